Context: an optimization exercise on an open-source flow, tuned for small area, a short achievable clock period and few clock cycles per item. The choices shown serve that exercise and are no tape-out recipe.
Where RTL was checked, it was by simulation tests only, not by an equivalence proof against the original.
Runs are listed by start time; runs that overlapped did not see each other's results, and the first one shown may already differ from the original design.
Some runs may be left out. An edit can pass the tests and still lose a function that they never use.
Function not checked in runs 1, 5 to 7, 10, 13, 15, 16 and 25 to 28: the RTL went through the layout flow alone.
Power and IR drop assume default switching activity. The flow treats the clock pin as an ideal source, which a real chip does not have.

===== flow/design.v =====
`timescale 1ns/1ps
module dut(
    clk    ,
    rst_n  ,
    addr   ,
    din    ,
    rw     ,
    enable ,
    dout   ,
    txd    ,
    tx_vld ,
    rxd    ,
    rx_vld   
);
input         clk    ;
input         rst_n  ;
input  [7:0 ] addr   ;
input  [31:0] din    ;
input         rw     ;
input         enable ;
output [31:0] dout   ;
input  [7:0 ] rxd    ;
input         rx_vld ;
output [7:0 ] txd    ;
output        tx_vld ;
wire        clk   ;
wire        rst_n ;
wire [7:0 ] addr   ;
wire [31:0] din    ;
wire        rw     ;
wire        enable ;
reg  [31:0] dout   ;
wire [7:0 ] rxd    ;
wire        rx_vld ;
reg  [7:0 ] txd    ;
reg         tx_vld ;
wire        write ;
wire        read  ;
wire [31:0] config_reg ;
reg         pkt_en;
reg  [31:0] min_pkt_size ;
reg  [31:0] max_pkt_size ;
reg  [7:0 ] mem[0:512];
reg  [9:0 ] mem_wr_ptr;
reg  [9:0 ] mem_rd_ptr;
reg  [9:0 ] need_to_sent_pkt_size;
reg  [9:0 ] sending_pkt_size;
reg  [2:0 ] pkt_recv_status;
reg  [1:0 ] pkt_sent_status;
reg         new_pkt;
reg         one_pkt_sent;
reg  [1:0 ] pkt_no;
assign write = (rw == 1'b0 && enable == 1'b1);
assign read  = (rw == 1'b1 && enable == 1'b1);
assign config_reg = {31'h0, pkt_en};
always @(posedge clk or negedge rst_n) begin
    if(rst_n == 1'b0) begin
        pkt_en <= 1'b0;
    end
    else begin
        if((addr == 8'h0) && (write == 1'b1)) begin
            pkt_en <= din[0];
        end
    end
end
always @(posedge clk or negedge rst_n) begin
    if(rst_n == 1'b0) begin
        min_pkt_size <= 32'd64;
    end
    else begin
        if((addr == 8'h4) && (write == 1'b1)) begin
            if((din[9:0] >= 64) && (din[9:0] < max_pkt_size[9:0]))
                min_pkt_size[9:0] <= din[9:0];
        end
    end
end
always @(posedge clk or negedge rst_n) begin
    if(rst_n == 1'b0) begin
        max_pkt_size <= 32'd512;
    end
    else begin
        if((addr == 8'h8) && (write == 1'b1)) begin
            if((din[9:0] <= 512) && (din[9:0] > min_pkt_size[9:0]))
                max_pkt_size[9:0] <= din[9:0];
        end
    end
end
always @(*) begin
    case(addr)
        8'h0    : dout = config_reg;
        8'h4    : dout = min_pkt_size;
        8'h8    : dout = max_pkt_size;
        default : dout = 32'h0;
    endcase
end
always @(posedge clk or negedge rst_n) begin
    if(rst_n == 1'b0) begin
        pkt_recv_status <= 'h0;
        pkt_recv_status <= 0;
        mem_wr_ptr <= 8'h0;
        new_pkt    <= 1'b0;
    end
    else begin
        case(pkt_recv_status)
            0: begin
                mem_wr_ptr <= 8'h0;
                if((rx_vld == 1'b1) && (pkt_en == 1'b1)) begin
                    mem_wr_ptr <= mem_wr_ptr + 1;
                    mem[mem_wr_ptr] <= rxd;
                    if(rxd != 8'h55) begin
                        pkt_recv_status <= 4;
                    end
                    else begin
                        pkt_recv_status <= 1;
                    end
                end
            end
            1: begin
                if(rx_vld == 1'b1) begin
                    mem_wr_ptr <= mem_wr_ptr + 1;
                    mem[mem_wr_ptr] <= rxd;
                    if(rxd != 8'hd5) begin
                        pkt_recv_status <= 4;
                    end
                    else begin
                        pkt_recv_status <= 2;
                    end
                end
                else begin
                    pkt_recv_status <= 4;
                end
            end
            2: begin
                if(rx_vld == 1'b1) begin
                    if(mem_wr_ptr == max_pkt_size) begin
                        pkt_recv_status <= 4;
                    end
                    else begin
                        mem_wr_ptr <= mem_wr_ptr + 1;
                        pkt_recv_status <= 2;
                        mem[mem_wr_ptr] <= rxd;
                    end
                end
                else begin
                    pkt_recv_status <= 3;
                end
            end
            3: begin
                if(mem_wr_ptr >= min_pkt_size) begin
                    new_pkt <= 1'b1;
                    need_to_sent_pkt_size <= mem_wr_ptr;
                end
                pkt_recv_status <= 4;
            end
            4: begin
                new_pkt <= 1'b0;
                if(rx_vld == 1'b0) begin
                    pkt_recv_status <= 0;
                end
            end
            default : begin
            end
        endcase
    end
end
always @(posedge clk or negedge rst_n) begin
    if(rst_n == 1'b0) begin
        pkt_sent_status <= 0;
        pkt_sent_status <= 'h0;
        mem_rd_ptr <= 'h0;
        sending_pkt_size <= 'h0;
        txd <= 'h0;
        tx_vld <= 1'b0;
        one_pkt_sent <= 1'b0;
    end
    else begin
        case(pkt_sent_status)
            0: begin
                if(pkt_no > 0) begin
                    pkt_sent_status <= 1;
                    sending_pkt_size <= need_to_sent_pkt_size;
                    mem_rd_ptr <= 'h0;
                end
            end
            1: begin
                if(mem_rd_ptr < sending_pkt_size) begin
                    mem_rd_ptr <= mem_rd_ptr + 1;
                    txd <= mem[mem_rd_ptr];
                    tx_vld <= 1'b1;
                end
                else begin
                    pkt_sent_status <= 2;
                    txd <= 'h0;
                    tx_vld <= 1'b0;
                end
            end
            2: begin
                pkt_sent_status <= 3;
                one_pkt_sent <= 1'b1;
            end
            3: begin
                pkt_sent_status <= 0;
                one_pkt_sent <= 1'b0;
            end
            default: begin
            end
        endcase
    end
end
always @(posedge clk or negedge rst_n) begin
    if(rst_n == 1'b0) begin
        pkt_no <= 'h0;
    end
    else begin
        if(new_pkt == 1'b1) begin
            pkt_no <= pkt_no + 1;
        end
        else if(one_pkt_sent == 1'b1) begin
            pkt_no <= pkt_no - 1;
        end
    end
end
endmodule

===== flow/run.sh =====
#!/bin/bash
# synth_recipe.tcl (not shown) runs the flow's synth.tcl, then flattens the netlist and writes it again
# the make line also repeats each setting of config.mk as NAME=value (left out here)
make -C /OpenROAD-flow-scripts/flow DESIGN_CONFIG=/design/flow/config.mk WORK_HOME=/design/flow/orfs CLKGATE_MAP_FILE= SYNTH_SCRIPT=/design/flow/synth_recipe.tcl finish

===== flow/config.mk =====
export PLATFORM = sky130hd
export DESIGN_NAME = dut
export DESIGN_NICKNAME = dut
export VERILOG_FILES = /design/flow/design.v
export SDC_FILE = /design/flow/constraint.sdc
export NUM_CORES = 8
export LEC_CHECK = 0
export CAP_MARGIN = 40
export CORE_MARGIN = 2
export CORE_UTILIZATION = 20
export PLACE_DENSITY = 0.3
export SLEW_MARGIN = 40
export SYNTH_MEMORY_MAX_BITS = 8192

===== flow/constraint.sdc =====
create_clock -name core_clock -period 9.0 [get_ports {clk}]
set_input_delay 1.8000 -clock core_clock [delete_from_list [all_inputs] [get_ports {clk}]]
set_output_delay 1.8000 -clock core_clock [all_outputs]
set_load 0.01 [all_outputs]

==> impl_metrics.csv, run 1 <==
group,metric,value,unit
outcome,status,"complete, no violations",
sta,worst_slew_pin_slew,1.17,ns
sta,worst_clock_skew,0.0594,ns
cts,cts_root_buf,"clkbuf_16",
power,seqPwrFrac,44.1,%
placement,port_buffers,49,
drt,first_pass_iters,10,
cts,cts_setup_buffers,0,
placement,dp_slack,1.99,ns
sta,setup_tns,0,ns
synth,async_flop_share,1.65,%
drt,drt_iter0_markers,39600,
power,p_sw_share,28.7,%
final_layout,most-common-layout-cells,"edfxtp_1, buf_4, a22oi_1",
global_routing,grt_max_degree,129,
global_routing,grt_pass1_wl,2340000,um
sta,finalCritPeriodShare,83.3,%
critical_path,arrival,8.58,ns
drt,vias,156000,
sta,drv_slew,0,
final_layout,area_delta_synth_final,35.7,%
sta,setup_violations,0,
synth,ys_seq_area_share,77.5,%
power,ir_drop,0.207,mV
power,p_comb_share,9.5,%
cts,cts_max_level,6,
cts,path_clk_slew,0.06,ns
power,intPower,34900,uW
die,core_area,0.807,mm2
final_layout,fin_cells,24000,
global_routing,busiest_layer,"met2",
cts,ctsResizeCount,0,
power,p_leak,0.0687,uW
sta,hold_viol,0,
sta,rsz0062_at_grt,"no",
sta,timing.fmax,133,MHz
drt,route.detailed.drc,0,
global_routing,grtUsageMet1,59.0,%
synth,synth-seq-cells,4183,
global_routing,grt_use_total,48.7,%
cts,clockBufferDepth,4,
placement,place.gp.congestion,1.08,
critical_path,criticalPathCategory,"reg -> reg",
final_layout,final_common_cell,"edfxtp_1",
final_layout,num-fill-cells,81900,
drt,viasPerCell,6.50,
drt,drt_wl_total,2060000,um
critical_path,setup.worst_path.start_class,"flop",
drt,detail_route.wl_per_cell,85.7,um
cts,cts_buffers,556,
global_routing,grt_use_met3,22.3,%
synth,synthDistinctLibCells,89,
run,drv_cap,0,
global_routing,grt_util_met2,64.5,%
die,fp.dieH,903,um
final_layout,layout-drive-gt1-share,31.9,%
critical_path,critical_path_required,10.08,ns
placement,dp.cells,22200,
die,die_x,903,um
die,row_count,330,
global_routing,grt.overflow.total,0,
synth,syn_avg_cell_area,16.2,um2
sta,min_period,7.50,ns
power,power.switching,14100,uW
critical_path,end_kind,"flop",
cts,clk-insertion-delay-late,1.20,ns
drt,ant_nets,0,
die,start_util,20.0,%
global_routing,antenna_found_initial,709,
global_routing,grt_pass1_vias,124000,
critical_path,cp_max_fo,18,
synth,syn_area,0.162,mm2
die,num_io_pins,94,
final_layout,fin_nets,12100,
cts,clock-sinks,4183,
die,die_area,0.816,mm2
power,power_density,223,mW/mm2
cts,cts_tree,"built",
sta,final.setup.worst_slack,1.50,ns
sta,maxSlewHeadroom,22.0,%
cts,hold_buffers,0,
synth,synth-edff-count,4114,
min_path,hold_path_class,"reg -> reg",
power,clkPwrFrac,46.4,%
placement,dp.final_hpwl,1540000,um
synth,netlist_instances,10000,
synth,yosysWarnings,2,
synth,synth-main-ff-cell,"edfxtp_1",
==> layer usage <==
metal | vias to the layer above | share of wire (%)
met3 | 4749 | 13
met5 | - | 0.079
met1 | 85900 | 38
met2 | 18400 | 39
li1 | 46900 | -
met4 | 117 | 10
==> power groups by stage <==
stage / sequential [uW] / clock (uW) / combinational [uW]
floorplan: 21900 / 0 / 956
global placement: 22000 / 0 / 4230
detailed placement: 22000 / 0 / 4280
CTS: 21600 / 22600 / 4290
global route: 21600 / 23300 / 4360
finish: 21600 / 22800 / 4640
==> state kept, by name, indices dropped and copies added, names as in the netlist, 2 cells and up <==
register	cells
need_to_sent_pkt_size	10
min_pkt_size	10
mem_rd_ptr	10
mem	4104
sending_pkt_size	10
txd	8
pkt_no	2
pkt_sent_status	2
pkt_recv_status	3
max_pkt_size	10
mem_wr_ptr	10
==> cell type report <==
cell class | count | area (um2) | share of cell area, %
multi-input combinational | 5059 | 40000 | 18.2
tap | 10800 | 13500 | 6.15
inverter | 54 | 203 | 0.0923
antenna | 792 | 1980 | 0.903
sequential | 4183 | 125000 | 57.1
clock inverter | 298 | 2840 | 1.29
timing repair buffer | 2167 | 21000 | 9.55
clock buffer | 693 | 14700 | 6.69
==> cell usage after synthesis, drive strengths merged (9+ instances only) <==
cell type | count | share of area (%)
edfxtp | 4114 | 76
a22oi | 1029 | 4.8
nor2 | 633 | 1.5
nand3 | 397 | 1.2
a32oi | 385 | 2.1
buf | 380 | 1.2
nor3 | 373 | 1.2
clkbuf | 347 | 0.81
nand2 | 249 | 0.58
nand4 | 213 | 0.82
a21oi | 193 | 0.60
o22ai | 182 | 0.70
a22o | 175 | 0.95
nor4 | 158 | 0.62
o21ai | 131 | 0.41
a32o | 96 | 0.59
a222oi | 70 | 0.43
dfrtp | 67 | 1.0
a221oi | 56 | 0.30
inv | 54 | 0.13
a221o | 50 | 0.31
and3 | 50 | 0.19
ha | 50 | 0.39
or4 | 43 | 0.20
a31oi | 38 | 0.15
a2111oi | 34 | 0.18
and4 | 33 | 0.18
mux2 | 33 | 0.23
nor2b | 30 | 0.12
nand2b | 24 | 0.093
a21o | 21 | 0.097
o211ai | 21 | 0.097
o221ai | 17 | 0.092
or3 | 16 | 0.062
a41oi | 15 | 0.081
o2111ai | 15 | 0.081
a211oi | 13 | 0.060
nor3b | 13 | 0.067
or2 | 13 | 0.050
xnor2 | 13 | 0.070
nor4bb | 12 | 0.074
o31ai | 10 | 0.046
and2 | 9 | 0.035
nand4b | 9 | 0.053
==> metrics by stage <==
| stage | hold slack [ns] | total power (uW) | util (%) | cell area (um2) |
|---|---|---|---|---|
| CTS | 0.485 | 48500 | 26.9 | 217000 |
| global placement | 0.475 | 26200 | 23.9 | 193000 |
| finish | 0.482 | 49000 | 27.2 | 220000 |
| global route | 0.492 | 49200 | 27.1 | 218000 |
| floorplan | 0.449 | 22900 | - | 162000 |
| detailed placement | 0.471 | 26300 | 24.7 | 199000 |
==> cells by family (layout without fill, tap and decap cells) <==
family,count (synthesis),after routing,share of synthesized area (%)
fa+ha+maj,50,50,0.387
buf+inv,781,3212,2.14
compound gates,2616,2616,12.4
simple gates,2312,2312,7.22
other cells,1,814,0.00232
mux,41,41,0.279
xor+xnor,18,18,0.0975
flops,4183,4183,77.5
==> critical path, stage by stage, from the launching register on <==
cell and delay, ns:
dfrtp_2 0.66, or3b_4 0.77, buf_12 0.38, nor2_4 0.12, buf_4 0.33, buf_4 0.39
a32oi_1 0.76, nand4_1 0.83, or4_1 0.79, nor4_1 0.31, nand4_1 0.13, or4_1 0.86
buf_4 0.32, o32a_1 0.32
==> path summary, 6_finish.rpt <==
path | start | to | slack [ns] | cells after the start
worst min-delay path | need_to_sent_pkt_size[9] | sending_pkt_size[9] | 0.48 | 1
worst max register to register | mem_rd_ptr[2] | txd[5] | 1.50 | 13
worst min register to register | need_to_sent_pkt_size[9] | sending_pkt_size[9] | 0.48 | 1
worst max-delay path | mem_rd_ptr[2] | txd[5] | 1.50 | 13
max in group asynchronous | rst_n | pkt_recv_status[2] | 7.05 | 3
min in group asynchronous | rst_n | txd[1] | 0.77 | 2
==> run 2: changes to the inputs <==
==> flow/design.v (replaced) <==
`timescale 1ns/1ps
module dut(
    clk    ,
    rst_n  ,
    addr   ,
    din    ,
    rw     ,
    enable ,
    dout   ,
    txd    ,
    tx_vld ,
    rxd    ,
    rx_vld
);
input         clk    ;
input         rst_n  ;
input  [7:0 ] addr   ;
input  [31:0] din    ;
input         rw     ;
input         enable ;
output [31:0] dout   ;
input  [7:0 ] rxd    ;
input         rx_vld ;
output [7:0 ] txd    ;
output        tx_vld ;
reg  [31:0] dout ;
reg  [7:0 ] txd  ;
reg         tx_vld ;
wire write = (rw == 1'b0) && (enable == 1'b1);
reg         pkt_en ;
reg  [9:0 ] min_pkt_size ;
reg  [9:0 ] max_pkt_size ;
always @(posedge clk or negedge rst_n) begin
    if (!rst_n) begin
        pkt_en       <= 1'b0;
        min_pkt_size <= 10'd64;
        max_pkt_size <= 10'd512;
    end
    else if (write) begin
        if (addr == 8'h0)
            pkt_en <= din[0];
        if ((addr == 8'h4) && (din[9:0] >= 10'd64) && (din[9:0] < max_pkt_size))
            min_pkt_size <= din[9:0];
        if ((addr == 8'h8) && (din[9:0] <= 10'd512) && (din[9:0] > min_pkt_size))
            max_pkt_size <= din[9:0];
    end
end
always @(*) begin
    case (addr)
        8'h0    : dout = {31'h0, pkt_en};
        8'h4    : dout = {22'h0, min_pkt_size};
        8'h8    : dout = {22'h0, max_pkt_size};
        default : dout = 32'h0;
    endcase
end
reg  [4095:0] line ;
always @(posedge clk)
    line <= {line[4087:0], rxd};
reg         rx_prev ;    
reg  [9:0 ] cnt ;        
reg         hdr_ok ;
reg  [4:0 ] tap ;        
reg         pend ;
reg  [3:0 ] wait_cnt ;
wire        frame_end = rx_prev & ~rx_vld;
wire        accept    = hdr_ok & (cnt < max_pkt_size) & (cnt >= min_pkt_size - 10'd1);
wire        start     = (frame_end & accept & (cnt[3:0] == 4'hf)) | (pend & (wait_cnt == 4'd1));
wire [9:0 ] cnt_rx    = rx_prev ? cnt + {9'd0, ~cnt[9]} : 10'd0;
always @(posedge clk or negedge rst_n) begin
    if (!rst_n) begin
        rx_prev <= 1'b0;
        pend    <= 1'b0;
        tx_vld  <= 1'b0;
    end
    else begin
        rx_prev <= rx_vld;
        if (frame_end & accept & (cnt[3:0] != 4'hf))
            pend <= 1'b1;
        else if (start)
            pend <= 1'b0;
        if (start)
            tx_vld <= 1'b1;
        else if (tx_vld & (cnt == 10'd0))
            tx_vld <= 1'b0;
    end
end
always @(posedge clk) begin
    if (rx_vld) begin
        cnt <= cnt_rx;
        tap <= cnt_rx[8:4];
        if (!rx_prev)
            hdr_ok <= pkt_en & (rxd == 8'h55);
        else if (cnt == 10'd0)
            hdr_ok <= hdr_ok & (rxd == 8'hd5);
    end
    else if (tx_vld)
        cnt <= cnt - 10'd1;
    if (frame_end)
        wait_cnt <= ~cnt[3:0];
    else
        wait_cnt <= wait_cnt - 4'd1;
end
reg  [7:0 ] tap_data ;
integer     i ;
always @(*) begin
    tap_data = line[63*8 +: 8];
    for (i = 4; i < 32; i = i + 1)
        if (tap == i)
            tap_data = line[(16*i+15)*8 +: 8];
end
always @(posedge clk)
    txd <= tap_data;
endmodule
--- a/flow/config.mk
+++ b/flow/config.mk
@@ -7,7 +7,6 @@
 export LEC_CHECK = 0
 export CAP_MARGIN = 40
 export CORE_MARGIN = 2
-export CORE_UTILIZATION = 20
-export PLACE_DENSITY = 0.3
+export CORE_UTILIZATION = 50
+export PLACE_DENSITY = 0.6
 export SLEW_MARGIN = 40
-export SYNTH_MEMORY_MAX_BITS = 8192
==> impl_metrics.csv, run 2 <==
group,metric,value,unit
synth,synthDistinctLibCells,82,
sta,hold_viol,0,
cts,clockBufferDepth,4,
min_path,min_to,"line[2697]",
sta,worst_slew_pin_slew,0.837,ns
critical_path,setup.worst_path.start_class,"primary input",
drt,drt_iter0_markers,1675,
sta,min_period,5.72,ns
cts,cts_setup_buffers,0,
cts,cts_tree,"built",
drt,drt_wl_total,120000,um
drt,vias,33700,
run,drv_cap,0,
synth,syn_area,0.0889,mm2
min_path,worstHoldStart,"line[2689]",
die,fp.dieH,426,um
power,total_power,34800,uW
cts,clk-insertion-delay-late,0.93,ns
global_routing,antenna_found_initial,8,
final_layout,final_util,59.2,%
critical_path,criticalPathCategory,"in -> out",
sta,drv_slew,0,
cts,clock-sinks,4148,
final_layout,layout-drive-gt1-share,11.7,%
final_layout,final_common_cell,"dfxtp_1",
sta,maxSlewHeadroom,44.0,%
synth,synth-seq-cells,4148,
final_layout,fin_nets,5447,
global_routing,grt_use_total,13.4,%
sta,rsz0062_at_grt,"no",
power,p_sw_share,19.5,%
power,seqPwrFrac,53.5,%
critical_path,arrival,3.92,ns
final_layout,finalInstanceArea,0.104,mm2
power,power.switching,6800,uW
synth,netlist_instances,4977,
die,die_area,0.181,mm2
placement,place.gp.congestion,0.758,
synth,synth_top_cell_area_share,92.5,%
critical_path,end_kind,"output port",
final_layout,largest_register_ff_count,4096,
synth,yosys-mux-area-fraction,0.951,%
die,num_io_pins,94,
sta,timing.fmax,175,MHz
critical_path,critical_path_required,7.20,ns
drt,viasPerCell,4.23,
outcome,status,"complete, no violations",
sta,worst_clock_skew,0.0687,ns
die,start_util,50.4,%
synth,synth_top_family_by_area,"compound AO/OA/AOI/OAI gates",
final_layout,area_delta_synth_final,17.4,%
min_path,hold_path_class,"reg -> reg",
die,core_area,0.176,mm2
global_routing,grt_pass1_vias,33900,
drt,route.detailed.drc,0,
power,clkPwrFrac,44.4,%
synth,synth_common_cells,"dfxtp_1, nor2_1, a21oi_1, nand2_1, o21ai_0",
sta,finalCritPeriodShare,63.6,%
final_layout,most-common-layout-cells,"dfxtp_1, clkbuf_16, clkbuf_8",
cts,hold_buffers,0,
power,ir_drop,0.250,mV
global_routing,grt.overflow.total,0,
placement,placed_area,0.0921,mm2
cts,path_clk_slew,0.06,ns
synth,synth_fa_ha_area_share,0.647,%
placement,port_buffers,49,
cts,cts_buffers,368,
die,die_x,426,um
critical_path,rrSetupSlack,5.40,ns
cts,cts_root_buf,"clkbuf_16",
min_path,hold-path-cell-count,0,
placement,dp.final_hpwl,66400,um
power,power_density,334,mW/mm2
sta,setup_violations,0,
power,intPower,28000,uW
power,p_leak,0.0420,uW
sta,setup_tns,0,ns
critical_path,rr_startpoint,"tap[1]",
synth,syn_avg_cell_area,17.9,um2
synth,yosys.area_share.simple,1.69,%
cts,ctsResizeCount,0,
synth,synth-main-ff-cell,"dfxtp_1",
synth,synthXorXnorAreaFrac,0.197,%
synth,ys_seq_area_share,93.7,%
final_layout,top_register,"line",
synth,synth_top_cell_by_area,"dfxtp_1",
drt,first_pass_iters,4,
drt,detail_route.wl_per_cell,15.1,um
global_routing,grt_pass1_wl,188000,um
synth,synth_area_leaders,"dfxtp_1, ha_1, dfrtp_1, edfxtp_1, mux2_2",
drt,ant_nets,0,
die,row_count,154,
synth,yosysWarnings,1,
synth,yosysMostFrequentCell,"dfxtp_1",
critical_path,reg2reg_to,"txd[5]",
cts,cts_max_level,5,
synth,async_flop_share,0.579,%
synth,synth_compound_area_share,2.15,%
power,p_comb_share,2.1,%
global_routing,grt_max_degree,80,
critical_path,rr_worst_depth,9,
synth,synth-edff-count,16,
critical_path,cp_max_fo,10,
-- run 2: layout make-up --
class / count / area [um2]
inverters: 38 / 143
repair buffers: 67 / 641
clock buffers: 534 / 10900
fillers: 13000 / 72100
diodes: 2 / 5.00
flip-flops and latches: 4148 / 83300
well taps: 2340 / 2930
clock inverters: 115 / 1400
multi-input cells: 725 / 5110
-- run 2: stage by stage --
step | worst slack, ns | instances | hold WS (ns)
2_1_floorplan | 4.38 | 4998 | 0.310
5_1_grt | 3.17 | 7967 | 0.274
3_3_place_gp | 3.24 | 7318 | 0.310
4_1_cts | 3.27 | 7967 | 0.272
6_report | 3.28 | 7969 | 0.283
3_5_place_dp | 3.27 | 7318 | 0.312
-- run 2: how the worst max path moves through the flow --
stage,start,endpoint,slack [ns],depth (start not counted)
2_1_floorplan,addr[5],dout[1],4.38,4
3_3_place_gp,addr[5],dout[9],3.24,6
3_5_place_dp,addr[4],dout[9],3.27,6
4_1_cts,addr[4],dout[8],3.27,6
5_1_grt,addr[4],dout[8],3.17,6
6_report,addr[5],dout[9],3.28,6
-- run 2: power by group through the flow --
stage	Sequential, uW	Combinational (uW)	Clock (uW)
5_1_grt	18600	797	16600
6_report	18600	728	15500
4_1_cts	18600	735	15900
3_3_place_gp	19000	710	0
2_1_floorplan	19000	455	0
3_5_place_dp	19000	730	0
-- run 2: worst max-delay path, stage by stage --
cell and delay [ns]:
clkdlybuf4s50_1 0.40, nor4_1 0.26, nand2_1 0.21, nor3b_4 0.46, a22o_1 0.23, clkdlybuf4s50_1 0.56
-- run 2: routing by layer --
metal	track usage, %	vias to the layer above	part of all wire, %
met5	0	-	0.010
met1	19.2	16100	50
li1	-	16700	-
met4	5.97	2	3.5
met2	19.3	582	42
met3	3.18	338	4.2
-- run 2: logic make-up (layout without fill, tap and decap cells) --
| group | Yosys count | count (layout) |
|---|---|---|
| multiplexers | 73 | 73 |
| AND/OR/NAND/NOR | 284 | 284 |
| buffers and inverters | 125 | 754 |
| adder cells (fa/ha/maj) | 46 | 46 |
| XOR/XNOR | 20 | 20 |
| AO/OA/AOI/OAI | 280 | 280 |
| flip-flops | 4148 | 4148 |
| other | 1 | 24 |
Testbench counts for the RTL of run 2, summed over its fixed seeds: cycles 100,898, frames 156.
==> run 3: changes to the inputs <==
--- a/flow/config.mk
+++ b/flow/config.mk
@@ -7,6 +7,10 @@
 export LEC_CHECK = 0
 export CAP_MARGIN = 40
 export CORE_MARGIN = 2
-export CORE_UTILIZATION = 50
-export PLACE_DENSITY = 0.6
+export CORE_UTILIZATION = 60
+export CTS_BUF_LIST = sky130_fd_sc_hd__clkbuf_8
+export CTS_CLUSTER_DIAMETER = 50
+export CTS_CLUSTER_SIZE = 20
+export PLACE_DENSITY = 0.7
+export SETUP_SLACK_MARGIN = 5
 export SLEW_MARGIN = 40
==> impl_metrics.csv, run 3 <==
group,metric,value,unit
cts,path_clk_slew,0.10,ns
critical_path,rrSetupSlack,5.33,ns
synth,syn_avg_cell_area,17.9,um2
placement,dp_slack,3.31,ns
power,power.switching,5480,uW
drt,drt_wl_total,114000,um
power,total_power,26600,uW
critical_path,cp_max_fo,5,
min_path,hold-path-cell-count,0,
critical_path,rr_worst_depth,8,
cts,cts_tree,"built",
drt,first_pass_iters,5,
global_routing,grt_pass1_vias,32400,
min_path,hold_path_class,"reg -> reg",
power,intPower,21200,uW
cts,clock-sinks,4148,
critical_path,path_cells,"buf_6, nor4_4, nand2_2, nor3_4, buf_4, buf_12, a22o_1, buf_2",
final_layout,final_common_cell,"dfxtp_1",
drt,viasPerCell,4.50,
final_layout,top_register,"line",
sta,worst_clock_skew,0.0400,ns
synth,synth-main-ff-cell,"dfxtp_1",
critical_path,cp_slowest_cell,"nor4_4",
drt,detail_route.wl_per_cell,15.9,um
critical_path,slowest_delay,0.27,ns
global_routing,antenna_found_initial,5,
synth,synth-edff-count,16,
critical_path,end_kind,"output port",
die,row_count,141,
synth,async_flop_share,0.579,%
global_routing,grt.overflow.total,0,
sta,final.setup.worst_slack,4.21,ns
sta,finalCritPeriodShare,53.2,%
synth,synth_area_leaders,"dfxtp_1, ha_1, dfrtp_1, edfxtp_1, mux2_2",
final_layout,largest_register_ff_count,4096,
sta,setup_violations,0,
critical_path,setup.worst_path.start_class,"primary input",
sta,setup_tns,0,ns
sta,worst_slew_pin_slew,0.842,ns
sta,drv_slew,0,
synth,synthDistinctLibCells,82,
final_layout,layout-drive-gt1-share,6.87,%
synth,netlist_instances,4977,
placement,place.gp.congestion,0.787,
synth,synth-seq-cells,4148,
synth,synth_top_cell_area_share,92.5,%
final_layout,most-common-layout-cells,"dfxtp_1, clkbuf_8, nor2_1",
critical_path,critical_path_required,7.20,ns
synth,ys_seq_area_share,93.7,%
run,drv_cap,0,
drt,drt_iter0_markers,1438,
power,clkPwrFrac,27.4,%
global_routing,grt_pass1_wl,178000,um
die,die_x,389,um
sta,holdWs,0.302,ns
outcome,status,"complete, no violations",
cts,clockBufferDepth,3,
drt,ant_nets,0,
power,p_sw_share,20.6,%
critical_path,arrival,2.99,ns
drt,route.detailed.drc,0,
cts,cts_root_buf,"clkbuf_8",
cts,cts_buffers,229,
power,seqPwrFrac,69.9,%
sta,maxSlewHeadroom,43.0,%
synth,synth_common_cells,"dfxtp_1, nor2_1, a21oi_1, nand2_1, o21ai_0",
die,fp.dieH,389,um
die,die_area,0.151,mm2
cts,cts_max_level,4,
power,p_leak,0.0378,uW
die,num_io_pins,94,
sta,min_period,4.79,ns
die,core_area,0.147,mm2
synth,syn_area,0.0889,mm2
sta,rsz0062_at_grt,"yes",
final_layout,area_delta_synth_final,7.01,%
synth,yosysWarnings,1,
cts,hold_buffers,0,
power,p_comb_share,2.7,%
power,ir_drop,0.212,mV
global_routing,grt_max_degree,111,
synth,synth_top_cell_by_area,"dfxtp_1",
sta,hold_viol,0,
die,start_util,60.3,%
synth,yosysMostFrequentCell,"dfxtp_1",
critical_path,criticalPathCategory,"in -> out",
placement,dp.final_hpwl,67500,um
cts,clk-insertion-delay-late,0.97,ns
placement,port_buffers,49,
power,power_density,280,mW/mm2
final_layout,fin_nets,5318,
drt,vias,32400,
sta,timing.fmax,209,MHz
global_routing,grt_use_total,15.2,%
==> run 3: cell counts after synthesis <==
No cell type changed its count.
==> run 3: cell type report <==
| cell class | instances | area (um2) |
|---|---|---|
| clock buffers | 232 | 3190 |
| flip-flops and latches | 4148 | 83300 |
| repair buffers | 77 | 703 |
| multi-input cells | 725 | 5120 |
| diodes | 4 | 10.0 |
| inverters | 38 | 143 |
| well taps | 1930 | 2410 |
| fillers | 9995 | 52300 |
| clock inverters | 32 | 278 |
==> run 3: final timing paths <==
| check | from | end |
|---|---|---|
| min | line[410] | line[418] |
| min in group asynchronous | rst_n | min_pkt_size[7] |
| max reg2reg | tap[1] | txd[0] |
| min reg2reg | line[410] | line[418] |
| max | addr[6] | dout[8] |
| max in group asynchronous | rst_n | min_pkt_size[1] |
==> run 3: routing by layer <==
metal	share of wire, %	wire length, um	global-route usage, %
met3	4.8	5430	3.57
met2	42	47900	22.4
met5	0	0	0
met1	51	57800	22.2
met4	2.7	3090	5.45
==> run 3: repair_timing <==
| item | in CTS | in global routing |
|---|---|---|
| gates resized for setup | 66 | 1 |
| cloned | 1 | 0 |
| setup endpoints to repair | 10 | 10 |
| setup buffers | 6 | 1 |
| hold endpoints to repair | 0 | 0 |
| pin swaps | 7 | 2 |
==> run 3: metrics by stage <==
| step | utilization [%] | area [um2] | std cells |
|---|---|---|---|
| after floorplan | - | 89000 | 4998 |
| after global placement | 62.1 | 91600 | 6909 |
| after detailed placement | 62.1 | 91700 | 6910 |
| after CTS | 64.5 | 95200 | 7181 |
| after global routing | 64.5 | 95200 | 7185 |
| final | 64.5 | 95200 | 7186 |
==> run 3: cell families (layout without fill, tap and decap cells) <==
group	count (synthesis)	count (layout)	share of synthesized area [%]
xor+xnor	20	20	0.197
compound gates	280	280	2.15
fa+ha+maj	46	46	0.647
flops	4148	4148	93.7
simple gates	284	284	1.69
buf+inv	125	379	0.686
other cells	1	26	0.00422
mux	73	73	0.951
==> run 3: power by group through the flow <==
| stage | logic (uW) | clock network [uW] | registers [uW] |
|---|---|---|---|
| after global placement | 697 | 0 | 19000 |
| final | 724 | 7290 | 18600 |
| after CTS | 722 | 7540 | 18600 |
| after detailed placement | 722 | 0 | 19000 |
| after global routing | 790 | 8180 | 18700 |
| after floorplan | 455 | 0 | 19000 |
==> run 3: critical path, delay by kind of cell <==
kind | cells | cell delay [ns]
AO/OA/AOI/OAI | 1 | 0.13
buffers and inverters | 4 | 0.47
AND/OR/NAND/NOR | 3 | 0.58
==> run 4: changes to the inputs <==
--- a/flow/config.mk
+++ b/flow/config.mk
@@ -8,9 +8,9 @@
 export CAP_MARGIN = 40
 export CORE_MARGIN = 2
 export CORE_UTILIZATION = 60
-export CTS_BUF_LIST = sky130_fd_sc_hd__clkbuf_8
+export CTS_BUF_LIST = sky130_fd_sc_hd__clkbuf_16
 export CTS_CLUSTER_DIAMETER = 50
-export CTS_CLUSTER_SIZE = 20
+export CTS_CLUSTER_SIZE = 30
 export PLACE_DENSITY = 0.7
 export SETUP_SLACK_MARGIN = 5
 export SLEW_MARGIN = 40
==> impl_metrics.csv, run 4 <==
group,metric,value,unit
global_routing,antenna_found_initial,4,
cts,clockBufferDepth,3,
critical_path,rr_startpoint,"tap[1]",
die,die_x,389,um
power,p_leak,0.0390,uW
critical_path,rr_worst_depth,8,
critical_path,cp_max_fo,5,
synth,ys_seq_area_share,93.7,%
drt,wl_met3,5470,um
critical_path,crit_family,"simple AND/OR/NAND/NOR gates",
cts,cts_tree,"built",
critical_path,criticalPathCategory,"in -> out",
synth,synth-main-ff-cell,"dfxtp_1",
cts,cts_root_buf,"clkbuf_16",
final_layout,layout-drive-gt1-share,7.56,%
critical_path,reg2reg_to,"txd[0]",
placement,dp.final_hpwl,67500,um
drt,detail_route.wl_per_cell,16.5,um
critical_path,critical_path_required,7.20,ns
min_path,hold-path-cell-count,0,
placement,place.gp.congestion,0.787,
global_routing,grt_max_degree,111,
synth,synth_top_cell_area_share,92.5,%
sta,maxSlewHeadroom,42.2,%
global_routing,grt_pass1_wl,184000,um
cts,cts_buffers,184,
critical_path,crit_buf_inv,4,
final_layout,most-common-layout-cells,"dfxtp_1, clkbuf_16, nor2_1",
min_path,hold_path_class,"reg -> reg",
min_path,worstHoldStart,"line[315]",
drt,drt_wl_total,119000,um
final_layout,fin_nets,5273,
synth,async_flop_share,0.579,%
power,power_density,299,mW/mm2
placement,port_buffers,49,
sta,timing.fmax,209,MHz
synth,syn_avg_cell_area,17.9,um2
critical_path,end_kind,"output port",
critical_path,rrSetupSlack,5.29,ns
sta,worst_slew_pin_slew,0.864,ns
synth,synthDistinctLibCells,82,
sta,worst_clock_skew,0.0289,ns
synth,synth-seq-cells,4148,
global_routing,grt_pass1_vias,32900,
min_path,min_to,"line[323]",
die,fp.dieH,389,um
drt,drt_iter0_markers,1617,
synth,synth_common_cells,"dfxtp_1, nor2_1, a21oi_1, nand2_1, o21ai_0",
sta,setup_violations,0,
power,ir_drop,0.235,mV
cts,cts_max_level,4,
cts,clock-sinks,4148,
drt,ant_nets,0,
drt,vias,32600,
die,start_util,60.3,%
synth,synth_area_leaders,"dfxtp_1, ha_1, dfrtp_1, edfxtp_1, mux2_2",
critical_path,path_cells,"buf_6, nor4_4, nand2_2, nor3_4, buf_4, buf_12, a22o_1, buf_2",
sta,setup_tns,0,ns
final_layout,largest_register_ff_count,4096,
critical_path,path_depth,8,
synth,synth_top_cell_by_area,"dfxtp_1",
synth,syn_area,0.0889,mm2
synth,yosysMostFrequentCell,"dfxtp_1",
sta,rsz0062_at_grt,"yes",
die,core_area,0.147,mm2
drt,highest_layer,"met5",
critical_path,cp_slowest_cell,"nor4_4",
critical_path,slowest_delay,0.27,ns
die,num_io_pins,94,
critical_path,arrival,2.99,ns
drt,viasPerCell,4.50,
drt,route.detailed.drc,0,
final_layout,final_util,66.3,%
synth,netlist_instances,4977,
outcome,status,"complete, no violations",
die,die_area,0.151,mm2
final_layout,final_common_cell,"dfxtp_1",
global_routing,grt_use_total,15.8,%
die,row_count,141,
drt,wl_met2,51700,um
cts,path_clk_slew,0.10,ns
cts,clk-insertion-delay-late,0.83,ns
final_layout,top_register,"line",
drt,wl_met1,58600,um
synth,yosysWarnings,1,
global_routing,grt.overflow.total,0,
sta,finalCritPeriodShare,53.2,%
cts,hold_buffers,0,
drt,first_pass_iters,8,
synth,synth-edff-count,16,
sta,hold_viol,0,
sta,drv_slew,0,
final_layout,area_delta_synth_final,9.97,%
run,drv_cap,0,
sta,min_period,4.79,ns
critical_path,setup.worst_path.start_class,"primary input",
==> run 4: worst max-delay path by stage <==
stage,startpoint,to
floorplan,addr[5],dout[1]
global placement,addr[5],dout[8]
detailed placement,addr[5],dout[7]
CTS,addr[6],dout[9]
global route,addr[6],dout[8]
finish,addr[6],dout[8]
==> run 4: stage by stage <==
| stage | std cells | setup slack, ns | power, uW | instance area, um2 | hold slack, ns |
|---|---|---|---|---|---|
| final | 7234 | 4.21 | 29200 | 97800 | 0.306 |
| after global routing | 7231 | 4.15 | 30200 | 97800 | 0.308 |
| after CTS | 7230 | 4.14 | 29500 | 97800 | 0.291 |
| after detailed placement | 6910 | 3.31 | 19800 | 91700 | 0.312 |
| after global placement | 6909 | 3.30 | 19700 | 91600 | 0.309 |
| after floorplan | 4998 | 4.42 | 19400 | 89000 | 0.310 |
==> run 4: where the power goes <==
part           total [uW]  switching, uW  internal [uW]  leakage (uW)
Sequential          18600            111          18500        0.0337
Clock                9870           5630           4240       0.00299
Combinational         729            466            263       0.00227
Total               29200           6210          23000        0.0390
==> run 4: cell type report <==
cell class / count / area [um2]
flip-flops and latches: 4148 / 83300
fillers: 9634 / 49700
multi-input cells: 725 / 5120
clock buffers: 189 / 4730
well taps: 1930 / 2410
clock inverters: 124 / 1380
repair buffers: 77 / 703
inverters: 38 / 143
diodes: 3 / 7.51
==> run 4: repair_timing <==
action                                  CTS  global route
pin swaps                                 7             2
cloned                                    1             0
gates resized for setup                  66             1
buffers inserted                          6             1
endpoints found under the setup margin   10            10
==> run 4: logic make-up after synthesis <==
logic type	count (synthesis)	share of synthesized area, %
xor+xnor	20	0.197
mux	73	0.951
simple gates	284	1.69
other cells	1	0.00422
fa+ha+maj	46	0.647
flops	4148	93.7
buf+inv	125	0.686
compound gates	280	2.15
==> run 4: layer usage <==
metal  track usage (%)  up-vias
met1              22.6    15500
li1                  -    16200
met4              5.83        2
met5                 0        -
met3              3.40      256
met2              24.1      559
==> run 5: changes to the inputs <==
==> flow/design.v (replaced) <==
`timescale 1ns/1ps
module dut(
    clk    ,
    rst_n  ,
    addr   ,
    din    ,
    rw     ,
    enable ,
    dout   ,
    txd    ,
    tx_vld ,
    rxd    ,
    rx_vld
);
input         clk    ;
input         rst_n  ;
input  [7:0 ] addr   ;
input  [31:0] din    ;
input         rw     ;
input         enable ;
output [31:0] dout   ;
input  [7:0 ] rxd    ;
input         rx_vld ;
output [7:0 ] txd    ;
output        tx_vld ;
reg  [7:0 ] txd  ;
reg         tx_vld ;
function lt10;
    input [9:0] a;
    input [9:0] b;
    integer k;
    reg r;
    begin
        r = 1'b0;
        for (k = 0; k < 10; k = k + 1)
            r = (~a[k] & b[k]) | ((~a[k] | b[k]) & r);
        lt10 = r;
    end
endfunction
reg         pkt_en ;
reg  [8:0 ] min_pkt_size ;    
reg  [9:0 ] max_pkt_size ;
wire        write = ~rw & enable;
wire [9:0 ] d     = din[9:0];
always @(posedge clk or negedge rst_n) begin
    if (!rst_n) begin
        pkt_en       <= 1'b0;
        min_pkt_size <= 9'd64;
        max_pkt_size <= 10'd512;
    end
    else if (write) begin
        if (addr == 8'h0)
            pkt_en <= d[0];
        if ((addr == 8'h4) && (|d[9:6]) && lt10(d, max_pkt_size))
            min_pkt_size <= d[8:0];
        if ((addr == 8'h8) && (~d[9] | ~|d[8:0]) && lt10({1'b0, min_pkt_size}, d))
            max_pkt_size <= d;
    end
end
wire        sel_hi = ~|{addr[7:4], addr[1:0]};
wire        sel0   = sel_hi & ~addr[3] & ~addr[2];
wire        sel4   = sel_hi & ~addr[3] &  addr[2];
wire        sel8   = sel_hi &  addr[3] & ~addr[2];
assign dout = {22'h0, ({10{sel8}} & max_pkt_size) |
                      ({10{sel4}} & {1'b0, min_pkt_size}) |
                      {9'h0, sel0 & pkt_en}};
reg  [4095:0] line ;
always @(posedge clk)
    line <= {line[4087:0], rxd};
reg         rx_prev ;    
reg         second ;     
reg  [9:0 ] cnt ;        
reg         over ;       
reg         hdr_ok ;
reg  [4:0 ] tap ;        
reg         pend ;
reg  [3:0 ] wait_cnt ;
wire        frame_end = rx_prev & ~rx_vld;
wire        accept    = pkt_en & hdr_ok & ~over & ~lt10(max_pkt_size, cnt) &
                        ~lt10(cnt, {1'b0, min_pkt_size});
wire        aligned   = (cnt[3:0] == 4'h0);
wire        start     = (frame_end & accept & aligned) | (pend & (wait_cnt == 4'h0));
always @(posedge clk or negedge rst_n) begin
    if (!rst_n) begin
        rx_prev <= 1'b0;
        pend    <= 1'b0;
        tx_vld  <= 1'b0;
    end
    else begin
        rx_prev <= rx_vld;
        if (frame_end & accept & ~aligned)
            pend <= 1'b1;
        else if (start)
            pend <= 1'b0;
        if (start)
            tx_vld <= 1'b1;
        else if (cnt == 10'd1)
            tx_vld <= 1'b0;
    end
end
always @(posedge clk) begin
    second <= rx_vld & ~rx_prev;
    if (rx_vld) begin
        tap <= cnt[8:4];
        if (!rx_prev) begin
            cnt  <= 10'd1;
            over <= 1'b0;
        end
        else begin
            cnt  <= cnt + 10'd1;
            over <= over | cnt[9];
        end
        if (second)
            hdr_ok <= (line[7:0] == 8'h55) & (rxd == 8'hd5);
    end
    else if (tx_vld)
        cnt <= cnt - 10'd1;
    if (frame_end)
        wait_cnt <= ~cnt[3:0];
    else
        wait_cnt <= wait_cnt - 4'd1;
end
reg  [7:0 ] tap_data ;
integer     i ;
always @(*) begin
    tap_data = 8'h0;
    for (i = 3; i < 32; i = i + 1)
        tap_data = tap_data | (line[(16*i+15)*8 +: 8] & {8{tap == i}});
end
always @(posedge clk)
    txd <= tap_data;
endmodule
--- a/flow/config.mk
+++ b/flow/config.mk
@@ -8,9 +8,9 @@
 export CAP_MARGIN = 40
 export CORE_MARGIN = 2
 export CORE_UTILIZATION = 60
-export CTS_BUF_LIST = sky130_fd_sc_hd__clkbuf_16
+export CTS_BUF_LIST = sky130_fd_sc_hd__clkbuf_8
 export CTS_CLUSTER_DIAMETER = 50
-export CTS_CLUSTER_SIZE = 30
+export CTS_CLUSTER_SIZE = 20
 export PLACE_DENSITY = 0.7
 export SETUP_SLACK_MARGIN = 5
 export SLEW_MARGIN = 40
==> impl_metrics.csv, run 5 <==
group,metric,value,unit
outcome,status,"complete, no violations",
final_layout,layout-drive-gt1-share,7.19,%
die,core_area,0.144,mm2
cts,cts_tree,"built",
synth,synth-main-ff-cell,"dfxtp_1",
sta,final.setup.worst_slack,4.21,ns
sta,min_period,4.79,ns
drt,route.detailed.drc,0,
sta,rsz0062_at_grt,"yes",
critical_path,setup.worst_path.start_class,"primary input",
cts,cts_root_buf,"clkbuf_8",
synth,synth_area_leaders,"dfxtp_1, dfrtp_1, edfxtp_1, a22oi_1, a22o_1",
global_routing,grt_max_degree,38,
synth,ys_seq_area_share,95.7,%
cts,path_clk_slew,0.10,ns
global_routing,grt_pass1_vias,30500,
sta,hold_viol,0,
run,drv_cap,0,
power,power_density,284,mW/mm2
drt,first_pass_iters,7,
synth,syn_avg_cell_area,18.4,um2
final_layout,fin_nets,5070,
cts,clockBufferDepth,3,
sta,setup_tns,0,ns
cts,cts_buffers,232,
cts,clock-sinks,4149,
sta,worst_slew_pin_slew,0.940,ns
die,fp.dieH,385,um
final_layout,final_common_cell,"dfxtp_1",
placement,port_buffers,49,
synth,netlist_instances,4724,
critical_path,slowest_delay,0.31,ns
drt,vias,31000,
final_layout,largest_register_ff_count,4096,
critical_path,criticalPathCategory,"in -> out",
power,p_leak,0.0372,uW
critical_path,end_kind,"output port",
drt,drt_iter0_markers,1403,
synth,syn_area,0.0871,mm2
sta,setup_violations,0,
final_layout,num-fill-cells,9516,
synth,synthDistinctLibCells,74,
global_routing,grt_use_total,15.2,%
synth,synth-seq-cells,4149,
synth,async_flop_share,0.554,%
critical_path,path_cells,"buf_6, nor4_4, nand2_2, nor3b_4, buf_6, a22o_1, buf_6",
final_layout,finalInstanceArea,0.0938,mm2
final_layout,area_delta_synth_final,7.70,%
synth,synth_top_cell_area_share,94.5,%
critical_path,cp_slowest_cell,"nor4_4",
die,num_io_pins,94,
global_routing,grt_pass1_wl,170000,um
synth,synth-edff-count,17,
global_routing,grt.overflow.total,0,
cts,cts_max_level,4,
synth,yosysMostFrequentCell,"dfxtp_1",
placement,dp.final_hpwl,67500,um
critical_path,cpMostUsedCell,"buf_6",
power,total_power,26700,uW
die,start_util,60.5,%
placement,dp_slack,3.31,ns
critical_path,critical_path_required,7.20,ns
final_layout,most-common-layout-cells,"dfxtp_1, clkbuf_8, a22oi_1",
synth,synth_common_cells,"dfxtp_1, nor2_1, a22oi_1",
drt,ant_nets,0,
sta,timing.fmax,209,MHz
drt,detail_route.wl_per_cell,16.0,um
final_layout,top_register,"line",
sta,worst_clock_skew,0.0369,ns
critical_path,cp_max_fo,5,
final_layout,reg_top3,"line x4096, cnt x10, max_pkt_size x10",
cts,clk-insertion-delay-late,0.96,ns
synth,yosysWarnings,1,
sta,finalCritPeriodShare,53.2,%
sta,maxSlewHeadroom,37.1,%
final_layout,final_util,65.2,%
global_routing,antenna_found_initial,16,
min_path,hold_path_class,"reg -> reg",
placement,place.gp.congestion,0.804,
power,ir_drop,0.214,mV
die,die_area,0.148,mm2
synth,synth_top_cell_by_area,"dfxtp_1",
drt,viasPerCell,4.45,
sta,drv_slew,0,
placement,placed_area,0.0900,mm2
critical_path,arrival,2.99,ns
drt,drt_wl_total,112000,um
die,die_x,385,um
die,row_count,139,
## run 5: layer usage
layer	track usage (%)	wire length (um)
met1	22.9	57900
met4	6.03	3520
met5	0	13
met3	3.07	5020
met2	21.7	45100
## run 5: cell type report
| type | instances | area (um2) | area share, % |
|---|---|---|---|
| diodes | 7 | 17.5 | 0.0187 |
| clock buffers | 235 | 3230 | 3.45 |
| clock inverters | 35 | 479 | 0.511 |
| inverters | 29 | 109 | 0.116 |
| multi-input cells | 514 | 3480 | 3.71 |
| flip-flops and latches | 4149 | 83300 | 88.9 |
| well taps | 1903 | 2380 | 2.54 |
| repair buffers | 85 | 718 | 0.766 |
## run 5: per-stage QoR
step | hold WS, ns | std cells
global placement | 0.310 | 6669
floorplan | 0.310 | 4745
finish | 0.307 | 6957
CTS | 0.303 | 6947
detailed placement | 0.312 | 6669
global route | 0.310 | 6952
## run 5: logic make-up after synthesis
family / share of synthesized area, %
AND/OR/NAND/NOR: 1.43
other: 0.00431
buffers and inverters: 0.467
AO/OA/AOI/OAI: 1.74
XOR/XNOR: 0.0604
flip-flops: 95.7
adder cells (fa/ha/maj): 0.155
multiplexers: 0.410
## run 5: critical path: cells and delay by family
kind                   cells  cell delay [ns]
AO/OA/AOI/OAI              1             0.16
buffers and inverters      3             0.36
AND/OR/NAND/NOR            3             0.66
## run 5: worst paths after layout
check / from / end / slack, ns / depth (start not counted)
max in group asynchronous: rst_n / max_pkt_size[1] / 7.84 / 1
setup / recovery: addr[0] / dout[8] / 4.21 / 7
min in group asynchronous: rst_n / max_pkt_size[6] / 0.79 / 1
hold reg to reg: line[1768] / line[1776] / 0.31 / 0
setup reg to reg: tap[0] / txd[0] / 5.65 / 9
hold / removal: line[1768] / line[1776] / 0.31 / 0
## run 5: power by group
group	switching (uW)	internal [uW]	leakage (uW)
Clock	4950	2590	0.00193
Combinational	374	144	0.00156
Sequential	89.3	18500	0.0337
## run 5: what timing repair did
item / in CTS / in global routing
endpoints found under the setup margin: 10 / 10
hold buffers: 0 / 0
pin swaps: 6 / 5
gates resized for setup: 69 / 2
buffers inserted: 7 / 3
cloned: 1 / 0
==> run 6: changes to the inputs <==
--- a/flow/config.mk
+++ b/flow/config.mk
@@ -5,6 +5,7 @@
 export SDC_FILE = /design/flow/constraint.sdc
 export NUM_CORES = 8
 export LEC_CHECK = 0
+export ABC_CLOCK_PERIOD_IN_PS = 500
 export CAP_MARGIN = 40
 export CORE_MARGIN = 2
 export CORE_UTILIZATION = 60
==> impl_metrics.csv, run 6 <==
group,metric,value,unit
sta,min_period,4.79,ns
min_path,hold_path_class,"reg -> reg",
global_routing,grt_pass1_vias,30500,
power,total_power,26700,uW
sta,setup_tns,0,ns
final_layout,num-fill-cells,9516,
run,drv_cap,0,
drt,detail_route.wl_per_cell,16.0,um
placement,dp.cells,6669,
die,die_area,0.148,mm2
critical_path,arrival,2.99,ns
final_layout,layout-drive-gt1-share,7.19,%
final_layout,reg_top3,"line x4096, cnt x10, max_pkt_size x10",
final_layout,fin_nets,5070,
critical_path,slowest_delay,0.31,ns
critical_path,cpMostUsedCell,"buf_6",
final_layout,area_delta_synth_final,7.70,%
power,power_density,284,mW/mm2
critical_path,critical_path_required,7.20,ns
synth,synth-seq-cells,4149,
cts,hold_buffers,0,
synth,synth_top_cell_area_share,94.5,%
outcome,status,"complete, no violations",
sta,setup_violations,0,
sta,drv_slew,0,
power,ir_drop,0.214,mV
synth,yosysMostFrequentCell,"dfxtp_1",
final_layout,multiInputGateArea,0.00348,mm2
synth,synth_common_cells,"dfxtp_1, nor2_1, a22oi_1",
critical_path,criticalPathCategory,"in -> out",
sta,worst_slew_pin_slew,0.940,ns
sta,finalCritPeriodShare,53.2,%
final_layout,most-common-layout-cells,"dfxtp_1, clkbuf_8, a22oi_1",
drt,first_pass_iters,7,
global_routing,antenna_found_initial,16,
cts,path_clk_slew,0.10,ns
final_layout,regArea,0.0833,mm2
final_layout,finalInstanceArea,0.0938,mm2
placement,placed_area,0.0900,mm2
sta,maxSlewHeadroom,37.1,%
sta,final.setup.worst_slack,4.21,ns
critical_path,path_cells,"buf_6, nor4_4, nand2_2, nor3b_4, buf_6, a22o_1, buf_6",
global_routing,grt_use_total,15.2,%
placement,place.gp.congestion,0.804,
synth,ys_seq_area_share,95.7,%
drt,route.detailed.drc,0,
critical_path,cp_max_fo,5,
sta,rsz0062_at_grt,"yes",
synth,syn_avg_cell_area,18.4,um2
die,start_util,60.5,%
critical_path,end_kind,"output port",
final_layout,top_register,"line",
synth,synth_area_leaders,"dfxtp_1, dfrtp_1, edfxtp_1, a22oi_1, a22o_1",
synth,synth-edff-count,17,
placement,dp_slack,3.31,ns
cts,cts_root_buf,"clkbuf_8",
die,fp.dieH,385,um
placement,port_buffers,49,
cts,cts_max_level,4,
cts,clk-insertion-delay-late,0.96,ns
final_layout,final_common_cell,"dfxtp_1",
die,row_count,139,
synth,yosysWarnings,1,
sta,timing.fmax,209,MHz
drt,vias,31000,
cts,clockBufferDepth,3,
drt,drt_iter0_markers,1403,
critical_path,cp_slowest_cell,"nor4_4",
drt,viasPerCell,4.45,
cts,cts_tree,"built",
sta,hold_viol,0,
drt,drt_wl_total,112000,um
cts,cts_buffers,232,
synth,synth_top_cell_by_area,"dfxtp_1",
placement,dp.final_hpwl,67500,um
global_routing,grt.overflow.total,0,
sta,worst_clock_skew,0.0369,ns
synth,syn_area,0.0871,mm2
die,core_area,0.144,mm2
cts,clock-sinks,4149,
synth,netlist_instances,4724,
synth,async_flop_share,0.554,%
die,num_io_pins,94,
final_layout,largest_register_ff_count,4096,
synth,synth-main-ff-cell,"dfxtp_1",
critical_path,setup.worst_path.start_class,"primary input",
power,p_leak,0.0372,uW
global_routing,grt_pass1_wl,170000,um
synth,synthDistinctLibCells,74,
die,die_x,385,um
drt,ant_nets,0,
global_routing,grt_max_degree,38,
final_layout,fin_cells,6957,
run 6: logic make-up (layout without fill, tap and decap cells):
| group | Yosys count | in the layout | synth area share, % |
|---|---|---|---|
| AOI/OAI and AO/OA | 208 | 208 | 1.74 |
| xor gates and xnor gates | 6 | 6 | 0.0604 |
| adders and majority gates | 12 | 12 | 0.155 |
| buffers and inverters | 82 | 384 | 0.467 |
| DFF | 4149 | 4149 | 95.7 |
| muxes | 31 | 31 | 0.410 |
| other | 1 | 29 | 0.00431 |
| and+or+nand+nor | 235 | 235 | 1.43 |
run 6: repair_timing:
action,in CTS,in global routing
gates cloned,1,0
resized for setup,69,2
endpoints found under the setup margin,10,10
buffers inserted,7,3
pin swaps,6,5
run 6: cell type report:
type | instances | share of cell area [%]
multi-input combinational | 514 | 3.71
tap | 1903 | 2.54
timing repair buffer | 85 | 0.766
clock buffer | 235 | 3.45
clock inverter | 35 | 0.511
sequential | 4149 | 88.9
antenna | 7 | 0.0187
inverter | 29 | 0.116
run 6: path summary, 6_finish.rpt:
check,startpoint,endpoint,slack [ns],cells after the start
worst max-delay path,addr[0],dout[8],4.21,7
worst min-delay path,line[1768],line[1776],0.31,0
worst max register to register,tap[0],txd[0],5.65,9
worst min register to register,line[1768],line[1776],0.31,0
max in group asynchronous,rst_n,max_pkt_size[1],7.84,1
min in group asynchronous,rst_n,max_pkt_size[6],0.79,1
run 6: worst max-delay path: cells and delay by family:
family | cells | cell delay (ns)
buf+inv | 3 | 0.36
simple gates | 3 | 0.66
compound gates | 1 | 0.16
run 6: stage by stage:
step                      util, %  hold slack, ns
after detailed placement     62.6           0.312
after global routing         65.2           0.310
after global placement       62.5           0.310
after CTS                    65.2           0.303
final                        65.2           0.307
after floorplan                 -           0.310
run 6: power breakdown:
group / switching [uW] / total [uW] / internal [uW]
clock network: 4950 / 7530 / 2590
logic: 374 / 519 / 144
registers: 89.3 / 18600 / 18500
total: 5410 / 26700 / 21200
run 6: metal layers:
layer | track usage (%) | vias up | share of wire [%]
met1 | 22.9 | 14700 | 52
met2 | 21.7 | 611 | 40
met3 | 3.07 | 254 | 4.5
met4 | 6.03 | 2 | 3.2
li1 | - | 15400 | -
met5 | 0 | - | 0.012
==> run 7: changes to the inputs <==
--- a/flow/design.v
+++ b/flow/design.v
@@ -57,13 +57,15 @@
             max_pkt_size <= d;
     end
 end
-wire        sel_hi = ~|{addr[7:4], addr[1:0]};
-wire        sel0   = sel_hi & ~addr[3] & ~addr[2];
-wire        sel4   = sel_hi & ~addr[3] &  addr[2];
-wire        sel8   = sel_hi &  addr[3] & ~addr[2];
-assign dout = {22'h0, ({10{sel8}} & max_pkt_size) |
-                      ({10{sel4}} & {1'b0, min_pkt_size}) |
-                      {9'h0, sel0 & pkt_en}};
+assign dout[31:10] = 22'h0;
+dout_bit3 u_dout0 (.a(addr), .r0(pkt_en), .r1(min_pkt_size[0]), .r2(max_pkt_size[0]), .y(dout[0]));
+genvar g;
+generate
+    for (g = 1; g < 9; g = g + 1) begin : g_dout
+        dout_bit2 u_dout (.a(addr), .r1(min_pkt_size[g]), .r2(max_pkt_size[g]), .y(dout[g]));
+    end
+endgenerate
+dout_bit1 u_dout9 (.a(addr), .r2(max_pkt_size[9]), .y(dout[9]));
 reg  [4095:0] line ;
 always @(posedge clk)
     line <= {line[4087:0], rxd};
@@ -130,3 +132,21 @@
 always @(posedge clk)
     txd <= tap_data;
 endmodule
+module dout_bit3(a, r0, r1, r2, y);
+input  [7:0] a;
+input        r0, r1, r2;
+output       y;
+assign y = ~|{a[7:4], a[1:0]} & (a[3] ? (~a[2] & r2) : (a[2] ? r1 : r0));
+endmodule
+module dout_bit2(a, r1, r2, y);
+input  [7:0] a;
+input        r1, r2;
+output       y;
+assign y = ~|{a[7:4], a[1:0]} & (a[3] ? (~a[2] & r2) : (a[2] & r1));
+endmodule
+module dout_bit1(a, r2, y);
+input  [7:0] a;
+input        r2;
+output       y;
+assign y = ~|{a[7:4], a[2:0]} & a[3] & r2;
+endmodule
--- a/flow/config.mk
+++ b/flow/config.mk
@@ -5,7 +5,6 @@
 export SDC_FILE = /design/flow/constraint.sdc
 export NUM_CORES = 8
 export LEC_CHECK = 0
-export ABC_CLOCK_PERIOD_IN_PS = 500
 export CAP_MARGIN = 40
 export CORE_MARGIN = 2
 export CORE_UTILIZATION = 60
@@ -15,3 +14,5 @@
 export PLACE_DENSITY = 0.7
 export SETUP_SLACK_MARGIN = 5
 export SLEW_MARGIN = 40
+export SYNTH_HIERARCHICAL = 1
+export SYNTH_MINIMUM_KEEP_SIZE = 0
==> impl_metrics.csv, run 7 <==
group,metric,value,unit
global_routing,grt.overflow.total,0,
global_routing,grt_pass1_wl,170000,um
final_layout,layout-drive-gt1-share,7.53,%
synth,async_flop_share,0.554,%
sta,drv_slew,0,
critical_path,critical_path_required,7.20,ns
critical_path,rrSetupSlack,5.84,ns
synth,synth-main-ff-cell,"dfxtp_1",
synth,synth_area_leaders,"dfxtp_1, dfrtp_1, edfxtp_1, a22oi_1, nor2_1",
drt,ant_nets,0,
final_layout,top_register,"line",
die,row_count,139,
critical_path,cp_max_fo,11,
critical_path,arrival,2.95,ns
synth,yosysMostFrequentCell,"dfxtp_1",
drt,drt_wl_total,111000,um
critical_path,end_kind,"output port",
synth,synth_common_cells,"dfxtp_1, nor2_1, a22oi_1",
critical_path,reg2reg_to,"txd[5]",
cts,hold_buffers,0,
final_layout,final_util,65.3,%
cts,clock-sinks,4149,
cts,cts_tree,"built",
sta,setup_tns,0,ns
synth,synth_top_cell_by_area,"dfxtp_1",
cts,clockBufferDepth,3,
critical_path,rr_worst_depth,7,
min_path,hold_path_class,"reg -> reg",
drt,viasPerCell,4.41,
power,p_leak,0.0372,uW
die,core_area,0.144,mm2
cts,cts_buffers,231,
cts,clk-insertion-delay-late,0.97,ns
power,p_sw_share,20.1,%
final_layout,area_delta_synth_final,7.75,%
die,num_io_pins,94,
sta,maxSlewHeadroom,39.7,%
cts,path_clk_slew,0.11,ns
synth,syn_area,0.0871,mm2
power,intPower,21200,uW
sta,timing.fmax,210,MHz
drt,route.detailed.drc,0,
run,drv_cap,0,
power,power.switching,5350,uW
drt,vias,30700,
global_routing,grt_pass1_vias,30000,
final_layout,num-fill-cells,9516,
placement,place.gp.congestion,0.786,
die,die_x,385,um
die,start_util,60.6,%
min_path,worstHoldStart,"line[1637]",
synth,yosysWarnings,7,
drt,first_pass_iters,5,
critical_path,criticalPathCategory,"in -> out",
final_layout,most-common-layout-cells,"dfxtp_1, clkbuf_8, a22oi_1",
sta,hold_viol,0,
final_layout,reg_top3,"line x4096, cnt x10, max_pkt_size x10",
placement,port_buffers,49,
final_layout,multiInputGateArea,0.00377,mm2
synth,ys_seq_area_share,95.7,%
min_path,min_to,"line[1645]",
global_routing,grt_max_degree,31,
die,die_area,0.148,mm2
synth,synth-seq-cells,4149,
sta,holdWs,0.310,ns
power,clkPwrFrac,28.1,%
drt,detail_route.wl_per_cell,16.0,um
die,fp.dieH,385,um
sta,setup_violations,0,
final_layout,largest_register_ff_count,4096,
global_routing,grt_use_total,15.2,%
cts,cts_max_level,4,
placement,dp.final_hpwl,66500,um
drt,drt_iter0_markers,1369,
final_layout,fin_nets,5061,
global_routing,antenna_found_initial,13,
min_path,hold-path-cell-count,0,
sta,worst_clock_skew,0.0446,ns
cts,cts_root_buf,"clkbuf_8",
power,seqPwrFrac,70.2,%
power,p_comb_share,1.8,%
outcome,status,"complete, no violations",
sta,rsz0062_at_grt,"yes",
synth,synthDistinctLibCells,71,
sta,worst_slew_pin_slew,0.904,ns
power,ir_drop,0.192,mV
synth,synth-edff-count,17,
synth,synth_top_cell_area_share,94.4,%
sta,finalCritPeriodShare,52.8,%
sta,min_period,4.75,ns
final_layout,regArea,0.0833,mm2
synth,syn_avg_cell_area,18.5,um2
critical_path,rr_startpoint,"tap[1]",
power,power_density,283,mW/mm2
synth,netlist_instances,4719,
final_layout,final_common_cell,"dfxtp_1",
critical_path,setup.worst_path.start_class,"primary input",
-- run 7: changes by cell type in the layout (fill, tap and decap cells not counted), moves of 10 or more --
| cell | before | now |
|---|---|---|
| a22o_1 | 25 | 14 |
| nor2_2 | 6 | 17 |
| nand3b_1 | 6 | 20 |
| mux2_2 | 17 | 7 |
| a221oi_1 | 7 | 24 |
| a21oi_1 | 27 | 16 |
| mux2i_1 | 12 | 22 |
-- run 7: worst max-delay path by stage --
stage                        from       to  cells past startpoint
after floorplan           addr[1]  dout[0]                      3
after global placement    addr[5]  dout[0]                      5
after detailed placement  addr[5]  dout[0]                      5
after CTS                 addr[6]  dout[0]                      5
after global routing      addr[6]  dout[0]                      5
final                     addr[6]  dout[0]                      5
-- run 7: metal layers --
layer	share of wire (%)	global-route usage [%]
met5	0	0
met4	2.3	5.00
met3	4.1	3.17
met2	42	22.4
met1	51	22.6
-- run 7: critical path, stage by stage --
cell     delay (ns)
buf_4          0.15
or4_4          0.53
nor4_4         0.15
o311a_1        0.20
buf_2          0.12
-- run 7: stage by stage --
| step | area (um2) | std cells | worst slack [ns] | total power, uW |
|---|---|---|---|---|
| 6_report | 93900 | 6946 | 4.25 | 26500 |
| 5_1_grt | 93900 | 6944 | 4.22 | 27500 |
| 4_1_cts | 93800 | 6938 | 4.25 | 26800 |
| 3_5_place_dp | 90200 | 6671 | 2.99 | 19500 |
| 3_3_place_gp | 90200 | 6671 | 3.02 | 19500 |
| 2_1_floorplan | 87300 | 4740 | 4.51 | 19200 |
-- run 7: what timing repair did --
action,CTS,global route
pin swaps,3,5
endpoints found under the setup margin,10,10
gates resized for setup,97,8
setup buffers,0,1
-- run 7: layout make-up --
cell class | instances | share of cell area [%]
antenna | 7 | 0.0187
multi-input combinational | 514 | 4.02
tap | 1903 | 2.54
clock buffer | 234 | 3.43
timing repair buffer | 73 | 0.672
clock inverter | 33 | 0.414
inverter | 33 | 0.132
sequential | 4149 | 88.8
-- run 7: per-module statistics from Yosys, one instance, submodules excluded --
module     cell area [um2]  cells
dout_bit1             30.0      3
dout_bit2             37.5      4
dut                  86800   4678
dout_bit3             45.0      6
-- run 7: power by group through the flow --
stage               logic (uW)  registers [uW]  clock network [uW]
finish                     466           18600                7450
global route               502           18700                8340
CTS                        468           18600                7690
detailed placement         464           19000                   0
global placement           446           19000                   0
floorplan                  265           19000                   0
-- run 7: cell families (layout without fill, tap and decap cells) --
family          Yosys count  in the layout  synth area share, %
flops                  4149           4149                 95.7
simple gates            248            248                 1.52
compound gates          194            194                 1.77
buf+inv                  77            373                0.427
mux                      33             33                0.412
fa+ha+maj                13             13                0.171
xor+xnor                  4              4               0.0402
other cells               1             29              0.00430
==> run 8: changes to the inputs <==
--- a/flow/design.v
+++ b/flow/design.v
@@ -58,14 +58,29 @@
     end
 end
 assign dout[31:10] = 22'h0;
-dout_bit3 u_dout0 (.a(addr), .r0(pkt_en), .r1(min_pkt_size[0]), .r2(max_pkt_size[0]), .y(dout[0]));
+wire [9:0] dz76, dz54, dz10, dt8, dt4;
 genvar g;
 generate
-    for (g = 1; g < 9; g = g + 1) begin : g_dout
-        dout_bit2 u_dout (.a(addr), .r1(min_pkt_size[g]), .r2(max_pkt_size[g]), .y(dout[g]));
+    for (g = 0; g < 10; g = g + 1) begin : g_dout
+        g_nor2  u_z76 (.a(addr[7]), .b(addr[6]), .y(dz76[g]));
+        g_nor2  u_z54 (.a(addr[5]), .b(addr[4]), .y(dz54[g]));
+        g_nor2  u_z10 (.a(addr[1]), .b(addr[0]), .y(dz10[g]));
+        g_and3b u_t8  (.an(addr[2]), .b(addr[3]), .c(max_pkt_size[g]), .y(dt8[g]));
+        if (g == 0) begin : g_b0
+            wire t4, t0;
+            g_and3b u_t4 (.an(addr[3]), .b(addr[2]), .c(min_pkt_size[0]), .y(t4));
+            g_nor3b u_t0 (.a(addr[3]), .b(addr[2]), .cn(pkt_en), .y(t0));
+            g_o3111a u_y (.a1(dt8[0]), .a2(t4), .a3(t0), .b1(dz76[0]), .c1(dz54[0]), .d1(dz10[0]), .x(dout[0]));
+        end
+        else if (g < 9) begin : g_b
+            g_and3b u_t4 (.an(addr[3]), .b(addr[2]), .c(min_pkt_size[g]), .y(dt4[g]));
+            g_o2111a u_y (.a1(dt8[g]), .a2(dt4[g]), .b1(dz76[g]), .c1(dz54[g]), .d1(dz10[g]), .x(dout[g]));
+        end
+        else begin : g_b9
+            g_and4 u_y (.a(dt8[9]), .b(dz76[9]), .c(dz54[9]), .d(dz10[9]), .x(dout[9]));
+        end
     end
 endgenerate
-dout_bit1 u_dout9 (.a(addr), .r2(max_pkt_size[9]), .y(dout[9]));
 reg  [4095:0] line ;
 always @(posedge clk)
     line <= {line[4087:0], rxd};
@@ -132,21 +147,33 @@
 always @(posedge clk)
     txd <= tap_data;
 endmodule
-module dout_bit3(a, r0, r1, r2, y);
-input  [7:0] a;
-input        r0, r1, r2;
-output       y;
-assign y = ~|{a[7:4], a[1:0]} & (a[3] ? (~a[2] & r2) : (a[2] ? r1 : r0));
+module g_nor2(a, b, y);
+input a, b;
+output y;
+assign y = ~(a | b);
 endmodule
-module dout_bit2(a, r1, r2, y);
-input  [7:0] a;
-input        r1, r2;
-output       y;
-assign y = ~|{a[7:4], a[1:0]} & (a[3] ? (~a[2] & r2) : (a[2] & r1));
+module g_and3b(an, b, c, y);
+input an, b, c;
+output y;
+assign y = ~an & b & c;
 endmodule
-module dout_bit1(a, r2, y);
-input  [7:0] a;
-input        r2;
-output       y;
-assign y = ~|{a[7:4], a[2:0]} & a[3] & r2;
+module g_nor3b(a, b, cn, y);
+input a, b, cn;
+output y;
+assign y = ~(a | b | ~cn);
 endmodule
+module g_o2111a(a1, a2, b1, c1, d1, x);
+input a1, a2, b1, c1, d1;
+output x;
+assign x = (a1 | a2) & b1 & c1 & d1;
+endmodule
+module g_o3111a(a1, a2, a3, b1, c1, d1, x);
+input a1, a2, a3, b1, c1, d1;
+output x;
+assign x = (a1 | a2 | a3) & b1 & c1 & d1;
+endmodule
+module g_and4(a, b, c, d, x);
+input a, b, c, d;
+output x;
+assign x = a & b & c & d;
+endmodule
==> impl_metrics.csv, run 8 <==
group,metric,value,unit
cts,clockBufferDepth,3,
critical_path,cp_slowest_cell,"o2111a_1",
global_routing,grt_pass1_vias,30300,
sta,rsz0062_at_grt,"yes",
power,ir_drop,0.180,mV
sta,timing.fmax,233,MHz
critical_path,path_cells,"buf_12, and3b_1, o2111a_1, buf_2",
final_layout,top_register,"line",
global_routing,grt.overflow.total,0,
final_layout,fin_cells,7011,
sta,setup_tns,0,ns
drt,vias,31100,
sta,holdWs,0.296,ns
placement,placed_area,0.0904,mm2
sta,finalCritPeriodShare,47.6,%
placement,place.gp.congestion,0.779,
final_layout,area_delta_synth_final,7.77,%
die,fp.dieH,386,um
critical_path,slowest_delay,0.24,ns
cts,cts_tree,"built",
synth,netlist_instances,4766,
global_routing,grt_max_degree,29,
synth,synth_area_leaders,"dfxtp_1, dfrtp_1, edfxtp_1, a22oi_1, mux2_2",
die,row_count,140,
synth,yosysMostFrequentCell,"dfxtp_1",
cts,clk-insertion-delay-late,0.97,ns
critical_path,cp_max_fo,6,
global_routing,antenna_found_initial,16,
final_layout,largest_register_ff_count,4096,
final_layout,layout-drive-gt1-share,7.44,%
min_path,hold_path_class,"reg -> reg",
drt,drt_wl_total,114000,um
die,num_io_pins,94,
drt,detail_route.wl_per_cell,16.3,um
global_routing,grt_use_total,15.5,%
final_layout,final_common_cell,"dfxtp_1",
die,die_x,386,um
power,seqPwrFrac,69.7,%
cts,cts_buffers,234,
power,p_comb_share,2.2,%
critical_path,end_kind,"output port",
final_layout,most-common-layout-cells,"dfxtp_1, clkbuf_8, nor2_1",
final_layout,finalInstanceArea,0.0943,mm2
synth,syn_avg_cell_area,18.4,um2
sta,worst_slew_pin_slew,0.876,ns
cts,clock-sinks,4149,
cts,path_clk_slew,0.11,ns
outcome,status,"complete, no violations",
power,p_leak,0.0376,uW
sta,maxSlewHeadroom,41.4,%
power,intPower,21200,uW
synth,synth-main-ff-cell,"dfxtp_1",
synth,synth_top_cell_by_area,"dfxtp_1",
sta,hold_viol,0,
synth,synth_common_cells,"dfxtp_1, nor2_1, a22oi_1",
die,die_area,0.149,mm2
synth,yosysWarnings,7,
placement,dp.cells,6718,
synth,ys_seq_area_share,95.3,%
synth,synth-edff-count,17,
synth,async_flop_share,0.554,%
drt,drt_iter0_markers,1335,
die,core_area,0.145,mm2
critical_path,setup.worst_path.start_class,"primary input",
final_layout,multiInputGateArea,0.00390,mm2
sta,drv_slew,0,
drt,ant_nets,0,
die,start_util,60.2,%
critical_path,critical_path_required,7.20,ns
placement,port_buffers,49,
final_layout,num-fill-cells,9686,
synth,synth_top_cell_area_share,94.0,%
global_routing,grt_pass1_wl,172000,um
sta,min_period,4.28,ns
power,p_sw_share,20.6,%
synth,synthDistinctLibCells,76,
drt,first_pass_iters,5,
final_layout,regArea,0.0833,mm2
final_layout,fin_nets,5104,
critical_path,arrival,2.48,ns
cts,cts_max_level,4,
synth,synth-seq-cells,4149,
drt,viasPerCell,4.44,
final_layout,reg_top3,"line x4096, cnt x10, max_pkt_size x10",
synth,syn_area,0.0875,mm2
power,power.switching,5490,uW
sta,worst_clock_skew,0.0487,ns
cts,hold_buffers,0,
critical_path,criticalPathCategory,"in -> out",
sta,setup_violations,0,
cts,cts_root_buf,"clkbuf_8",
placement,dp.final_hpwl,70500,um
run,drv_cap,0,
drt,route.detailed.drc,0,
power,power_density,283,mW/mm2
power,clkPwrFrac,28.1,%
-- run 8: routing by layer --
metal / GRT usage [%] / vias up / routed length (um)
li1: - / 15600 / -
met1: 23.0 / 14800 / 58800
met2: 22.2 / 543 / 46800
met3: 3.54 / 240 / 5440
met4: 5.66 / 2 / 3310
met5: 0 / - / 13
-- run 8: worst paths after layout --
| check | startpoint | end | slack [ns] | depth (start not counted) |
|---|---|---|---|---|
| setup / recovery | addr[3] | dout[7] | 4.72 | 4 |
| hold / removal | line[3746] | line[3754] | 0.30 | 0 |
| setup reg to reg | tap[4] | txd[4] | 5.79 | 8 |
| hold reg to reg | line[3746] | line[3754] | 0.30 | 0 |
| max in group asynchronous | rst_n | max_pkt_size[9] | 7.47 | 2 |
| min in group asynchronous | rst_n | rx_prev | 1.22 | 2 |
-- run 8: logic make-up (layout without fill, tap and decap cells) --
group / Yosys count / in the layout / share of synthesized area [%]
flops: 4149 / 4149 / 95.3
simple gates: 259 / 259 / 1.61
compound gates: 213 / 213 / 1.89
buf+inv: 83 / 380 / 0.469
mux: 46 / 46 / 0.566
fa+ha+maj: 11 / 11 / 0.144
xor+xnor: 4 / 4 / 0.0401
other cells: 1 / 32 / 0.00429
-- run 8: layout make-up --
type	count	share of cell area [%]
Clock inverter	33	0.411
Multi-Input combinational cell	555	4.14
Inverter	25	0.0995
Timing Repair Buffer	80	0.840
Sequential cell	4149	88.4
Antenna cell	10	0.0265
Clock buffer	242	3.53
Tap cell	1917	2.54
-- run 8: critical path: cells and delay by family --
kind            cells  cell delay (ns)
buf+inv             2             0.25
simple gates        1             0.20
compound gates      1             0.24
-- run 8: power by group through the flow --
stage | registers [uW] | clock network, uW | logic, uW
after global placement | 19000 | 0 | 549
after detailed placement | 19000 | 0 | 567
after global routing | 18600 | 8400 | 609
after floorplan | 19000 | 0 | 315
after CTS | 18600 | 7760 | 575
final | 18600 | 7520 | 579
-- run 8: what timing repair did --
action,4_1_cts,5_1_grt
setup endpoints to repair,10,10
resized for setup,95,6
cloned,5,1
endpoints found under the hold margin,0,0
pin swaps,8,6
setup buffers,2,0
-- run 8: stage by stage --
stage,setup WS (ns),power (uW),util (%)
after floorplan,4.98,19300,-
after global placement,3.35,19600,62.2
after detailed placement,3.40,19600,62.2
after CTS,4.67,27000,64.9
after global routing,4.67,27600,64.9
final,4.72,26700,64.9
-- run 8: Yosys stat by module (local to each module, per instance) --
module    cells  cell area (um2)
dut        4704            87100
g_o3111a      3             18.8
g_nor3b       1             12.5
g_o2111a      1             11.3
g_and3b       1             8.76
g_and4        1             8.76
g_nor2        1             3.75
Testbench counts for the RTL of run 8, summed over its fixed seeds: cycles 100,898, frames 156.
==> run 9: changes to the inputs <==
==> flow/flow/run.sh (new file) <==
#!/bin/bash
# The standard layout, with two changes to how ORFS is driven:
#  - clock tree synthesis without dummy loads, with clkbuf_8 clusters of <= 20 sinks
#  - port buffers start as buf_1 (the resizer sizes them up where timing needs it)
set -euo pipefail
export CTS_ARGS="-sink_clustering_enable -repair_clock_nets -buf_list sky130_fd_sc_hd__clkbuf_8 -sink_clustering_size 20 -sink_clustering_max_diameter 50 -dont_use_dummy_load"
export BUFFER_PORTS_ARGS="-buffer_cell sky130_fd_sc_hd__buf_1"
bash standard.sh > flow_make.log 2>&1
==> flow/standard.sh (new file) <==
#!/bin/bash
# synth_recipe.tcl (not shown) runs the flow's synth.tcl, then flattens the netlist and writes it again
# the make line also repeats each setting of config.mk as NAME=value (left out here)
make -C /OpenROAD-flow-scripts/flow DESIGN_CONFIG=/design/flow/config.mk WORK_HOME=/design/flow/orfs CLKGATE_MAP_FILE= SYNTH_SCRIPT=/design/flow/synth_recipe.tcl "${@:-finish}"
removed: flow/run.sh
==> impl_metrics.csv, run 9 <==
group,metric,value,unit
outcome,status,"complete, no violations",
cts,clk-insertion-delay-late,0.94,ns
critical_path,crit_family,"simple AND/OR/NAND/NOR gates",
min_path,worstHoldStart,"line[202]",
synth,synth_top_cell_by_area,"dfxtp_1",
critical_path,criticalPathCategory,"in -> out",
sta,min_period,4.29,ns
synth,synth_area_leaders,"dfxtp_1, dfrtp_1, edfxtp_1, a22oi_1, mux2_2",
min_path,hold_path_class,"reg -> reg",
synth,ys_seq_area_share,95.3,%
global_routing,grt_max_degree,32,
sta,hold_viol,0,
drt,ant_nets,0,
synth,synth-edff-count,17,
sta,finalCritPeriodShare,47.7,%
die,fp.dieH,386,um
synth,synth_top_cell_area_share,94.0,%
placement,port_buffers,49,
global_routing,grt_pass1_wl,171000,um
global_routing,grt.overflow.total,0,
sta,maxSlewHeadroom,40.0,%
die,row_count,140,
power,clkPwrFrac,27.1,%
power,power_density,281,mW/mm2
final_layout,reg_top3,"line x4096, cnt x10, max_pkt_size x10",
die,core_area,0.145,mm2
run,drv_cap,0,
cts,cts_max_level,4,
synth,yosysWarnings,7,
power,intPower,21000,uW
global_routing,antenna_found_initial,12,
die,num_io_pins,94,
global_routing,grt_pass1_vias,30200,
critical_path,arrival,2.49,ns
sta,drv_slew,0,
critical_path,critical_path_required,7.20,ns
cts,path_clk_slew,0.11,ns
drt,drt_wl_total,114000,um
critical_path,slowest_delay,0.22,ns
sta,final.setup.worst_slack,4.71,ns
placement,place.gp.congestion,0.796,
final_layout,layout-drive-gt1-share,7.03,%
cts,cts_buffers,235,
placement,dp.final_hpwl,70300,um
critical_path,reg2reg_to,"txd[6]",
drt,route.detailed.drc,0,
cts,clock-sinks,4149,
synth,syn_area,0.0875,mm2
final_layout,most-common-layout-cells,"dfxtp_1, clkbuf_8, nor2_1",
power,p_comb_share,2.2,%
sta,setup_tns,0,ns
synth,synthDistinctLibCells,76,
synth,yosysMostFrequentCell,"dfxtp_1",
synth,syn_avg_cell_area,18.4,um2
critical_path,cp_slowest_cell,"nor3_2",
synth,synth_common_cells,"dfxtp_1, nor2_1, a22oi_1",
sta,worst_slew_pin_slew,0.897,ns
final_layout,final_common_cell,"dfxtp_1",
cts,hold_buffers,0,
synth,synth-seq-cells,4149,
final_layout,area_delta_synth_final,7.03,%
power,ir_drop,0.195,mV
power,power.switching,5310,uW
final_layout,largest_register_ff_count,4096,
cts,cts_root_buf,"clkbuf_8",
cts,cts_tree,"built",
cts,clockBufferDepth,3,
power,p_leak,0.0373,uW
synth,synth-main-ff-cell,"dfxtp_1",
global_routing,grt_use_total,15.3,%
critical_path,rrSetupSlack,5.76,ns
drt,vias,31200,
sta,rsz0062_at_grt,"yes",
min_path,hold-path-cell-count,0,
final_layout,fin_nets,5109,
sta,setup_violations,0,
final_layout,num-fill-cells,9750,
die,start_util,60.2,%
drt,viasPerCell,4.47,
final_layout,top_register,"line",
power,seqPwrFrac,70.7,%
sta,worst_clock_skew,0.104,ns
critical_path,crit_buf_inv,2,
synth,async_flop_share,0.554,%
power,p_sw_share,20.2,%
critical_path,setup.worst_path.start_class,"primary input",
die,die_area,0.149,mm2
critical_path,end_kind,"output port",
drt,first_pass_iters,5,
synth,netlist_instances,4766,
critical_path,cp_max_fo,5,
sta,timing.fmax,233,MHz
die,die_x,386,um
critical_path,path_cells,"buf_16, and3b_1, nor3_2, nor2_2, buf_2",
min_path,min_to,"line[210]",
drt,detail_route.wl_per_cell,16.4,um
placement,dp_slack,4.11,ns
drt,drt_iter0_markers,1527,
critical_path,rr_worst_depth,9,
critical_path,rr_startpoint,"tap[4]",
==> run 9: cell counts after synthesis <==
No cell type changed its count.
==> run 9: modules after synthesis, one instance, submodules excluded <==
module,cells inside,copies in the design,flip-flops and latches,cell area (um2)
dut,4704,1,4149,87100
g_o3111a,3,1,0,18.8
g_nor3b,1,1,0,12.5
g_o2111a,1,8,0,11.3
g_and3b,1,19,0,8.76
g_and4,1,1,0,8.76
g_nor2,1,30,0,3.75
==> run 9: through the flow <==
step | utilization, % | cells | power (uW) | area [um2] | hold WS, ns
2_1_floorplan | - | 4787 | 19300 | 87600 | 0.310
3_3_place_gp | 62.0 | 6720 | 19600 | 90100 | 0.310
3_5_place_dp | 62.1 | 6721 | 19600 | 90100 | 0.312
4_1_cts | 64.4 | 6963 | 26600 | 93500 | 0.252
5_1_grt | 64.5 | 6968 | 27200 | 93600 | 0.254
6_report | 64.5 | 6976 | 26300 | 93600 | 0.248
==> run 9: metal layers <==
layer	up-vias	GRT usage, %	routed length [um]
met5	-	0	0
met4	0	5.86	3490
met3	255	3.28	5520
met2	603	21.8	46300
met1	14800	23.0	59200
li1	15500	-	-
==> run 9: logic make-up after synthesis <==
logic type	synth area share (%)
muxes	0.566
and+or+nand+nor	1.61
buffers and inverters	0.469
DFF	95.3
AOI/OAI and AO/OA	1.89
adders and majority gates	0.144
other	0.00429
xor gates and xnor gates	0.0401
==> run 9: what timing repair did <==
| action | CTS | global route |
|---|---|---|
| endpoints found under the setup margin | 10 | 10 |
| buffers inserted | 3 | 0 |
| pin swaps | 10 | 2 |
| resized for setup | 30 | 12 |
| cloned | 4 | 2 |
==> run 9: power groups by stage <==
stage               Sequential (uW)  Clock, uW  Combinational (uW)
floorplan                     19000          0                 315
global route                  18600       8000                 603
CTS                           18600       7370                 570
global placement              19000          0                 542
detailed placement            19000          0                 559
finish                        18600       7140                 580
==> run 9: worst reg2reg max path, delay by kind of cell, from the launching register on <==
family / cells / cell delay [ns]
buffers and inverters: 4 / 1.65
AOI/OAI and AO/OA: 4 / 0.81
DFF: 1 / 0.34
and+or+nand+nor: 1 / 0.36
==> run 9: cell type report <==
cell class                 instances  area, um2  area share, %
inverter                          25       93.8          0.100
sequential                      4149      83300           89.0
multi-input combinational        555       3900           4.17
tap                             1917       2400           2.56
antenna                           11       27.5         0.0294
timing repair buffer              84        624          0.667
clock buffer                     235       3230           3.45
==> run 9: how the worst max path moves through the flow <==
stage | startpoint | to | slack [ns] | depth (start not counted)
final | addr[3] | dout[0] | 4.71 | 5
after global placement | addr[2] | dout[0] | 4.08 | 5
after floorplan | addr[3] | dout[1] | 4.98 | 2
after global routing | addr[3] | dout[0] | 4.64 | 5
after CTS | addr[2] | dout[0] | 4.68 | 5
after detailed placement | addr[2] | dout[0] | 4.11 | 5
==> run 10: changes to the inputs <==
--- a/flow/design.v
+++ b/flow/design.v
@@ -58,26 +58,36 @@
     end
 end
 assign dout[31:10] = 22'h0;
-wire [9:0] dz76, dz54, dz10, dt8, dt4;
+wire [9:0] do76, do54, do10, dn8, dn4;
 genvar g;
 generate
     for (g = 0; g < 10; g = g + 1) begin : g_dout
-        g_nor2  u_z76 (.a(addr[7]), .b(addr[6]), .y(dz76[g]));
-        g_nor2  u_z54 (.a(addr[5]), .b(addr[4]), .y(dz54[g]));
-        g_nor2  u_z10 (.a(addr[1]), .b(addr[0]), .y(dz10[g]));
-        g_and3b u_t8  (.an(addr[2]), .b(addr[3]), .c(max_pkt_size[g]), .y(dt8[g]));
+        if (g < 9) begin : g_n
+            g_nand3b u_n8 (.an(addr[2]), .b(addr[3]), .c(max_pkt_size[g]), .y(dn8[g]));
+            g_nand3b u_n4 (.an(addr[3]), .b(addr[2]), .c(min_pkt_size[g]), .y(dn4[g]));
+        end
         if (g == 0) begin : g_b0
-            wire t4, t0;
-            g_and3b u_t4 (.an(addr[3]), .b(addr[2]), .c(min_pkt_size[0]), .y(t4));
-            g_nor3b u_t0 (.a(addr[3]), .b(addr[2]), .cn(pkt_en), .y(t0));
-            g_o3111a u_y (.a1(dt8[0]), .a2(t4), .a3(t0), .b1(dz76[0]), .c1(dz54[0]), .d1(dz10[0]), .x(dout[0]));
+            wire n0, z;
+            g_or3b   u_n0 (.a(addr[3]), .b(addr[2]), .cn(pkt_en), .x(n0));
+            g_nor2   u_z76 (.a(addr[7]), .b(addr[6]), .y(do76[0]));
+            g_nor2   u_z54 (.a(addr[5]), .b(addr[4]), .y(do54[0]));
+            g_nand2  u_z (.a(do76[0]), .b(do54[0]), .y(z));
+            g_or2    u_o10 (.a(addr[1]), .b(addr[0]), .x(do10[0]));
+            g_a311oi u_y (.a1(dn8[0]), .a2(dn4[0]), .a3(n0), .b1(z), .c1(do10[0]), .y(dout[0]));
         end
         else if (g < 9) begin : g_b
-            g_and3b u_t4 (.an(addr[3]), .b(addr[2]), .c(min_pkt_size[g]), .y(dt4[g]));
-            g_o2111a u_y (.a1(dt8[g]), .a2(dt4[g]), .b1(dz76[g]), .c1(dz54[g]), .d1(dz10[g]), .x(dout[g]));
+            g_or2    u_o76 (.a(addr[7]), .b(addr[6]), .x(do76[g]));
+            g_or2    u_o54 (.a(addr[5]), .b(addr[4]), .x(do54[g]));
+            g_or2    u_o10 (.a(addr[1]), .b(addr[0]), .x(do10[g]));
+            g_a2111oi u_y (.a1(dn8[g]), .a2(dn4[g]), .b1(do76[g]), .c1(do54[g]), .d1(do10[g]), .y(dout[g]));
         end
         else begin : g_b9
-            g_and4 u_y (.a(dt8[9]), .b(dz76[9]), .c(dz54[9]), .d(dz10[9]), .x(dout[9]));
+            wire t8, z76, z54, z10;
+            g_and3b u_t8  (.an(addr[2]), .b(addr[3]), .c(max_pkt_size[9]), .y(t8));
+            g_nor2  u_z76 (.a(addr[7]), .b(addr[6]), .y(z76));
+            g_nor2  u_z54 (.a(addr[5]), .b(addr[4]), .y(z54));
+            g_nor2  u_z10 (.a(addr[1]), .b(addr[0]), .y(z10));
+            g_and4  u_y (.a(t8), .b(z76), .c(z54), .d(z10), .x(dout[9]));
         end
     end
 endgenerate
@@ -152,25 +162,40 @@
 output y;
 assign y = ~(a | b);
 endmodule
+module g_nand2(a, b, y);
+input a, b;
+output y;
+assign y = ~(a & b);
+endmodule
+module g_or2(a, b, x);
+input a, b;
+output x;
+assign x = a | b;
+endmodule
 module g_and3b(an, b, c, y);
 input an, b, c;
 output y;
 assign y = ~an & b & c;
 endmodule
-module g_nor3b(a, b, cn, y);
+module g_nand3b(an, b, c, y);
+input an, b, c;
+output y;
+assign y = ~(~an & b & c);
+endmodule
+module g_or3b(a, b, cn, x);
 input a, b, cn;
-output y;
-assign y = ~(a | b | ~cn);
-endmodule
-module g_o2111a(a1, a2, b1, c1, d1, x);
+output x;
+assign x = a | b | ~cn;
+endmodule
+module g_a2111oi(a1, a2, b1, c1, d1, y);
 input a1, a2, b1, c1, d1;
-output x;
-assign x = (a1 | a2) & b1 & c1 & d1;
-endmodule
-module g_o3111a(a1, a2, a3, b1, c1, d1, x);
-input a1, a2, a3, b1, c1, d1;
-output x;
-assign x = (a1 | a2 | a3) & b1 & c1 & d1;
+output y;
+assign y = ~((a1 & a2) | b1 | c1 | d1);
+endmodule
+module g_a311oi(a1, a2, a3, b1, c1, y);
+input a1, a2, a3, b1, c1;
+output y;
+assign y = ~((a1 & a2 & a3) | b1 | c1);
 endmodule
 module g_and4(a, b, c, d, x);
 input a, b, c, d;
==> impl_metrics.csv, run 10 <==
group,metric,value,unit
cts,clk-insertion-delay-late,0.92,ns
sta,worst_clock_skew,0.106,ns
drt,wl_met1,56700,um
synth,synthDistinctLibCells,71,
power,intPower,20900,uW
sta,rsz0062_at_grt,"yes",
power,p_sw_share,19.1,%
final_layout,top_register,"line",
cts,clockBufferDepth,3,
critical_path,cp_max_fo,6,
placement,place.gp.congestion,0.788,
critical_path,crit_buf_inv,2,
power,p_leak,0.0371,uW
sta,min_period,4.50,ns
placement,placed_area,0.0901,mm2
synth,syn_area,0.0874,mm2
sta,finalCritPeriodShare,50.0,%
critical_path,setup.worst_path.start_class,"primary input",
sta,timing.fmax,222,MHz
critical_path,arrival,2.70,ns
global_routing,grt_pass1_vias,30000,
die,row_count,140,
sta,holdWs,0.252,ns
drt,route.detailed.drc,0,
power,power.switching,4930,uW
global_routing,grt_pass1_wl,166000,um
synth,syn_avg_cell_area,18.3,um2
final_layout,finalInstanceArea,0.0937,mm2
drt,first_pass_iters,5,
drt,vias,31000,
die,num_io_pins,94,
die,fp.dieH,386,um
critical_path,cp_slowest_cell,"a2111oi_4",
power,power_density,275,mW/mm2
critical_path,path_cells,"buf_12, or2_4, a2111oi_4, buf_2",
global_routing,antenna_found_initial,7,
sta,worst_slew_pin_slew,0.981,ns
placement,dp_slack,3.95,ns
critical_path,criticalPathCategory,"in -> out",
critical_path,slowest_delay,0.35,ns
run,drv_cap,0,
critical_path,crit_family,"compound AO/OA/AOI/OAI gates",
final_layout,final_common_cell,"dfxtp_1",
power,ir_drop,0.173,mV
sta,setup_tns,0,ns
sta,drv_slew,0,
synth,async_flop_share,0.554,%
drt,wl_met3,4680,um
synth,synth_top_cell_by_area,"dfxtp_1",
cts,clock-sinks,4149,
min_path,hold_path_class,"reg -> reg",
outcome,violations,"antenna violations",
cts,cts_tree,"built",
final_layout,layout-drive-gt1-share,7.02,%
global_routing,grt_use_total,14.8,%
synth,synth-seq-cells,4149,
placement,dp.final_hpwl,65200,um
sta,setup_violations,0,
cts,cts_root_buf,"clkbuf_8",
drt,detail_route.wl_per_cell,15.6,um
synth,synth_area_leaders,"dfxtp_1, dfrtp_1, edfxtp_1, a22oi_1, mux2i_1",
drt,wl_met2,44000,um
cts,hold_buffers,0,
final_layout,most-common-layout-cells,"dfxtp_1, clkbuf_8, nand2_1",
sta,final.setup.worst_slack,4.50,ns
global_routing,grt.overflow.total,0,
die,die_area,0.149,mm2
global_routing,grt_max_degree,47,
critical_path,critical_path_required,7.20,ns
drt,viasPerCell,4.44,
power,p_comb_share,0.8,%
outcome,status,"complete, but fails checks",
synth,yosysWarnings,7,
drt,drt_wl_total,109000,um
synth,netlist_instances,4766,
drt,drt_iter0_markers,1396,
power,seqPwrFrac,71.8,%
synth,yosysMostFrequentCell,"dfxtp_1",
die,core_area,0.145,mm2
cts,path_clk_slew,0.10,ns
final_layout,fin_nets,5105,
synth,synth_common_cells,"dfxtp_1, nand2_1, nor2_1",
drt,ant_nets,1,
final_layout,reg_top3,"line x4096, cnt x10, max_pkt_size x10",
power,clkPwrFrac,27.4,%
final_layout,largest_register_ff_count,4096,
synth,synth-main-ff-cell,"dfxtp_1",
sta,maxSlewHeadroom,34.5,%
drt,highest_layer,"met4",
cts,cts_buffers,233,
cts,cts_max_level,4,
die,start_util,60.2,%
synth,synth-edff-count,17,
die,die_x,386,um
final_layout,area_delta_synth_final,7.20,%
critical_path,end_kind,"output port",
placement,port_buffers,49,
synth,synth_top_cell_area_share,94.1,%
sta,hold_viol,0,
synth,ys_seq_area_share,95.4,%
[run 10: changes by cell type in the layout (fill, tap and decap cells not counted), sizes merged, moves of 16 or more]
cell and delta:
nand3b +21, or2 +25, nand2 +23, nand3 +16, and3b -18, nor2 -31
[run 10: per-module statistics from Yosys (local to each module, per instance)]
module | cells inside | cell area, um2
g_or3b | 1 | 8.76
g_or2 | 1 | 6.26
g_nor2 | 1 | 3.75
g_and4 | 1 | 8.76
g_a311oi | 1 | 8.76
g_and3b | 1 | 8.76
g_nand3b | 1 | 7.51
g_nand2 | 1 | 3.75
g_a2111oi | 1 | 15.0
dut | 4705 | 86900
[run 10: timing repair]
item                       CTS  global route
setup endpoints to repair   10            10
pin swaps                   22            10
gates cloned                 4             3
setup buffers                1             0
gates resized for setup     45            12
[run 10: power groups by stage]
stage,logic [uW],clock network (uW),registers (uW)
floorplan,116,0,18900
global placement,187,0,18900
detailed placement,191,0,18900
CTS,203,7340,18500
global route,221,7970,18500
finish,207,7070,18500
[run 10: stage by stage]
step / cells / power [uW] / utilization (%)
5_1_grt: 6962 / 26700 / 64.5
3_5_place_dp: 6720 / 19100 / 62.1
2_1_floorplan: 4787 / 19000 / -
4_1_cts: 6958 / 26100 / 64.4
6_report: 6974 / 25800 / 64.5
3_3_place_gp: 6719 / 19100 / 62.0
[run 10: final timing paths]
check	startpoint	endpoint	slack (ns)	cells past startpoint
max	addr[6]	dout[6]	4.50	4
min	line[2054]	line[2062]	0.25	0
max reg2reg	tap[0]	txd[7]	5.70	9
min reg2reg	line[2054]	line[2062]	0.25	0
max in group asynchronous	rst_n	max_pkt_size[9]	7.77	2
min in group asynchronous	rst_n	min_pkt_size[5]	0.85	2
[run 10: area by class of cell]
type | instances | area [um2]
Timing Repair Buffer | 80 | 674
Sequential cell | 4149 | 83300
Tap cell | 1917 | 2400
Clock buffer | 233 | 3210
Multi-Input combinational cell | 553 | 3920
Inverter | 29 | 109
Fill cell | 9724 | 51500
Antenna cell | 13 | 32.5
[run 10: metal layers]
metal / GRT usage [%] / vias up
met5: 0 / -
li1: - / 15400
met3: 3.00 / 224
met4: 5.84 / 0
met1: 22.4 / 14800
met2: 20.9 / 559
[run 10: cells by family (layout without fill, tap and decap cells)]
logic type      Yosys count  count (layout)  synth area share [%]
xor+xnor                  6               6                0.0601
flops                  4149            4149                  95.4
fa+ha+maj                15              15                 0.192
compound gates          200             200                  1.70
other cells               1              35               0.00429
buf+inv                  85             342                 0.462
mux                      47              47                 0.624
simple gates            263             263                  1.59
==> run 11: changes to the inputs <==
==> flow/design.v: back to that of run 8 <==
==> flow/flow/run.sh (replaced) <==
#!/bin/bash
# The standard layout, with two changes to how ORFS is driven:
#  - clock tree synthesis without dummy loads, with clkbuf_8 clusters of <= 20 sinks
#  - port buffers start as buf_1 (the resizer sizes them up where timing needs it)
set -euo pipefail
export CTS_ARGS="-sink_clustering_enable -repair_clock_nets -buf_list sky130_fd_sc_hd__clkbuf_16 -sink_clustering_size 32 -sink_clustering_max_diameter 60 -dont_use_dummy_load"
export BUFFER_PORTS_ARGS="-buffer_cell sky130_fd_sc_hd__buf_1"
bash standard.sh > flow_make.log 2>&1
==> impl_metrics.csv, run 11 <==
group,metric,value,unit
outcome,status,"complete, no violations",
sta,drv_slew,0,
cts,cts_buffers,162,
sta,holdWs,0.271,ns
synth,synth_fa_ha_area_share,0.144,%
synth,yosysWarnings,7,
cts,cts_max_level,4,
final_layout,largest_register_ff_count,4096,
synth,syn_avg_cell_area,18.4,um2
synth,synth-main-ff-cell,"dfxtp_1",
global_routing,grt_max_degree,33,
synth,synth_compound_area_share,1.89,%
die,num_io_pins,94,
sta,worst_clock_skew,0.103,ns
critical_path,arrival,2.49,ns
drt,ant_nets,0,
final_layout,top_register,"line",
critical_path,criticalPathCategory,"in -> out",
min_path,hold_path_class,"reg -> reg",
power,ir_drop,0.211,mV
final_layout,finalInstanceArea,0.0944,mm2
synth,synth_top_cell_by_area,"dfxtp_1",
synth,netlist_instances,4766,
critical_path,path_cells,"buf_16, and3b_1, nor3_2, nor2_2, buf_2",
drt,route.detailed.drc,0,
synth,yosys.area_share.simple,1.61,%
die,die_x,386,um
final_layout,num-fill-cells,9640,
drt,drt_wl_total,116000,um
global_routing,grt_pass1_vias,29900,
sta,worst_slew_pin_slew,0.874,ns
drt,drt_iter0_markers,1523,
synth,synthXorXnorAreaFrac,0.0400,%
die,fp.dieH,386,um
power,p_leak,0.0376,uW
placement,dp.final_hpwl,70300,um
die,start_util,60.2,%
final_layout,layout-drive-gt1-share,5.67,%
synth,synth_area_leaders,"dfxtp_1, dfrtp_1, edfxtp_1, a22oi_1, mux2_2",
critical_path,critical_path_required,7.20,ns
die,core_area,0.145,mm2
critical_path,cp_max_fo,5,
global_routing,grt.overflow.total,0,
critical_path,cp_slowest_cell,"nor3_2",
sta,hold_viol,0,
synth,ys_seq_area_share,95.3,%
power,power_density,289,mW/mm2
cts,clockBufferDepth,3,
global_routing,grt_pass1_wl,172000,um
placement,port_buffers,49,
synth,synthDistinctLibCells,76,
cts,cts_root_buf,"clkbuf_16",
critical_path,end_kind,"output port",
drt,detail_route.wl_per_cell,16.8,um
final_layout,fin_nets,5036,
critical_path,setup.worst_path.start_class,"primary input",
sta,min_period,4.29,ns
synth,synth_top_family_by_area,"compound AO/OA/AOI/OAI gates",
sta,maxSlewHeadroom,41.5,%
drt,vias,30900,
final_layout,reg_top3,"line x4096, cnt x10, max_pkt_size x10",
placement,place.gp.congestion,0.796,
synth,syn_area,0.0875,mm2
die,die_area,0.149,mm2
sta,setup_tns,0,ns
sta,finalCritPeriodShare,47.7,%
sta,setup_violations,0,
critical_path,crit_buf_inv,2,
synth,synth_common_cells,"dfxtp_1, nor2_1, a22oi_1",
synth,synth-seq-cells,4149,
drt,first_pass_iters,5,
cts,clk-insertion-delay-late,0.84,ns
placement,placed_area,0.0901,mm2
run,drv_cap,0,
drt,viasPerCell,4.48,
global_routing,grt_use_total,15.5,%
synth,yosys-mux-area-fraction,0.566,%
synth,yosysMostFrequentCell,"dfxtp_1",
synth,synth-edff-count,17,
sta,timing.fmax,233,MHz
global_routing,antenna_found_initial,10,
cts,path_clk_slew,0.11,ns
final_layout,final_common_cell,"dfxtp_1",
critical_path,slowest_delay,0.22,ns
cts,cts_tree,"built",
synth,synth_top_cell_area_share,94.0,%
final_layout,area_delta_synth_final,7.96,%
final_layout,most-common-layout-cells,"dfxtp_1, clkbuf_16, nor2_1",
cts,clock-sinks,4149,
die,row_count,140,
critical_path,crit_family,"simple AND/OR/NAND/NOR gates",
synth,async_flop_share,0.554,%
sta,rsz0062_at_grt,"yes",
==> run 11: cell types whose count changed in the layout (fill, tap and decap cells not counted), moves of 12 or more <==
cell       previous run  this run
nand3_1              27        11
nor2_1               42        66
or2_1                12         0
nand3b_1             22         1
clkbuf_8            233         0
clkbuf_16             3       164
nand2_1              52        29
and3b_1               2        20
or2_4                13         0
==> run 11: final cells by class <==
cell class                      count  area, um2  area share [%]
Inverter                           25       93.8          0.0994
Clock buffer                      162       4050            4.29
Sequential cell                  4149      83300            88.3
Tap cell                         1917       2400            2.54
Antenna cell                        6       15.0          0.0159
Multi-Input combinational cell    555       3910            4.14
Timing Repair Buffer               84        624           0.661
==> run 11: repair_timing <==
action | in CTS | in global routing
gates cloned | 4 | 2
pin swaps | 10 | 2
gates resized for setup | 30 | 12
hold endpoints to repair | 0 | 0
setup endpoints to repair | 10 | 10
hold buffers | 0 | 0
buffers inserted | 3 | 0
==> run 11: per-stage QoR <==
step | instances | utilization (%) | worst slack, ns | power [uW]
2_1_floorplan | 4787 | - | 4.98 | 19300
3_3_place_gp | 6720 | 62.0 | 4.08 | 19600
3_5_place_dp | 6721 | 62.1 | 4.11 | 19600
4_1_cts | 6890 | 65.0 | 4.68 | 27500
5_1_grt | 6892 | 65.0 | 4.64 | 28200
6_report | 6898 | 65.0 | 4.71 | 27300
==> run 11: logic make-up (layout without fill, tap and decap cells) <==
kind of cell / Yosys count / count (layout)
compound gates: 213 / 213
xor+xnor: 4 / 4
fa+ha+maj: 11 / 11
buf+inv: 83 / 271
flops: 4149 / 4149
mux: 46 / 46
other cells: 1 / 28
simple gates: 259 / 259
==> run 11: worst paths after layout <==
| kind | start | end | slack (ns) | cells past startpoint |
|---|---|---|---|---|
| max | addr[3] | dout[0] | 4.71 | 5 |
| max reg2reg | tap[4] | txd[2] | 5.79 | 9 |
| max in group asynchronous | rst_n | max_pkt_size[9] | 7.62 | 2 |
| min in group asynchronous | rst_n | rx_prev | 0.98 | 2 |
| min reg2reg | line[318] | line[326] | 0.27 | 0 |
| min | line[318] | line[326] | 0.27 | 0 |
==> run 11: where the power goes <==
group	total, uW	switching, uW	internal (uW)
logic	582	429	154
registers	18600	92.8	18500
clock network	8120	4880	3240
==> run 11: routing by layer <==
layer / global-route usage, % / share of wire [%] / up-vias
met5: 0 / 0 / -
met4: 5.48 / 2.8 / 0
met3: 3.29 / 4.4 / 235
met2: 22.3 / 41 / 511
met1: 23.3 / 52 / 14700
li1: - / - / 15400
==> run 11: per-module statistics from Yosys, one instance, submodules excluded <==
module | times used | cells | flip-flops and latches | cell area, um2
g_and4 | 1 | 1 | 0 | 8.76
g_o3111a | 1 | 3 | 0 | 18.8
g_nor2 | 30 | 1 | 0 | 3.75
dut | 1 | 4704 | 4149 | 87100
g_and3b | 19 | 1 | 0 | 8.76
g_o2111a | 8 | 1 | 0 | 11.3
g_nor3b | 1 | 1 | 0 | 12.5
Testbench counts for the RTL of run 11, summed over its fixed seeds: cycles 100,898, frames 156.
==> run 12: changes to the inputs <==
==> flow/flow/run.sh (replaced) <==
#!/bin/bash
# The standard layout, with two changes to how ORFS is driven:
#  - clock tree synthesis without dummy loads, with clkbuf_8 clusters of <= 20 sinks
#  - port buffers start as buf_1 (the resizer sizes them up where timing needs it)
set -euo pipefail
export CTS_ARGS="-sink_clustering_enable -repair_clock_nets -buf_list sky130_fd_sc_hd__clkbuf_8 -sink_clustering_size 24 -sink_clustering_max_diameter 40 -dont_use_dummy_load"
export BUFFER_PORTS_ARGS="-buffer_cell sky130_fd_sc_hd__buf_1"
bash standard.sh > flow_make.log 2>&1
--- a/flow/config.mk
+++ b/flow/config.mk
@@ -7,11 +7,11 @@
 export LEC_CHECK = 0
 export CAP_MARGIN = 40
 export CORE_MARGIN = 2
-export CORE_UTILIZATION = 60
+export CORE_UTILIZATION = 80
 export CTS_BUF_LIST = sky130_fd_sc_hd__clkbuf_8
 export CTS_CLUSTER_DIAMETER = 50
 export CTS_CLUSTER_SIZE = 20
-export PLACE_DENSITY = 0.7
+export PLACE_DENSITY = 0.9
 export SETUP_SLACK_MARGIN = 5
 export SLEW_MARGIN = 40
 export SYNTH_HIERARCHICAL = 1
==> impl_metrics.csv, run 12 <==
group,metric,value,unit
outcome,status,"stopped before the end",
outcome,stop_stage,"detailed placement (3_5_place_dp)",
outcome,tool.error,"[ERROR DPL-0033] detailed placement checks failed during check placement.",
synth,synth_area_leaders,"dfxtp_1, dfrtp_1, edfxtp_1, a22oi_1, mux2_2",
synth,syn_area,0.0875,mm2
die,start_util,80.5,%
synth,synth_top_cell_area_share,94.0,%
synth,yosysWarnings,7,
synth,syn_avg_cell_area,18.4,um2
synth,yosysMostFrequentCell,"dfxtp_1",
synth,synth_common_cells,"dfxtp_1, nor2_1, a22oi_1",
synth,synth-seq-cells,4149,
die,row_count,121,
synth,synth_top_cell_by_area,"dfxtp_1",
synth,synth-edff-count,17,
placement,port_buffers,49,
synth,async_flop_share,0.554,%
synth,synthDistinctLibCells,76,
die,num_io_pins,94,
placement,place.gp.congestion,0.826,
synth,netlist_instances,4766,
synth,synth-main-ff-cell,"dfxtp_1",
placement,dp.final_hpwl,116000,um
die,die_x,335,um
die,fp.dieH,335,um
synth,ys_seq_area_share,95.3,%
## run 12: worst max path at each step
stage,cells after the start,to
after floorplan,2,dout[1]
after global placement,5,dout[0]
## run 12: power groups by stage
stage             clock network (uW)  registers (uW)  logic, uW
global placement                   0           19000        521
floorplan                          0           19000        315
## run 12: cell families after synthesis
kind of cell / count (synthesis) / synth area share, %
DFF: 4149 / 95.3
and+or+nand+nor: 259 / 1.61
AOI/OAI and AO/OA: 213 / 1.89
buffers and inverters: 83 / 0.469
muxes: 46 / 0.566
adders and majority gates: 11 / 0.144
xor gates and xnor gates: 4 / 0.0401
other: 1 / 0.00429
## run 12: through the flow
stage / power, uW / cell area (um2) / instances
2_1_floorplan: 19300 / 87600 / 4787
3_3_place_gp: 19500 / 89400 / 6213
## run 12: per-module statistics from Yosys (local to each module, per instance)
module    cells inside  cell area, um2
g_nor3b              1            12.5
g_and3b              1            8.76
g_nor2               1            3.75
dut               4704           87100
g_o3111a             3            18.8
g_o2111a             1            11.3
g_and4               1            8.76
==> run 13: changes to the inputs <==
--- a/flow/design.v
+++ b/flow/design.v
@@ -58,27 +58,29 @@
     end
 end
 assign dout[31:10] = 22'h0;
-wire [9:0] dz76, dz54, dz10, dt8, dt4;
 genvar g;
 generate
     for (g = 0; g < 10; g = g + 1) begin : g_dout
-        g_nor2  u_z76 (.a(addr[7]), .b(addr[6]), .y(dz76[g]));
-        g_nor2  u_z54 (.a(addr[5]), .b(addr[4]), .y(dz54[g]));
-        g_nor2  u_z10 (.a(addr[1]), .b(addr[0]), .y(dz10[g]));
-        g_and3b u_t8  (.an(addr[2]), .b(addr[3]), .c(max_pkt_size[g]), .y(dt8[g]));
+        wire z76, z54, z10, nz, s8, s4, w;
+        g_nor2   u_z76 (.a(addr[7]), .b(addr[6]), .y(z76));
+        g_nor2   u_z54 (.a(addr[5]), .b(addr[4]), .y(z54));
+        g_nor2   u_z10 (.a(addr[1]), .b(addr[0]), .y(z10));
+        g_nand3  u_nz  (.a(z76), .b(z54), .c(z10), .y(nz));       
+        g_nor2b  u_s8  (.a(addr[2]), .bn(addr[3]), .y(s8));       
         if (g == 0) begin : g_b0
-            wire t4, t0;
-            g_and3b u_t4 (.an(addr[3]), .b(addr[2]), .c(min_pkt_size[0]), .y(t4));
-            g_nor3b u_t0 (.a(addr[3]), .b(addr[2]), .cn(pkt_en), .y(t0));
-            g_o3111a u_y (.a1(dt8[0]), .a2(t4), .a3(t0), .b1(dz76[0]), .c1(dz54[0]), .d1(dz10[0]), .x(dout[0]));
+            wire s0;
+            g_nor2b  u_s4 (.a(addr[3]), .bn(addr[2]), .y(s4));    
+            g_nor2   u_s0 (.a(addr[3]), .b(addr[2]), .y(s0));     
+            g_a222oi u_w  (.a1(s8), .a2(max_pkt_size[0]), .b1(s4), .b2(min_pkt_size[0]), .c1(s0), .c2(pkt_en), .y(w));
         end
         else if (g < 9) begin : g_b
-            g_and3b u_t4 (.an(addr[3]), .b(addr[2]), .c(min_pkt_size[g]), .y(dt4[g]));
-            g_o2111a u_y (.a1(dt8[g]), .a2(dt4[g]), .b1(dz76[g]), .c1(dz54[g]), .d1(dz10[g]), .x(dout[g]));
+            g_nor2b  u_s4 (.a(addr[3]), .bn(addr[2]), .y(s4));
+            g_a22oi  u_w  (.a1(s8), .a2(max_pkt_size[g]), .b1(s4), .b2(min_pkt_size[g]), .y(w));
         end
         else begin : g_b9
-            g_and4 u_y (.a(dt8[9]), .b(dz76[9]), .c(dz54[9]), .d(dz10[9]), .x(dout[9]));
+            g_nand2  u_w  (.a(s8), .b(max_pkt_size[9]), .y(w));
         end
+        g_nor2   u_y   (.a(w), .b(nz), .y(dout[g]));
     end
 endgenerate
 reg  [4095:0] line ;
@@ -152,28 +154,28 @@
 output y;
 assign y = ~(a | b);
 endmodule
-module g_and3b(an, b, c, y);
-input an, b, c;
+module g_nand2(a, b, y);
+input a, b;
 output y;
-assign y = ~an & b & c;
+assign y = ~(a & b);
 endmodule
-module g_nor3b(a, b, cn, y);
-input a, b, cn;
+module g_nand3(a, b, c, y);
+input a, b, c;
 output y;
-assign y = ~(a | b | ~cn);
+assign y = ~(a & b & c);
 endmodule
-module g_o2111a(a1, a2, b1, c1, d1, x);
-input a1, a2, b1, c1, d1;
-output x;
-assign x = (a1 | a2) & b1 & c1 & d1;
+module g_nor2b(a, bn, y);
+input a, bn;
+output y;
+assign y = ~(a | ~bn);
 endmodule
-module g_o3111a(a1, a2, a3, b1, c1, d1, x);
-input a1, a2, a3, b1, c1, d1;
-output x;
-assign x = (a1 | a2 | a3) & b1 & c1 & d1;
+module g_a22oi(a1, a2, b1, b2, y);
+input a1, a2, b1, b2;
+output y;
+assign y = ~((a1 & a2) | (b1 & b2));
 endmodule
-module g_and4(a, b, c, d, x);
-input a, b, c, d;
-output x;
-assign x = a & b & c & d;
+module g_a222oi(a1, a2, b1, b2, c1, c2, y);
+input a1, a2, b1, b2, c1, c2;
+output y;
+assign y = ~((a1 & a2) | (b1 & b2) | (c1 & c2));
 endmodule
==> flow/flow/run.sh (replaced) <==
#!/bin/bash
# The standard layout, with two changes to how ORFS is driven:
#  - clock tree synthesis without dummy loads, with clkbuf_8 clusters of <= 20 sinks
#  - port buffers start as buf_1 (the resizer sizes them up where timing needs it)
set -euo pipefail
export CTS_ARGS="-sink_clustering_enable -repair_clock_nets -buf_list sky130_fd_sc_hd__clkbuf_8 -sink_clustering_size 20 -sink_clustering_max_diameter 50 -dont_use_dummy_load"
export BUFFER_PORTS_ARGS="-buffer_cell sky130_fd_sc_hd__buf_1"
bash standard.sh > flow_make.log 2>&1
--- a/flow/config.mk
+++ b/flow/config.mk
@@ -7,11 +7,11 @@
 export LEC_CHECK = 0
 export CAP_MARGIN = 40
 export CORE_MARGIN = 2
-export CORE_UTILIZATION = 80
+export CORE_UTILIZATION = 60
 export CTS_BUF_LIST = sky130_fd_sc_hd__clkbuf_8
 export CTS_CLUSTER_DIAMETER = 50
 export CTS_CLUSTER_SIZE = 20
-export PLACE_DENSITY = 0.9
+export PLACE_DENSITY = 0.7
 export SETUP_SLACK_MARGIN = 5
 export SLEW_MARGIN = 40
 export SYNTH_HIERARCHICAL = 1
==> impl_metrics.csv, run 13 <==
group,metric,value,unit
outcome,status,"complete, no violations",
synth,yosysWarnings,7,
synth,yosysMostFrequentCell,"dfxtp_1",
power,power.switching,4980,uW
sta,hold_viol,0,
drt,detail_route.wl_per_cell,16.3,um
drt,drt_wl_total,114000,um
cts,path_clk_slew,0.10,ns
global_routing,grt_pass1_wl,172000,um
synth,ys_seq_area_share,95.2,%
critical_path,criticalPathCategory,"in -> out",
final_layout,most-common-layout-cells,"dfxtp_1, clkbuf_8, nor2_1",
die,num_io_pins,94,
drt,drt_iter0_markers,1575,
power,total_power,25900,uW
power,intPower,20900,uW
synth,syn_avg_cell_area,18.3,um2
global_routing,grt_max_degree,36,
final_layout,largest_register_ff_count,4096,
final_layout,regArea,0.0833,mm2
final_layout,num-fill-cells,9746,
synth,async_flop_share,0.554,%
final_layout,fin_cells,6984,
cts,cts_buffers,233,
drt,ant_nets,0,
power,ir_drop,0.191,mV
synth,synth-main-ff-cell,"dfxtp_1",
synth,synth_common_cells,"dfxtp_1, nor2_1, a22oi_1",
final_layout,layout-drive-gt1-share,7.08,%
power,clkPwrFrac,27.4,%
sta,rsz0062_at_grt,"yes",
placement,dp.cells,6735,
power,seqPwrFrac,71.7,%
global_routing,antenna_found_initial,13,
drt,route.detailed.drc,0,
die,row_count,140,
synth,netlist_instances,4774,
final_layout,final_util,64.4,%
placement,dp.final_hpwl,69400,um
cts,clock-sinks,4149,
synth,syn_area,0.0876,mm2
sta,setup_violations,0,
critical_path,end_kind,"output port",
global_routing,grt_pass1_vias,30300,
die,die_area,0.149,mm2
synth,synth-edff-count,17,
synth,synth_top_cell_area_share,93.9,%
cts,clk-insertion-delay-late,0.97,ns
die,core_area,0.145,mm2
critical_path,critical_path_required,7.20,ns
critical_path,cp_max_fo,2,
global_routing,grt_use_total,15.4,%
sta,final.setup.worst_slack,4.48,ns
final_layout,top_register,"line",
final_layout,reg_top3,"line x4096, cnt x10, max_pkt_size x10",
drt,viasPerCell,4.45,
final_layout,area_delta_synth_final,6.85,%
placement,port_buffers,49,
sta,setup_tns,0,ns
run,drv_cap,0,
min_path,hold_path_class,"reg -> reg",
critical_path,arrival,2.72,ns
synth,synthDistinctLibCells,81,
final_layout,multiInputGateArea,0.00400,mm2
cts,cts_tree,"built",
final_layout,final_common_cell,"dfxtp_1",
cts,clockBufferDepth,3,
sta,finalCritPeriodShare,50.2,%
synth,synth-seq-cells,4149,
placement,dp_slack,4.04,ns
die,start_util,60.3,%
synth,synth_top_cell_by_area,"dfxtp_1",
cts,hold_buffers,0,
cts,cts_root_buf,"clkbuf_8",
drt,vias,31100,
sta,worst_clock_skew,0.116,ns
power,p_sw_share,19.3,%
sta,min_period,4.52,ns
power,p_comb_share,0.9,%
power,p_leak,0.0370,uW
die,die_x,386,um
critical_path,setup.worst_path.start_class,"primary input",
synth,synth_area_leaders,"dfxtp_1, dfrtp_1, edfxtp_1, a22oi_1, nor2_1",
sta,timing.fmax,221,MHz
sta,drv_slew,0,
die,fp.dieH,386,um
sta,worst_slew_pin_slew,0.939,ns
global_routing,grt.overflow.total,0,
cts,cts_max_level,4,
sta,maxSlewHeadroom,37.3,%
final_layout,fin_nets,5118,
placement,place.gp.congestion,0.784,
drt,first_pass_iters,5,
power,power_density,276,mW/mm2
[run 13: area by class of cell]
cell class                      count  share of cell area (%)
Multi-Input combinational cell    577                    4.27
Timing Repair Buffer               78                   0.562
Sequential cell                  4149                    89.1
Inverter                           20                  0.0802
Tap cell                         1917                    2.56
Clock buffer                      233                    3.43
Antenna cell                       10                  0.0267
[run 13: power groups by stage]
stage               Sequential [uW]  Combinational, uW  Clock, uW
global route                  18600                238       7980
floorplan                     18900                133          0
global placement              19000                210          0
detailed placement            19000                215          0
finish                        18500                224       7100
CTS                           18500                223       7340
[run 13: through the flow]
step	hold WS [ns]	instance area [um2]
2_1_floorplan	0.310	87700
3_3_place_gp	0.310	90200
3_5_place_dp	0.312	90200
4_1_cts	0.237	93500
5_1_grt	0.236	93600
6_report	0.239	93600
[run 13: repair_timing]
| item | 4_1_cts | 5_1_grt |
|---|---|---|
| gates cloned | 1 | 0 |
| pin swaps | 11 | 4 |
| setup buffers | 5 | 0 |
| endpoints found under the setup margin | 10 | 10 |
| gates resized for setup | 28 | 2 |
[run 13: logic make-up after synthesis]
family | count (synthesis) | synth area share [%]
DFF | 4149 | 95.2
AOI/OAI and AO/OA | 197 | 1.76
other | 1 | 0.00428
xor gates and xnor gates | 6 | 0.0600
muxes | 34 | 0.461
and+or+nand+nor | 304 | 1.92
buffers and inverters | 69 | 0.440
adders and majority gates | 14 | 0.183
[run 13: metal layers]
layer,wire [um],GRT usage (%),vias to the layer above
met3,5570,3.57,234
met5,0,0,-
met2,46100,21.9,588
met4,3920,6.54,0
met1,58000,22.7,14800
li1,-,-,15500
[run 13: final timing paths]
path	startpoint	endpoint	slack [ns]	depth (start not counted)
worst min register to register	line[929]	line[937]	0.24	0
min in group asynchronous	rst_n	rx_prev	0.86	2
worst min-delay path	line[929]	line[937]	0.24	0
max in group asynchronous	rst_n	pkt_en	7.78	2
worst max register to register	tap[3]	txd[4]	5.91	7
worst max-delay path	addr[3]	dout[0]	4.48	6
[run 13: worst max-delay path, cell delays in order]
cell	delay (ns)
buf_8	0.10
buf_12	0.12
nor2b_4	0.11
a222oi_1	0.35
nor2_1	0.09
buf_2	0.15
[run 13: per-module statistics from Yosys (local to each module, per instance)]
module	cell area, um2	flops+latches	cells	times used
g_nor2	3.75	0	1	41
g_a22oi	12.5	0	1	8
g_nand2	3.75	0	1	1
g_nand3	5.00	0	1	10
dut	87000	4149	4694	1
g_a222oi	10.0	0	1	1
g_nor2b	13.8	0	1	19
==> run 14: changes to the inputs <==
==> flow/design.v: back to that of run 8 <==
==> flow/flow/run.sh (replaced) <==
#!/bin/bash
# The standard layout, with two changes to how ORFS is driven:
#  - clock tree synthesis without dummy loads, with clkbuf_8 clusters of <= 20 sinks
#  - port buffers start as buf_1 (the resizer sizes them up where timing needs it)
set -euo pipefail
export CTS_ARGS="-sink_clustering_enable -repair_clock_nets -buf_list sky130_fd_sc_hd__clkbuf_8 -sink_clustering_size 20 -sink_clustering_max_diameter 40 -dont_use_dummy_load"
export BUFFER_PORTS_ARGS="-buffer_cell sky130_fd_sc_hd__buf_1"
bash standard.sh > flow_make.log 2>&1
--- a/flow/config.mk
+++ b/flow/config.mk
@@ -7,11 +7,11 @@
 export LEC_CHECK = 0
 export CAP_MARGIN = 40
 export CORE_MARGIN = 2
-export CORE_UTILIZATION = 60
+export CORE_UTILIZATION = 75
 export CTS_BUF_LIST = sky130_fd_sc_hd__clkbuf_8
 export CTS_CLUSTER_DIAMETER = 50
 export CTS_CLUSTER_SIZE = 20
-export PLACE_DENSITY = 0.7
+export PLACE_DENSITY = 0.85
 export SETUP_SLACK_MARGIN = 5
 export SLEW_MARGIN = 40
 export SYNTH_HIERARCHICAL = 1
==> impl_metrics.csv, run 14 <==
group,metric,value,unit
outcome,status,"complete, no violations",
cts,clk-insertion-delay-late,0.99,ns
sta,hold_viol,0,
drt,viasPerCell,5.03,
drt,drt_wl_total,156000,um
synth,synth_top_cell_area_share,94.0,%
final_layout,reg_top3,"line x4096, cnt x10, max_pkt_size x10",
die,fp.dieH,346,um
critical_path,slowest_delay,0.22,ns
final_layout,regArea,0.0833,mm2
critical_path,path_cells,"buf_16, and3b_1, nor3_2, nor2_2, buf_2",
sta,min_period,4.29,ns
sta,setup_tns,0,ns
sta,worst_clock_skew,0.0846,ns
placement,port_buffers,49,
power,power.switching,5710,uW
critical_path,setup.worst_path.start_class,"primary input",
synth,synthXorXnorAreaFrac,0.0400,%
final_layout,largest_register_ff_count,4096,
cts,path_clk_slew,0.11,ns
critical_path,crit_buf_inv,2,
drt,vias,33300,
critical_path,rr_startpoint,"tap[1]",
drt,route.detailed.drc,0,
critical_path,rr_worst_depth,8,
synth,ys_seq_area_share,95.3,%
placement,place.gp.congestion,0.811,
critical_path,reg2reg_to,"txd[5]",
drt,drt_iter0_markers,2243,
critical_path,path_depth,5,
global_routing,grt_pass1_vias,36400,
sta,setup_violations,0,
sta,holdWs,0.272,ns
sta,drv_slew,0,
final_layout,most-common-layout-cells,"dfxtp_1, clkbuf_8, nor2_1",
drt,ant_nets,0,
synth,yosys-mux-area-fraction,0.566,%
global_routing,antenna_found_initial,26,
die,die_area,0.119,mm2
power,p_comb_share,2.2,%
final_layout,num-fill-cells,4655,
die,row_count,125,
final_layout,fin_cells,6623,
synth,yosysWarnings,7,
synth,synth_top_cell_by_area,"dfxtp_1",
power,power_density,290,mW/mm2
run,drv_cap,0,
synth,synthDistinctLibCells,76,
final_layout,top_register,"line",
sta,finalCritPeriodShare,47.6,%
global_routing,grt.overflow.total,0,
cts,cts_buffers,279,
synth,synth_compound_area_share,1.89,%
critical_path,cp_max_fo,5,
synth,synth-seq-cells,4149,
placement,dp.cells,6328,
synth,netlist_instances,4766,
synth,async_flop_share,0.554,%
synth,synth_area_leaders,"dfxtp_1, dfrtp_1, edfxtp_1, a22oi_1, mux2_2",
power,ir_drop,0.229,mV
min_path,hold_path_class,"reg -> reg",
critical_path,worstSetupEndpoint,"dout[0]",
synth,syn_avg_cell_area,18.4,um2
sta,worst_slew_pin_slew,0.967,ns
critical_path,end_kind,"output port",
final_layout,fin_nets,5152,
synth,yosys.area_share.simple,1.61,%
critical_path,crit_family,"simple AND/OR/NAND/NOR gates",
drt,first_pass_iters,5,
cts,cts_tree,"built",
synth,synth-edff-count,17,
synth,synth-main-ff-cell,"dfxtp_1",
cts,cts_max_level,5,
sta,maxSlewHeadroom,35.3,%
sta,rsz0062_at_grt,"yes",
power,p_sw_share,21.0,%
sta,timing.fmax,233,MHz
global_routing,grt_max_degree,30,
synth,synth_common_cells,"dfxtp_1, nor2_1, a22oi_1",
synth,synth_fa_ha_area_share,0.144,%
critical_path,cp_slowest_cell,"nor3_2",
final_layout,final_common_cell,"dfxtp_1",
global_routing,grt_use_total,26.6,%
final_layout,multiInputGateArea,0.00388,mm2
critical_path,arrival,2.49,ns
final_layout,final_util,80.9,%
power,seqPwrFrac,68.6,%
cts,clock-sinks,4149,
die,core_area,0.116,mm2
global_routing,grt_pass1_wl,229000,um
placement,dp.final_hpwl,94500,um
die,num_io_pins,94,
cts,cts_root_buf,"clkbuf_8",
power,intPower,21500,uW
final_layout,area_delta_synth_final,7.13,%
synth,yosysMostFrequentCell,"dfxtp_1",
drt,detail_route.wl_per_cell,23.6,um
power,clkPwrFrac,29.2,%
cts,clockBufferDepth,4,
critical_path,startpoint,"addr[3]",
critical_path,criticalPathCategory,"in -> out",
critical_path,rrSetupSlack,5.18,ns
die,start_util,75.5,%
power,p_leak,0.0376,uW
synth,synth_top_family_by_area,"compound AO/OA/AOI/OAI gates",
synth,syn_area,0.0875,mm2
critical_path,critical_path_required,7.20,ns
die,die_x,346,um
final_layout,layout-drive-gt1-share,7.78,%
run 14: cell types whose count changed after synthesis, sizes merged, moves of 11 or more:
cell / delta
a22o: +11
a22oi: -26
and3b: +20
nand2: -17
nand3: -23
nor2: -15
nor2b: -16
run 14: through the flow:
| step | cell area [um2] | setup WS [ns] | total power, uW |
|---|---|---|---|
| final | 93700 | 4.71 | 27200 |
| after global routing | 93700 | 4.67 | 27900 |
| after CTS | 93600 | 4.69 | 27300 |
| after detailed placement | 89600 | 4.10 | 19600 |
| after global placement | 89600 | 4.09 | 19500 |
| after floorplan | 87600 | 4.98 | 19300 |
run 14: kinds of logic (layout without fill, tap and decap cells):
logic type / count (synthesis) / in the layout
compound gates: 213 / 213
xor+xnor: 4 / 4
fa+ha+maj: 11 / 11
buf+inv: 83 / 387
flops: 4149 / 4149
mux: 46 / 46
other cells: 1 / 30
simple gates: 259 / 259
run 14: timing repair:
action                     4_1_cts  5_1_grt
hold buffers                     0        0
setup endpoints to repair       10       10
resized for setup               31       13
buffers inserted                 2        0
cloned                           5        1
pin swaps                        8        5
run 14: worst min path at each step:
stage	from	endpoint	slack, ns	depth (start not counted)
after global routing	line[698]	line[706]	0.28	0
after floorplan	line[992]	line[1000]	0.31	0
final	line[289]	line[297]	0.27	0
after global placement	line[912]	line[920]	0.31	0
after CTS	line[289]	line[297]	0.28	0
after detailed placement	line[195]	line[203]	0.31	0
run 14: layout make-up:
cell class	count	share of cell area, %
sequential	4149	88.9
multi-input combinational	555	4.15
timing repair buffer	83	0.665
tap	1524	2.03
antenna	8	0.0214
clock buffer	279	4.10
inverter	25	0.100
run 14: routing by layer:
metal | vias up | global-route usage [%] | part of all wire, %
li1 | 15600 | - | -
met1 | 16200 | 32.6 | 40
met2 | 1092 | 46.1 | 51
met3 | 439 | 4.53 | 4.7
met4 | 8 | 12.7 | 4.6
met5 | - | 0 | 0.035
run 14: Yosys stat by module, one instance, submodules excluded:
module,flip-flops and latches,times used,cells inside,cell area [um2]
g_nor2,0,30,1,3.75
g_nor3b,0,1,1,12.5
g_o2111a,0,8,1,11.3
g_and3b,0,19,1,8.76
dut,4149,1,4704,87100
g_and4,0,1,1,8.76
g_o3111a,0,1,3,18.8
run 14: power by group through the flow:
stage	logic (uW)	registers, uW	clock network, uW
floorplan	315	19000	0
global placement	498	19000	0
detailed placement	544	19100	0
CTS	577	18700	8040
global route	612	18700	8600
finish	608	18700	7930
Testbench counts for the RTL of run 14, summed over its fixed seeds: cycles 100,898, frames 156.
==> run 15: changes to the inputs <==
--- a/flow/design.v
+++ b/flow/design.v
@@ -58,26 +58,28 @@
     end
 end
 assign dout[31:10] = 22'h0;
-wire [9:0] dz76, dz54, dz10, dt8, dt4;
 genvar g;
 generate
     for (g = 0; g < 10; g = g + 1) begin : g_dout
-        g_nor2  u_z76 (.a(addr[7]), .b(addr[6]), .y(dz76[g]));
-        g_nor2  u_z54 (.a(addr[5]), .b(addr[4]), .y(dz54[g]));
-        g_nor2  u_z10 (.a(addr[1]), .b(addr[0]), .y(dz10[g]));
-        g_and3b u_t8  (.an(addr[2]), .b(addr[3]), .c(max_pkt_size[g]), .y(dt8[g]));
+        wire z76, z54, z10, nz, n8;
+        g_nor2   u_z76 (.a(addr[7]), .b(addr[6]), .y(z76));
+        g_nor2   u_z54 (.a(addr[5]), .b(addr[4]), .y(z54));
+        g_nor2   u_z10 (.a(addr[1]), .b(addr[0]), .y(z10));
+        g_nand3  u_nz  (.a(z76), .b(z54), .c(z10), .y(nz));       
+        g_nand3b u_n8  (.an(addr[2]), .b(addr[3]), .c(max_pkt_size[g]), .y(n8));
         if (g == 0) begin : g_b0
-            wire t4, t0;
-            g_and3b u_t4 (.an(addr[3]), .b(addr[2]), .c(min_pkt_size[0]), .y(t4));
-            g_nor3b u_t0 (.a(addr[3]), .b(addr[2]), .cn(pkt_en), .y(t0));
-            g_o3111a u_y (.a1(dt8[0]), .a2(t4), .a3(t0), .b1(dz76[0]), .c1(dz54[0]), .d1(dz10[0]), .x(dout[0]));
+            wire n4, n0;
+            g_nand3b u_n4 (.an(addr[3]), .b(addr[2]), .c(min_pkt_size[0]), .y(n4));
+            g_or3b   u_n0 (.a(addr[3]), .b(addr[2]), .cn(pkt_en), .x(n0));
+            g_a31oi  u_y  (.a1(n8), .a2(n4), .a3(n0), .b1(nz), .y(dout[0]));
         end
         else if (g < 9) begin : g_b
-            g_and3b u_t4 (.an(addr[3]), .b(addr[2]), .c(min_pkt_size[g]), .y(dt4[g]));
-            g_o2111a u_y (.a1(dt8[g]), .a2(dt4[g]), .b1(dz76[g]), .c1(dz54[g]), .d1(dz10[g]), .x(dout[g]));
+            wire n4;
+            g_nand3b u_n4 (.an(addr[3]), .b(addr[2]), .c(min_pkt_size[g]), .y(n4));
+            g_a21oi  u_y  (.a1(n8), .a2(n4), .b1(nz), .y(dout[g]));
         end
         else begin : g_b9
-            g_and4 u_y (.a(dt8[9]), .b(dz76[9]), .c(dz54[9]), .d(dz10[9]), .x(dout[9]));
+            g_nor2   u_y  (.a(n8), .b(nz), .y(dout[9]));
         end
     end
 endgenerate
@@ -152,28 +154,28 @@
 output y;
 assign y = ~(a | b);
 endmodule
-module g_and3b(an, b, c, y);
+module g_nand3(a, b, c, y);
+input a, b, c;
+output y;
+assign y = ~(a & b & c);
+endmodule
+module g_nand3b(an, b, c, y);
 input an, b, c;
 output y;
-assign y = ~an & b & c;
+assign y = ~(~an & b & c);
 endmodule
-module g_nor3b(a, b, cn, y);
+module g_or3b(a, b, cn, x);
 input a, b, cn;
+output x;
+assign x = a | b | ~cn;
+endmodule
+module g_a21oi(a1, a2, b1, y);
+input a1, a2, b1;
 output y;
-assign y = ~(a | b | ~cn);
+assign y = ~((a1 & a2) | b1);
 endmodule
-module g_o2111a(a1, a2, b1, c1, d1, x);
-input a1, a2, b1, c1, d1;
-output x;
-assign x = (a1 | a2) & b1 & c1 & d1;
+module g_a31oi(a1, a2, a3, b1, y);
+input a1, a2, a3, b1;
+output y;
+assign y = ~((a1 & a2 & a3) | b1);
 endmodule
-module g_o3111a(a1, a2, a3, b1, c1, d1, x);
-input a1, a2, a3, b1, c1, d1;
-output x;
-assign x = (a1 | a2 | a3) & b1 & c1 & d1;
-endmodule
-module g_and4(a, b, c, d, x);
-input a, b, c, d;
-output x;
-assign x = a & b & c & d;
-endmodule
==> flow/flow/run.sh (replaced) <==
#!/bin/bash
# The standard layout, with two changes to how ORFS is driven:
#  - clock tree synthesis without dummy loads, with clkbuf_8 clusters of <= 20 sinks
#  - port buffers start as buf_1 (the resizer sizes them up where timing needs it)
set -euo pipefail
export CTS_ARGS="-sink_clustering_enable -repair_clock_nets -buf_list sky130_fd_sc_hd__clkbuf_8 -sink_clustering_size 20 -sink_clustering_max_diameter 50 -dont_use_dummy_load"
export BUFFER_PORTS_ARGS="-buffer_cell sky130_fd_sc_hd__buf_1"
bash standard.sh > flow_make.log 2>&1
--- a/flow/config.mk
+++ b/flow/config.mk
@@ -7,11 +7,11 @@
 export LEC_CHECK = 0
 export CAP_MARGIN = 40
 export CORE_MARGIN = 2
-export CORE_UTILIZATION = 75
+export CORE_UTILIZATION = 60
 export CTS_BUF_LIST = sky130_fd_sc_hd__clkbuf_8
 export CTS_CLUSTER_DIAMETER = 50
 export CTS_CLUSTER_SIZE = 20
-export PLACE_DENSITY = 0.85
+export PLACE_DENSITY = 0.7
 export SETUP_SLACK_MARGIN = 5
 export SLEW_MARGIN = 40
 export SYNTH_HIERARCHICAL = 1
==> impl_metrics.csv, run 15 <==
group,metric,value,unit
sta,rsz0062_at_grt,"yes",
die,start_util,60.2,%
die,fp.dieH,386,um
cts,clockBufferDepth,3,
drt,drt_wl_total,114000,um
die,row_count,140,
sta,min_period,4.39,ns
sta,holdWs,0.239,ns
die,die_x,386,um
final_layout,fin_nets,5108,
synth,synth-main-ff-cell,"dfxtp_1",
critical_path,criticalPathCategory,"in -> out",
drt,detail_route.wl_per_cell,16.4,um
cts,clk-insertion-delay-late,0.97,ns
sta,worst_clock_skew,0.112,ns
cts,cts_root_buf,"clkbuf_8",
critical_path,arrival,2.59,ns
sta,drv_slew,0,
synth,yosysWarnings,7,
sta,worst_slew_pin_slew,0.956,ns
synth,syn_area,0.0874,mm2
drt,drt_iter0_markers,1507,
final_layout,final_util,64.4,%
cts,cts_buffers,235,
cts,cts_max_level,4,
sta,setup_violations,0,
die,num_io_pins,94,
die,core_area,0.145,mm2
power,power_density,277,mW/mm2
drt,viasPerCell,4.46,
synth,async_flop_share,0.554,%
min_path,hold_path_class,"reg -> reg",
final_layout,num-fill-cells,9680,
synth,yosysMostFrequentCell,"dfxtp_1",
final_layout,final_common_cell,"dfxtp_1",
final_layout,layout-drive-gt1-share,6.90,%
cts,hold_buffers,0,
synth,netlist_instances,4764,
cts,clock-sinks,4149,
synth,synthDistinctLibCells,79,
synth,synth_top_cell_by_area,"dfxtp_1",
die,die_area,0.149,mm2
run,drv_cap,0,
cts,path_clk_slew,0.10,ns
global_routing,grt.overflow.total,0,
final_layout,most-common-layout-cells,"dfxtp_1, clkbuf_8, nor2_1",
final_layout,top_register,"line",
sta,hold_viol,0,
sta,setup_tns,0,ns
sta,finalCritPeriodShare,48.8,%
synth,ys_seq_area_share,95.4,%
final_layout,area_delta_synth_final,6.98,%
critical_path,critical_path_required,7.20,ns
global_routing,grt_pass1_wl,172000,um
synth,synth_area_leaders,"dfxtp_1, dfrtp_1, edfxtp_1, a22oi_1, nor2_1",
placement,dp.final_hpwl,69500,um
synth,synth-seq-cells,4149,
synth,synth_top_cell_area_share,94.1,%
synth,synth_common_cells,"dfxtp_1, nor2_1, a22oi_1",
critical_path,setup.worst_path.start_class,"primary input",
cts,cts_tree,"built",
final_layout,reg_top3,"line x4096, cnt x10, max_pkt_size x10",
synth,synth-edff-count,17,
critical_path,cp_max_fo,6,
placement,port_buffers,49,
drt,first_pass_iters,7,
global_routing,grt_pass1_vias,30000,
power,ir_drop,0.225,mV
global_routing,antenna_found_initial,11,
final_layout,largest_register_ff_count,4096,
sta,maxSlewHeadroom,36.2,%
outcome,status,"complete, no violations",
global_routing,grt_use_total,15.5,%
drt,route.detailed.drc,0,
critical_path,end_kind,"output port",
synth,syn_avg_cell_area,18.3,um2
drt,vias,31100,
sta,timing.fmax,228,MHz
global_routing,grt_max_degree,35,
drt,ant_nets,0,
placement,place.gp.congestion,0.775,
power,p_leak,0.0369,uW
-- run 15: what timing repair did --
item / 4_1_cts / 5_1_grt
resized for setup: 39 / 19
gates cloned: 2 / 0
buffers inserted: 2 / 4
pin swaps: 9 / 8
endpoints found under the setup margin: 10 / 10
-- run 15: metal layers --
metal | GRT usage [%] | part of all wire (%) | up-vias
met4 | 5.30 | 2.6 | 2
met5 | 0 | 0.0061 | -
li1 | - | - | 15500
met3 | 3.45 | 4.8 | 218
met2 | 22.5 | 42 | 584
met1 | 23.1 | 51 | 14800
-- run 15: report_power, final --
group	leakage [uW]	internal [uW]	switching, uW
clock network	0.00169	2340	4770
logic	0.00151	65.6	155
registers	0.0337	18500	54.5
-- run 15: cell type report --
type | instances | area, um2 | area share (%)
Antenna cell | 9 | 22.5 | 0.0241
Timing Repair Buffer | 76 | 536 | 0.573
Tap cell | 1917 | 2400 | 2.57
Multi-Input combinational cell | 567 | 3880 | 4.15
Sequential cell | 4149 | 83300 | 89.1
Inverter | 20 | 75.1 | 0.0803
Clock buffer | 235 | 3230 | 3.46
-- run 15: worst paths after layout --
kind / startpoint / endpoint / slack, ns / cells after the start
worst min register to register: line[246] / line[254] / 0.24 / 0
worst max-delay path: addr[2] / dout[0] / 4.61 / 4
worst max register to register: tap[3] / txd[4] / 5.71 / 7
min in group asynchronous: rst_n / min_pkt_size[1] / 0.86 / 2
worst min-delay path: line[246] / line[254] / 0.24 / 0
max in group asynchronous: rst_n / max_pkt_size[9] / 7.75 / 2
-- run 15: worst max-delay path, cell delays in order --
cell     delay (ns)
buf_12         0.11
or3b_4         0.39
a31oi_4        0.16
buf_6          0.13
-- run 15: per-module statistics from Yosys, one instance, submodules excluded --
module | cell area [um2] | flip-flops and latches | times used
g_nor2 | 3.75 | 0 | 31
g_nand3 | 5.00 | 0 | 10
g_a21oi | 8.76 | 0 | 8
g_nand3b | 7.51 | 0 | 19
g_a31oi | 6.26 | 0 | 1
dut | 87000 | 4149 | 1
g_or3b | 8.76 | 0 | 1
-- run 15: through the flow --
stage / cell area (um2) / std cells / total power (uW) / worst slack [ns]
after CTS: 93400 / 6960 / 26100 / 4.54
after detailed placement: 90000 / 6721 / 19200 / 4.14
after global routing: 93500 / 6966 / 26800 / 4.59
after floorplan: 87500 / 4785 / 19100 / 4.84
after global placement: 89900 / 6721 / 19200 / 4.15
final: 93500 / 6973 / 25900 / 4.61
-- run 15: kinds of logic after synthesis --
kind of cell | after synthesis | share of synthesized area [%]
compound gates | 197 | 1.73
xor+xnor | 6 | 0.0601
fa+ha+maj | 14 | 0.183
buf+inv | 69 | 0.441
flops | 4149 | 95.4
mux | 34 | 0.462
other cells | 1 | 0.00429
simple gates | 294 | 1.75
==> run 16: changes to the inputs <==
==> flow/design.v (replaced) <==
`timescale 1ns/1ps
module dut(
    clk    ,
    rst_n  ,
    addr   ,
    din    ,
    rw     ,
    enable ,
    dout   ,
    txd    ,
    tx_vld ,
    rxd    ,
    rx_vld
);
input         clk    ;
input         rst_n  ;
input  [7:0 ] addr   ;
input  [31:0] din    ;
input         rw     ;
input         enable ;
output [31:0] dout   ;
input  [7:0 ] rxd    ;
input         rx_vld ;
output [7:0 ] txd    ;
output        tx_vld ;
function lt10;
    input [9:0] a;
    input [9:0] b;
    integer k;
    reg r;
    begin
        r = 1'b0;
        for (k = 0; k < 10; k = k + 1)
            r = (~a[k] & b[k]) | ((~a[k] | b[k]) & r);
        lt10 = r;
    end
endfunction
reg         pkt_en ;
reg  [8:0 ] min_pkt_size ;    
reg  [9:0 ] max_pkt_size ;
wire        write = ~rw & enable;
wire [9:0 ] d     = din[9:0];
always @(posedge clk or negedge rst_n) begin
    if (!rst_n) begin
        pkt_en       <= 1'b0;
        min_pkt_size <= 9'd64;
        max_pkt_size <= 10'd512;
    end
    else if (write) begin
        if (addr == 8'h0)
            pkt_en <= d[0];
        if ((addr == 8'h4) && (|d[9:6]) && lt10(d, max_pkt_size))
            min_pkt_size <= d[8:0];
        if ((addr == 8'h8) && (~d[9] | ~|d[8:0]) && lt10({1'b0, min_pkt_size}, d))
            max_pkt_size <= d;
    end
end
assign dout[31:10] = 22'h0;
wire [9:0] dz76, dz54, dz10, dt8, dt4;
genvar g;
generate
    for (g = 0; g < 10; g = g + 1) begin : g_dout
        g_nor2  u_z76 (.a(addr[7]), .b(addr[6]), .y(dz76[g]));
        g_nor2  u_z54 (.a(addr[5]), .b(addr[4]), .y(dz54[g]));
        g_nor2  u_z10 (.a(addr[1]), .b(addr[0]), .y(dz10[g]));
        g_and3b u_t8  (.an(addr[2]), .b(addr[3]), .c(max_pkt_size[g]), .y(dt8[g]));
        if (g == 0) begin : g_b0
            wire t4, t0;
            g_and3b u_t4 (.an(addr[3]), .b(addr[2]), .c(min_pkt_size[0]), .y(t4));
            g_nor3b u_t0 (.a(addr[3]), .b(addr[2]), .cn(pkt_en), .y(t0));
            g_o3111a u_y (.a1(dt8[0]), .a2(t4), .a3(t0), .b1(dz76[0]), .c1(dz54[0]), .d1(dz10[0]), .x(dout[0]));
        end
        else if (g < 9) begin : g_b
            g_and3b u_t4 (.an(addr[3]), .b(addr[2]), .c(min_pkt_size[g]), .y(dt4[g]));
            g_o2111a u_y (.a1(dt8[g]), .a2(dt4[g]), .b1(dz76[g]), .c1(dz54[g]), .d1(dz10[g]), .x(dout[g]));
        end
        else begin : g_b9
            g_and4 u_y (.a(dt8[9]), .b(dz76[9]), .c(dz54[9]), .d(dz10[9]), .x(dout[9]));
        end
    end
endgenerate
reg  [4087:0] line ;
always @(posedge clk)
    line <= {line[4079:0], rxd};
reg         rx_prev ;    
reg         second ;     
reg  [9:0 ] cnt ;        
reg         over ;       
reg         hdr_ok ;
reg         acc ;        
reg  [4:0 ] tap ;        
reg         pend ;
reg  [3:0 ] wait_cnt ;
reg         tx_on ;      
reg  [7:0 ] tx_byte ;
wire [9:0 ] cnt_inc   = cnt + 10'd1;
wire [9:0 ] cnt_rx    = rx_prev ? cnt_inc : 10'd1;
wire        over_rx   = rx_prev & (over | cnt[9]);
wire        frame_end = rx_prev & ~rx_vld;
wire        now       = frame_end & acc & (cnt[3:0] == 4'h0);
wire        start     = (frame_end & acc & (cnt[3:0] == 4'hf)) | (pend & (wait_cnt == 4'h1));
assign tx_vld = tx_on | now;
assign txd    = tx_on ? tx_byte : 8'h55;
always @(posedge clk or negedge rst_n) begin
    if (!rst_n) begin
        rx_prev <= 1'b0;
        pend    <= 1'b0;
        tx_on   <= 1'b0;
    end
    else begin
        rx_prev <= rx_vld;
        if (frame_end & acc & (cnt[3:0] != 4'h0) & (cnt[3:0] != 4'hf))
            pend <= 1'b1;
        else if (start)
            pend <= 1'b0;
        if (start | now)
            tx_on <= 1'b1;
        else if (cnt == 10'd1)
            tx_on <= 1'b0;
    end
end
always @(posedge clk) begin
    second <= rx_vld & ~rx_prev;
    if (rx_vld) begin
        tap  <= cnt[8:4];
        cnt  <= cnt_rx;
        over <= over_rx;
        acc  <= pkt_en & hdr_ok & ~over_rx & ~lt10(max_pkt_size, cnt_rx) &
                ~lt10(cnt_rx, {1'b0, min_pkt_size});
        if (second)
            hdr_ok <= (line[7:0] == 8'h55) & (rxd == 8'hd5);
    end
    else if (tx_vld)
        cnt <= cnt - 10'd1;
    if (frame_end)
        wait_cnt <= ~cnt[3:0];
    else
        wait_cnt <= wait_cnt - 4'd1;
end
reg  [7:0 ] tap_data ;
integer     i ;
always @(*) begin
    tap_data = 8'h0;
    for (i = 3; i < 32; i = i + 1)
        tap_data = tap_data | (line[(16*i+14)*8 +: 8] & {8{tap == i}});
end
always @(posedge clk)
    tx_byte <= tap_data;
endmodule
module g_nor2(a, b, y);
input a, b;
output y;
assign y = ~(a | b);
endmodule
module g_and3b(an, b, c, y);
input an, b, c;
output y;
assign y = ~an & b & c;
endmodule
module g_nor3b(a, b, cn, y);
input a, b, cn;
output y;
assign y = ~(a | b | ~cn);
endmodule
module g_o2111a(a1, a2, b1, c1, d1, x);
input a1, a2, b1, c1, d1;
output x;
assign x = (a1 | a2) & b1 & c1 & d1;
endmodule
module g_o3111a(a1, a2, a3, b1, c1, d1, x);
input a1, a2, a3, b1, c1, d1;
output x;
assign x = (a1 | a2 | a3) & b1 & c1 & d1;
endmodule
module g_and4(a, b, c, d, x);
input a, b, c, d;
output x;
assign x = a & b & c & d;
endmodule
==> impl_metrics.csv, run 16 <==
group,metric,value,unit
critical_path,rrSetupSlack,5.98,ns
die,num_io_pins,94,
die,row_count,139,
global_routing,grt_max_degree,24,
synth,netlist_instances,4681,
cts,path_clk_slew,0.11,ns
critical_path,path_cells,"buf_8, buf_12, inv_8, and3_4, a31o_4, buf_6",
min_path,hold_path_class,"reg -> reg",
critical_path,end_kind,"output port",
sta,setup_violations,0,
critical_path,crit_buf_inv,4,
cts,cts_tree,"built",
global_routing,grt.overflow.total,0,
synth,synth_common_cells,"dfxtp_1, nor2_1, a22oi_1",
sta,final.setup.worst_slack,4.68,ns
power,ir_drop,0.197,mV
power,p_leak,0.0372,uW
critical_path,cp_max_fo,2,
drt,viasPerCell,4.42,
min_path,hold-path-cell-count,0,
critical_path,arrival,2.52,ns
sta,finalCritPeriodShare,48.0,%
sta,worst_clock_skew,0.0955,ns
outcome,status,"complete, no violations",
cts,clockBufferDepth,3,
synth,syn_avg_cell_area,18.6,um2
run,drv_cap,0,
sta,timing.fmax,231,MHz
die,core_area,0.144,mm2
final_layout,reg_top3,"line x4088, cnt x10, max_pkt_size x10",
synth,synth-main-ff-cell,"dfxtp_1",
synth,syn_area,0.0869,mm2
cts,hold_buffers,0,
critical_path,setup.worst_path.start_class,"primary input",
sta,maxSlewHeadroom,40.0,%
sta,hold_viol,0,
synth,yosysWarnings,7,
die,die_x,384,um
cts,cts_root_buf,"clkbuf_8",
drt,first_pass_iters,5,
sta,min_period,4.32,ns
drt,ant_nets,0,
critical_path,critical_path_required,7.20,ns
synth,synth_area_leaders,"dfxtp_1, edfxtp_1, dfrtp_1, a22oi_1, nor2_1",
min_path,worstHoldStart,"line[3135]",
global_routing,grt_use_total,15.2,%
drt,detail_route.wl_per_cell,16.2,um
synth,synthDistinctLibCells,75,
drt,drt_wl_total,112000,um
drt,drt_iter0_markers,1501,
final_layout,final_common_cell,"dfxtp_1",
critical_path,rr_worst_depth,9,
sta,drv_slew,0,
critical_path,rr_startpoint,"cnt[0]",
placement,port_buffers,49,
critical_path,cp_slowest_cell,"a31o_4",
placement,dp.cells,6650,
min_path,min_to,"line[3143]",
final_layout,final_util,64.9,%
synth,synth_top_cell_by_area,"dfxtp_1",
sta,rsz0062_at_grt,"yes",
cts,clk-insertion-delay-late,0.96,ns
final_layout,largest_register_ff_count,4088,
placement,dp.final_hpwl,66300,um
final_layout,most-common-layout-cells,"dfxtp_1, clkbuf_8, a22oi_1",
critical_path,criticalPathCategory,"in -> out",
synth,async_flop_share,0.555,%
drt,vias,30500,
power,power_density,280,mW/mm2
final_layout,fin_nets,5056,
sta,worst_slew_pin_slew,0.896,ns
global_routing,antenna_found_initial,10,
critical_path,slowest_delay,0.22,ns
critical_path,reg2reg_to,"acc",
cts,cts_buffers,235,
placement,place.gp.congestion,0.729,
cts,cts_max_level,4,
synth,ys_seq_area_share,95.8,%
cts,clock-sinks,4142,
die,start_util,60.5,%
sta,setup_tns,0,ns
final_layout,top_register,"line",
drt,route.detailed.drc,0,
synth,synth_top_cell_area_share,94.5,%
placement,dp_slack,4.11,ns
die,fp.dieH,384,um
global_routing,grt_pass1_wl,169000,um
final_layout,regArea,0.0832,mm2
final_layout,layout-drive-gt1-share,7.43,%
final_layout,area_delta_synth_final,7.32,%
final_layout,fin_cells,6906,
critical_path,crit_family,"buffers and inverters",
final_layout,multiInputGateArea,0.00351,mm2
synth,yosysMostFrequentCell,"dfxtp_1",
synth,synth-seq-cells,4142,
synth,synth-edff-count,18,
global_routing,grt_pass1_vias,29800,
die,die_area,0.148,mm2
final_layout,num-fill-cells,9736,
-- run 16: per-layer routing --
layer / global-route usage (%) / wire [um]
met1: 23.2 / 58900
met2: 21.7 / 45800
met3: 3.05 / 4130
met4: 5.35 / 2830
met5: 0 / 0
-- run 16: timing repair --
| item | CTS | global route |
|---|---|---|
| gates resized for setup | 42 | 11 |
| pin swaps | 9 | 5 |
| endpoints found under the setup margin | 14 | 12 |
| setup buffers | 6 | 0 |
| cloned | 7 | 0 |
-- run 16: worst max-delay path by stage --
stage	start	endpoint	cells after the start
after floorplan	rx_vld	tx_vld	4
after global placement	addr[2]	dout[0]	5
after detailed placement	addr[3]	dout[0]	5
after CTS	rx_vld	tx_vld	6
after global routing	rx_vld	tx_vld	6
final	rx_vld	tx_vld	6
-- run 16: final cells by class --
type,instances,share of cell area (%)
timing repair buffer,93,0.804
antenna,8,0.0215
tap,1903,2.55
multi-input combinational,502,3.77
inverter,23,0.101
clock buffer,235,3.47
sequential,4142,89.3
-- run 16: where the power goes --
part           internal, uW  switching (uW)  leakage [uW]  total, uW
Combinational           136             273       0.00183        410
Sequential            18500            89.4        0.0336      18600
Clock                  2340            4770       0.00169       7110
-- run 16: modules after synthesis, one instance, submodules excluded --
module	cell area [um2]	flops+latches
g_o2111a	11.3	0
g_nor2	3.75	0
g_nor3b	12.5	0
g_and4	8.76	0
g_o3111a	18.8	0
g_and3b	8.76	0
dut	86400	4142
-- run 16: logic make-up after synthesis --
| kind of cell | share of synthesized area [%] |
|---|---|
| compound gates | 1.82 |
| xor+xnor | 0.150 |
| fa+ha+maj | 0.226 |
| buf+inv | 0.370 |
| flops | 95.8 |
| mux | 0.190 |
| other cells | 0.00432 |
| simple gates | 1.43 |
-- run 16: stage by stage --
| step | hold slack [ns] | instance area (um2) | total power, uW |
|---|---|---|---|
| 2_1_floorplan | 0.310 | 87000 | 19200 |
| 3_3_place_gp | 0.310 | 89600 | 19400 |
| 3_5_place_dp | 0.312 | 89600 | 19400 |
| 4_1_cts | 0.258 | 93200 | 26300 |
| 5_1_grt | 0.250 | 93200 | 27000 |
| 6_report | 0.254 | 93200 | 26100 |
-- run 16: worst register-to-register path, stage by stage (launching register included) --
cell and delay [ns]:
edfxtp_1 0.58, ha_1 0.36, xor2_2 0.25, nand2_1 0.09
maj3_2 0.33, maj3_2 0.32, maj3_2 0.31, maj3_2 0.32
a21oi_2 0.15, a2111oi_2 0.06
==> run 17: changes to the inputs <==
--- a/flow/design.v
+++ b/flow/design.v
@@ -99,7 +99,8 @@
 wire        frame_end = rx_prev & ~rx_vld;
 wire        now       = frame_end & acc & (cnt[3:0] == 4'h0);
 wire        start     = (frame_end & acc & (cnt[3:0] == 4'hf)) | (pend & (wait_cnt == 4'h1));
-assign tx_vld = tx_on | now;
+wire        ready_n   = ~(rx_prev & acc & (cnt[3:0] == 4'h0));
+g_o21ai u_tx_vld (.a1(ready_n), .a2(rx_vld), .b1(~tx_on), .y(tx_vld));
 assign txd    = tx_on ? tx_byte : 8'h55;
 always @(posedge clk or negedge rst_n) begin
     if (!rst_n) begin
@@ -177,3 +178,8 @@
 output x;
 assign x = a & b & c & d;
 endmodule
+module g_o21ai(a1, a2, b1, y);
+input a1, a2, b1;
+output y;
+assign y = ~((a1 | a2) & b1);
+endmodule
--- a/flow/config.mk
+++ b/flow/config.mk
@@ -5,7 +5,7 @@
 export SDC_FILE = /design/flow/constraint.sdc
 export NUM_CORES = 8
 export LEC_CHECK = 0
-export CAP_MARGIN = 40
+export CAP_MARGIN = 15
 export CORE_MARGIN = 2
 export CORE_UTILIZATION = 60
 export CTS_BUF_LIST = sky130_fd_sc_hd__clkbuf_8
@@ -13,6 +13,6 @@
 export CTS_CLUSTER_SIZE = 20
 export PLACE_DENSITY = 0.7
 export SETUP_SLACK_MARGIN = 5
-export SLEW_MARGIN = 40
+export SLEW_MARGIN = 15
 export SYNTH_HIERARCHICAL = 1
 export SYNTH_MINIMUM_KEEP_SIZE = 0
==> impl_metrics.csv, run 17 <==
group,metric,value,unit
cts,cts_root_buf,"clkbuf_8",
critical_path,end_kind,"output port",
drt,ant_nets,0,
synth,synth_top_family_by_area,"compound AO/OA/AOI/OAI gates",
power,p_leak,0.0372,uW
min_path,worstHoldStart,"line[153]",
sta,maxSlewHeadroom,21.4,%
min_path,min_to,"line[161]",
cts,clockBufferDepth,3,
synth,yosys.area_share.simple,1.43,%
die,die_area,0.148,mm2
final_layout,layout-drive-gt1-share,7.33,%
synth,yosysWarnings,7,
synth,synth-main-ff-cell,"dfxtp_1",
die,die_x,384,um
die,core_area,0.144,mm2
synth,yosysMostFrequentCell,"dfxtp_1",
critical_path,rrSetupSlack,5.93,ns
synth,yosys-mux-area-fraction,0.288,%
final_layout,reg_top3,"line x4088, cnt x10, max_pkt_size x10",
drt,detail_route.wl_per_cell,16.0,um
global_routing,grt.overflow.total,0,
placement,dp.final_hpwl,65100,um
sta,setup_violations,0,
synth,synth_top_cell_area_share,94.5,%
die,row_count,139,
outcome,status,"complete, no violations",
synth,netlist_instances,4682,
synth,synth-edff-count,18,
min_path,hold_path_class,"reg -> reg",
critical_path,reg2reg_to,"min_pkt_size[4]",
die,fp.dieH,384,um
run,drv_cap,0,
sta,worst_clock_skew,0.0916,ns
final_layout,num-fill-cells,9639,
synth,syn_avg_cell_area,18.6,um2
final_layout,fin_nets,5054,
sta,finalCritPeriodShare,47.4,%
drt,drt_iter0_markers,1631,
synth,synthDistinctLibCells,70,
cts,cts_tree,"built",
global_routing,grt_use_total,15.1,%
critical_path,setup.worst_path.start_class,"primary input",
synth,synthXorXnorAreaFrac,0.131,%
synth,synth_common_cells,"dfxtp_1, nor2_1, a22oi_1",
global_routing,grt_pass1_wl,168000,um
critical_path,cp_max_fo,6,
final_layout,final_common_cell,"dfxtp_1",
drt,viasPerCell,4.44,
global_routing,grt_pass1_vias,29500,
sta,hold_viol,0,
global_routing,antenna_found_initial,17,
final_layout,most-common-layout-cells,"dfxtp_1, clkbuf_8, a22oi_1",
drt,route.detailed.drc,0,
cts,cts_max_level,4,
synth,synth-seq-cells,4142,
final_layout,fin_cells,6908,
power,power_density,280,mW/mm2
sta,rsz0062_at_grt,"yes",
synth,synth_compound_area_share,1.74,%
critical_path,rr_worst_depth,9,
synth,synth_fa_ha_area_share,0.219,%
final_layout,top_register,"line",
cts,clock-sinks,4142,
critical_path,arrival,2.47,ns
global_routing,grt_max_degree,24,
sta,setup_tns,0,ns
critical_path,criticalPathCategory,"in -> out",
cts,path_clk_slew,0.09,ns
sta,timing.fmax,234,MHz
critical_path,path_cells,"clkbuf_16, and3b_1, o2111a_1, buf_2",
drt,first_pass_iters,17,
cts,clk-insertion-delay-late,0.93,ns
synth,async_flop_share,0.555,%
die,num_io_pins,94,
final_layout,largest_register_ff_count,4088,
die,start_util,60.5,%
critical_path,cp_slowest_cell,"o2111a_1",
critical_path,critical_path_required,7.20,ns
drt,vias,30700,
power,ir_drop,0.183,mV
cts,cts_buffers,234,
sta,drv_slew,0,
synth,synth_top_cell_by_area,"dfxtp_1",
placement,port_buffers,49,
critical_path,slowest_delay,0.23,ns
synth,ys_seq_area_share,95.8,%
synth,synth_area_leaders,"dfxtp_1, edfxtp_1, dfrtp_1, a22oi_1, nor2_1",
placement,dp.cells,6646,
synth,syn_area,0.0869,mm2
final_layout,final_util,64.9,%
sta,min_period,4.27,ns
placement,place.gp.congestion,0.763,
min_path,hold-path-cell-count,0,
sta,worst_slew_pin_slew,1.18,ns
drt,drt_wl_total,110000,um
final_layout,area_delta_synth_final,7.32,%
critical_path,rr_startpoint,"max_pkt_size[0]",
==> run 17: cell type report <==
type                    count  area [um2]  share of cell area (%)
well taps                1903        2380                    2.55
repair buffers             94         762                   0.817
clock buffers             234        3220                    3.46
inverters                  23        86.3                  0.0926
flip-flops and latches   4142       83200                    89.3
diodes                     12        30.0                  0.0322
multi-input cells         500        3520                    3.77
==> run 17: worst max-delay path: cells and delay by family <==
kind	cells	cell delay (ns)
buffers and inverters	2	0.27
AO/OA/AOI/OAI	1	0.23
AND/OR/NAND/NOR	1	0.16
==> run 17: where the power goes <==
group          total, uW  switching (uW)  internal [uW]
clock               7090            4760           2330
combinational        457             304            153
sequential         18600            80.4          18500
==> run 17: cells by family (layout without fill, tap and decap cells) <==
family	Yosys count	after routing
DFF	4142	4142
and+or+nand+nor	233	233
AOI/OAI and AO/OA	195	195
buffers and inverters	61	351
muxes	20	20
adders and majority gates	17	17
xor gates and xnor gates	13	13
other	1	34
==> run 17: worst max path at each step <==
stage / start / end / depth (start not counted)
2_1_floorplan: addr[3] / dout[2] / 2
3_3_place_gp: addr[2] / dout[3] / 4
3_5_place_dp: addr[3] / dout[3] / 4
4_1_cts: addr[2] / dout[0] / 5
5_1_grt: addr[0] / dout[0] / 5
6_report: addr[3] / dout[2] / 4
==> run 17: routing by layer <==
metal | vias to the layer above | share of wire (%) | global-route usage, %
li1 | 15300 | - | -
met1 | 14600 | 53 | 23.3
met2 | 553 | 40 | 20.8
met3 | 223 | 4.6 | 3.06
met4 | 0 | 2.9 | 6.03
met5 | - | 0 | 0
==> run 17: Yosys stat by module (local to each module, per instance) <==
module / cells inside / flops+latches
g_nor2: 1 / 0
g_and3b: 1 / 0
g_nor3b: 1 / 0
dut: 4619 / 4142
g_o3111a: 3 / 0
g_o2111a: 1 / 0
g_o21ai: 1 / 0
g_and4: 1 / 0
==> run 17: what timing repair did <==
| action | in CTS | in global routing |
|---|---|---|
| cloned | 6 | 1 |
| gates resized for setup | 46 | 8 |
| buffers inserted | 7 | 2 |
| hold buffers | 0 | 0 |
| pin swaps | 8 | 4 |
| endpoints found under the setup margin | 13 | 11 |
==> run 17: stage by stage <==
step	hold WS, ns	power (uW)	area (um2)	setup slack (ns)
finish	0.258	26100	93200	4.73
global placement	0.309	19400	89600	4.26
CTS	0.248	26400	93100	4.72
detailed placement	0.312	19400	89600	4.19
global route	0.253	27100	93200	4.71
floorplan	0.310	19200	86900	4.98
Testbench counts for the RTL of run 17, summed over its fixed seeds: cycles 100,742, frames 156.
==> run 18: changes to the inputs <==
--- a/flow/config.mk
+++ b/flow/config.mk
@@ -5,7 +5,7 @@
 export SDC_FILE = /design/flow/constraint.sdc
 export NUM_CORES = 8
 export LEC_CHECK = 0
-export CAP_MARGIN = 15
+export CAP_MARGIN = 40
 export CORE_MARGIN = 2
 export CORE_UTILIZATION = 60
 export CTS_BUF_LIST = sky130_fd_sc_hd__clkbuf_8
@@ -13,6 +13,6 @@
 export CTS_CLUSTER_SIZE = 20
 export PLACE_DENSITY = 0.7
 export SETUP_SLACK_MARGIN = 5
-export SLEW_MARGIN = 15
+export SLEW_MARGIN = 40
 export SYNTH_HIERARCHICAL = 1
 export SYNTH_MINIMUM_KEEP_SIZE = 0
==> impl_metrics.csv, run 18 <==
group,metric,value,unit
final_layout,fin_cells,6900,
synth,synth_compound_area_share,1.74,%
critical_path,setup.worst_path.start_class,"primary input",
critical_path,reg2reg_to,"min_pkt_size[3]",
placement,dp.cells,6646,
sta,setup_tns,0,ns
die,start_util,60.5,%
final_layout,largest_register_ff_count,4088,
power,p_leak,0.0371,uW
critical_path,end_kind,"output port",
sta,setup_violations,0,
sta,worst_slew_pin_slew,0.911,ns
power,power_density,280,mW/mm2
synth,async_flop_share,0.555,%
critical_path,arrival,2.46,ns
drt,vias,30700,
drt,viasPerCell,4.45,
cts,clock-sinks,4142,
synth,synth-main-ff-cell,"dfxtp_1",
cts,cts_max_level,4,
outcome,status,"complete, no violations",
sta,worst_clock_skew,0.0761,ns
critical_path,rr_worst_depth,9,
synth,netlist_instances,4682,
cts,cts_buffers,232,
synth,syn_area,0.0869,mm2
cts,hold_buffers,0,
die,core_area,0.144,mm2
run,drv_cap,0,
critical_path,rrSetupSlack,5.96,ns
placement,port_buffers,49,
global_routing,grt_pass1_wl,167000,um
sta,holdWs,0.264,ns
synth,syn_avg_cell_area,18.6,um2
sta,maxSlewHeadroom,39.2,%
critical_path,rr_startpoint,"max_pkt_size[0]",
global_routing,grt_use_total,15.1,%
final_layout,num-fill-cells,9657,
synth,synthDistinctLibCells,70,
global_routing,grt_max_degree,24,
final_layout,area_delta_synth_final,7.26,%
synth,synth_top_cell_area_share,94.5,%
final_layout,layout-drive-gt1-share,7.26,%
synth,ys_seq_area_share,95.8,%
synth,synth_common_cells,"dfxtp_1, nor2_1, a22oi_1",
final_layout,final_util,64.9,%
min_path,hold_path_class,"reg -> reg",
die,row_count,139,
placement,place.gp.congestion,0.763,
synth,synthXorXnorAreaFrac,0.131,%
synth,synth_fa_ha_area_share,0.219,%
sta,rsz0062_at_grt,"yes",
drt,drt_wl_total,110000,um
sta,drv_slew,0,
final_layout,reg_top3,"line x4088, cnt x10, max_pkt_size x10",
min_path,min_to,"line[849]",
synth,yosys.area_share.simple,1.43,%
synth,yosys-mux-area-fraction,0.288,%
drt,drt_iter0_markers,1578,
synth,synth-seq-cells,4142,
sta,timing.fmax,235,MHz
drt,ant_nets,0,
synth,yosysMostFrequentCell,"dfxtp_1",
final_layout,final_common_cell,"dfxtp_1",
global_routing,grt_pass1_vias,29600,
die,die_x,384,um
synth,synth_top_family_by_area,"compound AO/OA/AOI/OAI gates",
drt,first_pass_iters,16,
drt,route.detailed.drc,0,
critical_path,critical_path_required,7.20,ns
global_routing,antenna_found_initial,21,
cts,cts_root_buf,"clkbuf_8",
die,fp.dieH,384,um
die,die_area,0.148,mm2
final_layout,fin_nets,5050,
die,num_io_pins,94,
cts,cts_tree,"built",
cts,clockBufferDepth,3,
synth,synth_top_cell_by_area,"dfxtp_1",
synth,yosysWarnings,7,
synth,synth-edff-count,18,
sta,min_period,4.26,ns
critical_path,cp_max_fo,6,
power,ir_drop,0.182,mV
critical_path,criticalPathCategory,"in -> out",
min_path,hold-path-cell-count,0,
cts,clk-insertion-delay-late,0.95,ns
min_path,worstHoldStart,"line[841]",
global_routing,grt.overflow.total,0,
final_layout,most-common-layout-cells,"dfxtp_1, clkbuf_8, a22oi_1",
sta,finalCritPeriodShare,47.3,%
final_layout,top_register,"line",
placement,dp.final_hpwl,65300,um
synth,synth_area_leaders,"dfxtp_1, edfxtp_1, dfrtp_1, a22oi_1, nor2_1",
drt,detail_route.wl_per_cell,16.0,um
cts,path_clk_slew,0.10,ns
sta,hold_viol,0,
## run 18: worst max path at each step
stage          cells after the start    start  endpoint  slack, ns
3_5_place_dp                       4  addr[3]   dout[3]       4.21
3_3_place_gp                       4  addr[2]   dout[3]       4.26
2_1_floorplan                      2  addr[3]   dout[2]       4.98
5_1_grt                            5  addr[6]   dout[0]       4.69
6_report                           5  addr[2]   dout[0]       4.74
4_1_cts                            4  addr[2]   dout[3]       4.73
## run 18: layout make-up
type                    instances  area [um2]  share of cell area, %
multi-input cells             500        3520                   3.78
clock buffers                 232        3190                   3.43
well taps                    1903        2380                   2.56
diodes                          8        20.0                 0.0215
inverters                      23        86.3                 0.0927
flip-flops and latches       4142       83200                   89.3
repair buffers                 92         744                  0.799
## run 18: cells by family after synthesis
family	Yosys count
AO/OA/AOI/OAI	195
XOR/XNOR	13
adder cells (fa/ha/maj)	17
buffers and inverters	61
flip-flops	4142
multiplexers	20
other	1
AND/OR/NAND/NOR	233
## run 18: per-module statistics from Yosys, one instance, submodules excluded
| module | flops+latches | cells |
|---|---|---|
| dut | 4142 | 4619 |
| g_o3111a | 0 | 3 |
| g_nor3b | 0 | 1 |
| g_o2111a | 0 | 1 |
| g_and3b | 0 | 1 |
| g_and4 | 0 | 1 |
| g_o21ai | 0 | 1 |
| g_nor2 | 0 | 1 |
## run 18: power by group
group,total [uW],internal [uW],switching (uW)
Sequential,18600,18500,77.9
Clock,7090,2310,4780
Combinational,459,150,308
Total,26100,20900,5160
## run 18: layer usage
layer	share of wire, %	track usage [%]	vias up
li1	-	-	15300
met5	0	0	-
met4	3.2	6.07	0
met1	53	23.2	14700
met3	4.5	3.12	224
met2	40	20.8	519
## run 18: metrics by stage
stage                     instance area (um2)  setup WS, ns  total power [uW]
after global routing                    93100          4.69             27000
final                                   93200          4.74             26100
after detailed placement                89600          4.21             19400
after global placement                  89600          4.26             19400
after floorplan                         86900          4.98             19200
after CTS                               93100          4.73             26400
## run 18: critical path, stage by stage
cell     delay, ns
buf_16        0.11
and3b_1       0.17
nor3_2        0.20
nor2_2        0.05
buf_2         0.13
## run 18: repair_timing
action                     CTS  global route
cloned                       6             1
setup endpoints to repair   15            11
buffers inserted             7             0
pin swaps                    8             1
resized for setup           46             6
==> run 19: changes to the inputs <==
==> flow/config.mk (replaced) <==
export PLATFORM = sky130hd
export DESIGN_NAME = dut
export DESIGN_NICKNAME = dut
export VERILOG_FILES = /design/flow/design.v
export SDC_FILE = /design/flow/constraint.sdc
export NUM_CORES = 8
export LEC_CHECK = 0
export CAP_MARGIN = 15
export CORE_MARGIN = 2
export CORE_UTILIZATION = 60
export CTS_BUF_LIST = sky130_fd_sc_hd__clkbuf_8
export CTS_CLUSTER_DIAMETER = 50
export CTS_CLUSTER_SIZE = 20
export PLACE_DENSITY = 0.7
export SETUP_SLACK_MARGIN = 4.8
export SLEW_MARGIN = 15
export SYNTH_HIERARCHICAL = 1
export SYNTH_MINIMUM_KEEP_SIZE = 0
==> impl_metrics.csv, run 19 <==
group,metric,value,unit
outcome,status,"complete, no violations",
die,start_util,60.5,%
placement,dp.final_hpwl,64200,um
sta,finalCritPeriodShare,47.3,%
sta,worst_clock_skew,0.0746,ns
final_layout,most-common-layout-cells,"dfxtp_1, clkbuf_8, a22oi_1",
global_routing,grt_pass1_wl,167000,um
synth,ys_seq_area_share,95.8,%
die,core_area,0.144,mm2
synth,syn_area,0.0869,mm2
cts,cts_buffers,233,
synth,synth-main-ff-cell,"dfxtp_1",
power,p_sw_share,19.7,%
synth,syn_avg_cell_area,18.6,um2
synth,synth_top_cell_area_share,94.5,%
synth,synth_common_cells,"dfxtp_1, nor2_1, a22oi_1",
global_routing,grt_use_total,14.9,%
global_routing,grt_max_degree,28,
synth,synthDistinctLibCells,70,
synth,netlist_instances,4682,
final_layout,largest_register_ff_count,4088,
cts,cts_tree,"built",
synth,yosysWarnings,7,
sta,rsz0062_at_grt,"yes",
min_path,worstHoldStart,"line[266]",
cts,cts_max_level,4,
synth,synth-edff-count,18,
drt,viasPerCell,4.46,
critical_path,end_kind,"output port",
placement,placed_area,0.0895,mm2
power,power.switching,5150,uW
drt,first_pass_iters,16,
critical_path,cp_slowest_cell,"o2111a_1",
critical_path,criticalPathCategory,"in -> out",
global_routing,grt_pass1_vias,29800,
synth,synth_area_leaders,"dfxtp_1, edfxtp_1, dfrtp_1, a22oi_1, nor2_1",
cts,path_clk_slew,0.10,ns
sta,min_period,4.26,ns
sta,setup_tns,0,ns
critical_path,rrSetupSlack,5.84,ns
sta,drv_slew,0,
run,drv_cap,0,
sta,setup_violations,0,
global_routing,antenna_found_initial,14,
final_layout,final_common_cell,"dfxtp_1",
critical_path,setup.worst_path.start_class,"primary input",
final_layout,reg_top3,"line x4088, cnt x10, max_pkt_size x10",
drt,vias,30700,
global_routing,grt.overflow.total,0,
power,intPower,20900,uW
drt,detail_route.wl_per_cell,16.0,um
power,ir_drop,0.159,mV
sta,timing.fmax,235,MHz
final_layout,final_util,64.8,%
critical_path,slowest_delay,0.25,ns
power,seqPwrFrac,71.1,%
power,power_density,280,mW/mm2
cts,cts_root_buf,"clkbuf_8",
power,clkPwrFrac,27.2,%
critical_path,cp_max_fo,6,
final_layout,layout-drive-gt1-share,7.04,%
power,total_power,26100,uW
critical_path,arrival,2.46,ns
power,p_leak,0.0371,uW
cts,clk-insertion-delay-late,0.93,ns
final_layout,top_register,"line",
die,row_count,139,
final_layout,area_delta_synth_final,7.13,%
sta,maxSlewHeadroom,32.7,%
final_layout,finalInstanceArea,0.0931,mm2
critical_path,path_cells,"buf_12, and3b_1, o2111a_1, buf_2",
power,p_comb_share,1.7,%
critical_path,startpoint,"addr[3]",
min_path,hold_path_class,"reg -> reg",
critical_path,rr_startpoint,"max_pkt_size[0]",
sta,hold_viol,0,
die,die_area,0.148,mm2
die,num_io_pins,94,
die,die_x,384,um
cts,clock-sinks,4142,
placement,place.gp.congestion,0.767,
placement,port_buffers,49,
critical_path,critical_path_required,7.20,ns
sta,worst_slew_pin_slew,1.00,ns
drt,drt_wl_total,110000,um
synth,synth-seq-cells,4142,
final_layout,num-fill-cells,9748,
final_layout,fin_nets,5044,
synth,yosysMostFrequentCell,"dfxtp_1",
drt,ant_nets,0,
cts,clockBufferDepth,3,
drt,drt_iter0_markers,1653,
drt,route.detailed.drc,0,
synth,synth_top_cell_by_area,"dfxtp_1",
synth,async_flop_share,0.555,%
die,fp.dieH,384,um
-- run 19: layout make-up --
| cell class | count | area [um2] | area share (%) |
|---|---|---|---|
| flip-flops and latches | 4142 | 83200 | 89.4 |
| multi-input cells | 500 | 3510 | 3.77 |
| clock buffers | 233 | 3210 | 3.45 |
| diodes | 7 | 17.5 | 0.0188 |
| well taps | 1903 | 2380 | 2.56 |
| repair buffers | 85 | 633 | 0.680 |
| inverters | 23 | 86.3 | 0.0928 |
-- run 19: cell families after synthesis --
| logic type | count (synthesis) | share of synthesized area, % |
|---|---|---|
| AOI/OAI and AO/OA | 195 | 1.74 |
| xor gates and xnor gates | 13 | 0.131 |
| muxes | 20 | 0.288 |
| buffers and inverters | 61 | 0.380 |
| other | 1 | 0.00432 |
| DFF | 4142 | 95.8 |
| adders and majority gates | 17 | 0.219 |
| and+or+nand+nor | 233 | 1.43 |
-- run 19: power by group through the flow --
stage | Combinational [uW] | Sequential (uW) | Clock [uW]
CTS | 425 | 18600 | 7340
global route | 479 | 18600 | 7960
finish | 450 | 18600 | 7090
global placement | 394 | 19000 | 0
detailed placement | 405 | 19000 | 0
floorplan | 239 | 18900 | 0
-- run 19: worst max-delay path: cells and delay by family --
family          cells  cell delay [ns]
simple gates        1             0.15
compound gates      1             0.25
buf+inv             2             0.25
-- run 19: through the flow --
stage / hold slack (ns) / instances / worst slack (ns)
floorplan: 0.310 / 4703 / 4.90
global placement: 0.310 / 6641 / 4.20
detailed placement: 0.312 / 6641 / 4.10
CTS: 0.261 / 6881 / 4.73
global route: 0.257 / 6889 / 4.71
finish: 0.260 / 6893 / 4.74
-- run 19: path summary, 6_finish.rpt --
path / to / cells past startpoint
worst max-delay path: dout[7] / 4
worst min-delay path: line[274] / 0
worst max register to register: min_pkt_size[4] / 9
worst min register to register: line[274] / 0
max in group asynchronous: min_pkt_size[6] / 2
min in group asynchronous: pend / 2
-- run 19: what timing repair did --
action / in CTS / in global routing
cloned: 5 / 1
pin swaps: 7 / 1
endpoints found under the setup margin: 11 / 11
gates resized for setup: 36 / 8
endpoints found under the hold margin: 0 / 0
setup buffers: 2 / 4
hold buffers: 0 / 0
-- run 19: metal layers --
layer  vias up  part of all wire (%)  global-route usage (%)
li1      15200                     -                       -
met1     14600                    52                    22.9
met2       601                    39                    20.6
met3       249                   4.8                    3.32
met4         0                   3.3                    5.99
met5         -                     0                       0
-- run 19: Yosys stat by module, one instance, submodules excluded --
module	copies in the design	flops+latches	cells inside	cell area (um2)
g_o2111a	8	0	1	11.3
g_and3b	19	0	1	8.76
g_nor2	30	0	1	3.75
dut	1	4142	4619	86400
g_o21ai	1	0	1	5.00
g_o3111a	1	0	3	18.8
g_and4	1	0	1	8.76
g_nor3b	1	0	1	12.5
==> run 20: changes to the inputs <==
==> flow/flow/run.sh (replaced) <==
#!/bin/bash
# The standard layout, with two changes to how ORFS is driven:
#  - clock tree synthesis without dummy loads, with clkbuf_8 clusters of <= 20 sinks
#  - port buffers start as buf_1 (the resizer sizes them up where timing needs it)
set -euo pipefail
export CTS_ARGS="-sink_clustering_enable -repair_clock_nets -buf_list sky130_fd_sc_hd__clkbuf_4 -sink_clustering_size 11 -sink_clustering_max_diameter 40 -dont_use_dummy_load"
export BUFFER_PORTS_ARGS="-buffer_cell sky130_fd_sc_hd__buf_1"
bash standard.sh > flow_make.log 2>&1
==> flow/config.mk (replaced) <==
export PLATFORM = sky130hd
export DESIGN_NAME = dut
export DESIGN_NICKNAME = dut
export VERILOG_FILES = /design/flow/design.v
export SDC_FILE = /design/flow/constraint.sdc
export NUM_CORES = 8
export LEC_CHECK = 0
export CAP_MARGIN = 40
export CORE_MARGIN = 2
export CORE_UTILIZATION = 60
export CTS_BUF_LIST = sky130_fd_sc_hd__clkbuf_8
export CTS_CLUSTER_DIAMETER = 50
export CTS_CLUSTER_SIZE = 20
export PLACE_DENSITY = 0.7
export SETUP_SLACK_MARGIN = 5
export SLEW_MARGIN = 40
export SYNTH_HIERARCHICAL = 1
export SYNTH_MINIMUM_KEEP_SIZE = 0
==> impl_metrics.csv, run 20 <==
group,metric,value,unit
outcome,status,"complete, no violations",
synth,synth_common_cells,"dfxtp_1, nor2_1, a22oi_1",
cts,cts_tree,"built",
power,power_density,280,mW/mm2
synth,ys_seq_area_share,95.8,%
critical_path,end_kind,"output port",
drt,vias,32100,
synth,synth_top_cell_area_share,94.5,%
placement,dp_slack,4.21,ns
critical_path,crit_family,"buffers and inverters",
placement,place.gp.congestion,0.763,
drt,first_pass_iters,16,
min_path,worstHoldStart,"line[993]",
drt,ant_nets,0,
sta,timing.fmax,234,MHz
placement,port_buffers,49,
sta,drv_slew,0,
global_routing,grt.overflow.total,0,
synth,yosysMostFrequentCell,"dfxtp_1",
drt,drt_iter0_markers,1462,
critical_path,path_cells,"clkbuf_16, and3b_1, o2111a_1, buf_2",
critical_path,rrSetupSlack,5.95,ns
final_layout,num-fill-cells,9755,
min_path,min_to,"line[1001]",
synth,synth-edff-count,18,
synth,synth_top_cell_by_area,"dfxtp_1",
min_path,hold-path-cell-count,0,
die,start_util,60.5,%
sta,worst_slew_pin_slew,0.875,ns
drt,detail_route.wl_per_cell,15.7,um
die,die_area,0.148,mm2
drt,viasPerCell,4.51,
final_layout,fin_nets,5264,
synth,syn_avg_cell_area,18.6,um2
sta,setup_tns,0,ns
final_layout,final_common_cell,"dfxtp_1",
synth,synth-seq-cells,4142,
critical_path,rr_startpoint,"max_pkt_size[0]",
cts,clockBufferDepth,4,
global_routing,grt_pass1_wl,171000,um
global_routing,antenna_found_initial,22,
synth,syn_area,0.0869,mm2
global_routing,grt_use_total,15.4,%
power,p_leak,0.0376,uW
critical_path,slowest_delay,0.24,ns
critical_path,criticalPathCategory,"in -> out",
sta,min_period,4.27,ns
critical_path,reg2reg_to,"min_pkt_size[5]",
sta,hold_viol,0,
cts,cts_root_buf,"clkbuf_4",
final_layout,layout-drive-gt1-share,11.5,%
sta,rsz0062_at_grt,"yes",
synth,netlist_instances,4682,
sta,finalCritPeriodShare,47.4,%
sta,maxSlewHeadroom,41.6,%
drt,route.detailed.drc,0,
synth,synthDistinctLibCells,70,
cts,clock-sinks,4142,
final_layout,largest_register_ff_count,4088,
global_routing,grt_pass1_vias,31500,
die,num_io_pins,94,
final_layout,regArea,0.0832,mm2
cts,clk-insertion-delay-late,1.25,ns
synth,synth-main-ff-cell,"dfxtp_1",
critical_path,rr_worst_depth,9,
final_layout,multiInputGateArea,0.00356,mm2
cts,cts_buffers,437,
global_routing,grt_max_degree,28,
final_layout,reg_top3,"line x4088, cnt x10, max_pkt_size x10",
final_layout,area_delta_synth_final,7.54,%
synth,yosysWarnings,7,
cts,path_clk_slew,0.11,ns
critical_path,setup.worst_path.start_class,"primary input",
die,row_count,139,
die,core_area,0.144,mm2
placement,dp.final_hpwl,65300,um
die,fp.dieH,384,um
sta,final.setup.worst_slack,4.73,ns
final_layout,top_register,"line",
run,drv_cap,0,
drt,drt_wl_total,112000,um
die,die_x,384,um
critical_path,crit_buf_inv,2,
critical_path,cp_slowest_cell,"o2111a_1",
power,ir_drop,0.180,mV
synth,async_flop_share,0.555,%
critical_path,cp_max_fo,5,
critical_path,critical_path_required,7.20,ns
sta,setup_violations,0,
critical_path,arrival,2.47,ns
synth,synth_area_leaders,"dfxtp_1, edfxtp_1, dfrtp_1, a22oi_1, nor2_1",
sta,worst_clock_skew,0.0764,ns
min_path,hold_path_class,"reg -> reg",
cts,cts_max_level,5,
final_layout,most-common-layout-cells,"dfxtp_1, clkbuf_4, a22oi_1",
-- run 20: per-stage QoR --
| stage | total power (uW) | hold WS, ns | cells | instance area [um2] | utilization, % |
|---|---|---|---|---|---|
| 2_1_floorplan | 19200 | 0.310 | 4703 | 86900 | - |
| 3_3_place_gp | 19400 | 0.309 | 6646 | 89600 | 62.4 |
| 3_5_place_dp | 19400 | 0.312 | 6646 | 89600 | 62.4 |
| 4_1_cts | 26500 | 0.246 | 7097 | 93200 | 64.9 |
| 5_1_grt | 27300 | 0.237 | 7112 | 93400 | 65.0 |
| 6_report | 26200 | 0.251 | 7115 | 93400 | 65.0 |
-- run 20: worst max-delay path by stage --
stage / from / to / slack (ns) / depth (start not counted)
floorplan: addr[3] / dout[2] / 4.98 / 2
global route: addr[6] / dout[0] / 4.69 / 5
global placement: addr[2] / dout[3] / 4.26 / 4
CTS: cnt[1] / tx_vld / 4.73 / 5
finish: addr[3] / dout[1] / 4.73 / 4
detailed placement: addr[3] / dout[3] / 4.21 / 4
-- run 20: metal layers --
layer / up-vias / GRT usage [%] / part of all wire (%)
li1: 15900 / - / -
met1: 15200 / 22.9 / 51
met2: 717 / 21.3 / 41
met4: 2 / 7.30 / 3.1
met3: 273 / 3.59 / 4.9
met5: - / 0 / 0.012
-- run 20: final cells by class --
cell class / count / area share (%)
Timing Repair Buffer: 101 / 0.906
Multi-Input combinational cell: 500 / 3.81
Clock buffer: 437 / 3.51
Antenna cell: 9 / 0.0241
Inverter: 23 / 0.0924
Sequential cell: 4142 / 89.1
Tap cell: 1903 / 2.55
-- run 20: cell families (layout without fill, tap and decap cells) --
group	count (synthesis)	in the layout	synth area share, %
fa+ha+maj	17	17	0.219
other cells	1	31	0.00432
flops	4142	4142	95.8
compound gates	195	195	1.74
xor+xnor	13	13	0.131
buf+inv	61	561	0.380
mux	20	20	0.288
simple gates	233	233	1.43
-- run 20: worst reg2reg max path: cells and delay by family, from the launching register on --
family,cells,cell delay [ns]
compound gates,3,0.74
fa+ha+maj,4,1.21
mux,1,0.35
flops,1,0.45
simple gates,1,0.19
-- run 20: what timing repair did --
item	CTS	global route
setup buffers	11	6
resized for setup	69	8
pin swaps	13	7
endpoints found under the hold margin	0	0
cloned	3	3
hold buffers	0	0
setup endpoints to repair	19	19
-- run 20: Yosys stat by module (local to each module, per instance) --
module	area [um2]	cells	times used
g_nor3b	12.5	1	1
dut	86400	4619	1
g_o3111a	18.8	3	1
g_and4	8.76	1	1
g_and3b	8.76	1	19
g_o2111a	11.3	1	8
g_o21ai	5.00	1	1
g_nor2	3.75	1	30
-- run 20: where the power goes --
| part | total [uW] | switching (uW) | internal, uW | leakage [uW] |
|---|---|---|---|---|
| clock network | 7100 | 4860 | 2240 | 0.00201 |
| registers | 18600 | 77.2 | 18500 | 0.0336 |
| logic | 530 | 328 | 201 | 0.00190 |
==> run 21: changes to the inputs <==
==> flow/flow/run.sh (replaced) <==
#!/bin/bash
# The standard layout, with two changes to how ORFS is driven:
#  - clock tree synthesis without dummy loads, with clkbuf_8 clusters of <= 20 sinks
#  - port buffers start as buf_1 (the resizer sizes them up where timing needs it)
set -euo pipefail
export CTS_ARGS="-sink_clustering_enable -repair_clock_nets -buf_list sky130_fd_sc_hd__clkbuf_8 -sink_clustering_size 21 -sink_clustering_max_diameter 50 -dont_use_dummy_load"
export BUFFER_PORTS_ARGS="-buffer_cell sky130_fd_sc_hd__buf_1"
bash standard.sh > flow_make.log 2>&1
==> impl_metrics.csv, run 21 <==
group,metric,value,unit
outcome,status,"complete, no violations",
critical_path,critical_path_required,7.20,ns
min_path,hold_path_class,"reg -> reg",
synth,synth-edff-count,18,
critical_path,arrival,2.46,ns
cts,cts_tree,"built",
drt,detail_route.wl_per_cell,16.1,um
drt,drt_wl_total,111000,um
final_layout,layout-drive-gt1-share,7.11,%
die,row_count,139,
final_layout,largest_register_ff_count,4088,
synth,async_flop_share,0.555,%
synth,synth_common_cells,"dfxtp_1, nor2_1, a22oi_1",
critical_path,end_kind,"output port",
synth,synth-main-ff-cell,"dfxtp_1",
critical_path,criticalPathCategory,"in -> out",
drt,ant_nets,0,
synth,synth_top_cell_by_area,"dfxtp_1",
power,ir_drop,0.196,mV
cts,clock-sinks,4142,
synth,yosysWarnings,7,
power,power_density,280,mW/mm2
drt,first_pass_iters,18,
final_layout,fin_nets,5042,
global_routing,grt.overflow.total,0,
synth,ys_seq_area_share,95.8,%
critical_path,path_cells,"clkbuf_16, and3b_1, o2111a_1, buf_2",
synth,synthDistinctLibCells,70,
placement,port_buffers,49,
placement,place.gp.congestion,0.763,
sta,maxSlewHeadroom,40.5,%
final_layout,most-common-layout-cells,"dfxtp_1, clkbuf_8, a22oi_1",
die,die_area,0.148,mm2
drt,route.detailed.drc,0,
global_routing,grt_max_degree,24,
critical_path,cp_max_fo,6,
final_layout,top_register,"line",
die,fp.dieH,384,um
critical_path,rrSetupSlack,5.96,ns
sta,setup_violations,0,
drt,vias,30600,
sta,timing.fmax,235,MHz
power,total_power,26000,uW
sta,worst_clock_skew,0.0644,ns
sta,drv_slew,0,
final_layout,final_common_cell,"dfxtp_1",
synth,synth_area_leaders,"dfxtp_1, edfxtp_1, dfrtp_1, a22oi_1, nor2_1",
final_layout,reg_top3,"line x4088, cnt x10, max_pkt_size x10",
cts,clockBufferDepth,3,
cts,cts_buffers,224,
sta,holdWs,0.251,ns
critical_path,cp_slowest_cell,"o2111a_1",
power,p_leak,0.0371,uW
synth,syn_area,0.0869,mm2
die,start_util,60.5,%
critical_path,setup.worst_path.start_class,"primary input",
sta,worst_slew_pin_slew,0.892,ns
synth,synth_top_cell_area_share,94.5,%
die,num_io_pins,94,
cts,clk-insertion-delay-late,0.96,ns
final_layout,area_delta_synth_final,7.14,%
critical_path,slowest_delay,0.23,ns
sta,rsz0062_at_grt,"yes",
synth,synth-seq-cells,4142,
global_routing,grt_pass1_vias,29600,
cts,hold_buffers,0,
final_layout,num-fill-cells,9677,
cts,cts_max_level,4,
drt,viasPerCell,4.44,
run,drv_cap,0,
synth,netlist_instances,4682,
sta,min_period,4.26,ns
sta,setup_tns,0,ns
global_routing,grt_pass1_wl,168000,um
sta,hold_viol,0,
cts,cts_root_buf,"clkbuf_8",
global_routing,grt_use_total,15.1,%
die,die_x,384,um
synth,syn_avg_cell_area,18.6,um2
die,core_area,0.144,mm2
placement,dp.final_hpwl,65300,um
drt,drt_iter0_markers,1623,
cts,path_clk_slew,0.10,ns
sta,finalCritPeriodShare,47.3,%
synth,yosysMostFrequentCell,"dfxtp_1",
global_routing,antenna_found_initial,20,
==> run 21: cell counts after synthesis <==
No cell type changed its count.
==> run 21: timing repair <==
| action | in CTS | in global routing |
|---|---|---|
| gates resized for setup | 46 | 6 |
| setup endpoints to repair | 15 | 11 |
| cloned | 6 | 1 |
| buffers inserted | 7 | 0 |
| pin swaps | 8 | 1 |
==> run 21: cells by family after synthesis <==
kind of cell             after synthesis  synth area share, %
other                                  1              0.00432
flip-flops                          4142                 95.8
adder cells (fa/ha/maj)               17                0.219
AND/OR/NAND/NOR                      233                 1.43
multiplexers                          20                0.288
AO/OA/AOI/OAI                        195                 1.74
buffers and inverters                 61                0.380
XOR/XNOR                              13                0.131
==> run 21: modules after synthesis, one instance, submodules excluded <==
module    copies in the design  flip-flops and latches
dut                          1                    4142
g_o3111a                     1                       0
g_nor3b                      1                       0
g_o2111a                     8                       0
g_and3b                     19                       0
g_and4                       1                       0
g_o21ai                      1                       0
g_nor2                      30                       0
==> run 21: metrics by stage <==
| step | cells | setup slack, ns | util, % | area, um2 |
|---|---|---|---|---|
| floorplan | 4703 | 4.98 | - | 86900 |
| global placement | 6646 | 4.26 | 62.4 | 89600 |
| detailed placement | 6646 | 4.21 | 62.4 | 89600 |
| CTS | 6883 | 4.73 | 64.7 | 93000 |
| global route | 6888 | 4.69 | 64.8 | 93000 |
| finish | 6897 | 4.74 | 64.8 | 93100 |
==> run 21: cell type report <==
| type | count | area (um2) | share of cell area, % |
|---|---|---|---|
| clock buffers | 224 | 3080 | 3.31 |
| diodes | 13 | 32.5 | 0.0350 |
| inverters | 23 | 86.3 | 0.0928 |
| repair buffers | 92 | 744 | 0.800 |
| well taps | 1903 | 2380 | 2.56 |
| multi-input cells | 500 | 3520 | 3.78 |
| flip-flops and latches | 4142 | 83200 | 89.4 |
==> run 21: metal layers <==
metal  routed length (um)  GRT usage, %
met1                58300          23.2
met2                43700          20.9
met3                 5100          3.22
met4                 3810          6.26
met5                   13             0
==> run 21: worst paths after layout <==
check	from	to	cells after the start
hold reg to reg	line[254]	line[262]	0
setup reg to reg	max_pkt_size[0]	min_pkt_size[3]	9
hold / removal	line[254]	line[262]	0
min in group asynchronous	rst_n	rx_prev	2
max in group asynchronous	rst_n	min_pkt_size[6]	2
setup / recovery	addr[2]	dout[2]	4
==> run 21: critical path, delay by kind of cell <==
family / cells / cell delay (ns)
AND/OR/NAND/NOR: 1 / 0.17
buffers and inverters: 2 / 0.25
AO/OA/AOI/OAI: 1 / 0.23
==> run 21: where the power goes <==
part | internal (uW) | switching (uW) | leakage (uW)
registers | 18500 | 77.5 | 0.0337
clock network | 2240 | 4760 | 0.00161
logic | 151 | 310 | 0.00182
==> run 22: changes to the inputs <==
==> flow/config.mk (replaced) <==
export PLATFORM = sky130hd
export DESIGN_NAME = dut
export DESIGN_NICKNAME = dut
export VERILOG_FILES = /design/flow/design.v
export SDC_FILE = /design/flow/constraint.sdc
export NUM_CORES = 8
export LEC_CHECK = 0
export CAP_MARGIN = 15
export CORE_MARGIN = 2
export CORE_UTILIZATION = 60
export CTS_BUF_LIST = sky130_fd_sc_hd__clkbuf_8
export CTS_CLUSTER_DIAMETER = 50
export CTS_CLUSTER_SIZE = 20
export PLACE_DENSITY = 0.7
export SETUP_SLACK_MARGIN = 4.8
export SLEW_MARGIN = 15
export SYNTH_HIERARCHICAL = 1
export SYNTH_MINIMUM_KEEP_SIZE = 0
==> impl_metrics.csv, run 22 <==
group,metric,value,unit
outcome,status,"complete, no violations",
critical_path,cp_max_fo,6,
synth,yosysMostFrequentCell,"dfxtp_1",
sta,finalCritPeriodShare,47.3,%
sta,rsz0062_at_grt,"yes",
drt,viasPerCell,4.45,
die,fp.dieH,384,um
cts,clk-insertion-delay-late,0.95,ns
synth,async_flop_share,0.555,%
cts,clock-sinks,4142,
final_layout,reg_top3,"line x4088, cnt x10, max_pkt_size x10",
power,p_leak,0.0370,uW
synth,synth_top_cell_area_share,94.5,%
drt,first_pass_iters,16,
critical_path,path_depth,4,
critical_path,startpoint,"addr[3]",
final_layout,top_register,"line",
sta,drv_slew,0,
cts,clockBufferDepth,3,
sta,worst_clock_skew,0.0938,ns
cts,cts_max_level,4,
critical_path,crit_family,"compound AO/OA/AOI/OAI gates",
synth,syn_avg_cell_area,18.6,um2
placement,place.gp.congestion,0.767,
critical_path,critical_path_required,7.20,ns
critical_path,slowest_delay,0.26,ns
global_routing,grt_max_degree,28,
synth,synth-main-ff-cell,"dfxtp_1",
final_layout,layout-drive-gt1-share,6.82,%
sta,hold_viol,0,
global_routing,antenna_found_initial,15,
die,die_area,0.148,mm2
placement,dp.final_hpwl,64200,um
critical_path,crit_buf_inv,2,
final_layout,largest_register_ff_count,4088,
critical_path,end_kind,"output port",
critical_path,criticalPathCategory,"in -> out",
synth,synth-seq-cells,4142,
critical_path,arrival,2.46,ns
global_routing,grt_pass1_vias,29600,
final_layout,final_util,64.7,%
placement,dp.cells,6641,
sta,worst_slew_pin_slew,0.928,ns
critical_path,setup.worst_path.start_class,"primary input",
critical_path,path_cells,"buf_12, and3b_1, o2111a_1, buf_2",
min_path,hold-path-cell-count,0,
critical_path,cp_slowest_cell,"o2111a_1",
final_layout,most-common-layout-cells,"dfxtp_1, clkbuf_8, a22oi_1",
synth,ys_seq_area_share,95.8,%
synth,syn_area,0.0869,mm2
global_routing,grt_use_total,14.9,%
drt,drt_wl_total,109000,um
final_layout,area_delta_synth_final,6.97,%
final_layout,fin_nets,5032,
sta,setup_tns,0,ns
global_routing,grt_pass1_wl,166000,um
cts,hold_buffers,0,
drt,drt_iter0_markers,1648,
final_layout,fin_cells,6880,
final_layout,final_common_cell,"dfxtp_1",
drt,ant_nets,0,
die,row_count,139,
run,drv_cap,0,
sta,min_period,4.26,ns
cts,cts_buffers,225,
drt,detail_route.wl_per_cell,15.9,um
placement,port_buffers,49,
cts,path_clk_slew,0.11,ns
synth,synth_top_cell_by_area,"dfxtp_1",
sta,holdWs,0.250,ns
critical_path,rr_worst_depth,9,
die,core_area,0.144,mm2
global_routing,grt.overflow.total,0,
sta,maxSlewHeadroom,37.6,%
drt,vias,30600,
min_path,hold_path_class,"reg -> reg",
synth,synthDistinctLibCells,70,
drt,route.detailed.drc,0,
power,power_density,280,mW/mm2
cts,cts_root_buf,"clkbuf_8",
critical_path,rr_startpoint,"max_pkt_size[0]",
sta,timing.fmax,235,MHz
power,ir_drop,0.173,mV
synth,netlist_instances,4682,
sta,setup_violations,0,
critical_path,rrSetupSlack,5.84,ns
die,num_io_pins,94,
die,start_util,60.5,%
min_path,worstHoldStart,"line[520]",
die,die_x,384,um
synth,synth_common_cells,"dfxtp_1, nor2_1, a22oi_1",
synth,synth-edff-count,18,
synth,yosysWarnings,7,
synth,synth_area_leaders,"dfxtp_1, edfxtp_1, dfrtp_1, a22oi_1, nor2_1",
cts,cts_tree,"built",
## run 22: changes by cell type in the layout (fill, tap and decap cells not counted), moves of 2 or more
cell     delta
buf_4       -6
buf_12      -2
nor2_2      -5
diode_2     -7
nor2_4      +4
buf_6       -2
## run 22: layout make-up
type / count / area (um2)
Clock buffer: 225 / 3100
Tap cell: 1903 / 2380
Sequential cell: 4142 / 83200
Antenna cell: 6 / 15.0
Multi-Input combinational cell: 500 / 3510
Timing Repair Buffer: 81 / 603
Fill cell: 9762 / 50700
Inverter: 23 / 86.3
## run 22: kinds of logic after synthesis
| group | after synthesis | share of synthesized area [%] |
|---|---|---|
| DFF | 4142 | 95.8 |
| and+or+nand+nor | 233 | 1.43 |
| AOI/OAI and AO/OA | 195 | 1.74 |
| buffers and inverters | 61 | 0.380 |
| muxes | 20 | 0.288 |
| adders and majority gates | 17 | 0.219 |
| xor gates and xnor gates | 13 | 0.131 |
| other | 1 | 0.00432 |
## run 22: final timing paths
kind / endpoint
min in group asynchronous: max_pkt_size[6]
worst max-delay path: dout[7]
worst max register to register: min_pkt_size[4]
max in group asynchronous: min_pkt_size[6]
worst min register to register: line[528]
worst min-delay path: line[528]
## run 22: Yosys stat by module (local to each module, per instance)
module | flops+latches | area [um2] | cells inside
g_o2111a | 0 | 11.3 | 1
g_o3111a | 0 | 18.8 | 3
dut | 4142 | 86400 | 4619
g_o21ai | 0 | 5.00 | 1
g_nor3b | 0 | 12.5 | 1
g_nor2 | 0 | 3.75 | 1
g_and3b | 0 | 8.76 | 1
g_and4 | 0 | 8.76 | 1
## run 22: report_power, final
group          switching [uW]  internal (uW)  leakage [uW]
registers                87.3          18500        0.0337
logic                     297            131       0.00174
clock network            4740           2250       0.00162
total                    5130          20900        0.0370
## run 22: layer usage
| metal | track usage (%) | vias up | wire length, um |
|---|---|---|---|
| met2 | 20.4 | 542 | 43000 |
| met5 | 0 | - | 0 |
| met1 | 23.1 | 14600 | 57700 |
| li1 | - | 15200 | - |
| met3 | 3.33 | 244 | 5220 |
| met4 | 5.84 | 0 | 3490 |
## run 22: what timing repair did
action / CTS / global route
gates cloned: 5 / 1
setup endpoints to repair: 11 / 11
hold endpoints to repair: 0 / 0
resized for setup: 36 / 8
buffers inserted: 2 / 0
pin swaps: 7 / 1
## run 22: stage by stage
step	setup WS, ns	total power (uW)	area [um2]
after floorplan	4.90	19200	86900
after global placement	4.20	19400	89500
after detailed placement	4.10	19400	89500
after CTS	4.73	26200	92900
after global routing	4.71	26900	92900
final	4.74	26000	92900
==> run 23: changes to the inputs <==
--- a/flow/config.mk
+++ b/flow/config.mk
@@ -11,6 +11,7 @@
 export CTS_BUF_LIST = sky130_fd_sc_hd__clkbuf_8
 export CTS_CLUSTER_DIAMETER = 50
 export CTS_CLUSTER_SIZE = 20
+export GPL_TIMING_DRIVEN = 0
 export PLACE_DENSITY = 0.7
 export SETUP_SLACK_MARGIN = 4.8
 export SLEW_MARGIN = 15
==> impl_metrics.csv, run 23 <==
group,metric,value,unit
global_routing,grt_use_total,15.4,%
synth,syn_area,0.0869,mm2
synth,synth-edff-count,18,
die,fp.dieH,384,um
cts,clk-insertion-delay-late,0.95,ns
critical_path,rr_startpoint,"cnt[0]",
drt,drt_wl_total,112000,um
sta,finalCritPeriodShare,47.3,%
synth,synth-main-ff-cell,"dfxtp_1",
power,ir_drop,0.201,mV
final_layout,fin_nets,5059,
drt,first_pass_iters,16,
sta,rsz0062_at_grt,"yes",
run,drv_cap,0,
die,core_area,0.144,mm2
drt,drt_iter0_markers,1600,
global_routing,grt_pass1_vias,30400,
synth,async_flop_share,0.555,%
final_layout,fin_cells,6906,
placement,port_buffers,47,
min_path,hold_path_class,"reg -> reg",
synth,ys_seq_area_share,95.8,%
synth,yosysMostFrequentCell,"dfxtp_1",
cts,clockBufferDepth,3,
placement,dp_slack,4.21,ns
synth,synth-seq-cells,4142,
outcome,status,"complete, no violations",
cts,cts_buffers,223,
power,p_leak,0.0372,uW
synth,syn_avg_cell_area,18.6,um2
sta,worst_clock_skew,0.0833,ns
final_layout,layout-drive-gt1-share,7.30,%
final_layout,top_register,"line",
synth,synthXorXnorAreaFrac,0.131,%
synth,synth_area_leaders,"dfxtp_1, edfxtp_1, dfrtp_1, a22oi_1, nor2_1",
drt,vias,30800,
placement,dp.cells,6669,
synth,synth_top_cell_area_share,94.5,%
synth,yosys.area_share.simple,1.43,%
final_layout,finalInstanceArea,0.0934,mm2
critical_path,slowest_delay,0.23,ns
critical_path,path_cells,"buf_16, and3b_1, o2111a_1, buf_2",
sta,maxSlewHeadroom,40.3,%
critical_path,setup.worst_path.start_class,"primary input",
placement,dp.final_hpwl,65300,um
critical_path,criticalPathCategory,"in -> out",
sta,drv_slew,0,
sta,setup_tns,0,ns
placement,placed_area,0.0900,mm2
global_routing,grt_max_degree,24,
synth,synthDistinctLibCells,70,
die,row_count,139,
cts,hold_buffers,0,
synth,yosysWarnings,7,
die,start_util,60.5,%
sta,timing.fmax,235,MHz
sta,min_period,4.26,ns
synth,synth_common_cells,"dfxtp_1, nor2_1, a22oi_1",
synth,yosys-mux-area-fraction,0.288,%
sta,holdWs,0.274,ns
cts,cts_tree,"built",
drt,detail_route.wl_per_cell,16.2,um
die,die_x,384,um
drt,ant_nets,0,
global_routing,grt.overflow.total,0,
critical_path,end_kind,"output port",
global_routing,antenna_found_initial,21,
power,power_density,279,mW/mm2
placement,place.gp.congestion,0.762,
cts,path_clk_slew,0.11,ns
critical_path,rr_worst_depth,11,
final_layout,largest_register_ff_count,4088,
synth,netlist_instances,4682,
final_layout,most-common-layout-cells,"dfxtp_1, clkbuf_8, a22oi_1",
synth,synth_top_family_by_area,"compound AO/OA/AOI/OAI gates",
sta,hold_viol,0,
critical_path,critical_path_required,7.20,ns
critical_path,rrSetupSlack,5.99,ns
min_path,worstHoldStart,"line[2788]",
sta,setup_violations,0,
drt,route.detailed.drc,0,
synth,synth_top_cell_by_area,"dfxtp_1",
critical_path,arrival,2.46,ns
sta,final.setup.worst_slack,4.74,ns
cts,cts_root_buf,"clkbuf_8",
final_layout,reg_top3,"line x4088, cnt x10, max_pkt_size x10",
die,num_io_pins,94,
critical_path,reg2reg_to,"acc",
drt,viasPerCell,4.46,
critical_path,cp_max_fo,6,
critical_path,cp_slowest_cell,"o2111a_1",
cts,clock-sinks,4142,
final_layout,area_delta_synth_final,7.51,%
final_layout,final_common_cell,"dfxtp_1",
synth,synth_fa_ha_area_share,0.219,%
global_routing,grt_pass1_wl,172000,um
synth,synth_compound_area_share,1.74,%
sta,worst_slew_pin_slew,0.895,ns
die,die_area,0.148,mm2
min_path,hold-path-cell-count,0,
min_path,min_to,"line[2796]",
cts,cts_max_level,4,
-- run 23: cell count changes in the layout (fill, tap and decap cells not counted), moves of 2 or more --
cell      delta
buf_8        +4
nor2_2      -14
buf_4        +2
buf_1        -4
clkbuf_2     +3
nor2_4      +17
buf_16      +10
nor2_1       -3
clkbuf_1     +9
buf_2        +3
-- run 23: layout make-up --
| class | instances | area, um2 |
|---|---|---|
| Buffer | 38 | 254 |
| Sequential cell | 4142 | 83200 |
| Antenna cell | 5 | 12.5 |
| Multi-Input combinational cell | 500 | 3610 |
| Inverter | 23 | 86.3 |
| Timing Repair Buffer | 72 | 756 |
| Fill cell | 9686 | 50300 |
| Clock buffer | 223 | 3070 |
| Tap cell | 1903 | 2380 |
-- run 23: worst max-delay path by stage --
| stage | from | endpoint | depth (start not counted) |
|---|---|---|---|
| after floorplan | din[1] | min_pkt_size[0] | 10 |
| after global placement | tap[3] | tx_byte[0] | 4 |
| after detailed placement | addr[2] | dout[6] | 4 |
| after CTS | addr[2] | dout[6] | 4 |
| after global routing | addr[2] | dout[5] | 4 |
| final | addr[3] | dout[1] | 4 |
-- run 23: routing by layer --
layer  vias up  global-route usage, %  part of all wire (%)
met4         0                   6.42                   3.3
li1      15300                      -                     -
met1     14700                   23.6                    52
met5         -                      0                     0
met3       253                   3.19                   4.7
met2       594                   21.4                    40
-- run 23: what timing repair did --
| item | CTS | global route |
|---|---|---|
| gates resized for setup | 42 | 12 |
| gates cloned | 6 | 0 |
| setup endpoints to repair | 13 | 11 |
| buffers inserted | 2 | 1 |
| pin swaps | 8 | 2 |
-- run 23: cell families (layout without fill, tap and decap cells) --
family,count (synthesis),in the layout
DFF,4142,4142
and+or+nand+nor,233,233
AOI/OAI and AO/OA,195,195
buffers and inverters,61,356
muxes,20,20
adders and majority gates,17,17
xor gates and xnor gates,13,13
other,1,27
-- run 23: modules after synthesis (local to each module, per instance) --
module,flip-flops and latches,copies in the design,cells,cell area (um2)
g_nor3b,0,1,1,12.5
g_and4,0,1,1,8.76
g_and3b,0,19,1,8.76
g_nor2,0,30,1,3.75
g_o3111a,0,1,3,18.8
dut,4142,1,4619,86400
g_o21ai,0,1,1,5.00
g_o2111a,0,8,1,11.3
-- run 23: worst max-delay path: cells and delay by family --
family,cells,cell delay (ns)
simple gates,1,0.18
compound gates,1,0.23
buf+inv,2,0.25
-- run 23: power breakdown --
| group | switching [uW] | total, uW | internal, uW |
|---|---|---|---|
| Sequential | 75.6 | 18600 | 18500 |
| Combinational | 344 | 513 | 169 |
| Clock | 4760 | 6990 | 2230 |
-- run 23: metrics by stage --
stage	util [%]	power, uW
2_1_floorplan	-	19200
3_3_place_gp	62.3	19400
3_5_place_dp	62.7	19500
4_1_cts	65.0	26300
5_1_grt	65.0	27000
6_report	65.0	26100
==> run 24: changes to the inputs <==
--- a/flow/config.mk
+++ b/flow/config.mk
@@ -7,12 +7,11 @@
 export LEC_CHECK = 0
 export CAP_MARGIN = 15
 export CORE_MARGIN = 2
-export CORE_UTILIZATION = 60
+export CORE_UTILIZATION = 65
 export CTS_BUF_LIST = sky130_fd_sc_hd__clkbuf_8
 export CTS_CLUSTER_DIAMETER = 50
 export CTS_CLUSTER_SIZE = 20
-export GPL_TIMING_DRIVEN = 0
-export PLACE_DENSITY = 0.7
+export PLACE_DENSITY = 0.78
 export SETUP_SLACK_MARGIN = 4.8
 export SLEW_MARGIN = 15
 export SYNTH_HIERARCHICAL = 1
==> impl_metrics.csv, run 24 <==
group,metric,value,unit
final_layout,reg_top3,"line x4088, cnt x10, max_pkt_size x10",
power,ir_drop,0.196,mV
sta,timing.fmax,234,MHz
die,fp.dieH,370,um
critical_path,arrival,2.47,ns
synth,synth_common_cells,"dfxtp_1, nor2_1, a22oi_1",
final_layout,regArea,0.0832,mm2
final_layout,largest_register_ff_count,4088,
min_path,worstHoldStart,"line[304]",
sta,worst_clock_skew,0.0861,ns
die,row_count,134,
critical_path,rr_worst_depth,9,
drt,vias,31000,
synth,synth-edff-count,18,
synth,synth_compound_area_share,1.74,%
placement,place.gp.congestion,0.766,
cts,clock-sinks,4142,
critical_path,rrSetupSlack,5.79,ns
global_routing,grt_max_degree,28,
die,num_io_pins,94,
final_layout,fin_cells,6745,
synth,synth-main-ff-cell,"dfxtp_1",
die,die_x,370,um
sta,setup_violations,0,
critical_path,criticalPathCategory,"in -> out",
critical_path,rr_startpoint,"max_pkt_size[0]",
final_layout,finalInstanceArea,0.0927,mm2
power,seqPwrFrac,71.3,%
cts,cts_setup_buffers,0,
cts,cts_root_buf,"clkbuf_8",
synth,netlist_instances,4682,
placement,dp.final_hpwl,73800,um
min_path,hold-path-cell-count,0,
sta,rsz0062_at_grt,"yes",
global_routing,grt_use_total,18.4,%
global_routing,grt.overflow.total,0,
die,core_area,0.133,mm2
drt,viasPerCell,4.60,
synth,synth_top_cell_by_area,"dfxtp_1",
cts,path_clk_slew,0.11,ns
run,drv_cap,0,
synth,syn_area,0.0869,mm2
synth,yosysMostFrequentCell,"dfxtp_1",
final_layout,most-common-layout-cells,"dfxtp_1, clkbuf_8, a22oi_1",
placement,placed_area,0.0894,mm2
final_layout,num-fill-cells,7745,
synth,synth_top_family_by_area,"compound AO/OA/AOI/OAI gates",
cts,clk-insertion-delay-late,0.95,ns
power,intPower,20800,uW
power,power_density,281,mW/mm2
power,clkPwrFrac,27.0,%
die,die_area,0.137,mm2
sta,min_period,4.27,ns
critical_path,setup.worst_path.start_class,"primary input",
synth,ys_seq_area_share,95.8,%
synth,synth-seq-cells,4142,
synth,synthDistinctLibCells,70,
synth,synth_area_leaders,"dfxtp_1, edfxtp_1, dfrtp_1, a22oi_1, nor2_1",
sta,drv_slew,0,
synth,yosys-mux-area-fraction,0.288,%
cts,cts_tree,"built",
power,p_sw_share,20.0,%
cts,hold_buffers,0,
sta,setup_tns,0,ns
critical_path,reg2reg_to,"min_pkt_size[4]",
synth,synthXorXnorAreaFrac,0.131,%
synth,yosys.area_share.simple,1.43,%
global_routing,grt_pass1_vias,32000,
cts,cts_buffers,221,
synth,async_flop_share,0.555,%
sta,maxSlewHeadroom,43.3,%
drt,route.detailed.drc,0,
critical_path,end_kind,"output port",
placement,port_buffers,49,
final_layout,top_register,"line",
drt,drt_iter0_markers,1914,
synth,synth_fa_ha_area_share,0.219,%
synth,synth_top_cell_area_share,94.5,%
final_layout,area_delta_synth_final,6.72,%
min_path,hold_path_class,"reg -> reg",
sta,worst_slew_pin_slew,0.844,ns
critical_path,critical_path_required,7.20,ns
power,p_leak,0.0370,uW
final_layout,final_common_cell,"dfxtp_1",
power,power.switching,5220,uW
die,start_util,65.2,%
drt,detail_route.wl_per_cell,18.4,um
final_layout,multiInputGateArea,0.00350,mm2
global_routing,antenna_found_initial,20,
global_routing,grt_pass1_wl,187000,um
min_path,min_to,"line[312]",
synth,yosysWarnings,7,
power,p_comb_share,1.6,%
final_layout,layout-drive-gt1-share,6.88,%
drt,first_pass_iters,6,
sta,finalCritPeriodShare,47.4,%
placement,dp.cells,6513,
cts,clockBufferDepth,3,
cts,cts_max_level,4,
critical_path,cp_max_fo,6,
drt,drt_wl_total,124000,um
final_layout,fin_nets,5032,
synth,syn_avg_cell_area,18.6,um2
drt,ant_nets,0,
sta,hold_viol,0,
outcome,status,"complete, no violations",
==> run 24: worst max-delay path by stage <==
stage | startpoint | endpoint | slack [ns]
6_report | addr[2] | dout[3] | 4.73
5_1_grt | addr[3] | dout[0] | 4.70
4_1_cts | addr[3] | dout[0] | 4.75
3_5_place_dp | addr[3] | dout[0] | 4.19
3_3_place_gp | addr[3] | dout[0] | 4.18
2_1_floorplan | din[1] | min_pkt_size[0] | 4.90
==> run 24: cell type report <==
cell class	count	area share, %
diodes	6	0.0162
clock buffers	221	3.28
inverters	23	0.0931
multi-input cells	500	3.77
flip-flops and latches	4142	89.8
well taps	1768	2.39
repair buffers	85	0.674
==> run 24: cells by family (layout without fill, tap and decap cells) <==
family | Yosys count | after routing
buffers and inverters | 61 | 329
and+or+nand+nor | 233 | 233
other | 1 | 28
xor gates and xnor gates | 13 | 13
muxes | 20 | 20
adders and majority gates | 17 | 17
DFF | 4142 | 4142
AOI/OAI and AO/OA | 195 | 195
==> run 24: power groups by stage <==
| stage | Sequential (uW) | Clock, uW | Combinational (uW) |
|---|---|---|---|
| floorplan | 18900 | 0 | 239 |
| global placement | 19000 | 0 | 385 |
| detailed placement | 19000 | 0 | 400 |
| CTS | 18600 | 7210 | 414 |
| global route | 18600 | 7810 | 445 |
| finish | 18600 | 7040 | 421 |
==> run 24: per-layer routing <==
metal / vias to the layer above / routed length, um / GRT usage (%)
li1: 15200 / - / -
met1: 15000 / 58500 / 25.8
met2: 575 / 56400 / 28.8
met3: 248 / 5210 / 3.55
met4: 2 / 4160 / 7.00
met5: - / 13 / 0
==> run 24: critical path: stages <==
cell      delay, ns
buf_16         0.11
and3b_1        0.15
o2111a_1       0.25
buf_2          0.15
==> run 24: Yosys stat by module, one instance, submodules excluded <==
| module | copies in the design | flip-flops and latches | cells inside |
|---|---|---|---|
| dut | 1 | 4142 | 4619 |
| g_and3b | 19 | 0 | 1 |
| g_and4 | 1 | 0 | 1 |
| g_nor2 | 30 | 0 | 1 |
| g_nor3b | 1 | 0 | 1 |
| g_o2111a | 8 | 0 | 1 |
| g_o21ai | 1 | 0 | 1 |
| g_o3111a | 1 | 0 | 3 |
==> run 24: what timing repair did <==
action,4_1_cts,5_1_grt
setup endpoints to repair,11,11
endpoints found under the hold margin,0,0
cloned,4,1
gates resized for setup,36,10
pin swaps,10,5
==> run 24: per-stage QoR <==
step | utilization [%] | power [uW] | setup slack (ns) | hold slack [ns]
after floorplan | - | 19200 | 4.90 | 0.310
after global placement | 67.2 | 19400 | 4.18 | 0.310
after detailed placement | 67.2 | 19400 | 4.19 | 0.312
after CTS | 69.6 | 26200 | 4.75 | 0.244
after global routing | 69.6 | 26900 | 4.70 | 0.259
final | 69.6 | 26000 | 4.73 | 0.244
==> run 25: changes to the inputs <==
--- a/flow/design.v
+++ b/flow/design.v
@@ -56,26 +56,29 @@
     end
 end
 assign dout[31:10] = 22'h0;
-wire [9:0] dz76, dz54, dz10, dt8, dt4;
 genvar g;
 generate
     for (g = 0; g < 10; g = g + 1) begin : g_dout
-        g_nor2  u_z76 (.a(addr[7]), .b(addr[6]), .y(dz76[g]));
-        g_nor2  u_z54 (.a(addr[5]), .b(addr[4]), .y(dz54[g]));
-        g_nor2  u_z10 (.a(addr[1]), .b(addr[0]), .y(dz10[g]));
-        g_and3b u_t8  (.an(addr[2]), .b(addr[3]), .c(max_pkt_size[g]), .y(dt8[g]));
+        wire z76, z54, z10, nz, n8;
+        g_nor2   u_z76 (.a(addr[7]), .b(addr[6]), .y(z76));
+        g_nor2   u_z54 (.a(addr[5]), .b(addr[4]), .y(z54));
+        g_nor2   u_z10 (.a(addr[1]), .b(addr[0]), .y(z10));
+        g_nand3  u_nz  (.a(z76), .b(z54), .c(z10), .y(nz));       
+        g_nand3b u_n8  (.an(addr[2]), .b(addr[3]), .c(max_pkt_size[g]), .y(n8));
         if (g == 0) begin : g_b0
-            wire t4, t0;
-            g_and3b u_t4 (.an(addr[3]), .b(addr[2]), .c(min_pkt_size[0]), .y(t4));
-            g_nor3b u_t0 (.a(addr[3]), .b(addr[2]), .cn(pkt_en), .y(t0));
-            g_o3111a u_y (.a1(dt8[0]), .a2(t4), .a3(t0), .b1(dz76[0]), .c1(dz54[0]), .d1(dz10[0]), .x(dout[0]));
+            wire n4, s0, n0;
+            g_nand3b u_n4 (.an(addr[3]), .b(addr[2]), .c(min_pkt_size[0]), .y(n4));
+            g_nor2   u_s0 (.a(addr[3]), .b(addr[2]), .y(s0));
+            g_nand2  u_n0 (.a(s0), .b(pkt_en), .y(n0));
+            g_a31oi  u_y  (.a1(n8), .a2(n4), .a3(n0), .b1(nz), .y(dout[0]));
         end
         else if (g < 9) begin : g_b
-            g_and3b u_t4 (.an(addr[3]), .b(addr[2]), .c(min_pkt_size[g]), .y(dt4[g]));
-            g_o2111a u_y (.a1(dt8[g]), .a2(dt4[g]), .b1(dz76[g]), .c1(dz54[g]), .d1(dz10[g]), .x(dout[g]));
+            wire n4;
+            g_nand3b u_n4 (.an(addr[3]), .b(addr[2]), .c(min_pkt_size[g]), .y(n4));
+            g_a21oi  u_y  (.a1(n8), .a2(n4), .b1(nz), .y(dout[g]));
         end
         else begin : g_b9
-            g_and4 u_y (.a(dt8[9]), .b(dz76[9]), .c(dz54[9]), .d(dz10[9]), .x(dout[9]));
+            g_nor2   u_y  (.a(n8), .b(nz), .y(dout[9]));
         end
     end
 endgenerate
@@ -153,30 +156,40 @@
 output y;
 assign y = ~(a | b);
 endmodule
-module g_and3b(an, b, c, y);
+module g_nand2(a, b, y);
+input a, b;
+output y;
+assign y = ~(a & b);
+endmodule
+module g_nand3(a, b, c, y);
+input a, b, c;
+output y;
+assign y = ~(a & b & c);
+endmodule
+module g_nand3b(an, b, c, y);
 input an, b, c;
 output y;
-assign y = ~an & b & c;
+assign y = ~(~an & b & c);
 endmodule
-module g_nor3b(a, b, cn, y);
-input a, b, cn;
+module g_nor2b(a, bn, y);
+input a, bn;
 output y;
-assign y = ~(a | b | ~cn);
+assign y = ~(a | ~bn);
 endmodule
-module g_o2111a(a1, a2, b1, c1, d1, x);
-input a1, a2, b1, c1, d1;
-output x;
-assign x = (a1 | a2) & b1 & c1 & d1;
+module g_a21oi(a1, a2, b1, y);
+input a1, a2, b1;
+output y;
+assign y = ~((a1 & a2) | b1);
 endmodule
-module g_o3111a(a1, a2, a3, b1, c1, d1, x);
-input a1, a2, a3, b1, c1, d1;
-output x;
-assign x = (a1 | a2 | a3) & b1 & c1 & d1;
+module g_a31oi(a1, a2, a3, b1, y);
+input a1, a2, a3, b1;
+output y;
+assign y = ~((a1 & a2 & a3) | b1);
 endmodule
-module g_and4(a, b, c, d, x);
-input a, b, c, d;
-output x;
-assign x = a & b & c & d;
+module g_a22oi(a1, a2, b1, b2, y);
+input a1, a2, b1, b2;
+output y;
+assign y = ~((a1 & a2) | (b1 & b2));
 endmodule
 module g_o21ai(a1, a2, b1, y);
 input a1, a2, b1;
--- a/flow/config.mk
+++ b/flow/config.mk
@@ -7,11 +7,11 @@
 export LEC_CHECK = 0
 export CAP_MARGIN = 15
 export CORE_MARGIN = 2
-export CORE_UTILIZATION = 65
+export CORE_UTILIZATION = 60
 export CTS_BUF_LIST = sky130_fd_sc_hd__clkbuf_8
 export CTS_CLUSTER_DIAMETER = 50
 export CTS_CLUSTER_SIZE = 20
-export PLACE_DENSITY = 0.78
+export PLACE_DENSITY = 0.7
 export SETUP_SLACK_MARGIN = 4.8
 export SLEW_MARGIN = 15
 export SYNTH_HIERARCHICAL = 1
==> impl_metrics.csv, run 25 <==
group,metric,value,unit
global_routing,grt_pass1_vias,30000,
critical_path,path_cells,"buf_12, nor2_1, nand3_1, a21oi_2, buf_2",
drt,drt_iter0_markers,1653,
drt,ant_nets,0,
placement,port_buffers,49,
global_routing,grt_max_degree,24,
critical_path,slowest_delay,0.15,ns
die,die_area,0.148,mm2
sta,setup_violations,0,
placement,placed_area,0.0895,mm2
synth,synth-main-ff-cell,"dfxtp_1",
final_layout,layout-drive-gt1-share,7.34,%
die,num_io_pins,94,
sta,timing.fmax,235,MHz
synth,yosysWarnings,7,
global_routing,grt_use_total,15.2,%
cts,clk-insertion-delay-late,0.97,ns
critical_path,setup.worst_path.start_class,"primary input",
sta,hold_viol,0,
min_path,min_to,"line[1765]",
cts,clock-sinks,4142,
min_path,hold-path-cell-count,0,
final_layout,final_common_cell,"dfxtp_1",
critical_path,reg2reg_to,"min_pkt_size[3]",
synth,async_flop_share,0.555,%
synth,synth_common_cells,"dfxtp_1, nor2_1, a22oi_1",
sta,setup_tns,0,ns
sta,final.setup.worst_slack,4.75,ns
power,p_leak,0.0369,uW
critical_path,critical_path_required,7.20,ns
sta,rsz0062_at_grt,"yes",
power,ir_drop,0.165,mV
min_path,hold_path_class,"reg -> reg",
sta,maxSlewHeadroom,20.3,%
sta,drv_slew,0,
drt,first_pass_iters,5,
drt,vias,30900,
cts,path_clk_slew,0.11,ns
die,fp.dieH,384,um
synth,syn_avg_cell_area,18.5,um2
die,core_area,0.144,mm2
cts,cts_buffers,225,
synth,synth-edff-count,18,
die,row_count,139,
cts,clockBufferDepth,3,
placement,dp.cells,6651,
global_routing,grt_pass1_wl,169000,um
final_layout,fin_nets,5048,
final_layout,finalInstanceArea,0.0931,mm2
placement,dp.final_hpwl,64600,um
cts,cts_max_level,4,
placement,dp_slack,4.29,ns
cts,cts_tree,"built",
synth,yosysMostFrequentCell,"dfxtp_1",
critical_path,crit_buf_inv,2,
critical_path,end_kind,"output port",
synth,synthDistinctLibCells,66,
sta,worst_clock_skew,0.103,ns
critical_path,arrival,2.45,ns
power,power_density,280,mW/mm2
min_path,worstHoldStart,"line[1757]",
synth,syn_area,0.0868,mm2
final_layout,reg_top3,"line x4088, cnt x10, max_pkt_size x10",
global_routing,grt.overflow.total,0,
power,total_power,26000,uW
critical_path,cp_slowest_cell,"buf_2",
die,start_util,60.5,%
critical_path,cp_max_fo,11,
final_layout,most-common-layout-cells,"dfxtp_1, clkbuf_8, a22oi_1",
drt,detail_route.wl_per_cell,16.2,um
global_routing,antenna_found_initial,15,
sta,finalCritPeriodShare,47.3,%
final_layout,largest_register_ff_count,4088,
synth,synth_top_cell_area_share,94.5,%
run,drv_cap,0,
sta,worst_slew_pin_slew,1.19,ns
synth,synth_top_cell_by_area,"dfxtp_1",
synth,ys_seq_area_share,95.8,%
critical_path,rr_startpoint,"max_pkt_size[0]",
synth,synth-seq-cells,4142,
drt,drt_wl_total,112000,um
final_layout,area_delta_synth_final,7.21,%
cts,cts_root_buf,"clkbuf_8",
drt,route.detailed.drc,0,
synth,netlist_instances,4691,
outcome,status,"complete, no violations",
critical_path,criticalPathCategory,"in -> out",
drt,viasPerCell,4.47,
placement,place.gp.congestion,0.769,
critical_path,rr_worst_depth,9,
critical_path,rrSetupSlack,5.83,ns
final_layout,fin_cells,6900,
sta,min_period,4.25,ns
die,die_x,384,um
critical_path,crit_family,"buffers and inverters",
synth,synth_area_leaders,"dfxtp_1, edfxtp_1, dfrtp_1, a22oi_1, nor2_1",
final_layout,top_register,"line",
[run 25: cell count changes after synthesis, sizes merged, moves of 8 or more]
cell    delta
nand3b    +19
nand3      +9
and3b     -19
o2111a     -8
a21oi      +8
[run 25: cells by family (layout without fill, tap and decap cells)]
logic type      count (synthesis)  in the layout  synth area share [%]
flops                        4142           4142                  95.8
simple gates                  241            241                  1.43
compound gates                196            196                  1.72
buf+inv                        61            336                 0.380
mux                            20             20                 0.288
fa+ha+maj                      17             17                 0.219
xor+xnor                       13             13                 0.131
other cells                     1             32               0.00432
[run 25: Yosys stat by module, one instance, submodules excluded, excerpt]
module | copies in the design | area [um2] | cells | flops+latches
g_nand3 | 10 | 5.00 | 1 | 0
g_nand3b | 19 | 7.51 | 1 | 0
g_nand2 | 1 | 3.75 | 1 | 0
g_o21ai | 1 | 5.00 | 1 | 0
dut | 1 | 86400 | 4619 | 4142
g_nor2 | 32 | 3.75 | 1 | 0
[run 25: final cells by class]
| class | instances | area, um2 |
|---|---|---|
| Fill cell | 9757 | 50600 |
| Tap cell | 1903 | 2380 |
| Timing Repair Buffer | 88 | 738 |
| Inverter | 23 | 86.3 |
| Antenna cell | 10 | 25.0 |
| Clock buffer | 225 | 3100 |
| Multi-Input combinational cell | 509 | 3550 |
| Sequential cell | 4142 | 83200 |
[run 25: worst max-delay path by stage]
stage	endpoint	from	cells past startpoint	slack [ns]
CTS	dout[5]	addr[1]	5	4.79
detailed placement	dout[5]	addr[3]	4	4.29
global route	dout[0]	addr[2]	4	4.73
finish	dout[3]	addr[5]	5	4.75
global placement	dout[0]	addr[3]	4	4.35
floorplan	min_pkt_size[0]	din[1]	10	4.90
[run 25: power by group]
group          internal, uW  switching, uW  leakage [uW]
clock network          2250           4750       0.00162
registers             18500           89.3        0.0337
logic                   157            311       0.00161
[run 25: worst register-to-register path: cells and delay by family (launching register included)]
family	cells	cell delay (ns)
multiplexers	1	0.35
AO/OA/AOI/OAI	3	0.76
adder cells (fa/ha/maj)	4	1.26
AND/OR/NAND/NOR	1	0.21
flip-flops	1	0.45
[run 25: per-layer routing]
layer	vias to the layer above	share of wire, %	global-route usage (%)
li1	15200	-	-
met1	14800	52	23.0
met2	597	41	21.4
met3	255	4.5	3.14
met4	0	3.2	5.98
met5	-	0	0
[run 25: through the flow]
step	hold WS, ns	utilization, %
after detailed placement	0.312	62.3
after global routing	0.248	64.8
after global placement	0.310	62.3
after floorplan	0.310	-
final	0.250	64.8
after CTS	0.250	64.7
[run 25: what timing repair did]
item	CTS	global route
pin swaps	17	7
endpoints found under the hold margin	0	0
gates cloned	3	3
resized for setup	63	14
setup endpoints to repair	15	11
setup buffers	2	6
hold buffers	0	0
==> run 26: changes to the inputs <==
--- a/flow/design.v
+++ b/flow/design.v
@@ -59,26 +59,30 @@
 genvar g;
 generate
     for (g = 0; g < 10; g = g + 1) begin : g_dout
-        wire z76, z54, z10, nz, n8;
+        wire z76, z54, z10, nz, s8, w;
         g_nor2   u_z76 (.a(addr[7]), .b(addr[6]), .y(z76));
         g_nor2   u_z54 (.a(addr[5]), .b(addr[4]), .y(z54));
         g_nor2   u_z10 (.a(addr[1]), .b(addr[0]), .y(z10));
         g_nand3  u_nz  (.a(z76), .b(z54), .c(z10), .y(nz));       
-        g_nand3b u_n8  (.an(addr[2]), .b(addr[3]), .c(max_pkt_size[g]), .y(n8));
+        g_nor2b  u_s8  (.a(addr[2]), .bn(addr[3]), .y(s8));       
         if (g == 0) begin : g_b0
-            wire n4, s0, n0;
-            g_nand3b u_n4 (.an(addr[3]), .b(addr[2]), .c(min_pkt_size[0]), .y(n4));
-            g_nor2   u_s0 (.a(addr[3]), .b(addr[2]), .y(s0));
-            g_nand2  u_n0 (.a(s0), .b(pkt_en), .y(n0));
-            g_a31oi  u_y  (.a1(n8), .a2(n4), .a3(n0), .b1(nz), .y(dout[0]));
+            wire s4, s0, w0;
+            g_nor2b  u_s4 (.a(addr[3]), .bn(addr[2]), .y(s4));    
+            g_nor2   u_s0 (.a(addr[3]), .b(addr[2]), .y(s0));     
+            g_a22oi  u_w  (.a1(s8), .a2(max_pkt_size[0]), .b1(s4), .b2(min_pkt_size[0]), .y(w));
+            g_nand2  u_w0 (.a(s0), .b(pkt_en), .y(w0));
+            g_a21oi  u_y  (.a1(w), .a2(w0), .b1(nz), .y(dout[0]));
         end
-        else if (g < 9) begin : g_b
-            wire n4;
-            g_nand3b u_n4 (.an(addr[3]), .b(addr[2]), .c(min_pkt_size[g]), .y(n4));
-            g_a21oi  u_y  (.a1(n8), .a2(n4), .b1(nz), .y(dout[g]));
-        end
-        else begin : g_b9
-            g_nor2   u_y  (.a(n8), .b(nz), .y(dout[9]));
+        else begin : g_b
+            if (g < 9) begin : g_w
+                wire s4;
+                g_nor2b  u_s4 (.a(addr[3]), .bn(addr[2]), .y(s4));
+                g_a22oi  u_w  (.a1(s8), .a2(max_pkt_size[g]), .b1(s4), .b2(min_pkt_size[g]), .y(w));
+            end
+            else begin : g_w9
+                g_nand2  u_w  (.a(s8), .b(max_pkt_size[9]), .y(w));
+            end
+            g_nor2   u_y  (.a(w), .b(nz), .y(dout[g]));
         end
     end
 endgenerate
==> impl_metrics.csv, run 26 <==
group,metric,value,unit
min_path,worstHoldStart,"line[1432]",
drt,ant_nets,0,
die,core_area,0.144,mm2
sta,worst_clock_skew,0.0854,ns
cts,clockBufferDepth,3,
final_layout,largest_register_ff_count,4088,
sta,setup_violations,0,
final_layout,final_util,64.8,%
placement,place.gp.congestion,0.778,
critical_path,setup.worst_path.start_class,"primary input",
synth,yosysWarnings,7,
synth,synth_top_cell_area_share,94.3,%
synth,netlist_instances,4701,
synth,ys_seq_area_share,95.6,%
synth,synth-edff-count,18,
min_path,min_to,"line[1440]",
min_path,hold-path-cell-count,0,
synth,synth-main-ff-cell,"dfxtp_1",
cts,cts_max_level,4,
synth,synthDistinctLibCells,68,
cts,clock-sinks,4142,
sta,finalCritPeriodShare,48.5,%
global_routing,grtUsageMet1,23.5,%
global_routing,grt_use_total,15.0,%
drt,drt_wl_total,109000,um
final_layout,final_common_cell,"dfxtp_1",
critical_path,cp_max_fo,6,
global_routing,grt_pass1_wl,168000,um
cts,hold_buffers,0,
die,start_util,60.5,%
sta,final.setup.worst_slack,4.64,ns
cts,cts_buffers,225,
sta,min_period,4.36,ns
power,ir_drop,0.187,mV
final_layout,fin_cells,6906,
sta,hold_viol,0,
placement,dp.cells,6662,
cts,path_clk_slew,0.11,ns
synth,syn_area,0.0870,mm2
min_path,hold_path_class,"reg -> reg",
placement,dp.final_hpwl,64400,um
sta,setup_tns,0,ns
drt,detail_route.wl_per_cell,15.8,um
global_routing,antenna_found_initial,20,
power,p_leak,0.0370,uW
cts,cts_tree,"built",
final_layout,area_delta_synth_final,7.06,%
sta,maxSlewHeadroom,39.7,%
synth,syn_avg_cell_area,18.5,um2
critical_path,criticalPathCategory,"in -> out",
final_layout,top_register,"line",
cts,clk-insertion-delay-late,0.95,ns
sta,worst_slew_pin_slew,0.902,ns
global_routing,busiest_layer,"met1",
global_routing,grt_util_met2,20.5,%
sta,drv_slew,0,
global_routing,grt.overflow.total,0,
global_routing,grt_use_met3,3.28,%
run,drv_cap,0,
outcome,status,"complete, no violations",
final_layout,fin_nets,5057,
critical_path,end_kind,"output port",
global_routing,grt_max_degree,28,
synth,yosysMostFrequentCell,"dfxtp_1",
synth,synth_common_cells,"dfxtp_1, nor2_1, a22oi_1",
cts,cts_root_buf,"clkbuf_8",
final_layout,reg_top3,"line x4088, cnt x10, max_pkt_size x10",
sta,rsz0062_at_grt,"yes",
global_routing,grt_pass1_vias,29800,
drt,vias,30600,
placement,port_buffers,49,
placement,dp_slack,4.35,ns
die,die_x,385,um
sta,timing.fmax,229,MHz
critical_path,rr_startpoint,"max_pkt_size[0]",
critical_path,rrSetupSlack,5.79,ns
drt,viasPerCell,4.43,
critical_path,rr_worst_depth,9,
die,row_count,139,
final_layout,most-common-layout-cells,"dfxtp_1, clkbuf_8, a22oi_1",
power,total_power,26000,uW
critical_path,reg2reg_to,"min_pkt_size[3]",
critical_path,critical_path_required,7.20,ns
die,fp.dieH,385,um
synth,synth_area_leaders,"dfxtp_1, edfxtp_1, dfrtp_1, a22oi_1, nor2_1",
drt,first_pass_iters,5,
critical_path,arrival,2.56,ns
synth,synth-seq-cells,4142,
synth,async_flop_share,0.555,%
drt,drt_iter0_markers,1446,
final_layout,layout-drive-gt1-share,7.49,%
drt,route.detailed.drc,0,
die,die_area,0.148,mm2
die,num_io_pins,94,
power,power_density,279,mW/mm2
synth,synth_top_cell_by_area,"dfxtp_1",
## run 26: kinds of logic after synthesis
| group | after synthesis | share of synthesized area, % |
|---|---|---|
| buffers and inverters | 61 | 0.379 |
| other | 1 | 0.00431 |
| AND/OR/NAND/NOR | 250 | 1.60 |
| adder cells (fa/ha/maj) | 17 | 0.218 |
| flip-flops | 4142 | 95.6 |
| multiplexers | 20 | 0.288 |
| XOR/XNOR | 13 | 0.131 |
| AO/OA/AOI/OAI | 197 | 1.77 |
## run 26: area by class of cell
class,count,area (um2)
Tap cell,1903,2380
Sequential cell,4142,83200
Timing Repair Buffer,87,668
Inverter,23,86.3
Fill cell,9551,50600
Multi-Input combinational cell,519,3710
Clock buffer,225,3100
Antenna cell,7,17.5
## run 26: modules after synthesis, one instance, submodules excluded
module / area, um2 / copies in the design
dut: 86400 / 1
g_nor2b: 13.8 / 19
g_a22oi: 12.5 / 9
g_a21oi: 8.76 / 1
g_nand3: 5.00 / 10
g_o21ai: 5.00 / 1
g_nand2: 3.75 / 2
g_nor2: 3.75 / 40
## run 26: power by group
group	switching [uW]	leakage [uW]	internal [uW]
clock	4730	0.00162	2250
combinational	293	0.00170	147
sequential	97.0	0.0337	18500
total	5120	0.0370	20900
## run 26: critical path, stage by stage
cell,delay (ns)
buf_12,0.12
buf_12,0.12
nor2b_4,0.11
a22oi_2,0.19
a21oi_2,0.07
buf_2,0.14
## run 26: timing repair
action                     4_1_cts  5_1_grt
gates cloned                     4        1
hold endpoints to repair         0        0
setup endpoints to repair       15       11
buffers inserted                 1        6
pin swaps                       14        6
resized for setup               42       10
## run 26: how the worst max path moves through the flow
stage / cells past startpoint / end / from / slack, ns
after floorplan: 10 / min_pkt_size[0] / din[1] / 4.90
after global placement: 10 / min_pkt_size[1] / din[0] / 4.34
after detailed placement: 10 / min_pkt_size[7] / din[0] / 4.35
after CTS: 6 / dout[0] / addr[3] / 4.64
after global routing: 6 / dout[0] / addr[3] / 4.61
final: 6 / dout[0] / addr[3] / 4.64
## run 26: metal layers
layer / up-vias / wire length, um
met5: - / 0
met4: 0 / 2930
met3: 218 / 5010
met2: 504 / 43000
met1: 14600 / 58400
li1: 15300 / -
## run 26: through the flow
step / cell area (um2) / hold WS, ns
final: 93200 / 0.236
after global routing: 93200 / 0.248
after CTS: 93100 / 0.229
after detailed placement: 89800 / 0.312
after global placement: 89800 / 0.310
after floorplan: 87100 / 0.310
==> run 27: changes to the inputs <==
--- a/flow/design.v
+++ b/flow/design.v
@@ -59,30 +59,26 @@
 genvar g;
 generate
     for (g = 0; g < 10; g = g + 1) begin : g_dout
-        wire z76, z54, z10, nz, s8, w;
+        wire z76, z54, z10, nz, n8;
         g_nor2   u_z76 (.a(addr[7]), .b(addr[6]), .y(z76));
         g_nor2   u_z54 (.a(addr[5]), .b(addr[4]), .y(z54));
         g_nor2   u_z10 (.a(addr[1]), .b(addr[0]), .y(z10));
         g_nand3  u_nz  (.a(z76), .b(z54), .c(z10), .y(nz));       
-        g_nor2b  u_s8  (.a(addr[2]), .bn(addr[3]), .y(s8));       
+        g_nand3b u_n8  (.an(addr[2]), .b(addr[3]), .c(max_pkt_size[g]), .y(n8));
         if (g == 0) begin : g_b0
-            wire s4, s0, w0;
-            g_nor2b  u_s4 (.a(addr[3]), .bn(addr[2]), .y(s4));    
-            g_nor2   u_s0 (.a(addr[3]), .b(addr[2]), .y(s0));     
-            g_a22oi  u_w  (.a1(s8), .a2(max_pkt_size[0]), .b1(s4), .b2(min_pkt_size[0]), .y(w));
-            g_nand2  u_w0 (.a(s0), .b(pkt_en), .y(w0));
-            g_a21oi  u_y  (.a1(w), .a2(w0), .b1(nz), .y(dout[0]));
+            wire n4, s0, n0;
+            g_nand3b u_n4 (.an(addr[3]), .b(addr[2]), .c(min_pkt_size[0]), .y(n4));
+            g_nor2   u_s0 (.a(addr[3]), .b(addr[2]), .y(s0));
+            g_nand2  u_n0 (.a(s0), .b(pkt_en), .y(n0));
+            g_a31oi  u_y  (.a1(n8), .a2(n4), .a3(n0), .b1(nz), .y(dout[0]));
         end
-        else begin : g_b
-            if (g < 9) begin : g_w
-                wire s4;
-                g_nor2b  u_s4 (.a(addr[3]), .bn(addr[2]), .y(s4));
-                g_a22oi  u_w  (.a1(s8), .a2(max_pkt_size[g]), .b1(s4), .b2(min_pkt_size[g]), .y(w));
-            end
-            else begin : g_w9
-                g_nand2  u_w  (.a(s8), .b(max_pkt_size[9]), .y(w));
-            end
-            g_nor2   u_y  (.a(w), .b(nz), .y(dout[g]));
+        else if (g < 9) begin : g_b
+            wire n4;
+            g_nand3b u_n4 (.an(addr[3]), .b(addr[2]), .c(min_pkt_size[g]), .y(n4));
+            g_a21oi  u_y  (.a1(n8), .a2(n4), .b1(nz), .y(dout[g]));
+        end
+        else begin : g_b9
+            g_nor2   u_y  (.a(n8), .b(nz), .y(dout[9]));
         end
     end
 endgenerate
--- a/flow/config.mk
+++ b/flow/config.mk
@@ -12,7 +12,7 @@
 export CTS_CLUSTER_DIAMETER = 50
 export CTS_CLUSTER_SIZE = 20
 export PLACE_DENSITY = 0.7
-export SETUP_SLACK_MARGIN = 4.8
+export SETUP_SLACK_MARGIN = 5
 export SLEW_MARGIN = 15
 export SYNTH_HIERARCHICAL = 1
 export SYNTH_MINIMUM_KEEP_SIZE = 0
==> impl_metrics.csv, run 27 <==
group,metric,value,unit
placement,dp_slack,4.28,ns
final_layout,largest_register_ff_count,4088,
cts,hold_buffers,0,
placement,dp.final_hpwl,65000,um
synth,synth_top_cell_area_share,94.5,%
synth,syn_avg_cell_area,18.5,um2
synth,ys_seq_area_share,95.8,%
synth,synth-seq-cells,4142,
die,num_io_pins,94,
die,row_count,139,
die,core_area,0.144,mm2
cts,cts_max_level,4,
drt,drt_wl_total,112000,um
cts,cts_tree,"built",
power,clkPwrFrac,26.8,%
sta,rsz0062_at_grt,"yes",
final_layout,most-common-layout-cells,"dfxtp_1, clkbuf_8, a22oi_1",
synth,synth_top_cell_by_area,"dfxtp_1",
run,drv_cap,0,
die,start_util,60.5,%
critical_path,end_kind,"output port",
cts,clockBufferDepth,3,
final_layout,final_util,65.0,%
min_path,hold_path_class,"reg -> reg",
critical_path,rr_worst_depth,9,
synth,netlist_instances,4691,
sta,timing.fmax,237,MHz
critical_path,rrSetupSlack,5.91,ns
outcome,status,"complete, no violations",
synth,synth_area_leaders,"dfxtp_1, edfxtp_1, dfrtp_1, a22oi_1, nor2_1",
critical_path,arrival,2.43,ns
power,power.switching,5150,uW
cts,cts_buffers,224,
global_routing,grt_pass1_wl,169000,um
final_layout,reg_top3,"line x4088, cnt x10, max_pkt_size x10",
final_layout,final_common_cell,"dfxtp_1",
placement,port_buffers,49,
power,intPower,20900,uW
sta,setup_tns,0,ns
die,fp.dieH,384,um
sta,maxSlewHeadroom,32.2,%
cts,clk-insertion-delay-late,0.96,ns
global_routing,grt_max_degree,24,
critical_path,slowest_delay,0.16,ns
die,die_area,0.148,mm2
sta,worst_slew_pin_slew,1.01,ns
min_path,worstHoldStart,"line[218]",
critical_path,reg2reg_to,"min_pkt_size[0]",
critical_path,crit_buf_inv,2,
drt,detail_route.wl_per_cell,16.2,um
synth,yosysMostFrequentCell,"dfxtp_1",
sta,min_period,4.23,ns
synth,async_flop_share,0.555,%
drt,first_pass_iters,5,
die,die_x,384,um
critical_path,cp_slowest_cell,"a31oi_1",
critical_path,rr_startpoint,"max_pkt_size[0]",
drt,vias,30800,
critical_path,crit_family,"buffers and inverters",
power,ir_drop,0.223,mV
sta,setup_violations,0,
drt,route.detailed.drc,0,
synth,synth_common_cells,"dfxtp_1, nor2_1, a22oi_1",
sta,hold_viol,0,
min_path,hold-path-cell-count,0,
final_layout,area_delta_synth_final,7.57,%
placement,place.gp.congestion,0.803,
power,seqPwrFrac,71.3,%
sta,final.setup.worst_slack,4.77,ns
min_path,min_to,"line[226]",
critical_path,cp_max_fo,6,
power,p_leak,0.0370,uW
final_layout,top_register,"line",
power,p_comb_share,1.9,%
critical_path,critical_path_required,7.20,ns
synth,yosysWarnings,7,
final_layout,fin_nets,5053,
cts,cts_root_buf,"clkbuf_8",
sta,finalCritPeriodShare,47.0,%
global_routing,grt_use_total,15.2,%
cts,path_clk_slew,0.10,ns
drt,ant_nets,0,
global_routing,grt.overflow.total,0,
final_layout,layout-drive-gt1-share,7.89,%
synth,synthDistinctLibCells,66,
global_routing,grt_pass1_vias,30200,
power,p_sw_share,19.8,%
synth,synth-edff-count,18,
critical_path,setup.worst_path.start_class,"primary input",
critical_path,criticalPathCategory,"in -> out",
sta,drv_slew,0,
sta,worst_clock_skew,0.0877,ns
cts,clock-sinks,4142,
drt,viasPerCell,4.47,
synth,synth-main-ff-cell,"dfxtp_1",
global_routing,antenna_found_initial,13,
synth,syn_area,0.0868,mm2
critical_path,path_cells,"buf_12, nor2_1, nand2_1, a31oi_1, buf_2",
power,power_density,279,mW/mm2
drt,drt_iter0_markers,1662,
sta,holdWs,0.249,ns
==> run 27: power by group through the flow <==
stage / logic (uW) / clock network [uW] / registers [uW]
floorplan: 240 / 0 / 18900
global placement: 387 / 0 / 19000
detailed placement: 399 / 0 / 19000
CTS: 469 / 7240 / 18600
global route: 533 / 7870 / 18600
finish: 499 / 6990 / 18600
==> run 27: timing repair <==
action                     4_1_cts  5_1_grt
setup endpoints to repair       19       11
pin swaps                       25       22
gates cloned                     4        6
buffers inserted                 6        3
resized for setup               79       48
==> run 27: per-stage QoR <==
| step | total power [uW] | instances | instance area (um2) |
|---|---|---|---|
| finish | 26000 | 6903 | 93400 |
| global route | 27000 | 6900 | 93400 |
| CTS | 26300 | 6886 | 93000 |
| detailed placement | 19400 | 6652 | 89500 |
| global placement | 19400 | 6652 | 89500 |
| floorplan | 19200 | 4712 | 86900 |
==> run 27: modules after synthesis (local to each module, per instance) <==
module,flip-flops and latches,cell area (um2)
g_nor2,0,3.75
g_a31oi,0,6.26
g_nand3b,0,7.51
g_a21oi,0,8.76
g_nand3,0,5.00
dut,4142,86400
g_o21ai,0,5.00
g_nand2,0,3.75
==> run 27: worst reg2reg max path, cell delays in order (launching register included) <==
cell,delay (ns)
dfrtp_1,0.45
nor3b_2,0.20
o22ai_1,0.09
maj3_2,0.31
maj3_2,0.30
maj3_2,0.29
maj3_2,0.32
a21oi_2,0.13
o31a_1,0.55
mux2_4,0.35
==> run 27: area by class of cell <==
class                   count  area (um2)
fillers                  9671       50200
inverters                  23        86.3
well taps                1903        2380
diodes                      8        20.0
multi-input cells         509        3700
clock buffers             224        3080
repair buffers             94         918
flip-flops and latches   4142       83200
==> run 27: per-layer routing <==
layer | track usage (%) | routed length, um | share of wire, %
met1 | 22.9 | 57600 | 51
met3 | 3.28 | 5280 | 4.7
met4 | 6.37 | 4110 | 3.7
met2 | 21.2 | 44900 | 40
met5 | 0 | 0 | 0
==> run 27: how the worst max path moves through the flow <==
stage / from / to / slack [ns] / depth (start not counted)
6_report: addr[2] / dout[0] / 4.77 / 5
5_1_grt: addr[4] / dout[6] / 4.73 / 5
4_1_cts: addr[3] / dout[3] / 4.80 / 4
3_5_place_dp: addr[3] / dout[5] / 4.28 / 4
3_3_place_gp: addr[3] / dout[3] / 4.37 / 4
2_1_floorplan: addr[2] / dout[0] / 5.00 / 2
==> run 27: kinds of logic (layout without fill, tap and decap cells) <==
family	after synthesis	after routing	share of synthesized area [%]
AO/OA/AOI/OAI	196	196	1.72
XOR/XNOR	13	13	0.131
adder cells (fa/ha/maj)	17	17	0.219
buffers and inverters	61	341	0.380
flip-flops	4142	4142	95.8
multiplexers	20	20	0.288
other	1	30	0.00432
AND/OR/NAND/NOR	241	241	1.43
==> run 28: changes to the inputs <==
--- a/flow/design.v
+++ b/flow/design.v
@@ -56,14 +56,19 @@
     end
 end
 assign dout[31:10] = 22'h0;
+wire [4:0] dnz;    
 genvar g;
 generate
-    for (g = 0; g < 10; g = g + 1) begin : g_dout
-        wire z76, z54, z10, nz, n8;
+    for (g = 0; g < 5; g = g + 1) begin : g_z
+        wire z76, z54, z10;
         g_nor2   u_z76 (.a(addr[7]), .b(addr[6]), .y(z76));
         g_nor2   u_z54 (.a(addr[5]), .b(addr[4]), .y(z54));
         g_nor2   u_z10 (.a(addr[1]), .b(addr[0]), .y(z10));
-        g_nand3  u_nz  (.a(z76), .b(z54), .c(z10), .y(nz));       
+        g_nand3  u_nz  (.a(z76), .b(z54), .c(z10), .y(dnz[g]));
+    end
+    for (g = 0; g < 10; g = g + 1) begin : g_dout
+        wire nz = dnz[g / 2];
+        wire n8;
         g_nand3b u_n8  (.an(addr[2]), .b(addr[3]), .c(max_pkt_size[g]), .y(n8));
         if (g == 0) begin : g_b0
             wire n4, s0, n0;
==> impl_metrics.csv, run 28 <==
group,metric,value,unit
drt,route.detailed.drc,0,
final_layout,layout-drive-gt1-share,7.49,%
die,row_count,139,
sta,holdWs,0.226,ns
final_layout,top_register,"line",
cts,clock-sinks,4142,
drt,drt_iter0_markers,1575,
critical_path,end_kind,"output port",
final_layout,reg_top3,"line x4088, cnt x10, max_pkt_size x10",
synth,synth_area_leaders,"dfxtp_1, edfxtp_1, dfrtp_1, a22oi_1, nor2_1",
synth,syn_avg_cell_area,18.6,um2
final_layout,fin_nets,5025,
run,drv_cap,0,
drt,viasPerCell,4.45,
die,num_io_pins,94,
critical_path,rrSetupSlack,5.89,ns
final_layout,most-common-layout-cells,"dfxtp_1, clkbuf_8, a22oi_1",
critical_path,cp_slowest_cell,"a31oi_4",
power,power.switching,5150,uW
cts,cts_buffers,223,
critical_path,path_cells,"buf_8, nor2_4, nand3_4, a31oi_4, buf_6",
sta,worst_slew_pin_slew,1.09,ns
power,ir_drop,0.192,mV
sta,worst_clock_skew,0.0952,ns
final_layout,finalInstanceArea,0.0930,mm2
drt,detail_route.wl_per_cell,16.0,um
synth,netlist_instances,4671,
sta,maxSlewHeadroom,27.1,%
synth,synth_common_cells,"dfxtp_1, nor2_1, a22oi_1",
sta,min_period,4.27,ns
cts,clk-insertion-delay-late,0.97,ns
min_path,hold_path_class,"reg -> reg",
critical_path,reg2reg_to,"min_pkt_size[3]",
critical_path,startpoint,"addr[5]",
sta,setup_violations,0,
synth,async_flop_share,0.555,%
synth,synth_top_cell_area_share,94.6,%
placement,dp.final_hpwl,63900,um
power,p_comb_share,1.8,%
die,fp.dieH,384,um
global_routing,antenna_found_initial,13,
synth,syn_area,0.0868,mm2
global_routing,grt_pass1_vias,29800,
drt,highest_layer,"met5",
cts,cts_tree,"built",
placement,placed_area,0.0895,mm2
global_routing,grt_use_total,15.0,%
synth,yosysWarnings,7,
critical_path,rr_startpoint,"max_pkt_size[0]",
power,p_leak,0.0368,uW
power,clkPwrFrac,26.8,%
sta,rsz0062_at_grt,"yes",
global_routing,grt_max_degree,24,
power,power_density,280,mW/mm2
critical_path,cp_max_fo,6,
die,start_util,60.4,%
critical_path,setup.worst_path.start_class,"primary input",
global_routing,grt.overflow.total,0,
critical_path,slowest_delay,0.17,ns
drt,vias,30600,
critical_path,criticalPathCategory,"in -> out",
sta,hold_viol,0,
power,seqPwrFrac,71.3,%
sta,setup_tns,0,ns
critical_path,arrival,2.47,ns
outcome,status,"complete, no violations",
synth,synth_top_cell_by_area,"dfxtp_1",
sta,final.setup.worst_slack,4.73,ns
cts,cts_max_level,4,
critical_path,worstSetupEndpoint,"dout[0]",
drt,wl_met3,5720,um
synth,synth-main-ff-cell,"dfxtp_1",
final_layout,area_delta_synth_final,7.24,%
sta,finalCritPeriodShare,47.5,%
cts,path_clk_slew,0.11,ns
die,die_x,384,um
cts,cts_root_buf,"clkbuf_8",
placement,port_buffers,49,
drt,wl_met2,44000,um
placement,place.gp.congestion,0.773,
power,p_sw_share,19.8,%
cts,clockBufferDepth,3,
drt,wl_met1,56000,um
synth,ys_seq_area_share,95.9,%
drt,ant_nets,0,
sta,drv_slew,0,
synth,synth-seq-cells,4142,
die,die_area,0.148,mm2
critical_path,critical_path_required,7.20,ns
die,core_area,0.144,mm2
synth,synth-edff-count,18,
final_layout,final_util,64.8,%
final_layout,largest_register_ff_count,4088,
global_routing,grt_pass1_wl,166000,um
drt,drt_wl_total,110000,um
synth,synthDistinctLibCells,66,
critical_path,rr_worst_depth,9,
sta,timing.fmax,234,MHz
drt,first_pass_iters,19,
final_layout,final_common_cell,"dfxtp_1",
placement,dp_slack,4.29,ns
power,intPower,20900,uW
synth,yosysMostFrequentCell,"dfxtp_1",
## run 28: cells by family (layout without fill, tap and decap cells)
| group | after synthesis | after routing | synth area share [%] |
|---|---|---|---|
| compound gates | 196 | 196 | 1.72 |
| xor+xnor | 13 | 13 | 0.131 |
| fa+ha+maj | 17 | 17 | 0.219 |
| buf+inv | 61 | 333 | 0.381 |
| flops | 4142 | 4142 | 95.9 |
| mux | 20 | 20 | 0.288 |
| other cells | 1 | 31 | 0.00432 |
| simple gates | 221 | 221 | 1.34 |
## run 28: modules after synthesis (local to each module, per instance)
module,flip-flops and latches,times used,cells inside
g_nand2,0,1,1
g_nand3,0,5,1
g_nor2,0,17,1
dut,4142,1,4619
g_nand3b,0,19,1
g_a21oi,0,8,1
g_o21ai,0,1,1
g_a31oi,0,1,1
## run 28: power groups by stage
stage               clock (uW)  sequential, uW  combinational [uW]
detailed placement           0           19000                 407
finish                    6980           18600                 474
global route              7830           18600                 506
CTS                       7210           18600                 467
floorplan                    0           18900                 238
global placement             0           19000                 396
## run 28: area by class of cell
class                           count  area, um2
Tap cell                         1903       2380
Timing Repair Buffer               87        721
Multi-Input combinational cell    489       3550
Clock buffer                      223       3070
Inverter                           23       86.3
Fill cell                        9719      50600
Antenna cell                        9       22.5
Sequential cell                  4142      83200
## run 28: how the worst min path moves through the flow
stage / to / cells after the start / startpoint
after global placement: line[3251] / 0 / line[3243]
after global routing: line[253] / 0 / line[245]
after CTS: line[253] / 0 / line[245]
final: line[253] / 0 / line[245]
after detailed placement: line[1027] / 0 / line[1019]
after floorplan: line[1000] / 0 / line[992]
## run 28: worst max-delay path: cells and delay by family
kind	cells	cell delay, ns
buf+inv	2	0.25
simple gates	2	0.23
compound gates	1	0.17
## run 28: timing repair
action,CTS,global route
pin swaps,27,6
cloned,4,0
setup buffers,7,0
hold buffers,0,0
gates resized for setup,75,21
setup endpoints to repair,15,11
## run 28: layer usage
metal	up-vias	GRT usage (%)
met5	-	0
met4	2	6.84
met3	263	3.48
met2	598	21.1
met1	14500	22.3
li1	15200	-
## run 28: metrics by stage
stage,instances,total power [uW]
2_1_floorplan,4692,19200
3_3_place_gp,6633,19400
4_1_cts,6867,26200
6_report,6876,26000
5_1_grt,6872,26900
3_5_place_dp,6633,19400
==> run 29: changes to the inputs <==
==> flow/design.v: back to that of run 17 <==
==> flow/run.sh (new file) <==
#!/bin/bash
# synth_recipe.tcl (not shown) runs the flow's synth.tcl, then flattens the netlist and writes it again
# the make line also repeats each setting of config.mk as NAME=value (left out here)
make -C /OpenROAD-flow-scripts/flow DESIGN_CONFIG=/design/flow/config.mk WORK_HOME=/design/flow/orfs CLKGATE_MAP_FILE= SYNTH_SCRIPT=/design/flow/synth_recipe.tcl finish
--- a/flow/config.mk
+++ b/flow/config.mk
@@ -10,9 +10,9 @@
 export CORE_UTILIZATION = 60
 export CTS_BUF_LIST = sky130_fd_sc_hd__clkbuf_8
 export CTS_CLUSTER_DIAMETER = 50
-export CTS_CLUSTER_SIZE = 20
+export CTS_CLUSTER_SIZE = 21
 export PLACE_DENSITY = 0.7
-export SETUP_SLACK_MARGIN = 5
+export SETUP_SLACK_MARGIN = 4.8
 export SLEW_MARGIN = 15
 export SYNTH_HIERARCHICAL = 1
 export SYNTH_MINIMUM_KEEP_SIZE = 0
removed: flow/flow/run.sh
removed: flow/standard.sh
==> impl_metrics.csv, run 29 <==
group,metric,value,unit
sta,maxSlewHeadroom,25.1,%
final_layout,largest_register_ff_count,4088,
sta,setup_violations,0,
cts,clockBufferDepth,3,
sta,drv_slew,0,
critical_path,setup.worst_path.start_class,"primary input",
die,row_count,139,
synth,async_flop_share,0.555,%
critical_path,arrival,2.47,ns
critical_path,cp_slowest_cell,"o2111a_1",
placement,place.gp.congestion,0.772,
critical_path,crit_family,"buffers and inverters",
cts,cts_tree,"built",
critical_path,critical_path_required,7.20,ns
global_routing,antenna_found_initial,12,
synth,synthXorXnorAreaFrac,0.131,%
power,ir_drop,0.221,mV
global_routing,grt_pass1_wl,168000,um
sta,finalCritPeriodShare,47.4,%
critical_path,criticalPathCategory,"in -> out",
synth,synth_top_cell_area_share,94.5,%
drt,drt_iter0_markers,1701,
synth,yosysWarnings,7,
outcome,status,"complete, no violations",
final_layout,layout-drive-gt1-share,7.82,%
drt,viasPerCell,4.41,
synth,synth-seq-cells,4142,
sta,timing.fmax,234,MHz
synth,netlist_instances,4682,
final_layout,num-fill-cells,9654,
synth,synthDistinctLibCells,70,
synth,yosys.area_share.simple,1.43,%
synth,synth_fa_ha_area_share,0.219,%
final_layout,reg_top3,"line x4088, cnt x10, max_pkt_size x10",
min_path,hold-path-cell-count,0,
die,num_io_pins,94,
power,p_leak,0.0374,uW
sta,setup_tns,0,ns
die,core_area,0.144,mm2
drt,route.detailed.drc,0,
critical_path,rrSetupSlack,5.85,ns
min_path,worstHoldStart,"line[3726]",
global_routing,grt_pass1_vias,29900,
synth,synth_top_family_by_area,"compound AO/OA/AOI/OAI gates",
critical_path,end_kind,"output port",
synth,synth_area_leaders,"dfxtp_1, edfxtp_1, dfrtp_1, a22oi_1, nor2_1",
cts,cts_buffers,223,
synth,synth-edff-count,18,
drt,ant_nets,0,
sta,worst_clock_skew,0.0382,ns
drt,first_pass_iters,18,
final_layout,final_common_cell,"dfxtp_1",
critical_path,rr_worst_depth,9,
synth,yosys-mux-area-fraction,0.288,%
critical_path,cp_max_fo,6,
synth,syn_avg_cell_area,18.6,um2
synth,yosysMostFrequentCell,"dfxtp_1",
final_layout,top_register,"line",
cts,clock-sinks,4142,
critical_path,crit_buf_inv,2,
global_routing,grt.overflow.total,0,
power,total_power,26400,uW
cts,cts_root_buf,"clkbuf_8",
placement,port_buffers,49,
critical_path,path_cells,"buf_16, and3b_1, o2111a_1, buf_2",
synth,synth_common_cells,"dfxtp_1, nor2_1, a22oi_1",
die,die_x,384,um
global_routing,grt_use_total,15.0,%
sta,min_period,4.27,ns
final_layout,area_delta_synth_final,7.85,%
sta,worst_slew_pin_slew,1.11,ns
synth,synth_top_cell_by_area,"dfxtp_1",
min_path,min_to,"line[3734]",
final_layout,multiInputGateArea,0.00353,mm2
die,start_util,60.5,%
critical_path,reg2reg_to,"min_pkt_size[4]",
die,die_area,0.148,mm2
drt,drt_wl_total,110000,um
final_layout,most-common-layout-cells,"dfxtp_1, clkbuf_8, a22oi_1",
drt,vias,30600,
synth,syn_area,0.0869,mm2
final_layout,fin_nets,5038,
synth,synth_compound_area_share,1.74,%
global_routing,grt_max_degree,28,
synth,ys_seq_area_share,95.8,%
cts,hold_buffers,0,
cts,path_clk_slew,0.11,ns
run,drv_cap,0,
die,fp.dieH,384,um
cts,cts_max_level,4,
synth,synth-main-ff-cell,"dfxtp_1",
cts,clk-insertion-delay-late,0.93,ns
sta,rsz0062_at_grt,"yes",
drt,detail_route.wl_per_cell,15.8,um
power,power_density,282,mW/mm2
min_path,hold_path_class,"reg -> reg",
final_layout,regArea,0.0832,mm2
critical_path,slowest_delay,0.25,ns
critical_path,rr_startpoint,"max_pkt_size[0]",
sta,hold_viol,0,
placement,dp.final_hpwl,64100,um
==> run 29: cell count changes after synthesis <==
cell	before	now
and4_1	1	2
and3b_1	0	19
nor3b_2	0	1
a21oi_2	9	1
nor2_1	64	78
nand3_1	28	24
o2111a_1	0	8
nand2_1	30	29
nor3_2	0	1
a31oi_1	8	7
nand3b_1	22	3
==> run 29: worst max-delay path by stage <==
stage                        from              end  cells after the start
after floorplan            din[1]  min_pkt_size[0]                     10
after global placement     rx_vld           tx_vld                      3
after detailed placement   rx_vld           tx_vld                      3
after CTS                   tx_on           txd[1]                      2
after global routing        tx_on           txd[7]                      2
final                     addr[3]          dout[8]                      4
==> run 29: worst register-to-register path: stages (launching register included) <==
cell	delay [ns]
dfrtp_1	0.44
nor3b_1	0.22
o22ai_1	0.12
maj3_2	0.32
maj3_2	0.31
maj3_2	0.31
maj3_2	0.32
a21oi_2	0.10
o31a_1	0.54
mux2_4	0.35
==> run 29: area by class of cell <==
cell class,instances,share of cell area (%)
timing repair buffer,89,0.904
multi-input combinational,500,3.77
inverter,23,0.0922
sequential,4142,88.8
clock inverter,40,0.446
antenna,7,0.0187
tap,1903,2.54
clock buffer,231,3.39
==> run 29: what timing repair did <==
item | in CTS | in global routing
resized for setup | 112 | 12
setup buffers | 8 | 5
pin swaps | 7 | 3
setup endpoints to repair | 19 | 18
cloned | 6 | 0
==> run 29: metrics by stage <==
stage          setup WS [ns]  utilization (%)  area (um2)  hold WS, ns  cells
2_1_floorplan           4.90                -       86900        0.310   4703
5_1_grt                 4.69             65.2       93700        0.308   6931
3_5_place_dp            3.50             62.5       89800        0.312   6638
6_report                4.73             65.2       93700        0.309   6935
4_1_cts                 4.64             65.2       93600        0.308   6923
3_3_place_gp            3.55             62.5       89800        0.310   6638
==> run 29: logic make-up after synthesis <==
kind of cell,after synthesis
compound gates,195
xor+xnor,13
fa+ha+maj,17
buf+inv,61
flops,4142
mux,20
other cells,1
simple gates,233
==> run 29: Yosys stat by module, one instance, submodules excluded, a selection <==
module	cells inside	times used	flops+latches	cell area (um2)
dut	4619	1	4142	86400
g_nor3b	1	1	0	12.5
g_o2111a	1	8	0	11.3
g_and4	1	1	0	8.76
g_o21ai	1	1	0	5.00
g_nor2	1	30	0	3.75
==> run 29: layer usage <==
layer | wire [um] | GRT usage (%)
met1 | 57700 | 23.1
met3 | 5440 | 3.32
met5 | 0 | 0
met4 | 2230 | 5.35
met2 | 44300 | 20.9
==> run 29: power breakdown <==
| part | total, uW | internal (uW) | switching (uW) | leakage (uW) |
|---|---|---|---|---|
| clock network | 7390 | 2470 | 4920 | 0.00187 |
| logic | 454 | 165 | 288 | 0.00187 |
| registers | 18600 | 18500 | 102 | 0.0337 |
Testbench counts for the RTL of run 29, summed over its fixed seeds: cycles 100,742, frames 156.
==> run 30: changes to the inputs <==
==> flow/flow/run.sh (new file) <==
#!/bin/bash
# The standard layout, with two changes to how ORFS is driven:
#  - clock tree synthesis without dummy loads, with clkbuf_8 clusters of <= 20 sinks
#  - port buffers start as buf_1 (the resizer sizes them up where timing needs it)
set -euo pipefail
export CTS_ARGS="-sink_clustering_enable -repair_clock_nets -buf_list sky130_fd_sc_hd__clkbuf_8 -sink_clustering_size 21 -sink_clustering_max_diameter 50 -dont_use_dummy_load"
export BUFFER_PORTS_ARGS="-buffer_cell sky130_fd_sc_hd__buf_4"
bash standard.sh > flow_make.log 2>&1
==> flow/standard.sh (new file) <==
#!/bin/bash
# synth_recipe.tcl (not shown) runs the flow's synth.tcl, then flattens the netlist and writes it again
# the make line also repeats each setting of config.mk as NAME=value (left out here)
make -C /OpenROAD-flow-scripts/flow DESIGN_CONFIG=/design/flow/config.mk WORK_HOME=/design/flow/orfs CLKGATE_MAP_FILE= SYNTH_SCRIPT=/design/flow/synth_recipe.tcl "${@:-finish}"
--- a/flow/config.mk
+++ b/flow/config.mk
@@ -10,7 +10,7 @@
 export CORE_UTILIZATION = 60
 export CTS_BUF_LIST = sky130_fd_sc_hd__clkbuf_8
 export CTS_CLUSTER_DIAMETER = 50
-export CTS_CLUSTER_SIZE = 21
+export CTS_CLUSTER_SIZE = 20
 export PLACE_DENSITY = 0.7
 export SETUP_SLACK_MARGIN = 4.8
 export SLEW_MARGIN = 15
removed: flow/run.sh
==> impl_metrics.csv, run 30 <==
group,metric,value,unit
drt,drt_wl_total,110000,um
final_layout,top_register,"line",
synth,syn_avg_cell_area,18.6,um2
cts,clock-sinks,4142,
global_routing,antenna_found_initial,11,
synth,yosys.area_share.simple,1.43,%
synth,synth_area_leaders,"dfxtp_1, edfxtp_1, dfrtp_1, a22oi_1, nor2_1",
power,clkPwrFrac,26.9,%
die,num_io_pins,94,
synth,synthXorXnorAreaFrac,0.131,%
synth,synthDistinctLibCells,70,
global_routing,grt_pass1_wl,167000,um
global_routing,grt.overflow.total,0,
sta,finalCritPeriodShare,47.6,%
critical_path,end_kind,"output port",
sta,hold_viol,0,
critical_path,setup.worst_path.start_class,"primary input",
power,power.switching,5150,uW
final_layout,fin_nets,5030,
final_layout,area_delta_synth_final,7.14,%
sta,maxSlewHeadroom,35.5,%
sta,worst_slew_pin_slew,0.959,ns
final_layout,final_common_cell,"dfxtp_1",
synth,async_flop_share,0.555,%
cts,path_clk_slew,0.10,ns
critical_path,rrSetupSlack,5.87,ns
critical_path,worstSetupEndpoint,"dout[7]",
cts,clockBufferDepth,3,
drt,detail_route.wl_per_cell,15.9,um
critical_path,critical_path_required,7.20,ns
sta,worst_clock_skew,0.0818,ns
min_path,hold-path-cell-count,0,
placement,dp.final_hpwl,64500,um
cts,clk-insertion-delay-late,0.98,ns
synth,ys_seq_area_share,95.8,%
cts,cts_root_buf,"clkbuf_8",
synth,syn_area,0.0869,mm2
power,ir_drop,0.179,mV
power,intPower,20900,uW
synth,yosysWarnings,7,
drt,first_pass_iters,17,
global_routing,grt_use_total,15.0,%
drt,drt_iter0_markers,1574,
sta,drv_slew,0,
run,drv_cap,0,
global_routing,grt_pass1_vias,29600,
drt,route.detailed.drc,0,
critical_path,rr_worst_depth,9,
synth,synth-edff-count,18,
placement,placed_area,0.0897,mm2
final_layout,finalInstanceArea,0.0931,mm2
final_layout,final_util,64.8,%
die,core_area,0.144,mm2
drt,vias,30700,
critical_path,rr_startpoint,"max_pkt_size[0]",
final_layout,largest_register_ff_count,4088,
synth,synth_common_cells,"dfxtp_1, nor2_1, a22oi_1",
cts,cts_buffers,224,
power,power_density,280,mW/mm2
global_routing,grt_max_degree,28,
critical_path,criticalPathCategory,"in -> out",
power,seqPwrFrac,71.4,%
sta,min_period,4.28,ns
die,row_count,139,
final_layout,layout-drive-gt1-share,7.33,%
power,p_leak,0.0371,uW
critical_path,arrival,2.48,ns
placement,port_buffers,49,
synth,synth-seq-cells,4142,
cts,cts_max_level,4,
critical_path,reg2reg_to,"min_pkt_size[3]",
sta,rsz0062_at_grt,"yes",
cts,cts_tree,"built",
synth,synth-main-ff-cell,"dfxtp_1",
synth,netlist_instances,4682,
die,fp.dieH,384,um
drt,ant_nets,0,
final_layout,most-common-layout-cells,"dfxtp_1, clkbuf_8, buf_4",
synth,yosysMostFrequentCell,"dfxtp_1",
die,start_util,60.5,%
die,die_area,0.148,mm2
cts,hold_buffers,0,
synth,synth_top_cell_by_area,"dfxtp_1",
sta,setup_tns,0,ns
critical_path,cp_max_fo,6,
min_path,hold_path_class,"reg -> reg",
power,p_comb_share,1.7,%
die,die_x,384,um
sta,timing.fmax,234,MHz
synth,synth_compound_area_share,1.74,%
synth,synth_fa_ha_area_share,0.219,%
outcome,status,"complete, no violations",
drt,viasPerCell,4.45,
synth,synth_top_family_by_area,"compound AO/OA/AOI/OAI gates",
placement,place.gp.congestion,0.764,
synth,synth_top_cell_area_share,94.5,%
critical_path,startpoint,"addr[3]",
sta,holdWs,0.251,ns
final_layout,reg_top3,"line x4088, cnt x10, max_pkt_size x10",
power,p_sw_share,19.8,%
synth,yosys-mux-area-fraction,0.288,%
sta,setup_violations,0,
-- run 30: cell counts after synthesis --
No cell type changed its count.
-- run 30: worst min path at each step --
stage	start	to
6_report	line[277]	line[285]
5_1_grt	line[277]	line[285]
4_1_cts	line[277]	line[285]
3_5_place_dp	line[1171]	line[1179]
3_3_place_gp	line[3607]	line[3615]
2_1_floorplan	line[992]	line[1000]
-- run 30: power groups by stage --
stage / clock, uW / combinational [uW] / sequential, uW
detailed placement: 0 / 421 / 19000
floorplan: 0 / 239 / 18900
CTS: 7250 / 431 / 18600
global route: 7880 / 472 / 18600
finish: 7010 / 437 / 18600
global placement: 0 / 409 / 19000
-- run 30: layout make-up --
type	instances	area, um2
diodes	11	27.5
multi-input cells	500	3500
clock buffers	224	3080
fillers	9710	50600
repair buffers	80	763
flip-flops and latches	4142	83200
well taps	1903	2380
inverters	23	86.3
-- run 30: repair_timing --
action	CTS	global route
buffers inserted	0	2
cloned	5	0
setup endpoints to repair	10	11
pin swaps	11	4
gates resized for setup	20	3
-- run 30: kinds of logic (layout without fill, tap and decap cells) --
family,count (synthesis),count (layout)
buffers and inverters,61,327
other,1,33
xor gates and xnor gates,13,13
adders and majority gates,17,17
DFF,4142,4142
AOI/OAI and AO/OA,195,195
muxes,20,20
and+or+nand+nor,233,233
-- run 30: routing by layer --
metal	vias to the layer above	track usage, %	wire length [um]
met5	-	0	56
met4	2	6.89	4040
met3	267	3.03	4820
met2	554	20.3	42700
met1	14600	23.1	58000
li1	15200	-	-
-- run 30: per-module statistics from Yosys, one instance, submodules excluded --
module | cells | flip-flops and latches | area [um2]
g_and3b | 1 | 0 | 8.76
dut | 4619 | 4142 | 86400
g_o2111a | 1 | 0 | 11.3
g_o3111a | 3 | 0 | 18.8
g_o21ai | 1 | 0 | 5.00
g_and4 | 1 | 0 | 8.76
g_nor3b | 1 | 0 | 12.5
g_nor2 | 1 | 0 | 3.75
-- run 30: stage by stage --
step / setup slack (ns) / total power (uW) / cells
CTS: 4.73 / 26300 / 6870
floorplan: 4.90 / 19200 / 4703
finish: 4.72 / 26000 / 6883
detailed placement: 4.36 / 19400 / 6641
global placement: 4.37 / 19400 / 6641
global route: 4.69 / 27000 / 6873
-- run 30: critical path: stages --
cell      delay (ns)
buf_12          0.11
and3b_1         0.20
o2111a_1        0.25
buf_6           0.12

[re-timing with driven ports]
Ports are ideal in the flow. The routed layouts listed here were re-timed in OpenROAD.
Step 1 assumes that a clkbuf_16 drives the clock port and a buf_2 every other input.
Step 2, shift: input delay + t, output delay - t, t = (earliest + latest rising clock arrival at the registers) / 2. This alone moves slack from input paths to output paths.
Three values: no drivers, after step 1, after step 2; two values: the first two.
run | shift t [ns] | setup WS [ns] | worst slew at a driven data input, ns
run 1 | 1.321 | 1.502 / 1.502 / 1.502 | 0.22
run 2 | 0.968 | 3.276 / 3.248 / 3.248 | 0.07
run 3 | 1.019 | 4.208 / 4.177 / 4.177 | 0.05
run 4 | 0.889 | 4.214 / 4.183 / 4.183 | 0.05
run 5 | 1.018 | 4.208 / 4.175 / 4.175 | 0.04
run 6 | 1.018 | 4.208 / 4.175 / 4.175 | 0.04
run 7 | 1.019 | 4.247 / 4.223 / 4.223 | 0.06
run 8 | 1.019 | 4.716 / 4.455 / 4.421 | 0.29
run 9 | 0.964 | 4.708 / 4.451 / 4.451 | 0.27
run 10 | 0.971 | 4.499 / 4.371 / 4.371 | 0.21
run 11 | 0.850 | 4.708 / 4.451 / 4.451 | 0.27
run 13 | 0.972 | 4.481 / 4.443 / 4.443 | 0.06
run 14 | 1.018 | 4.712 / 4.471 / 4.471 | 0.28
run 15 | 0.974 | 4.608 / 4.514 / 4.514 | 0.15
run 16 | 0.988 | 4.679 / 4.457 / 4.457 | 0.29
run 17 | 0.950 | 4.735 / 4.452 / 4.376 | 0.29
run 18 | 0.985 | 4.740 / 4.463 / 4.381 | 0.30
run 19 | 0.966 | 4.742 / 4.484 / 4.338 | 0.28
run 20 | 1.280 | 4.734 / 4.460 / 4.394 | 0.27
run 21 | 0.992 | 4.743 / 4.461 / 4.396 | 0.30
run 22 | 0.971 | 4.740 / 4.483 / 4.279 | 0.28
run 23 | 0.993 | 4.741 / 4.474 / 4.474 | 0.30
run 24 | 0.974 | 4.731 / 4.490 / 4.254 | 0.27
run 25 | 0.983 | 4.747 / 4.631 / 4.258 | 0.21
run 26 | 0.959 | 4.637 / 4.586 / 4.286 | 0.07
run 27 | 0.984 | 4.773 / 4.650 / 4.330 | 0.22
run 28 | 0.972 | 4.729 / 4.638 / 4.380 | 0.22
run 29 | 0.973 | 4.733 / 4.468 / 3.945 | 0.31
run 30 | 1.014 | 4.720 / 4.477 / 4.315 | 0.29
For run 29, which loses most, drivers alone change the setup slack by -0.265 ns; drivers and shift together by -0.788 ns.
